Background: an optimization exercise with open tools, aiming at small area, a short achievable clock period and few clock cycles. Do not read the settings as production practice.
Where RTL was checked, it was by simulation tests only, not by an equivalence proof against the original.
Runs are listed by start time; runs that overlapped did not see each other's results, and the first one shown may already differ from the original design.
The series may have gaps, and a smaller design here may also do less where the tests do not look.
No functional check of the RTL was part of runs 5 to 9, 12 and 15.

==> design/flow/design.v <==
module B2BCD_IP #(parameter WIDTH = 4, parameter DIGIT = 2) (
    Binary_code,
    BCD_code
);
input  [WIDTH-1:0]   Binary_code;
output [DIGIT*4-1:0] BCD_code;
parameter W = WIDTH - 3;
parameter D = DIGIT * 4;
genvar i, j;
integer m;
wire [D-1:0] Binary_code_temp;
assign Binary_code_temp = {{(D - WIDTH){1'b0}}, Binary_code};
assign BCD_code = loop_i[W - 1].BCD_temp;
reg [D-1:0] result;
generate
for(i = 0; i < W; i = i + 1) begin: loop_i
    reg [3:0] result [0:5];
    reg [D-1:0] BCD_temp;
    case(i)
    0: begin
        for(j = 0; j <= i / 3; j = j + 1) begin
            always@ (*) begin
                case(Binary_code_temp[WIDTH - i + j * 4 -: 4])
                0: result[j] = 0;
                1: result[j] = 1;
                2: result[j] = 2;
                3: result[j] = 3;
                4: result[j] = 4;
                5: result[j] = 8;
                6: result[j] = 9;
                7: result[j] = 10;
                8: result[j] = 11;
                9: result[j] = 12;
                default: result[j] = 0;
                endcase
            end
        end
    end
    default: begin  
        for(j = 0; j <= i / 3; j = j + 1) begin
            always@ (*) begin
                case(loop_i[i - 1].BCD_temp[WIDTH - i + j * 4 -: 4])
                0: result[j] = 0;
                1: result[j] = 1;
                2: result[j] = 2;
                3: result[j] = 3;
                4: result[j] = 4;
                5: result[j] = 8;
                6: result[j] = 9;
                7: result[j] = 10;
                8: result[j] = 11;
                9: result[j] = 12;
                default: result[j] = 0;
                endcase
            end
        end
    end
    endcase
    case(i)
    0: begin
        always@ (*) begin
            BCD_temp = Binary_code_temp;
            for(m = 0; m <= i / 3; m = m + 1) begin
                BCD_temp[WIDTH - i + m * 4 -: 4] = result[m];
            end
        end
    end
    default: begin
        always@ (*) begin
            BCD_temp = loop_i[i - 1].BCD_temp;
            for(m = 0; m <= i / 3; m = m + 1) begin
                BCD_temp[WIDTH - i + m * 4 -: 4] = result[m];
            end
        end
    end
    endcase
end
endgenerate
endmodule
module handle_binary(Binary_temp, BCD);
parameter WIDTH = 4;
parameter DIGIT = 2;
input [DIGIT * 4-1:0] Binary_temp;
output [DIGIT * 4-1:0] BCD;
reg [DIGIT * 4-1:0] BCD;
integer k;
always@ (*) begin
    BCD = 0;
    for (k = 0; k < WIDTH; k = k + 1) begin
        case(WIDTH)
        0, 1, 2, 3, 4: begin
            if (BCD[3:0] >= 5) BCD[3:0] = BCD[3:0] + 3;
            if (BCD[7:4] >= 5) BCD[7:4] = BCD[7:4] + 3;
            BCD = {BCD[DIGIT*4-2:0], Binary_temp[WIDTH - 1 - k]};	 
        end
        5, 6, 7, 8: begin
            if (BCD[3:0] >= 5) BCD[3:0] = BCD[3:0] + 3;
            if (BCD[7:4] >= 5) BCD[7:4] = BCD[7:4] + 3;
            BCD = {BCD[DIGIT*4-2:0], Binary_temp[WIDTH - 1 - k]};	 
        end
        9, 10, 11, 12: begin
            if (BCD[3:0] >= 5) BCD[3:0] = BCD[3:0] + 3;
            if (BCD[7:4] >= 5) BCD[7:4] = BCD[7:4] + 3;
            BCD = {BCD[DIGIT*4-2:0], Binary_temp[WIDTH - 1 - k]};	 
        end
        13, 14, 15, 16: begin
            if (BCD[3:0] >= 5) BCD[3:0] = BCD[3:0] + 3;
            if (BCD[7:4] >= 5) BCD[7:4] = BCD[7:4] + 3;
            BCD = {BCD[DIGIT*4-2:0], Binary_temp[WIDTH - 1 - k]};	 
        end
        17, 18, 19, 20: begin
            if (BCD[3:0] >= 5) BCD[3:0] = BCD[3:0] + 3;
            if (BCD[7:4] >= 5) BCD[7:4] = BCD[7:4] + 3;
            BCD = {BCD[DIGIT*4-2:0], Binary_temp[WIDTH - 1 - k]};	 
        end
        endcase
    end
end
endmodule
module UT_TOP (
    clk, rst_n, in_valid, in_time,
    out_valid, out_display, out_day
);
input clk, rst_n, in_valid;
input [30:0] in_time;
output reg out_valid;
output reg [3:0] out_display;
output reg [2:0] out_day;
parameter IDLE = 0;
parameter INPUT = 1;
parameter CAL = 2;
parameter OUTPUT = 3;
reg [1:0] next_state, current_state;
reg [4:0] count;
reg [4:0] four_year_span;
reg [1:0] leap_count;  
reg [30:0] in_time_reg;
reg [26:0] four_year;
reg [24:0] one_year;
reg [21:0] month;
reg [17:0] date;
reg [17:0] hour;
reg [5:0] minute;
reg [5:0] second;
reg [10:0] year_ip_in;
reg [3:0] month_ip_in;
reg [4:0] date_ip_in;
reg [4:0] hour_ip_in;
reg [5:0] minute_ip_in;
reg [5:0] second_ip_in;
reg [11:0] bin;
wire [15:0] bout;
reg [2:0] out_day_reg;  
reg [15:0] year_ip_out;
reg [7:0] month_ip_out, date_ip_out, hour_ip_out, minute_ip_out, second_ip_out;
always@ (posedge clk or negedge rst_n) begin
  if(!rst_n)
    current_state <= IDLE;
  else
    current_state <= next_state;
end
always@ (*) begin
    case(current_state)
    IDLE: begin
        if(in_valid)
            next_state = CAL;
        else
            next_state = IDLE;
    end
    CAL: begin
        if(count == 17)
            next_state = IDLE;
        else
            next_state = CAL;
    end
    default: next_state = current_state;
    endcase
end
B2BCD_IP #(.WIDTH(12), .DIGIT(4)) B0(.Binary_code(bin), .BCD_code(bout));
always@ (*) begin
    if(current_state == CAL) begin
        case(count - 1)
        2: bin = {1'b0, year_ip_in};
        3: bin = {8'b0, month_ip_in};
        4: bin = {7'b0, date_ip_in};
        5: bin = {7'b0, hour_ip_in};
        6: bin = {6'b0, minute_ip_in};
        7: bin = {6'b0, second_ip_in};
        default: bin = 0;
        endcase
    end
    else begin
        bin = 0;
    end
end
always@ (posedge clk or negedge rst_n) begin
    if(!rst_n) begin
        year_ip_out <= 0;
        month_ip_out <= 0;
        date_ip_out <= 0;
        hour_ip_out <= 0;
        minute_ip_out <= 0;
        second_ip_out <= 0;
    end
    else begin
        if(current_state == IDLE) begin
            year_ip_out <= 0;
            month_ip_out <= 0;
            date_ip_out <= 0;
            hour_ip_out <= 0;
            minute_ip_out <= 0;
            second_ip_out <= 0;
        end
        else if(current_state == CAL) begin
            case(count - 1)
            2: year_ip_out <= bout;
            3: month_ip_out <= bout[7:0];
            4: date_ip_out <= bout[7:0];
            5: hour_ip_out <= bout[7:0];
            6: minute_ip_out <= bout[7:0];
            7: second_ip_out <= bout[7:0];
            endcase
        end
    end
end
always@ (posedge clk or negedge rst_n) begin
    if(!rst_n) begin
        in_time_reg <= 0;
    end
    else begin
        if(in_valid) begin
            in_time_reg <= in_time;
        end
        else if(current_state == CAL) begin
            in_time_reg <= in_time_reg;
        end
    end
end
always@ (posedge clk or negedge rst_n) begin
    if(!rst_n) begin
        count <= 0;
    end
    else begin
        if(current_state == IDLE) begin
            count <= 0;
        end
        else if(current_state == CAL) begin
            count <= count + 1;
        end
        else begin
            count <= count;
        end
    end
end
always@ (posedge clk or negedge rst_n) begin
    if(!rst_n) begin
        four_year_span <= 0;
    end
    else begin
        if(current_state == IDLE)
            four_year_span <= 0;
        else if(current_state == CAL) begin
            if(count == 0) begin
                if(in_time_reg >= 0 && in_time_reg < 126230400) four_year_span <= 0;
                else if(in_time_reg < 252460800)  four_year_span <= 1;
                else if(in_time_reg < 378691200)  four_year_span <= 2;
                else if(in_time_reg < 504921600)  four_year_span <= 3;
                else if(in_time_reg < 631152000)  four_year_span <= 4;
                else if(in_time_reg < 757382400)  four_year_span <= 5;
                else if(in_time_reg < 883612800)  four_year_span <= 6;
                else if(in_time_reg < 1009843200) four_year_span <= 7;
                else if(in_time_reg < 1136073600) four_year_span <= 8;
                else if(in_time_reg < 1262304000) four_year_span <= 9;
                else if(in_time_reg < 1388534400) four_year_span <= 10;
                else if(in_time_reg < 1514764800) four_year_span <= 11;
                else if(in_time_reg < 1640995200) four_year_span <= 12;
                else if(in_time_reg < 1767225600) four_year_span <= 13;
                else if(in_time_reg < 1893456000) four_year_span <= 14;
                else if(in_time_reg < 2019686400) four_year_span <= 15;
                else if(in_time_reg < 2145916800) four_year_span <= 16;
                else                              four_year_span <= 17;
            end
            else begin
                four_year_span <= four_year_span;
            end
        end
    end
end
always@ (posedge clk or negedge rst_n) begin
    if(!rst_n) begin
        four_year <= 0;
    end
    else begin
        if(current_state == IDLE)
            four_year <= 0;
        else if(current_state == CAL) begin
            if(in_time_reg >= 0 && in_time_reg < 126230400) four_year <= in_time_reg;
            else if(in_time_reg < 252460800)  four_year <= in_time_reg - 126230400;
            else if(in_time_reg < 378691200)  four_year <= in_time_reg - 252460800;
            else if(in_time_reg < 504921600)  four_year <= in_time_reg - 378691200;
            else if(in_time_reg < 631152000)  four_year <= in_time_reg - 504921600;
            else if(in_time_reg < 757382400)  four_year <= in_time_reg - 631152000;
            else if(in_time_reg < 883612800)  four_year <= in_time_reg - 757382400;
            else if(in_time_reg < 1009843200) four_year <= in_time_reg - 883612800;
            else if(in_time_reg < 1136073600) four_year <= in_time_reg - 1009843200;
            else if(in_time_reg < 1262304000) four_year <= in_time_reg - 1136073600;
            else if(in_time_reg < 1388534400) four_year <= in_time_reg - 1262304000;
            else if(in_time_reg < 1514764800) four_year <= in_time_reg - 1388534400;
            else if(in_time_reg < 1640995200) four_year <= in_time_reg - 1514764800;
            else if(in_time_reg < 1767225600) four_year <= in_time_reg - 1640995200;
            else if(in_time_reg < 1893456000) four_year <= in_time_reg - 1767225600;
            else if(in_time_reg < 2019686400) four_year <= in_time_reg - 1893456000;
            else if(in_time_reg < 2145916800) four_year <= in_time_reg - 2019686400;
            else                              four_year <= in_time_reg - 2145916800;
        end
    end
end
always@ (posedge clk or negedge rst_n) begin
    if(!rst_n) begin
        one_year <= 0;
    end
    else begin
        if(current_state == IDLE)
            one_year <= 0;
        else if(current_state == CAL) begin
            if(four_year >= 0 && four_year < 31536000)
                one_year <= four_year;
            else if(four_year < 63072000)
                one_year <= four_year - 31536000;
            else if(four_year < 94694400)
                one_year <= four_year - 63072000;
            else
                one_year <= four_year - 94694400;
        end
    end
end
always@ (posedge clk or negedge rst_n) begin
    if(!rst_n) begin
        leap_count <= 0;
    end
    else begin
        if(current_state == IDLE) begin
            leap_count <= 0;
        end
        else if (current_state == CAL) begin
            if(four_year >= 0 && four_year < 31536000)
                leap_count <= 0;
            else if(four_year < 63072000)
                leap_count <= 1;
            else if(four_year < 94694400)
                leap_count <= 2;
            else
                leap_count <= 3;
        end
    end
end
always@ (posedge clk) begin
    if(current_state == IDLE) begin
        year_ip_in <= 0;
    end
    else if(current_state == CAL) begin
        if(count == 2)
            year_ip_in <= 1970 + four_year_span * 4 + leap_count;
    end
end
always@ (posedge clk or negedge rst_n) begin
    if(!rst_n) begin
        month <= 0;
        month_ip_in <= 0;
    end
    else begin
        if(current_state == IDLE) begin
            month <= 0;
            month_ip_in <= 0;
        end
        else if(current_state == CAL) begin
            if(count == 2) begin
                if(leap_count == 2) begin  
                    if(one_year >= 0 && one_year < 2678400) begin 
                        month <= one_year;
                        month_ip_in <= 1;
                    end
                    else if(one_year < 5184000) begin 
                        month <= one_year - 2678400;
                        month_ip_in <= 2;
                    end
                    else if(one_year < 7862400) begin 
                        month <= one_year - 5184000;
                        month_ip_in <= 3;
                    end
                    else if(one_year < 10454400) begin 
                        month <= one_year - 7862400;
                        month_ip_in <= 4;
                    end
                    else if(one_year < 13132800) begin 
                        month <= one_year - 10454400;
                        month_ip_in <= 5;
                    end
                    else if(one_year < 15724800) begin 
                        month <= one_year - 13132800;
                        month_ip_in <= 6;
                    end
                    else if(one_year < 18403200) begin 
                        month <= one_year - 15724800;
                        month_ip_in <= 7;
                    end
                    else if(one_year < 21081600) begin 
                        month <= one_year - 18403200;
                        month_ip_in <= 8;
                    end
                    else if(one_year < 23673600) begin 
                        month <= one_year - 21081600;
                        month_ip_in <= 9;
                    end
                    else if(one_year < 26352000) begin 
                        month <= one_year - 23673600;
                        month_ip_in <= 10;
                    end
                    else if(one_year < 28944000) begin 
                        month <= one_year - 26352000;
                        month_ip_in <= 11;
                    end
                    else  begin 
                        month <= one_year - 28944000;
                        month_ip_in <= 12;
                    end
                end
                else begin  
                    if(one_year >= 0 && one_year < 2678400) begin 
                        month <= one_year;
                        month_ip_in <= 1;
                    end
                    else if(one_year < 5097600) begin 
                        month <= one_year - 2678400;
                        month_ip_in <= 2;
                    end
                    else if(one_year < 7776000) begin 
                        month <= one_year - 5097600;
                        month_ip_in <= 3;
                    end
                    else if(one_year < 10368000) begin 
                        month <= one_year - 7776000;
                        month_ip_in <= 4;
                    end
                    else if(one_year < 13046400) begin 
                        month <= one_year - 10368000;
                        month_ip_in <= 5;
                    end
                    else if(one_year < 15638400) begin 
                        month <= one_year - 13046400;
                        month_ip_in <= 6;
                    end
                    else if(one_year < 18316800) begin 
                        month <= one_year - 15638400;
                        month_ip_in <= 7;
                    end
                    else if(one_year < 20995200) begin 
                        month <= one_year - 18316800;
                        month_ip_in <= 8;
                    end
                    else if(one_year < 23587200) begin 
                        month <= one_year - 20995200;
                        month_ip_in <= 9;
                    end
                    else if(one_year < 26265600) begin 
                        month <= one_year - 23587200;
                        month_ip_in <= 10;
                    end
                    else if(one_year < 28857600) begin 
                        month <= one_year - 26265600;
                        month_ip_in <= 11;
                    end
                    else begin 
                        month <= one_year - 28857600;
                        month_ip_in <= 12;
                    end
                end
            end
        end
    end
end
always@ (posedge clk or negedge rst_n) begin
    if(!rst_n) begin
        date <= 0;
        date_ip_in <= 0;
    end
    else begin
        if(current_state == IDLE) begin
            date <= 0;
            date_ip_in <= 0;
        end
        else if(current_state == CAL) begin
            if(count == 3) begin
                if(month >= 0 && month < 86400) begin
                    date <= month;
                    date_ip_in <= 1;
                end
                else if(month < 172800) begin
                    date <= month - 86400;
                    date_ip_in <= 2;
                end
                else if(month < 259200) begin
                    date <= month - 172800;
                    date_ip_in <= 3;
                end
                else if(month < 345600) begin
                    date <= month - 259200;
                    date_ip_in <= 4;
                end
                else if(month < 432000) begin
                    date <= month - 345600;
                    date_ip_in <= 5;
                end
                else if(month < 518400) begin
                    date <= month - 432000;
                    date_ip_in <= 6;
                end
                else if(month < 604800) begin
                    date <= month - 518400;
                    date_ip_in <= 7;
                end
                else if(month < 691200) begin
                    date <= month - 604800;
                    date_ip_in <= 8;
                end
                else if(month < 777600) begin
                    date <= month - 691200;
                    date_ip_in <= 9;
                end
                else if(month < 864000) begin
                    date <= month - 777600;
                    date_ip_in <= 10;
                end
                else if(month < 950400) begin
                    date <= month - 864000;
                    date_ip_in <= 11;
                end
                else if(month < 1036800) begin
                    date <= month - 950400;
                    date_ip_in <= 12;
                end
                else if(month < 1123200) begin
                    date <= month - 1036800;
                    date_ip_in <= 13;
                end
                else if(month < 1209600) begin
                    date <= month - 1123200;
                    date_ip_in <= 14;
                end
                else if(month < 1296000) begin
                    date <= month - 1209600;
                    date_ip_in <= 15;
                end
                else if(month < 1382400) begin
                    date <= month - 1296000;
                    date_ip_in <= 16;
                end
                else if(month < 1468800) begin
                    date <= month - 1382400;
                    date_ip_in <= 17;
                end
                else if(month < 1555200) begin
                    date <= month - 1468800;
                    date_ip_in <= 18;
                end
                else if(month < 1641600) begin
                    date <= month - 1555200;
                    date_ip_in <= 19;
                end
                else if(month < 1728000) begin
                    date <= month - 1641600;
                    date_ip_in <= 20;
                end
                else if(month < 1814400) begin
                    date <= month - 1728000;
                    date_ip_in <= 21;
                end
                else if(month < 1900800) begin
                    date <= month - 1814400;
                    date_ip_in <= 22;
                end
                else if(month < 1987200) begin
                    date <= month - 1900800;
                    date_ip_in <= 23;
                end
                else if(month < 2073600) begin
                    date <= month - 1987200;
                    date_ip_in <= 24;
                end
                else if(month < 2160000) begin
                    date <= month - 2073600;
                    date_ip_in <= 25;
                end
                else if(month < 2246400) begin
                    date <= month - 2160000;
                    date_ip_in <= 26;
                end
                else if(month < 2332800) begin
                    date <= month - 2246400;
                    date_ip_in <= 27;
                end
                else if(month < 2419200) begin
                    date <= month - 2332800;
                    date_ip_in <= 28;
                end
                else if(month < 2505600) begin
                    date <= month - 2419200;
                    date_ip_in <= 29;
                end
                else if(month < 2592000) begin
                    date <= month - 2505600;
                    date_ip_in <= 30;
                end
                else begin
                    date <= month - 2592000;
                    date_ip_in <= 31;
                end
            end
        end
    end
end
always@ (posedge clk or negedge rst_n) begin
    if(!rst_n) begin
        hour <= 0;
        hour_ip_in <= 0;
    end
    else begin
        if(current_state == IDLE) begin
            hour <= 0;
            hour_ip_in <= 0;
        end
        else if(current_state == CAL) begin
            if(date >= 0 && date < 3600) begin
                hour <= date;
                hour_ip_in <= 0;
            end
            else if(date < 7200) begin
                hour <= date - 3600;
                hour_ip_in <= 1;
            end
            else if(date < 10800) begin
                hour <= date - 7200;
                hour_ip_in <= 2;
            end
            else if(date < 14400) begin
                hour <= date - 10800;
                hour_ip_in <= 3;
            end
            else if(date < 18000) begin
                hour <= date - 14400;
                hour_ip_in <= 4;
            end
            else if(date < 21600) begin
                hour <= date - 18000;
                hour_ip_in <= 5;
            end
            else if(date < 25200) begin
                hour <= date - 21600;
                hour_ip_in <= 6;
            end
            else if(date < 28800) begin
                hour <= date - 25200;
                hour_ip_in <= 7;
            end
            else if(date < 32400) begin
                hour <= date - 28800;
                hour_ip_in <= 8;
            end
            else if(date < 36000) begin
                hour <= date - 32400;
                hour_ip_in <= 9;
            end
            else if(date < 39600) begin
                hour <= date - 36000;
                hour_ip_in <= 10;
            end
            else if(date < 43200) begin
                hour <= date - 39600;
                hour_ip_in <= 11;
            end
            else if(date < 46800) begin
                hour <= date - 43200;
                hour_ip_in <= 12;
            end
            else if(date < 50400) begin
                hour <= date - 46800;
                hour_ip_in <= 13;
            end
            else if(date < 54000) begin
                hour <= date - 50400;
                hour_ip_in <= 14;
            end
            else if(date < 57600) begin
                hour <= date - 54000;
                hour_ip_in <= 15;
            end
            else if(date < 61200) begin
                hour <= date - 57600;
                hour_ip_in <= 16;
            end
            else if(date < 64800) begin
                hour <= date - 61200;
                hour_ip_in <= 17;
            end
            else if(date < 68400) begin
                hour <= date - 64800;
                hour_ip_in <= 18;
            end
            else if(date < 72000) begin
                hour <= date - 68400;
                hour_ip_in <= 19;
            end
            else if(date < 75600) begin
                hour <= date - 72000;
                hour_ip_in <= 20;
            end
            else if(date < 79200) begin
                hour <= date - 75600;
                hour_ip_in <= 21;
            end
            else if(date < 82800) begin
                hour <= date - 79200;
                hour_ip_in <= 22;
            end
            else begin
                hour <= date - 82800;
                hour_ip_in <= 23;
            end
        end
    end
end
always@ (posedge clk or negedge rst_n) begin
    if(!rst_n) begin
        minute_ip_in <= 0;
        second_ip_in <= 0;
    end
    else begin
        if(current_state == IDLE) begin
            minute_ip_in <= 0;
            second_ip_in <= 0;
        end
        else if(current_state == CAL) begin
            minute_ip_in <= hour / 'd60;
            second_ip_in <= hour % 'd60;
        end
    end
end
always@ (*) begin
    if(current_state == CAL) begin
        if(count == 4) begin
            if(month_ip_in == 1 || month_ip_in == 2) begin
                out_day_reg = (date_ip_in + (month_ip_in + 12) * 2 + 3 * (month_ip_in + 13) / 5 + (year_ip_in - 1) + (year_ip_in - 1) / 4) % 7;
            end
            else begin
                out_day_reg = (date_ip_in + month_ip_in * 2 + 3 * (month_ip_in + 1) / 5 + year_ip_in + year_ip_in / 4 ) % 7;
            end
        end
        else begin
            out_day_reg = 0;
        end
    end
    else begin
        out_day_reg = 0;
    end
end
always@ (posedge clk or negedge rst_n) begin
    if(!rst_n) begin
        out_valid <= 0;
    end
    else begin
        if(current_state == CAL) begin
            if(count >= 4 && count <= 17)
                out_valid <= 1;
            else
                out_valid <= 0;
        end
        else begin
            out_valid <= 0;
        end
    end
end
always@ (posedge clk or negedge rst_n) begin
    if(!rst_n) begin
        out_day <= 0;
    end
    else begin
        if(current_state == CAL) begin
            if(count == 4) begin
                out_day <= out_day_reg;
            end
            else begin
                out_day <= out_day;
            end
        end
        else begin
            out_day <= 0;
        end
    end
end
always@ (posedge clk or negedge rst_n) begin
    if(!rst_n) begin
        out_display <= 0;
    end
    else begin
        if(current_state == CAL) begin
            case(count)
            4: out_display <= year_ip_out[15:12];
            5: out_display <= year_ip_out[11:8];
            6: out_display <= year_ip_out[7:4];
            7: out_display <= year_ip_out[3:0];
            8: out_display <= month_ip_out[7:4];
            9: out_display <= month_ip_out[3:0];
            10: out_display <= date_ip_out[7:4];
            11: out_display <= date_ip_out[3:0];
            12: out_display <= hour_ip_out[7:4];
            13: out_display <= hour_ip_out[3:0];
            14: out_display <= minute_ip_out[7:4];
            15: out_display <= minute_ip_out[3:0];
            16: out_display <= second_ip_out[7:4];
            17: out_display <= second_ip_out[3:0];
            default: out_display <= 0;
            endcase
        end
        else begin
            out_display <= 0;
        end
    end
end
endmodule
==> design/flow/run.sh <==
#!/bin/bash
# synth_recipe.tcl (not shown) runs the flow's synth.tcl, then flattens the netlist and writes it again
# the make line also repeats each setting of config.mk as NAME=value (left out here)
make -C /OpenROAD-flow-scripts/flow DESIGN_CONFIG=/design/flow/config.mk WORK_HOME=/design/flow/orfs CLKGATE_MAP_FILE= SYNTH_SCRIPT=/design/flow/synth_recipe.tcl finish
==> design/flow/config.mk <==
export PLATFORM = sky130hd
export DESIGN_NAME = UT_TOP
export DESIGN_NICKNAME = UT_TOP
export VERILOG_FILES = /design/flow/design.v
export SDC_FILE = /design/flow/constraint.sdc
export NUM_CORES = 4
export LEC_CHECK = 0
export CAP_MARGIN = 20
export CORE_MARGIN = 2
export CORE_UTILIZATION = 40
export SLEW_MARGIN = 20
==> design/flow/constraint.sdc <==
create_clock -name core_clock -period 20.0 [get_ports {clk}]
set_input_delay 4.0000 -clock core_clock [delete_from_list [all_inputs] [get_ports {clk}]]
set_output_delay 4.0000 -clock core_clock [all_outputs]
set_load 0.01 [all_outputs]
==> results of run 1 <==
==> per-layer routing <==
| metal | GRT usage [%] | routed length (microns) | share of wire [%] | vias to the layer above |
|---|---|---|---|---|
| li1 | - | - | - | 22010 |
| met1 | 41.87 | 68360 | 42 | 22340 |
| met2 | 45.57 | 68920 | 43 | 2979 |
| met3 | 5.289 | 17600 | 11 | 517 |
| met4 | 10.97 | 6542 | 4.1 | 0 |
| met5 | 0 | 0 | 0 | - |
==> worst max-delay path by stage <==
stage | slack [ps] | from | end | cells past startpoint
after floorplan | 5270 | month_ip_in[0] | out_day[1] | 68
after global placement | 3710 | month_ip_in[0] | out_day[1] | 66
after detailed placement | 3470 | month_ip_in[0] | out_day[1] | 66
after CTS | 3400 | month_ip_in[0] | out_day[1] | 66
after global routing | 1840 | month_ip_in[0] | out_day[1] | 66
final | 3330 | month_ip_in[0] | out_day[1] | 66
==> layout make-up <==
type / instances / area [sq um] / area share (%)
Sequential cell: 253 / 6280 / 14.85
Antenna cell: 1 / 2.502 / 0.005918
Inverter: 160 / 603.1 / 1.426
Tap cell: 1298 / 1624 / 3.841
Clock buffer: 48 / 857.1 / 2.027
Timing Repair Buffer: 182 / 1469 / 3.474
Multi-Input combinational cell: 5136 / 31400 / 74.25
Clock inverter: 6 / 52.55 / 0.1243
==> per-stage QoR <==
step           cell area, sq um  cells  setup WS [ps]  hold slack, ps
6_report                  42280   7084           3326           449.8
5_1_grt                   42280   7084           1840           488.4
4_1_cts                   42270   7083           3399           452.1
3_5_place_dp              41360   7029           3465           444.0
3_3_place_gp              41360   7029           3711           441.7
2_1_floorplan             40190   6071           5266           433.7
==> cells by family (layout without fill, tap and decap cells) <==
| logic type | count (synthesis) | in the layout |
|---|---|---|
| compound gates | 2489 | 2489 |
| xor+xnor | 176 | 176 |
| buf+inv | 682 | 396 |
| other cells | 0 | 1 |
| mux | 74 | 74 |
| fa+ha+maj | 219 | 219 |
| simple gates | 2178 | 2178 |
| flops | 253 | 253 |
==> cells in the mapped netlist (all sizes together), types with 20 or more instances <==
cell	n
a31o	20
o31ai	47
a21o	66
or2	41
o311ai	36
xnor2	137
a221oi	73
o21ai	602
nor2	625
or3	44
nor3	160
nor2b	40
a21boi	29
nand4	35
a31oi	149
o21a	59
nor4	32
xor2	39
mux2i	39
a22oi	39
o21bai	23
a2111oi	22
o22ai	74
a21oi	656
a311oi	43
a211oi	116
a211o	23
and2	85
fa	31
buf	43
ha	182
and3	57
nand3	213
o221ai	71
dfrtp	242
inv	148
o211ai	135
nand2	740
nand2b	55
clkbuf	479
mux2	35
o2111ai	29
==> critical path, delay by kind of cell, from the launching register on <==
kind	cells	cell delay (ps)
compound gates	29	7370
fa+ha+maj	12	3830
simple gates	13	2660
buf+inv	9	1060
mux	2	670
flops	1	640
xor+xnor	1	260
==> out/qor.txt, run 1 <==
total number of vias = 47850
r2r setup slk = 3330 ps
top cell type's share of synthesized area = 15.07%
syn avg cell area = 6.620 sq um
final design utilization = 42.34%
H-tree levels = 1
slowest CP cell = dfrtp_1
area grow syn2layout = 5.209%
Die Width = 321.0 microns
TritonCTS clock tree = built
adder-cell area share of the yosys netlist = 7.369%
GRT Residual Overflow = 0
Seq cells post-synth = 253
final cycle utilization of the critical path = 83.37%
CTS clk-pin slew, worst paths = 60 ps
final routed DRC violation total = 0
crit path kind = register to register
Synth Cell Area = 40190 sq um
final net count = 6009
Data required, critical path = 20480 ps
Hold/Removal Path Class = register to register
Die Y-Extent = 321.0 microns
R2R depth = 66
Slew Limit Fails = 0
first-pass GRT wire length = 251.9 mm
simple-gate area share of the yosys netlist = 24.61%
WHS Endpoint = second_ip_in[1]
Final ANT Viol Nets = 0
crit-path most repeated cell = inv_1
synth unique cells = 111
CTS root buf = clkbuf_16
Die ar. = 103000 sq um
Final min period = 16670 ps
endpoints failing setup = 0
number of synthesized flops with an enable pin = 0
max incr delay on CP = 640 ps
drt wl/cell = 22.79 microns
CP Capture Type = register
outcome = timing/DRC/antenna clean
clk_skew = 15.88 ps
DPL Wire Length = 116.1 mm
Slew Limit Headroom = 27.83%
Row Count = 116
Seq/Total Area, Yosys = 15.62%
Reg-to-Reg Start = month_ip_in[0]
clock insertion delay at the later pin of the skew report = 600 ps
total track usage = 29.85%
leading cell types in the layout, fill and taps excluded = nand2_1 (739), a21oi_1 (651), nor2_1 (623)
post-DR vias/cell = 6.755
Ys Warns = 11
Iteration-0 DRC Markers = 6972
post-synthesis mux area share = 1.952%
# Post-CTS Setup Buffers = 0
Worst Path Arrival = 17160 ps
initial antenna violation count = 1
vias in the first global route = 43700
Sink Count = 253
largest area contributor in the netlist = dfrtp_1
XOR/XNOR Fraction of Synth Area = 3.835%
total wire length = 161.4 mm
top cells by area, synth = dfrtp_1 (15%), a21oi_1 (8.1%), o21ai_0 (7.1%)
Inserted Clock Buffers = 29
worst-case clock buffer depth = 3
CP Launch Type = register
share of layout cells above drive strength 1 = 5.704%
I/O Buffers = 41
Hold Fails Final Rpt = 0
# fillers = 10520
fmax = 0.05997 GHz
compound-gate portion of the synthesized area = 40.18%
sum of negative setup slack = 0 ps
hold_buf cts = 0
most common cell after layout, fill and taps aside = nand2_1
ys flop type = dfrtp_1
Cells after Synth = 6071
Initial Util = 40.25%
asr flop ratio synth = 95.65%
IO Pins = 42
placer's final routability congestion estimate = 1.033
largest net degree at the start of global routing = 109
post-synthesis net count = 6318
core box area = 99860 sq um
worst r2r dst = out_day[1]
min-delay src = hour[1]
RSZ-0062 raised after global routing = no
maxcap violations = 0
dominant combinational cell family by area after synthesis = compound AO/OA/AOI/OAI gates
cell depth of the worst hold path = 1
crit path max fanout = 12
Resized Gates After CTS = 0
Least-Margin Pin Slew = 1083 ps
max reg flops = 31
Initial DRT Pass Iterations = 9
Testbench counts, summed over its fixed seeds: cycles 6,392.
Power of run 1 is left out: the tool's default activity adds up to more than one toggle a clock period on the data nets, which glitch-free logic cannot reach.
==> run 2: changes to the inputs <==
==> design/flow/design.v (replaced) <==
module B2BCD_IP #(parameter WIDTH = 4, parameter DIGIT = 2) (
    Binary_code,
    BCD_code
);
input  [WIDTH-1:0]   Binary_code;
output reg [DIGIT*4-1:0] BCD_code;
integer i, j;
always @(*) begin
    BCD_code = 0;
    for (i = WIDTH - 1; i >= 0; i = i - 1) begin
        for (j = 0; j < DIGIT; j = j + 1)
            if (BCD_code[j*4 +: 4] >= 5) BCD_code[j*4 +: 4] = BCD_code[j*4 +: 4] + 4'd3;
        BCD_code = {BCD_code[DIGIT*4-2:0], Binary_code[i]};
    end
end
endmodule
module UT_TOP (
    clk, rst_n, in_valid, in_time,
    out_valid, out_display, out_day
);
input clk, rst_n, in_valid;
input [30:0] in_time;
output reg out_valid;
output reg [3:0] out_display;
output reg [2:0] out_day;
reg [4:0] cnt;
reg [10:0] R;       
reg [15:0] S;       
reg [13:0] HS;      
reg [1:0] h1; reg [3:0] h0;
reg [2:0] m1; reg [3:0] m0;
reg [2:0] s1; reg [3:0] s0;
reg y2k;
wire ph_b = cnt[2] & cnt[0] | cnt[2] & cnt[1];    
wire [11:0] C = ph_b ? 12'd1461 : 12'd675;
reg [10:0] r_t; reg [15:0] s_t; reg [11:0] x; reg q;
integer k;
always @(*) begin
    r_t = R; s_t = S;
    for (k = 0; k < 4; k = k + 1) begin
        x = {r_t, s_t[15]};
        q = (x >= C);
        r_t = q ? (x - C) : x[10:0];
        s_t = {s_t[14:0], q};
    end
end
function [19:0] dd;    
    input [19:0] v; input b;
    reg [1:0] a1; reg [3:0] a0; reg [2:0] b1; reg [3:0] b0; reg [2:0] c1; reg [3:0] c0;
    reg k0, k1, k2, k3, k4;
    begin
        {a1, a0, b1, b0, c1, c0} = v;
        k0 = c0 >= 5; k1 = c1 >= 3; k2 = b0 >= 5; k3 = b1 >= 3; k4 = a0 >= 5;
        c0 = {(k0 ? c0 - 4'd5 : c0), b} ;
        c1 = {(k1 ? c1 - 3'd3 : c1), k0};
        b0 = {(k2 ? b0 - 4'd5 : b0), k1};
        b1 = {(k3 ? b1 - 3'd3 : b1), k2};
        a0 = {(k4 ? a0 - 4'd5 : a0), k3};
        a1 = {a1[0], k4};
        dd = {a1, a0, b1, b0, c1, c0};
    end
endfunction
wire [19:0] dd1 = dd({h1,h0,m1,m0,s1,s0}, HS[13]);
wire [19:0] dd2 = dd(dd1, HS[12]);
wire [15:0] Dd = {R[9:0], S[15:10]};        
wire [2:0] wd = (Dd + 16'd4) % 7;
wire y2k_n = Dd >= 16'd10957;
wire [6:0] yo = S[6:0];                      
wire [8:0] doy = R[10:2];
wire leap = (yo[1:0] == 2'b10);
reg [6:0] yv; reg [3:0] yt, yn;
always @(*) begin
    yv = (yo < 30) ? yo + 7'd70 : yo - 7'd30;
    yt = yv / 10; yn = yv % 10;
end
reg [3:0] mon; reg [8:0] dm; reg [8:0] d2;
always @(*) begin
    d2 = doy - leap;
    if (doy < 31) begin mon = 1; dm = doy; end
    else if (doy < 59 + leap) begin mon = 2; dm = doy - 31; end
    else if (d2 < 90)  begin mon = 3;  dm = d2 - 59;  end
    else if (d2 < 120) begin mon = 4;  dm = d2 - 90;  end
    else if (d2 < 151) begin mon = 5;  dm = d2 - 120; end
    else if (d2 < 181) begin mon = 6;  dm = d2 - 151; end
    else if (d2 < 212) begin mon = 7;  dm = d2 - 181; end
    else if (d2 < 243) begin mon = 8;  dm = d2 - 212; end
    else if (d2 < 273) begin mon = 9;  dm = d2 - 243; end
    else if (d2 < 304) begin mon = 10; dm = d2 - 273; end
    else if (d2 < 334) begin mon = 11; dm = d2 - 304; end
    else               begin mon = 12; dm = d2 - 334; end
end
wire [4:0] dom = dm[4:0] + 5'd1;
wire [3:0] dt = dom / 10;
wire [3:0] dn = dom % 10;
always @(posedge clk or negedge rst_n) begin
    if (!rst_n) cnt <= 0;
    else if (in_valid) cnt <= 1;
    else if (cnt == 18) cnt <= 0;
    else if (cnt != 0) cnt <= cnt + 1;
end
always @(posedge clk) begin
    if (in_valid) begin
        R <= {3'b0, in_time[30:23]};
        S <= in_time[22:7];
    end else if (cnt == 4) begin
        R <= {1'b0, s_t[15:6]};
        S <= {s_t[5:0], 2'b10, 8'b0};
    end else if (cnt >= 1 && cnt <= 6) begin
        R <= r_t;
        S <= s_t;
    end
end
always @(posedge clk) begin
    if (in_valid) HS[6:0] <= in_time[6:0];
    else if (cnt == 4) begin
        HS[13:7] <= r_t[6:0];
        {h1, h0, m1, m0, s1} <= 0;
        s0 <= {1'b0, r_t[9:7]};
    end else if (cnt >= 5 && cnt <= 11) begin
        HS <= {HS[11:0], 2'b00};
        {h1, h0, m1, m0, s1, s0} <= dd2;
    end
end
always @(posedge clk) if (cnt == 5) y2k <= y2k_n;
always @(posedge clk or negedge rst_n) begin
    if (!rst_n) begin
        out_valid <= 0; out_display <= 0; out_day <= 0;
    end else begin
        out_valid <= (cnt >= 5 && cnt <= 18);
        if (cnt == 5) out_day <= wd;
        else if (!(cnt >= 6 && cnt <= 18)) out_day <= 0;
        case (cnt)
        5:  out_display <= y2k_n ? 4'd2 : 4'd1;
        6:  out_display <= y2k ? 4'd0 : 4'd9;
        7:  out_display <= yt;
        8:  out_display <= yn;
        9:  out_display <= {3'b0, mon >= 10};
        10: out_display <= (mon >= 10) ? mon - 4'd10 : mon;
        11: out_display <= dt;
        12: out_display <= dn;
        13: out_display <= {2'b0, h1};
        14: out_display <= h0;
        15: out_display <= {1'b0, m1};
        16: out_display <= m0;
        17: out_display <= {1'b0, s1};
        18: out_display <= s0;
        default: out_display <= 0;
        endcase
    end
end
endmodule
==> out/qor.txt, run 2 <==
outcome = timing/DRC/antenna clean
Hold/Removal Path Class = register to register
GRT Residual Overflow = 0
total number of vias = 10240
Row Count = 59
I/O Buffers = 41
clock insertion delay at the later pin of the skew report = 350 ps
Die Width = 166.0 microns
final routed DRC violation total = 0
core box area = 25910 sq um
IO Pins = 42
post-DR vias/cell = 6.116
Placed Instance Area = 11170 sq um
Initial DRT Pass Iterations = 6
top cell type's share of synthesized area = 16.88%
# Post-CTS Setup Buffers = 0
TritonCTS clock tree = built
total track usage = 21.86%
drt wl/cell = 18.43 microns
most common cell after layout, fill and taps aside = nand2_1
CP Launch Type = register
top cells by area, synth = edfxtp_1 (17%), ha_1 (10%), xnor2_1 (5.0%)
final cycle utilization of the critical path = 55.05%
crit-path most repeated cell = o21a_1
max reg flops = 16
total wire length = 30.86 mm
post-synthesis net count = 1446
cell depth of the worst hold path = 2
H-tree levels = 3
Resized Gates After CTS = 0
asr flop ratio synth = 17.33%
first-pass GRT wire length = 50.16 mm
CTS clk-pin slew, worst paths = 70 ps
cell with the most instances after synthesis = nand2_1
Seq cells post-synth = 75
Initial Util = 40.52%
Sink Count = 75
maxcap violations = 0
DPL Wire Length = 23.43 mm
Inserted Clock Buffers = 9
WHS Endpoint = HS[9]
vias in the first global route = 9589
ys flop type = edfxtp_1
Iteration-0 DRC Markers = 919
Hold Fails Final Rpt = 0
CP Capture Type = register
Ys Warns = 1
Final min period = 11010 ps
placer's final routability congestion estimate = 0.9002
leading cell types in the layout, fill and taps excluded = nand2_1 (127), a21oi_1 (102), nor2_1 (100)
Slew Limit Fails = 0
Data required, critical path = 20060 ps
number of synthesized flops with an enable pin = 59
antenna diode count = 0
min-delay src = HS[7]
hold_buf cts = 0
largest net degree at the start of global routing = 62
RSZ-0062 raised after global routing = no
syn avg cell area = 7.936 sq um
fmax = 0.09083 GHz
Cells after Synth = 1323
fin area = 11520 sq um
largest area contributor in the netlist = edfxtp_1
synth cell count leaders = nand2_1 (128), a21oi_1 (103), nor2_1 (100)
endpoints failing setup = 0
sum of negative setup slack = 0 ps
Synth Cell Area = 10500 sq um
worst r2r dst = R[7]
r2r setup slk = 8990 ps
Final ANT Viol Nets = 0
max incr delay on CP = 690 ps
crit path max fanout = 17
final net count = 1457
Die Y-Extent = 166.0 microns
slowest CP cell = o31ai_4
Slew Limit Headroom = 30.00%
CTS root buf = clkbuf_16
Die ar. = 27560 sq um
Least-Margin Pin Slew = 1050 ps
# fillers = 2563
crit path kind = register to register
synth unique cells = 104
Reg-to-Reg Start = cnt[2]
R2R depth = 39
area grow syn2layout = 9.761%
share of layout cells above drive strength 1 = 6.497%
clk_skew = 9.956 ps
Worst Path Arrival = 11070 ps
worst-case clock buffer depth = 2
Seq/Total Area, Yosys = 20.55%
initial antenna violation count = 0
==> run 2: changes by cell type in the layout (fill, tap and decap cells not counted), moves of 124 or more <==
| cell | before | now |
|---|---|---|
| nand3_1 | 212 | 44 |
| buf_4 | 141 | 15 |
| o21ai_0 | 571 | 95 |
| nand2_1 | 739 | 127 |
| dfrtp_1 | 241 | 13 |
| nor2_1 | 623 | 100 |
| a31oi_1 | 147 | 23 |
| a21oi_1 | 651 | 102 |
==> run 2: layer usage <==
metal | up-vias | global-route usage, % | share of wire (%)
met2 | 342 | 36.71 | 47
met1 | 4873 | 29.82 | 46
met5 | - | 0 | 0
met3 | 38 | 2.502 | 5.7
met4 | 0 | 5.936 | 1.7
li1 | 4985 | - | -
==> run 2: per-stage QoR <==
step           cells  hold WS, ps  util, %  setup slack (ps)
2_1_floorplan   1323        490.7        -             10720
3_3_place_gp    1658        495.1    43.12              9345
3_5_place_dp    1658        507.6    43.12              9125
4_1_cts         1674        522.2    44.46              9090
5_1_grt         1674        576.1    44.47              8146
6_report        1674        521.6    44.47              8991
==> run 2: cell type report <==
| class | instances | area [sq um] | share of cell area (%) |
|---|---|---|---|
| tap | 335 | 419.2 | 3.637 |
| timing repair buffer | 56 | 518.0 | 4.495 |
| multi-input combinational | 1127 | 7836 | 68.00 |
| clock inverter | 7 | 123.9 | 1.075 |
| inverter | 65 | 244.0 | 2.117 |
| clock buffer | 9 | 225.2 | 1.954 |
| sequential | 75 | 2157 | 18.72 |
==> run 2: worst max path at each step <==
stage,start,endpoint,slack (ps),depth (start not counted)
after floorplan,cnt[2],HS[12],10720,41
after global placement,cnt[2],R[7],9340,39
after detailed placement,cnt[2],R[7],9120,39
after CTS,cnt[2],R[7],9090,39
after global routing,cnt[2],R[7],8150,39
final,cnt[2],R[7],8990,39
==> run 2: kinds of logic (layout without fill, tap and decap cells) <==
| kind of cell | Yosys count | count (layout) | synth area share, % |
|---|---|---|---|
| AND/OR/NAND/NOR | 454 | 454 | 21.51 |
| AO/OA/AOI/OAI | 449 | 449 | 29.83 |
| buffers and inverters | 121 | 137 | 4.874 |
| adder cells (fa/ha/maj) | 91 | 91 | 11.10 |
| XOR/XNOR | 87 | 87 | 7.532 |
| flip-flops | 75 | 75 | 20.55 |
| multiplexers | 46 | 46 | 4.612 |
==> run 2: critical path, delay by kind of cell (launching register included) <==
family	cells	cell delay, ps
AOI/OAI and AO/OA	20	5340
DFF	1	610
buffers and inverters	4	910
and+or+nand+nor	7	1320
muxes	2	510
xor gates and xnor gates	2	400
adders and majority gates	4	1650
Testbench counts for the RTL of run 2, summed over its fixed seeds: cycles 6,392.
Power of run 2 is left out for the same reason.
==> run 3: changes to the inputs <==
==> design/flow/design.v (replaced) <==
module B2BCD_IP #(parameter WIDTH = 4, parameter DIGIT = 2) (
    Binary_code,
    BCD_code
);
input  [WIDTH-1:0]   Binary_code;
output reg [DIGIT*4-1:0] BCD_code;
integer i, j;
always @(*) begin
    BCD_code = 0;
    for (i = WIDTH - 1; i >= 0; i = i - 1) begin
        for (j = 0; j < DIGIT; j = j + 1)
            if (BCD_code[j*4 +: 4] >= 5) BCD_code[j*4 +: 4] = BCD_code[j*4 +: 4] + 4'd3;
        BCD_code = {BCD_code[DIGIT*4-2:0], Binary_code[i]};
    end
end
endmodule
module UT_TOP (
    clk, rst_n, in_valid, in_time,
    out_valid, out_display, out_day
);
input clk, rst_n, in_valid;
input [30:0] in_time;
output reg out_valid;
output reg [3:0] out_display;
output reg [2:0] out_day;
reg [4:0] cnt;
reg [27:0] S;                  
reg [4:0] hh;                  
reg [2:0] m1; reg [3:0] m0;    
reg [2:0] s1; reg [3:0] s0;    
reg [2:0] w;                   
reg [10:0] RB;                 
reg [6:0] Y;                   
function [3:0] dec10; input [3:0] d;
    case (d)
    4'd5: dec10 = 4'b1000; 4'd6: dec10 = 4'b1001; 4'd7: dec10 = 4'b1010;
    4'd8: dec10 = 4'b1011; 4'd9: dec10 = 4'b1100;
    default: dec10 = {1'b0, d[2:0]};
    endcase
endfunction
function [2:0] dec6; input [2:0] d;
    case (d)
    3'd3: dec6 = 3'b100; 3'd4: dec6 = 3'b101; 3'd5: dec6 = 3'b110;
    default: dec6 = {1'b0, d[1:0]};
    endcase
endfunction
reg [4:0] th; reg [2:0] tm1; reg [3:0] tm0; reg [2:0] ts1; reg [3:0] ts0;
reg [27:0] tS; reg [6:0] qd;
reg [3:0] e0, e2; reg [2:0] e1, e3; reg c4;
integer k;
always @(*) begin
    th = hh; tm1 = m1; tm0 = m0; ts1 = s1; ts0 = s0; tS = S;
    for (k = 6; k >= 0; k = k - 1) begin
        e0 = dec10(ts0); e1 = dec6(ts1); e2 = dec10(tm0); e3 = dec6(tm1);
        c4 = th[4] | (th[3] & th[2]);
        ts0 = {e0[2:0], tS[27]};
        ts1 = {e1[1:0], e0[3]};
        tm0 = {e2[2:0], e1[2]};
        tm1 = {e3[1:0], e2[3]};
        th  = {c4 ? {th[4] & th[2], th[4] & ~th[2]} : th[3:2], th[1:0], e3[2]};
        tS  = {tS[26:0], c4};
        qd[k] = c4;
    end
end
wire [2:0] w_n = ({w, 1'b0} + qd[6] + qd[5:3] + qd[2:0]) % 7;   
reg [1:0] bb;
always @(*) begin
    case (cnt[1:0])
    2'd1: bb = S[5:4];
    2'd2: bb = S[3:2];
    2'd3: bb = S[1:0];
    default: bb = 2'b10;
    endcase
end
wire [11:0] x1 = {RB, bb[1]};
wire q1 = x1 >= 12'd1461;
wire [10:0] r1 = q1 ? x1 - 12'd1461 : x1[10:0];
wire [11:0] x2 = {r1, bb[0]};
wire q2 = x2 >= 12'd1461;
wire [10:0] r2 = q2 ? x2 - 12'd1461 : x2[10:0];
wire [14:0] D = S[14:0];
wire y2k = D >= 15'd10957;
wire [6:0] yv = (Y < 30) ? Y + 7'd70 : Y - 7'd30;
wire [3:0] yt = yv / 10;
wire [3:0] yn = yv % 10;
wire [8:0] doy = RB[10:2];
wire leap = (Y[1:0] == 2'b10);
wire late = doy >= (leap ? 9'd60 : 9'd59);
wire [8:0] d2 = doy + (late ? (leap ? 9'd1 : 9'd2) : 9'd0);
wire hi = d2 >= 214;
wire [7:0] r = hi ? d2 - 9'd214 : d2;
wire [1:0] pair = r >= 183 ? 2'd3 : r >= 122 ? 2'd2 : r >= 61 ? 2'd1 : 2'd0;
wire [5:0] rr = r - pair * 6'd61;
wire sec = rr >= 31;
wire [4:0] d0 = sec ? rr - 6'd31 : rr;       
wire [3:0] mon = (hi ? 4'd8 : 4'd1) + {pair, sec};
wire [4:0] dom = d0 + 5'd1;
always @(posedge clk or negedge rst_n) begin
    if (!rst_n) cnt <= 0;
    else if (in_valid) cnt <= 1;
    else if (cnt == 20) cnt <= 0;
    else if (cnt != 0) cnt <= cnt + 1;
end
always @(posedge clk) begin
    if (in_valid) begin
        S <= in_time[27:0];
        hh <= 0; m1 <= 0; m0 <= 0; s1 <= 0; s0 <= {1'b0, in_time[30:28]};
        w <= 0;
    end else if (cnt >= 1 && cnt <= 4) begin
        S <= tS; hh <= th; m1 <= tm1; m0 <= tm0; s1 <= ts1; s0 <= ts0;
        w <= w_n;
    end
end
always @(posedge clk) begin
    if (cnt == 4) RB <= {2'b0, tS[14:6]};
    else if (cnt >= 5 && cnt <= 8) begin
        RB <= r2;
        Y <= {Y[4:0], q1, q2};
    end
end
always @(posedge clk or negedge rst_n) begin
    if (!rst_n) begin
        out_valid <= 0; out_display <= 0; out_day <= 0;
    end else begin
        out_valid <= (cnt >= 7 && cnt <= 20);
        out_day <= (cnt >= 7 && cnt <= 20) ? ((w + 3'd4) % 7) : 3'd0;
        case (cnt)
        7:  out_display <= y2k ? 4'd2 : 4'd1;
        8:  out_display <= y2k ? 4'd0 : 4'd9;
        9:  out_display <= yt;
        10: out_display <= yn;
        11: out_display <= {3'b0, mon >= 10};
        12: out_display <= (mon >= 10) ? mon - 4'd10 : mon;
        13: out_display <= dom / 10;
        14: out_display <= dom % 10;
        15: out_display <= hh / 10;
        16: out_display <= hh % 10;
        17: out_display <= {1'b0, m1};
        18: out_display <= m0;
        19: out_display <= {1'b0, s1};
        20: out_display <= s0;
        default: out_display <= 0;
        endcase
    end
end
endmodule
--- a/design/flow/config.mk
+++ b/design/flow/config.mk
@@ -5,6 +5,7 @@
 export SDC_FILE = /design/flow/constraint.sdc
 export NUM_CORES = 4
 export LEC_CHECK = 0
+export ABC_AREA = 1
 export CAP_MARGIN = 20
 export CORE_MARGIN = 2
 export CORE_UTILIZATION = 40
==> out/qor.txt, run 3 <==
endpoints failing setup = 0
leading cell types in the layout, fill and taps excluded = nand2_1 (379), inv_1 (215), nor2_1 (120)
crit path max fanout = 11
IO Pins = 42
drt wl/cell = 12.86 microns
Initial DRT Pass Iterations = 5
CP startpoint = Y[1]
Hold Fails Final Rpt = 0
clock insertion delay at the later pin of the skew report = 350 ps
Reg-to-Reg Start = Y[1]
largest area contributor in the netlist = nand2_1
Sink Count = 81
final routed DRC violation total = 0
outcome = timing/DRC/antenna clean
Die ar. = 22980 sq um
syn avg cell area = 6.380 sq um
crit-path most repeated cell = nand2_1
Worst Path Arrival = 9660 ps
total track usage = 19.32%
top cells by area, synth = nand2_1 (16%), edfxtp_1 (16%), inv_1 (9.3%)
max reg flops = 28
R2R depth = 63
core box area = 21620 sq um
H-tree levels = 3
CTS clk-pin slew, worst paths = 60 ps
Row Count = 54
post-DR vias/cell = 5.008
final design utilization = 44.68%
clk_skew = 5.730 ps
maxcap violations = 0
Least-Margin Pin Slew = 838.1 ps
Die Y-Extent = 151.6 microns
worst r2r dst = out_display[3]
Slew Limit Fails = 0
vias in the first global route = 7559
final net count = 1482
crit path kind = register to register
DPL Wire Length = 17.67 mm
area grow syn2layout = 10.84%
CP Capture Type = register
number of synthesized flops with an enable pin = 47
# Post-CTS Setup Buffers = 0
# fillers = 2279
top cell type's share of synthesized area = 16.32%
Inserted Clock Buffers = 9
Iteration-0 DRC Markers = 567
sum of negative setup slack = 0 ps
total number of vias = 8433
Synth Cell Area = 8715 sq um
antenna diode count = 0
Final ANT Viol Nets = 0
TritonCTS clock tree = built
Cells after Synth = 1366
largest net degree at the start of global routing = 53
I/O Buffers = 41
share of layout cells above drive strength 1 = 9.687%
asr flop ratio synth = 16.05%
post-synthesis net count = 1448
total wire length = 21.65 mm
Data required, critical path = 20280 ps
CTS root buf = clkbuf_16
area of the multi-input gates = 5519 sq um
Slew Limit Headroom = 44.07%
CP Launch Type = register
synth unique cells = 61
cell with the most instances after synthesis = nand2_1
Die Width = 151.6 microns
r2r setup slk = 10620 ps
RSZ-0062 raised after global routing = no
GRT Residual Overflow = 0
hold_buf cts = 0
Ys Warns = 1
fmax = 0.1066 GHz
Final min period = 9380 ps
Initial Util = 40.31%
register area = 2157 sq um
ys flop type = edfxtp_1
slowest CP cell = o21ai_0
initial antenna violation count = 0
placer's final routability congestion estimate = 0.8864
Seq cells post-synth = 81
Hold/Removal Path Class = register to register
Critical Path Sink = out_display[3]
synth cell count leaders = nand2_1 (379), inv_1 (215), nor2_1 (120)
first-pass GRT wire length = 35.67 mm
cell depth of the worst hold path = 0
Resized Gates After CTS = 0
Seq/Total Area, Yosys = 24.75%
max incr delay on CP = 560 ps
most common cell after layout, fill and taps aside = nand2_1
worst-case clock buffer depth = 2
final cycle utilization of the critical path = 46.90%
-- run 3: changes by cell type in the layout (fill, tap and decap cells not counted), moves of 27 or more --
cell / before / now
nand2_1: 127 / 379
inv_1: 63 / 215
xnor2_1: 60 / 4
a21oi_1: 102 / 47
ha_1: 85 / 40
nand3_1: 44 / 82
nor3_1: 44 / 11
inv_2: 0 / 32
mux2i_1: 32 / 0
nand2_2: 1 / 33
nand2b_1: 27 / 0
-- run 3: through the flow --
| stage | hold slack [ps] | setup slack (ps) | cell area (sq um) | instances |
|---|---|---|---|---|
| 4_1_cts | 486.2 | 10580 | 9659 | 1684 |
| 3_5_place_dp | 471.5 | 10590 | 9390 | 1669 |
| 3_3_place_gp | 461.0 | 11000 | 9390 | 1669 |
| 5_1_grt | 495.2 | 9456 | 9659 | 1684 |
| 6_report | 483.9 | 10620 | 9659 | 1684 |
| 2_1_floorplan | 451.1 | 11570 | 8715 | 1366 |
-- run 3: cell families after synthesis --
family | synth area share [%]
buffers and inverters | 11.92
AOI/OAI and AO/OA | 16.67
xor gates and xnor gates | 4.135
and+or+nand+nor | 34.95
adders and majority gates | 7.581
DFF | 24.75
-- run 3: cell type report --
cell class	count	share of cell area, %
Clock buffer	9	2.332
Multi-Input combinational cell	1015	57.14
Clock inverter	6	0.4534
Sequential cell	81	22.33
Tap cell	280	3.627
Inverter	250	9.715
Timing Repair Buffer	43	4.404
-- run 3: metal layers --
| metal | wire length (microns) | vias up | track usage, % |
|---|---|---|---|
| li1 | - | 4470 | - |
| met1 | 10710 | 3786 | 26.78 |
| met2 | 9813 | 158 | 31.99 |
| met3 | 828 | 19 | 3.114 |
| met4 | 295 | 0 | 3.750 |
| met5 | 0 | - | 0 |
-- run 3: worst min-delay path by stage --
| stage | slack (ps) | startpoint | endpoint |
|---|---|---|---|
| after CTS | 490 | Y[1] | Y[3] |
| after global placement | 460 | Y[1] | Y[3] |
| after detailed placement | 470 | Y[1] | Y[3] |
| final | 480 | Y[1] | Y[3] |
| after global routing | 500 | Y[1] | Y[3] |
| after floorplan | 450 | Y[0] | Y[2] |
-- run 3: worst max-delay path, delay by kind of cell, from the launching register on --
kind	cells	cell delay, ps
and+or+nand+nor	34	3460
adders and majority gates	9	2510
AOI/OAI and AO/OA	9	1630
buffers and inverters	9	910
xor gates and xnor gates	2	420
DFF	1	360
Testbench counts for the RTL of run 3, summed over its fixed seeds: cycles 7,032.
Power of run 3 is left out for the same reason.
==> run 4: changes to the inputs <==
==> design/flow/design.v (replaced) <==
module B2BCD_IP #(parameter WIDTH = 4, parameter DIGIT = 2) (
    Binary_code,
    BCD_code
);
input  [WIDTH-1:0]   Binary_code;
output reg [DIGIT*4-1:0] BCD_code;
integer i, j;
always @(*) begin
    BCD_code = 0;
    for (i = WIDTH - 1; i >= 0; i = i - 1) begin
        for (j = 0; j < DIGIT; j = j + 1)
            if (BCD_code[j*4 +: 4] >= 5) BCD_code[j*4 +: 4] = BCD_code[j*4 +: 4] + 4'd3;
        BCD_code = {BCD_code[DIGIT*4-2:0], Binary_code[i]};
    end
end
endmodule
module UT_TOP (
    clk, rst_n, in_valid, in_time,
    out_valid, out_display, out_day
);
input clk, rst_n, in_valid;
input [30:0] in_time;
output reg out_valid;
output reg [3:0] out_display;
output reg [2:0] out_day;
reg [4:0] cnt;                 
reg [27:0] S;                  
reg [4:0] hh;                  
reg [2:0] m1; reg [3:0] m0;    
reg [2:0] s1; reg [3:0] s0;    
reg [2:0] w;                   
reg [10:0] RB;                 
reg [2:0] yt; reg [3:0] yn;    
wire idle = (cnt == 5'd0);
wire ph_a = (cnt >= 5'd1) && (cnt <= 5'd4);
wire ph_b = (cnt >= 5'd5) && (cnt <= 5'd8);
function [3:0] dec10; input [3:0] d;
    reg c;
    begin
        c = d[3] | d[2] & (d[1] | d[0]);
        dec10 = {c, d[3] & d[0] | ~c & d[2], d[1] & (~d[2] | d[0]) | d[3] & ~d[0], d[0] ^ c};
    end
endfunction
function [2:0] dec6; input [2:0] d;
    reg c;
    begin
        c = d[2] | d[1] & d[0];
        dec6 = {c, d[2] & d[0] | ~d[2] & d[1] & ~d[0], d[0] ^ c};
    end
endfunction
reg [4:0] th; reg [2:0] tm1; reg [3:0] tm0; reg [2:0] ts1; reg [3:0] ts0;
reg [27:0] tS; reg [6:0] qd;
reg [3:0] e0, e2; reg [2:0] e1, e3; reg c4;
integer k;
always @(*) begin
    th = hh; tm1 = m1; tm0 = m0; ts1 = s1; ts0 = s0; tS = S;
    for (k = 6; k >= 0; k = k - 1) begin
        e0 = dec10(ts0); e1 = dec6(ts1); e2 = dec10(tm0); e3 = dec6(tm1);
        c4 = th[4] | (th[3] & th[2]);
        ts0 = {e0[2:0], tS[27]};
        ts1 = {e1[1:0], e0[3]};
        tm0 = {e2[2:0], e1[2]};
        tm1 = {e3[1:0], e2[3]};
        th  = {th[4] & th[2] | ~c4 & th[3], c4 ? th[4] & ~th[2] : th[2], th[1:0], e3[2]};
        tS  = {tS[26:0], c4};
        qd[k] = c4;
    end
end
wire [2:0] w_n = ({w, 1'b0} + S[6] + S[5:3] + S[2:0]) % 7;   
reg [1:0] bb;
always @(*) begin
    case (cnt[1:0])
    2'd1: bb = S[5:4];
    2'd2: bb = S[3:2];
    2'd3: bb = S[1:0];
    default: bb = 2'b10;
    endcase
end
wire [11:0] x1 = {RB, bb[1]};
wire q1 = x1 >= 12'd1461;
wire [10:0] r1 = q1 ? x1 - 12'd1461 : x1[10:0];
wire [11:0] x2 = {r1, bb[0]};
wire q2 = x2 >= 12'd1461;
wire [10:0] r2 = q2 ? x2 - 12'd1461 : x2[10:0];
wire [3:0] ya = dec10({1'b0, yt});
wire [3:0] yb = dec10(yn);
wire [3:0] yc = dec10({ya[2:0], yb[3]});
wire [3:0] yd = dec10({yb[2:0], q1});
wire [2:0] yt_n = {yc[1:0], yd[3]};
wire [3:0] yn_n = {yd[2:0], q2};
wire y2k = S[14:0] >= 15'd10957;
wire leap = ~yn[0] & (yn[1] ^ yt[0]);         
wire [8:0] doy = RB[10:2];
wire late = doy >= (leap ? 9'd60 : 9'd59);
wire [8:0] d2 = doy + (late ? (leap ? 9'd1 : 9'd2) : 9'd0);
wire hi = d2 >= 9'd214;
wire [7:0] r = hi ? d2 - 9'd214 : d2;
wire [7:0] rs = RB[7:0];
wire [1:0] pair = rs >= 8'd183 ? 2'd3 : rs >= 8'd122 ? 2'd2 : rs >= 8'd61 ? 2'd1 : 2'd0;
wire [5:0] rr = rs - pair * 6'd61;
wire sec = rr >= 6'd31;
wire [4:0] d0 = sec ? rr - 6'd31 : rr;       
wire [3:0] mon = (RB[10] ? 4'd8 : 4'd1) + RB[9:7];
reg [3:0] dt, dn;
always @(*) begin
    if (RB[4:0] >= 5'd29)      begin dt = 3; dn = RB[4:0] - 5'd29; end
    else if (RB[4:0] >= 5'd19) begin dt = 2; dn = RB[4:0] - 5'd19; end
    else if (RB[4:0] >= 5'd9)  begin dt = 1; dn = RB[4:0] - 5'd9;  end
    else                       begin dt = 0; dn = RB[4:0] + 5'd1;  end
end
always @(posedge clk or negedge rst_n) begin
    if (!rst_n) cnt <= 0;
    else if (idle) cnt <= in_valid ? 5'd1 : 5'd0;
    else if (cnt == 5'd20) cnt <= 0;
    else cnt <= cnt + 1;
end
always @(posedge clk) begin
    if (idle) begin
        S <= in_time[27:0];
        hh <= 0; m1 <= 0; m0 <= 0; s1 <= 0; s0 <= {1'b0, in_time[30:28]};
    end else if (ph_a) begin
        S <= tS; hh <= th; m1 <= tm1; m0 <= tm0; s1 <= ts1; s0 <= ts0;
    end
end
always @(posedge clk) begin
    if (idle) w <= 3'd2;
    else if (cnt >= 5'd2 && cnt <= 5'd5) w <= w_n;
end
always @(posedge clk) begin
    if (cnt == 5'd4) begin
        RB <= {2'b0, tS[14:6]};
        yt <= 0; yn <= 0;
    end else if (ph_b) begin
        RB <= r2;
        yt <= yt_n; yn <= yn_n;
    end else if (cnt == 5'd9)  RB <= {3'b0, r[7:0]} | {hi, 10'b0};
    else if (cnt == 5'd10) RB <= {RB[10], pair, sec, 2'b0, d0};
end
always @(posedge clk or negedge rst_n) begin
    if (!rst_n) begin
        out_valid <= 0; out_display <= 0; out_day <= 0;
    end else begin
        out_valid <= (cnt >= 5'd7);
        out_day <= (cnt >= 5'd7) ? w : 3'd0;
        case (cnt)
        7:  out_display <= y2k ? 4'd2 : 4'd1;
        8:  out_display <= y2k ? 4'd0 : 4'd9;
        9:  out_display <= (yt >= 3'd3) ? {1'b0, yt} - 4'd3 : {1'b0, yt} + 4'd7;
        10: out_display <= yn;
        11: out_display <= {3'b0, RB[10] & (RB[9:8] != 2'b00)};
        12: out_display <= (mon >= 4'd10) ? mon - 4'd10 : mon;
        13: out_display <= dt;
        14: out_display <= dn;
        15: out_display <= (hh >= 5'd20) ? 4'd2 : (hh >= 5'd10) ? 4'd1 : 4'd0;
        16: out_display <= (hh >= 5'd20) ? hh - 5'd20 : (hh >= 5'd10) ? hh - 5'd10 : hh;
        17: out_display <= {1'b0, m1};
        18: out_display <= m0;
        19: out_display <= {1'b0, s1};
        20: out_display <= s0;
        default: out_display <= 0;
        endcase
    end
end
endmodule
==> out/qor.txt, run 4 <==
RSZ-0062 raised after global routing = no
I/O Buffers = 41
worst r2r dst = RB[6]
core box area = 19330 sq um
IO Pins = 42
min-delay src = w[2]
worst path cell trace = clkdlybuf4s50_1
Worst Path Arrival = 1220 ps
post-synthesis net count = 1228
Hold Fails Final Rpt = 0
Final ANT Viol Nets = 0
r2r setup slk = 15130 ps
TritonCTS clock tree = built
leading cell types in the layout, fill and taps excluded = nand2_1 (267), inv_1 (175), o21ai_0 (91)
Seq cells post-synth = 81
synth unique cells = 67
R2R depth = 25
cell depth of the worst hold path = 2
share of layout cells above drive strength 1 = 9.628%
Critical path buffers and inverters = 1
cell with the most instances after synthesis = nand2_1
max incr delay on CP = 530 ps
CP Capture Type = output port
slowest CP cell = clkdlybuf4s50_1
final cycle utilization of the critical path = 26.12%
endpoints failing setup = 0
CP startpoint = out_day[0]
ys flop type = edfxtp_1
Die Width = 144.1 microns
Final min period = 5225 ps
worst hold slack = 454.6 ps
most common cell after layout, fill and taps aside = nand2_1
outcome = timing/DRC/antenna clean
Data required, critical path = 16000 ps
final net count = 1264
DPL Wire Length = 17.00 mm
area grow syn2layout = 12.70%
# fillers = 2015
Reg-to-Reg Start = yt[0]
final routed DRC violation total = 0
sum of negative setup slack = 0 ps
WHS Endpoint = out_day[2]
initial antenna violation count = 0
GRT Residual Overflow = 0
top cells by area, synth = edfxtp_1 (15%), nand2_1 (13%), inv_1 (8.4%)
# Post-CTS Setup Buffers = 0
total number of vias = 7442
clk_skew = 10.08 ps
largest net degree at the start of global routing = 47
vias in the first global route = 6889
Synth Cell Area = 7854 sq um
post-DR vias/cell = 5.136
Sink Count = 81
H-tree levels = 3
drt wl/cell = 14.86 microns
crit path kind = register to output port
Initial DRT Pass Iterations = 6
CP Launch Type = register
first-pass GRT wire length = 34.87 mm
asr flop ratio synth = 16.05%
CP top delay family = buffers and inverters
CTS clk-pin slew, worst paths = 70 ps
crit path max fanout = 1
Seq/Total Area, Yosys = 26.57%
Slew Limit Fails = 0
Row Count = 51
antenna diode count = 0
max reg flops = 28
Resized Gates After CTS = 0
maxcap violations = 0
worst-case clock buffer depth = 2
hold_buf cts = 0
Least-Margin Pin Slew = 733.8 ps
Slew Limit Headroom = 50.92%
Die Y-Extent = 144.1 microns
total wire length = 21.53 mm
largest area contributor in the netlist = edfxtp_1
CTS root buf = clkbuf_16
Iteration-0 DRC Markers = 592
Ys Warns = 1
top cell type's share of synthesized area = 15.29%
Hold/Removal Path Class = register to register
placer's final routability congestion estimate = 0.9160
clock insertion delay at the later pin of the skew report = 350 ps
total track usage = 21.45%
synth cell count leaders = nand2_1 (267), inv_1 (175), o21ai_0 (91)
Cells after Synth = 1143
Inserted Clock Buffers = 9
Die ar. = 20770 sq um
syn avg cell area = 6.871 sq um
Initial Util = 40.62%
number of synthesized flops with an enable pin = 40
fmax = 0.1914 GHz
==> run 4: changes by cell type in the layout (fill, tap and decap cells not counted), moves of 7 or more <==
cell / delta
nand3_1: -25
nand2_1: -112
nand2_2: -11
inv_1: -40
nor2_1: -35
edfxtp_1: -7
nand4_1: -7
a21oi_1: +10
dfxtp_1: +7
nor2_2: -7
inv_2: -9
==> run 4: per-layer routing <==
layer / routed length, microns / track usage [%] / vias up
met4: 318 / 6.037 / 0
met3: 906 / 2.285 / 20
met5: 0 / 0 / -
li1: - / - / 3850
met2: 10280 / 37.19 / 159
met1: 10020 / 28.32 / 3413
==> run 4: area by class of cell <==
cell class / count / area [sq um] / share of cell area [%]
tap: 265 / 331.6 / 3.746
sequential: 81 / 2087 / 23.58
multi-input combinational: 841 / 4912 / 55.50
timing repair buffer: 44 / 432.9 / 4.891
clock buffer: 9 / 225.2 / 2.545
clock inverter: 7 / 98.84 / 1.117
inverter: 202 / 763.2 / 8.623
==> run 4: how the worst max path moves through the flow <==
| stage | end | slack, ps | depth (start not counted) |
|---|---|---|---|
| 6_report | out_day[0] | 14780 | 1 |
| 5_1_grt | RB[6] | 14660 | 25 |
| 4_1_cts | out_day[0] | 14750 | 1 |
| 3_5_place_dp | out_display[1] | 15030 | 1 |
| 3_3_place_gp | out_display[1] | 15050 | 1 |
| 2_1_floorplan | s0[2] | 15570 | 1 |
==> run 4: cells by family after synthesis <==
family / count (synthesis) / share of synthesized area, %
buffers and inverters: 221 / 10.98
xor gates and xnor gates: 42 / 4.779
AOI/OAI and AO/OA: 277 / 22.40
and+or+nand+nor: 469 / 26.02
DFF: 81 / 26.57
adders and majority gates: 51 / 8.985
muxes: 2 / 0.2708
==> run 4: metrics by stage <==
stage          area [sq um]  setup slack, ps  instances  util (%)
2_1_floorplan          7854            15570       1143         -
3_3_place_gp           8527            15050       1433     44.10
3_5_place_dp           8527            15030       1433     44.10
4_1_cts                8851            14750       1449     45.78
5_1_grt                8851            14660       1449     45.78
6_report               8851            14780       1449     45.78
Testbench counts for the RTL of run 4, summed over its fixed seeds: cycles 7,032.
Power of run 4 is left out for the same reason.
==> run 5: changes to the inputs <==
--- a/design/flow/design.v
+++ b/design/flow/design.v
@@ -66,7 +66,19 @@
         qd[k] = c4;
     end
 end
-wire [2:0] w_n = ({w, 1'b0} + S[6] + S[5:3] + S[2:0]) % 7;   
+function [2:0] wstep; input [2:0] v; input b;
+    reg [2:0] t;
+    begin
+        t = {v[1:0], v[2]};
+        wstep = b ? ((t == 3'd7) ? 3'd1 : t + 3'd1) : t;
+    end
+endfunction
+reg [2:0] w_n;
+integer j;
+always @(*) begin
+    w_n = w;
+    for (j = 6; j >= 0; j = j - 1) w_n = wstep(w_n, S[j]);
+end
 reg [1:0] bb;
 always @(*) begin
     case (cnt[1:0])
@@ -141,7 +153,7 @@
         out_valid <= 0; out_display <= 0; out_day <= 0;
     end else begin
         out_valid <= (cnt >= 5'd7);
-        out_day <= (cnt >= 5'd7) ? w : 3'd0;
+        out_day <= (cnt >= 5'd7 && w != 3'd7) ? w : 3'd0;
         case (cnt)
         7:  out_display <= y2k ? 4'd2 : 4'd1;
         8:  out_display <= y2k ? 4'd0 : 4'd9;
==> design/flow/flow/run.sh (new file) <==
#!/bin/bash
# Standard ORFS flow (standard.sh), with the port buffers the standard flow's flow
# inserts on every input and output made from buf_2 cells instead of the
# default delay-buffer cell.
set -e
export BUFFER_PORTS_ARGS="-buffer_cell sky130_fd_sc_hd__buf_2"
ls -la > listing.log 2>&1
bash standard.sh > standard.log 2>&1
==> design/flow/standard.sh (new file) <==
#!/bin/bash
# synth_recipe.tcl (not shown) runs the flow's synth.tcl, then flattens the netlist and writes it again
# the make line also repeats each setting of config.mk as NAME=value (left out here)
make -C /OpenROAD-flow-scripts/flow DESIGN_CONFIG=/design/flow/config.mk WORK_HOME=/design/flow/orfs CLKGATE_MAP_FILE= SYNTH_SCRIPT=/design/flow/synth_recipe.tcl "${@:-finish}"
removed: design/flow/run.sh
==> out/qor.txt, run 5 <==
leading cell types in the layout, fill and taps excluded = nand2_1 (293), inv_1 (166), o21ai_0 (102)
TritonCTS clock tree = built
crit path max fanout = 5
first-pass GRT wire length = 35.46 mm
Ys Warns = 1
dpl cells = 1459
adder-cell area share of the yosys netlist = 9.326%
worst hold slack = 489.2 ps
Row Count = 51
fin area = 8558 sq um
synth unique cells = 57
syn avg cell area = 6.656 sq um
r2r setup slk = 14350 ps
final non-filler cell total = 1475
outcome = timing/DRC/antenna clean
IO Pins = 42
# fillers = 2055
Die ar. = 20590 sq um
simple-gate area share of the yosys netlist = 27.26%
crit path kind = register to register
Data required, critical path = 20210 ps
Final min period = 5650 ps
hold_buf cts = 0
most common cell after layout, fill and taps aside = nand2_1
area grow syn2layout = 9.986%
worst-case clock buffer depth = 2
post-DR vias/cell = 5.191
synth cell count leaders = nand2_1 (293), inv_1 (166), o21ai_0 (102)
RSZ-0062 raised after global routing = no
cell with the most instances after synthesis = nand2_1
post-synthesis mux area share = 0%
max incr delay on CP = 350 ps
final cycle utilization of the critical path = 28.25%
CTS clk-pin slew, worst paths = 60 ps
Slew Limit Headroom = 30.36%
initial antenna violation count = 0
Slew Limit Fails = 0
Synth Cell Area = 7781 sq um
slowest CP cell = dfxtp_1
Resized Gates After CTS = 0
share of layout cells above drive strength 1 = 10.83%
largest net degree at the start of global routing = 55
vias in the first global route = 7004
XOR/XNOR Fraction of Synth Area = 3.940%
largest area contributor in the netlist = edfxtp_1
Inserted Clock Buffers = 9
Die Width = 143.5 microns
H-tree levels = 3
total number of vias = 7656
Worst Path Arrival = 5860 ps
ys flop type = edfxtp_1
fmax = 0.1770 GHz
maxcap violations = 0
Seq/Total Area, Yosys = 26.82%
placer's final routability congestion estimate = 0.9253
CP startpoint = w[2]
compound-gate portion of the synthesized area = 22.45%
Iteration-0 DRC Markers = 581
asr flop ratio synth = 16.05%
sum of negative setup slack = 0 ps
clock insertion delay at the later pin of the skew report = 360 ps
number of synthesized flops with an enable pin = 40
Die Y-Extent = 143.5 microns
CP Capture Type = register
Critical Path Sink = w[2]
total track usage = 21.92%
final net count = 1294
endpoints failing setup = 0
Least-Margin Pin Slew = 1043 ps
drt wl/cell = 14.69 microns
dominant combinational cell family by area after synthesis = simple AND/OR/NAND/NOR gates
Sink Count = 81
core box area = 19270 sq um
GRT Residual Overflow = 0
CP Launch Type = register
Cells after Synth = 1169
crit-path most repeated cell = ha_1
Initial DRT Pass Iterations = 5
Final ANT Viol Nets = 0
Placed Instance Area = 8270 sq um
clk_skew = 14.22 ps
worst r2r dst = w[2]
Seq cells post-synth = 81
antenna diode count = 0
CTS root buf = clkbuf_16
Initial Util = 40.38%
Hold/Removal Path Class = register to register
top cells by area, synth = edfxtp_1 (15%), nand2_1 (14%), ha_1 (8.0%)
total wire length = 21.67 mm
I/O Buffers = 41
# Post-CTS Setup Buffers = 0
post-synthesis net count = 1258
max reg flops = 28
R2R depth = 31
top cell type's share of synthesized area = 15.44%
final routed DRC violation total = 0
Hold Fails Final Rpt = 0
Reg-to-Reg Start = w[2]
DPL Wire Length = 17.10 mm
run 5: worst min path at each step:
stage               slack (ps)  start  cells after the start    end
floorplan                  460  s0[3]                      2  s0[3]
global placement           480   w[0]                      2   w[0]
detailed placement         480   w[0]                      2   w[0]
CTS                        490   w[0]                      2   w[0]
global route               530   w[0]                      2   w[0]
finish                     490   w[0]                      2   w[0]
run 5: layer usage:
layer,wire [microns],global-route usage (%)
met1,10500,30.72
met5,0,0
met4,413,6.811
met3,1093,2.699
met2,9658,35.24
run 5: area by class of cell:
type | instances | area [sq um] | share of cell area, %
timing repair buffer | 45 | 235.2 | 2.749
inverter | 188 | 709.4 | 8.289
clock buffer | 11 | 232.7 | 2.719
sequential | 81 | 2087 | 24.39
tap | 265 | 331.6 | 3.874
multi-input combinational | 880 | 4907 | 57.34
clock inverter | 5 | 55.05 | 0.6433
run 5: through the flow:
step | worst slack (ps) | util, %
final | 14350 | 44.41
after global routing | 13830 | 44.41
after CTS | 14350 | 44.41
after global placement | 14620 | 42.92
after detailed placement | 14410 | 42.92
after floorplan | 14930 | -
run 5: critical path, delay by kind of cell, from the launching register on:
| family | cells | cell delay [ps] |
|---|---|---|
| flip-flops | 1 | 350 |
| AND/OR/NAND/NOR | 7 | 750 |
| AO/OA/AOI/OAI | 10 | 1260 |
| adder cells (fa/ha/maj) | 14 | 3140 |
run 5: cells by family (layout without fill, tap and decap cells):
kind of cell	Yosys count	after routing
AO/OA/AOI/OAI	285	285
XOR/XNOR	35	35
adder cells (fa/ha/maj)	55	55
buffers and inverters	208	249
flip-flops	81	81
AND/OR/NAND/NOR	505	505
Power of run 5 is left out for the same reason.
==> run 6: changes to the inputs <==
==> design/flow/run.sh (new file) <==
#!/bin/bash
# synth_recipe.tcl (not shown) runs the flow's synth.tcl, then flattens the netlist and writes it again
# the make line also repeats each setting of config.mk as NAME=value (left out here)
make -C /OpenROAD-flow-scripts/flow DESIGN_CONFIG=/design/flow/config.mk WORK_HOME=/design/flow/orfs CLKGATE_MAP_FILE= SYNTH_SCRIPT=/design/flow/synth_recipe.tcl finish
--- a/design/flow/config.mk
+++ b/design/flow/config.mk
@@ -8,5 +8,5 @@
 export ABC_AREA = 1
 export CAP_MARGIN = 20
 export CORE_MARGIN = 2
-export CORE_UTILIZATION = 40
+export CORE_UTILIZATION = 70
 export SLEW_MARGIN = 20
removed: design/flow/flow/run.sh
removed: design/flow/standard.sh
==> out/qor.txt, run 6 <==
outcome = timing/DRC/antenna clean
Critical path buffers and inverters = 0
Final ANT Viol Nets = 0
Initial DRT Pass Iterations = 5
Slew Limit Headroom = 37.78%
Hold Fails Final Rpt = 0
Hold/Removal Path Class = register to register
Sink Count = 81
number of synthesized flops with an enable pin = 40
cell with the most instances after synthesis = nand2_1
Initial Util = 71.78%
max incr delay on CP = 360 ps
crit path kind = register to register
initial antenna violation count = 0
ys flop type = edfxtp_1
Inserted Clock Buffers = 9
CP Launch Type = register
r2r setup slk = 14150 ps
fmax = 0.1709 GHz
adder-cell area share of the yosys netlist = 9.326%
CTS root buf = clkbuf_8
IO Pins = 42
endpoints failing setup = 0
Ys Warns = 1
Row Count = 38
clk_skew = 15.86 ps
DPL Wire Length = 16.41 mm
Setup WS pre-CTS = 14300 ps
GRT Residual Overflow = 0
slowest CP cell = dfxtp_1
H-tree levels = 3
CP Capture Type = register
Die Width = 109.4 microns
I/O Buffers = 41
first-pass GRT wire length = 34.04 mm
crit path max fanout = 5
Slew Limit Fails = 0
largest area contributor in the netlist = edfxtp_1
maxcap violations = 0
total wire length = 21.23 mm
simple-gate area share of the yosys netlist = 27.26%
largest net degree at the start of global routing = 55
met1 WL = 8.898 mm
Worst Path Arrival = 6110 ps
TritonCTS clock tree = built
post-DR vias/cell = 5.910
leading cell types in the layout, fill and taps excluded = nand2_1 (293), inv_1 (166), o21ai_0 (102)
vias in the first global route = 7202
antenna diode count = 0
total track usage = 36.57%
cell depth of the worst hold path = 2
Top Metal Used = met4
clock insertion delay at the later pin of the skew report = 390 ps
post-route setup slack = 14150 ps
compound-gate portion of the synthesized area = 22.45%
hold_buf cts = 0
synth unique cells = 57
met3 routed WL = 1.908 mm
most common cell after layout, fill and taps aside = nand2_1
CTS clk-pin slew, worst paths = 90 ps
core box area = 10840 sq um
asr flop ratio synth = 16.05%
R2R depth = 31
final cycle utilization of the critical path = 29.25%
final net count = 1294
Least-Margin Pin Slew = 929.9 ps
post-synthesis mux area share = 0%
Die ar. = 11970 sq um
syn avg cell area = 6.656 sq um
post-synthesis net count = 1258
# Post-CTS Setup Buffers = 0
XOR/XNOR Fraction of Synth Area = 3.940%
synth cell count leaders = nand2_1 (293), inv_1 (166), o21ai_0 (102)
final routed DRC violation total = 0
WP depth = 31
Synth Cell Area = 7781 sq um
Resized Gates After CTS = 0
Seq/Total Area, Yosys = 26.82%
crit-path most repeated cell = ha_1
Cells after Synth = 1169
sum of negative setup slack = 0 ps
drt wl/cell = 15.72 microns
total number of vias = 7979
placer's final routability congestion estimate = 0.9860
CP top delay family = adder cells
max reg flops = 28
Data required, critical path = 20260 ps
share of layout cells above drive strength 1 = 7.521%
Die Y-Extent = 109.4 microns
RSZ-0062 raised after global routing = no
top cell type's share of synthesized area = 15.44%
top cells by area, synth = edfxtp_1 (15%), nand2_1 (14%), ha_1 (8.0%)
Iteration-0 DRC Markers = 818
worst-case clock buffer depth = 2
Seq cells post-synth = 81
Final min period = 5850 ps
dominant combinational cell family by area after synthesis = simple AND/OR/NAND/NOR gates
area grow syn2layout = 9.407%
met2 wire len = 9.619 mm
-- run 6: cell type report --
type | count | area (sq um)
flip-flops and latches | 81 | 2087
inverters | 188 | 709.4
fillers | 858 | 2327
well taps | 140 | 175.2
multi-input cells | 880 | 4907
clock inverters | 6 | 66.31
repair buffers | 45 | 440.4
clock buffers | 10 | 127.6
-- run 6: through the flow --
stage	hold slack [ps]	util [%]	instance area, sq um	std cells
global route	543.6	78.53	8513	1350
finish	501.0	78.53	8513	1350
floorplan	458.2	-	7781	1169
detailed placement	490.6	76.74	8319	1334
CTS	503.8	78.53	8513	1350
global placement	478.1	76.74	8319	1334
-- run 6: final timing paths --
check                            from  endpoint
worst max-delay path             w[2]      w[2]
min in group asynchronous       rst_n    cnt[0]
max in group asynchronous       rst_n    cnt[4]
worst max register to register   w[2]      w[2]
worst min-delay path             w[0]      w[0]
worst min register to register   w[0]      w[0]
-- run 6: cells by family (layout without fill, tap and decap cells) --
kind of cell / count (synthesis) / count (layout)
compound gates: 285 / 285
simple gates: 505 / 505
buf+inv: 208 / 249
xor+xnor: 35 / 35
flops: 81 / 81
fa+ha+maj: 55 / 55
-- run 6: worst register-to-register path, delay by kind of cell, from the launching register on --
family	cells	cell delay (ps)
flops	1	360
fa+ha+maj	14	3190
compound gates	10	1350
simple gates	7	810
-- run 6: routing by layer --
layer / GRT usage (%) / vias up
met5: 0 / -
met4: 17.45 / 0
met3: 8.180 / 72
met2: 58.82 / 378
met1: 46.58 / 3565
li1: - / 3964
Power of run 6 is left out for the same reason.
==> run 7: changes to the inputs <==
--- a/design/flow/design.v
+++ b/design/flow/design.v
@@ -33,7 +33,7 @@
 reg [2:0] yt; reg [3:0] yn;    
 wire idle = (cnt == 5'd0);
 wire ph_a = (cnt >= 5'd1) && (cnt <= 5'd4);
-wire ph_b = (cnt >= 5'd5) && (cnt <= 5'd8);
+wire ph_b = (cnt >= 5'd5) && (cnt <= 5'd8);    
 function [3:0] dec10; input [3:0] d;
     reg c;
     begin
@@ -66,34 +66,33 @@
         qd[k] = c4;
     end
 end
-function [2:0] wstep; input [2:0] v; input b;
-    reg [2:0] t;
+function [2:0] add7; input [2:0] a; input [2:0] b;
+    reg [3:0] t;
     begin
-        t = {v[1:0], v[2]};
-        wstep = b ? ((t == 3'd7) ? 3'd1 : t + 3'd1) : t;
+        t = a + b;
+        add7 = t[2:0] + t[3];
     end
 endfunction
-reg [2:0] w_n;
-integer j;
-always @(*) begin
-    w_n = w;
-    for (j = 6; j >= 0; j = j - 1) w_n = wstep(w_n, S[j]);
-end
+wire [2:0] w_n = add7(add7({w[1:0], w[2]}, S[5:3]), add7(S[2:0], {2'b0, S[6]}));
 reg [1:0] bb;
 always @(*) begin
     case (cnt[1:0])
-    2'd1: bb = S[5:4];
-    2'd2: bb = S[3:2];
-    2'd3: bb = S[1:0];
-    default: bb = 2'b10;
+    2'd1: bb = S[4:3];
+    2'd2: bb = S[2:1];
+    2'd3: bb = {S[0], 1'b1};
+    default: bb = 2'b00;
     endcase
 end
 wire [11:0] x1 = {RB, bb[1]};
 wire q1 = x1 >= 12'd1461;
-wire [10:0] r1 = q1 ? x1 - 12'd1461 : x1[10:0];
-wire [11:0] x2 = {r1, bb[0]};
+wire [10:0] r1a = q1 ? x1 - 12'd1461 : x1[10:0];
+wire [11:0] x2 = {r1a, bb[0]};
 wire q2 = x2 >= 12'd1461;
 wire [10:0] r2 = q2 ? x2 - 12'd1461 : x2[10:0];
+wire [12:0] z = {RB, 1'b0};
+wire [13:0] za1 = {1'b0, z} - 14'd1461;
+wire q1s = ~za1[13];
+wire [10:0] r1 = q1s ? za1[10:0] : z[10:0];
 wire [3:0] ya = dec10({1'b0, yt});
 wire [3:0] yb = dec10(yn);
 wire [3:0] yc = dec10({ya[2:0], yb[3]});
@@ -101,6 +100,7 @@
 wire [2:0] yt_n = {yc[1:0], yd[3]};
 wire [3:0] yn_n = {yd[2:0], q2};
 wire y2k = S[14:0] >= 15'd10957;
+wire [3:0] ytf = {yt, yn >= 4'd5};
 wire leap = ~yn[0] & (yn[1] ^ yt[0]);         
 wire [8:0] doy = RB[10:2];
 wire late = doy >= (leap ? 9'd60 : 9'd59);
@@ -123,7 +123,7 @@
 always @(posedge clk or negedge rst_n) begin
     if (!rst_n) cnt <= 0;
     else if (idle) cnt <= in_valid ? 5'd1 : 5'd0;
-    else if (cnt == 5'd20) cnt <= 0;
+    else if (cnt == 5'd19) cnt <= 0;
     else cnt <= cnt + 1;
 end
 always @(posedge clk) begin
@@ -140,11 +140,14 @@
 end
 always @(posedge clk) begin
     if (cnt == 5'd4) begin
-        RB <= {2'b0, tS[14:6]};
+        RB <= {1'b0, tS[14:5]};
         yt <= 0; yn <= 0;
-    end else if (ph_b) begin
+    end else if (ph_b && cnt != 5'd8) begin
         RB <= r2;
         yt <= yt_n; yn <= yn_n;
+    end else if (ph_b) begin
+        RB <= r1;
+        yt <= {ya[1:0], yb[3]}; yn <= {yb[2:0], q1s};
     end else if (cnt == 5'd9)  RB <= {3'b0, r[7:0]} | {hi, 10'b0};
     else if (cnt == 5'd10) RB <= {RB[10], pair, sec, 2'b0, d0};
 end
@@ -152,23 +155,23 @@
     if (!rst_n) begin
         out_valid <= 0; out_display <= 0; out_day <= 0;
     end else begin
-        out_valid <= (cnt >= 5'd7);
-        out_day <= (cnt >= 5'd7 && w != 3'd7) ? w : 3'd0;
+        out_valid <= (cnt >= 5'd6);
+        out_day <= (cnt >= 5'd6 && w != 3'd7) ? w : 3'd0;
         case (cnt)
-        7:  out_display <= y2k ? 4'd2 : 4'd1;
-        8:  out_display <= y2k ? 4'd0 : 4'd9;
-        9:  out_display <= (yt >= 3'd3) ? {1'b0, yt} - 4'd3 : {1'b0, yt} + 4'd7;
-        10: out_display <= yn;
-        11: out_display <= {3'b0, RB[10] & (RB[9:8] != 2'b00)};
-        12: out_display <= (mon >= 4'd10) ? mon - 4'd10 : mon;
-        13: out_display <= dt;
-        14: out_display <= dn;
-        15: out_display <= (hh >= 5'd20) ? 4'd2 : (hh >= 5'd10) ? 4'd1 : 4'd0;
-        16: out_display <= (hh >= 5'd20) ? hh - 5'd20 : (hh >= 5'd10) ? hh - 5'd10 : hh;
-        17: out_display <= {1'b0, m1};
-        18: out_display <= m0;
-        19: out_display <= {1'b0, s1};
-        20: out_display <= s0;
+        6:  out_display <= y2k ? 4'd2 : 4'd1;
+        7:  out_display <= y2k ? 4'd0 : 4'd9;
+        8:  out_display <= (ytf >= 4'd3) ? ytf - 4'd3 : ytf + 4'd7;
+        9:  out_display <= yn;
+        10: out_display <= {3'b0, RB[10] & (RB[7:0] >= 8'd61)};
+        11: out_display <= (mon >= 4'd10) ? mon - 4'd10 : mon;
+        12: out_display <= dt;
+        13: out_display <= dn;
+        14: out_display <= (hh >= 5'd20) ? 4'd2 : (hh >= 5'd10) ? 4'd1 : 4'd0;
+        15: out_display <= (hh >= 5'd20) ? hh - 5'd20 : (hh >= 5'd10) ? hh - 5'd10 : hh;
+        16: out_display <= {1'b0, m1};
+        17: out_display <= m0;
+        18: out_display <= {1'b0, s1};
+        19: out_display <= s0;
         default: out_display <= 0;
         endcase
     end
==> design/flow/flow/run.sh (new file) <==
#!/bin/bash
# Standard ORFS flow (standard.sh), with the port buffers the standard flow's flow
# inserts on every input and output made from buf_2 cells instead of the
# default delay-buffer cell.
set -e
export BUFFER_PORTS_ARGS="-buffer_cell sky130_fd_sc_hd__buf_2"
bash standard.sh > standard.log 2>&1
==> design/flow/standard.sh (new file) <==
#!/bin/bash
# synth_recipe.tcl (not shown) runs the flow's synth.tcl, then flattens the netlist and writes it again
# the make line also repeats each setting of config.mk as NAME=value (left out here)
make -C /OpenROAD-flow-scripts/flow DESIGN_CONFIG=/design/flow/config.mk WORK_HOME=/design/flow/orfs CLKGATE_MAP_FILE= SYNTH_SCRIPT=/design/flow/synth_recipe.tcl "${@:-finish}"
removed: design/flow/run.sh
==> out/qor.txt, run 7 <==
placer's final routability congestion estimate = 1.045
total number of vias = 8653
post-synthesis net count = 1345
initial antenna violation count = 0
crit-path most repeated cell = nand2_1
IO Pins = 42
H-tree levels = 3
Worst Path Arrival = 5210 ps
cell with the most instances after synthesis = nand2_1
Data required, critical path = 20180 ps
final net count = 1377
# fillers = 890
worst r2r dst = RB[4]
slowest CP cell = a311oi_1
share of layout cells above drive strength 1 = 10.79%
DPL Wire Length = 18.16 mm
Row Count = 39
WHS Endpoint = out_day[1]
clock insertion delay at the later pin of the skew report = 360 ps
adder-cell area share of the yosys netlist = 9.739%
synth unique cells = 71
simple-gate area share of the yosys netlist = 28.00%
Iteration-0 DRC Markers = 985
max reg flops = 28
post-DR vias/cell = 6.047
ys flop type = edfxtp_1
top cell type's share of synthesized area = 14.93%
CP top delay family = compound AO/OA/AOI/OAI gates
min-delay src = w[1]
core box area = 11470 sq um
cell depth of the worst hold path = 2
Resized Gates After CTS = 0
# Post-CTS Setup Buffers = 0
hold_buf cts = 0
Hold/Removal Path Class = register to register
Seq cells post-synth = 81
Ys Warns = 1
fmax = 0.1989 GHz
area grow syn2layout = 7.327%
Initial DRT Pass Iterations = 7
largest net degree at the start of global routing = 41
max incr delay on CP = 460 ps
Sink Count = 81
Seq/Total Area, Yosys = 25.42%
Inserted Clock Buffers = 9
endpoints failing setup = 0
final routed DRC violation total = 0
Die Width = 112.6 microns
Die ar. = 12670 sq um
I/O Buffers = 41
syn avg cell area = 6.593 sq um
Least-Margin Pin Slew = 1003 ps
antenna diode count = 0
Final ANT Viol Nets = 0
Cells after Synth = 1251
CP Capture Type = register
Reg-to-Reg Start = yt[0]
largest area contributor in the netlist = edfxtp_1
total track usage = 37.64%
CP Launch Type = register
compound-gate portion of the synthesized area = 21.09%
CTS clk-pin slew, worst paths = 70 ps
dominant combinational cell family by area after synthesis = simple AND/OR/NAND/NOR gates
Final min period = 5028 ps
most common cell after layout, fill and taps aside = nand2_1
asr flop ratio synth = 16.05%
Initial Util = 71.93%
r2r setup slk = 14970 ps
Die Y-Extent = 112.6 microns
total wire length = 23.73 mm
TritonCTS clock tree = built
post-synthesis mux area share = 0.2427%
XOR/XNOR Fraction of Synth Area = 4.232%
vias in the first global route = 8039
Slew Limit Headroom = 32.87%
R2R depth = 28
drt wl/cell = 16.58 microns
worst-case clock buffer depth = 2
final cycle utilization of the critical path = 25.14%
synth cell count leaders = nand2_1 (317), inv_1 (185), nor2_1 (105)
RSZ-0062 raised after global routing = no
clk_skew = 8.978 ps
sum of negative setup slack = 0 ps
leading cell types in the layout, fill and taps excluded = nand2_1 (317), inv_1 (185), nor2_1 (105)
crit path max fanout = 9
crit path kind = register to register
maxcap violations = 0
number of synthesized flops with an enable pin = 41
Synth Cell Area = 8248 sq um
first-pass GRT wire length = 38.23 mm
Slew Limit Fails = 0
Hold Fails Final Rpt = 0
Critical path buffers and inverters = 4
outcome = timing/DRC/antenna clean
GRT Residual Overflow = 0
CTS root buf = clkbuf_16
top cells by area, synth = edfxtp_1 (15%), nand2_1 (14%), inv_1 (8.4%)
[run 7: cell type report]
| cell class | instances | area (sq um) | area share (%) |
|---|---|---|---|
| Multi-Input combinational cell | 930 | 5221 | 58.98 |
| Inverter | 214 | 803.3 | 9.074 |
| Sequential cell | 81 | 2097 | 23.69 |
| Clock buffer | 10 | 229.0 | 2.587 |
| Clock inverter | 6 | 72.57 | 0.8198 |
| Timing Repair Buffer | 47 | 250.2 | 2.827 |
| Tap cell | 143 | 178.9 | 2.021 |
[run 7: cells by family after synthesis]
group / count (synthesis)
compound gates: 282
xor+xnor: 39
fa+ha+maj: 60
buf+inv: 240
flops: 81
mux: 2
simple gates: 547
[run 7: routing by layer]
metal | GRT usage, % | wire length, microns | up-vias
li1 | - | - | 4201
met1 | 52.21 | 9941 | 3868
met2 | 57.41 | 10280 | 513
met3 | 11.34 | 2965 | 71
met4 | 10.24 | 543 | 0
met5 | 0 | 0 | -
[run 7: through the flow]
| step | utilization, % | instance area, sq um | hold slack (ps) | instances | setup slack, ps |
|---|---|---|---|---|---|
| 2_1_floorplan | - | 8248 | 443.2 | 1251 | 15570 |
| 3_3_place_gp | 74.57 | 8551 | 479.2 | 1415 | 15230 |
| 3_5_place_dp | 74.57 | 8551 | 495.1 | 1415 | 15140 |
| 4_1_cts | 77.20 | 8852 | 503.7 | 1431 | 15120 |
| 5_1_grt | 77.20 | 8852 | 514.5 | 1431 | 14440 |
| 6_report | 77.20 | 8852 | 502.5 | 1431 | 14970 |
[run 7: worst max path at each step]
stage                 from    end  slack [ps]  cells past startpoint
2_1_floorplan  in_time[30]  s0[2]       15570                      1
3_3_place_gp         yt[0]  RB[4]       15230                     28
3_5_place_dp         yt[0]  RB[4]       15140                     28
4_1_cts              yt[0]  RB[4]       15120                     28
5_1_grt              yt[0]  RB[4]       14440                     28
6_report             yt[0]  RB[4]       14970                     28
[run 7: tightest hold or removal path, cell delays in order, from the launching register on]
cell and delay (ps):
dfxtp_1 340, inv_1 80, nor2_1 50
Power of run 7 is left out for the same reason.
==> run 8: changes to the inputs <==
--- a/design/flow/design.v
+++ b/design/flow/design.v
@@ -83,12 +83,13 @@
     default: bb = 2'b00;
     endcase
 end
-wire [11:0] x1 = {RB, bb[1]};
-wire q1 = x1 >= 12'd1461;
-wire [10:0] r1a = q1 ? x1 - 12'd1461 : x1[10:0];
-wire [11:0] x2 = {r1a, bb[0]};
-wire q2 = x2 >= 12'd1461;
-wire [10:0] r2 = q2 ? x2 - 12'd1461 : x2[10:0];
+wire [12:0] y = {RB, bb};
+wire [13:0] ya1 = {1'b0, y} - 14'd1461;
+wire [13:0] ya2 = {1'b0, y} - 14'd2922;
+wire [13:0] ya3 = {1'b0, y} - 14'd4383;
+wire q1 = ~ya2[13];
+wire q2 = q1 ? ~ya3[13] : ~ya1[13];
+wire [10:0] r2 = q1 ? (q2 ? ya3[10:0] : ya2[10:0]) : (q2 ? ya1[10:0] : y[10:0]);
 wire [12:0] z = {RB, 1'b0};
 wire [13:0] za1 = {1'b0, z} - 14'd1461;
 wire q1s = ~za1[13];
==> out/qor.txt, run 8 <==
Data required, critical path = 20080 ps
CP Capture Type = register
Least-Margin Pin Slew = 897.7 ps
Seq/Total Area, Yosys = 25.55%
R2R depth = 27
largest net degree at the start of global routing = 49
register area = 2097 sq um
area grow syn2layout = 7.241%
drt wl/cell = 17.26 microns
Ys Warns = 1
Slew Limit Headroom = 39.75%
WHS Endpoint = out_day[2]
leading cell types in the layout, fill and taps excluded = nand2_1 (273), inv_1 (182), nor2_1 (99), o21ai_0 (99), a21oi_1 (72)
crit path max fanout = 11
Slew Limit Fails = 0
top cell type's share of synthesized area = 15.00%
most common cell after layout, fill and taps aside = nand2_1
Iteration-0 DRC Markers = 1321
Die Width = 112.3 microns
outcome = timing/DRC/antenna clean
share of layout cells above drive strength 1 = 11.07%
CTS root buf = clkbuf_16
Initial DRT Pass Iterations = 6
top cells by area, synth = edfxtp_1 (15%), nand2_1 (12%), inv_1 (8.3%)
H-tree levels = 3
IO Pins = 42
core box area = 11420 sq um
placer's final routability congestion estimate = 1.020
final routed DRC violation total = 0
CTS clk-pin slew, worst paths = 60 ps
Initial Util = 71.88%
initial antenna violation count = 1
total track usage = 39.48%
ys flop type = edfxtp_1
worst-case clock buffer depth = 2
# Post-CTS Setup Buffers = 0
Seq cells post-synth = 81
Synth Cell Area = 8208 sq um
asr flop ratio synth = 16.05%
vias in the first global route = 8084
r2r setup slk = 14770 ps
GRT Residual Overflow = 0
crit path kind = register to register
Die ar. = 12610 sq um
Row Count = 39
total wire length = 24.32 mm
Resized Gates After CTS = 0
post-DR vias/cell = 6.168
max reg flops = 28
post-synthesis net count = 1325
CP startpoint = RB[2]
Reg-to-Reg Start = RB[2]
Final min period = 5229 ps
sum of negative setup slack = 0 ps
first-pass GRT wire length = 39.92 mm
I/O Buffers = 41
RSZ-0062 raised after global routing = no
number of synthesized flops with an enable pin = 41
cell depth of the worst hold path = 2
Sink Count = 81
# fillers = 890
worst r2r dst = RB[6]
synth cell count leaders = nand2_1 (273), inv_1 (182), nor2_1 (99), o21ai_0 (99), a21oi_1 (72)
min-delay src = w[2]
cell with the most instances after synthesis = nand2_1
hold_buf cts = 0
syn avg cell area = 6.673 sq um
DPL Wire Length = 18.71 mm
area of the multi-input gates = 5220 sq um
fmax = 0.1912 GHz
Hold Fails Final Rpt = 0
final cycle utilization of the critical path = 26.15%
Final ANT Viol Nets = 0
clk_skew = 9.343 ps
Worst Path Arrival = 5310 ps
Cells after Synth = 1230
final net count = 1355
synth unique cells = 59
largest area contributor in the netlist = edfxtp_1
clock insertion delay at the later pin of the skew report = 350 ps
maxcap violations = 0
Inserted Clock Buffers = 9
TritonCTS clock tree = built
endpoints failing setup = 0
total number of vias = 8691
Hold/Removal Path Class = register to register
Die Y-Extent = 112.3 microns
CP Launch Type = register
## run 8: cell types whose count changed after synthesis, moves of 5 or more
cell / before / now
a21oi_1: 57 / 72
clkbuf_1: 19 / 25
inv_2: 25 / 15
nand2_1: 317 / 273
nand2_2: 19 / 26
nand3_1: 69 / 63
nor2_1: 105 / 99
nor3_1: 12 / 17
o21ai_1: 23 / 30
## run 8: cell type report
| type | count | share of cell area (%) |
|---|---|---|
| inverter | 204 | 8.827 |
| tap | 143 | 2.033 |
| multi-input combinational | 916 | 59.30 |
| sequential | 81 | 23.82 |
| timing repair buffer | 48 | 2.928 |
| clock buffer | 13 | 2.843 |
| clock inverter | 3 | 0.2132 |
| antenna | 1 | 0.02843 |
## run 8: cells by family (layout without fill, tap and decap cells)
family	count (synthesis)	count (layout)	share of synthesized area, %
compound gates	310	310	22.85
xor+xnor	37	37	3.948
fa+ha+maj	61	61	9.939
buf+inv	233	268	10.85
flops	81	81	25.55
mux	3	3	0.3659
other cells	0	1	0
simple gates	505	505	26.49
## run 8: per-layer routing
layer | vias up | GRT usage, % | wire length (microns)
met5 | - | 0 | 0
met4 | 0 | 12.76 | 687
met3 | 66 | 7.505 | 2914
met2 | 541 | 62.13 | 10790
met1 | 3904 | 55.31 | 9928
li1 | 4180 | - | -
## run 8: worst max-delay path by stage
stage / cells past startpoint / to / slack (ps)
5_1_grt: 21 / RB[3] / 14420
3_5_place_dp: 27 / RB[6] / 15000
2_1_floorplan: 1 / s0[2] / 15570
3_3_place_gp: 27 / RB[6] / 15190
6_report: 27 / RB[6] / 14770
4_1_cts: 27 / RB[6] / 14980
## run 8: critical path, cell delays in order, from the launching register on
cell      delay [ps]
edfxtp_1         620
clkinv_1         470
ha_1             420
o21ai_0          160
nand2_1           70
a21oi_1          130
o211ai_1         110
nand2_1           80
inv_1             40
ha_1             190
fa_1             410
xor2_1           250
ha_1             230
inv_1             50
a21oi_1          180
inv_1             60
nand2_1           70
o21ai_0          100
inv_1             60
nor2_1            70
inv_1            180
nand2_1          100
or2_2            290
o21ai_0          100
xor2_1           180
o22ai_1           90
a21oi_1          150
a22oi_1           80
## run 8: metrics by stage
stage	utilization [%]	area, sq um	cells	hold slack (ps)	worst slack, ps
2_1_floorplan	-	8208	1230	437.6	15570
3_3_place_gp	74.71	8531	1392	466.6	15190
3_5_place_dp	74.71	8531	1392	479.1	15000
4_1_cts	77.07	8800	1408	487.0	14980
5_1_grt	77.07	8800	1408	516.1	14420
6_report	77.09	8802	1409	485.4	14770
Power of run 8 is left out for the same reason.
==> run 9: changes to the inputs <==
--- a/design/flow/design.v
+++ b/design/flow/design.v
@@ -77,9 +77,9 @@
 reg [1:0] bb;
 always @(*) begin
     case (cnt[1:0])
-    2'd1: bb = S[4:3];
-    2'd2: bb = S[2:1];
-    2'd3: bb = {S[0], 1'b1};
+    2'd1: bb = S[4:3];            
+    2'd2: bb = S[9:8];            
+    2'd3: bb = {S[14], 1'b1};     
     default: bb = 2'b00;
     endcase
 end
@@ -100,14 +100,14 @@
 wire [3:0] yd = dec10({yb[2:0], q1});
 wire [2:0] yt_n = {yc[1:0], yd[3]};
 wire [3:0] yn_n = {yd[2:0], q2};
-wire y2k = S[14:0] >= 15'd10957;
 wire [3:0] ytf = {yt, yn >= 4'd5};
 wire leap = ~yn[0] & (yn[1] ^ yt[0]);         
 wire [8:0] doy = RB[10:2];
-wire late = doy >= (leap ? 9'd60 : 9'd59);
-wire [8:0] d2 = doy + (late ? (leap ? 9'd1 : 9'd2) : 9'd0);
-wire hi = d2 >= 9'd214;
-wire [7:0] r = hi ? d2 - 9'd214 : d2;
+wire late = {doy, ~leap} >= 10'd119;           
+wire hi   = {doy, ~leap} >= 10'd425;           
+wire [8:0] kadd = hi ? (leap ? -9'd213 : -9'd212) : late ? (leap ? 9'd1 : 9'd2) : 9'd0;
+wire [8:0] rsum = doy + kadd;
+wire [7:0] r = rsum[7:0];
 wire [7:0] rs = RB[7:0];
 wire [1:0] pair = rs >= 8'd183 ? 2'd3 : rs >= 8'd122 ? 2'd2 : rs >= 8'd61 ? 2'd1 : 2'd0;
 wire [5:0] rr = rs - pair * 6'd61;
@@ -128,13 +128,18 @@
     else cnt <= cnt + 1;
 end
 always @(posedge clk) begin
+    if (idle) S <= in_time[27:0];
+    else S <= tS;
+end
+always @(posedge clk) begin
     if (idle) begin
-        S <= in_time[27:0];
         hh <= 0; m1 <= 0; m0 <= 0; s1 <= 0; s0 <= {1'b0, in_time[30:28]};
     end else if (ph_a) begin
-        S <= tS; hh <= th; m1 <= tm1; m0 <= tm0; s1 <= ts1; s0 <= ts0;
+        hh <= th; m1 <= tm1; m0 <= tm0; s1 <= ts1; s0 <= ts0;
     end
 end
+reg y2k;
+always @(posedge clk) if (cnt == 5'd5) y2k <= S[14:0] >= 15'd10957;
 always @(posedge clk) begin
     if (idle) w <= 3'd2;
     else if (cnt >= 5'd2 && cnt <= 5'd5) w <= w_n;
==> out/qor.txt, run 9 <==
outcome = timing/DRC/antenna clean
Setup WS pre-CTS = 15210 ps
Hold Fails Final Rpt = 0
Hold/Removal Path Class = register to register
share of layout cells above drive strength 1 = 12.44%
vias in the first global route = 7889
placer's final routability congestion estimate = 1.036
adder-cell area share of the yosys netlist = 10.06%
XOR/XNOR Fraction of Synth Area = 2.945%
slowest CP cell = edfxtp_1
final routed DRC violation total = 0
worst path cell trace = inv_1, ha_1, inv_1, nand3_1, a31oi_1, a21boi_0, inv_1, fa_1, inv_1, ha_1, a21oi_1, xor2_1, nor4_1, nor2_1, o211ai_1, nand3_1, o21ai_0, nand2_1, o211ai_1, o21ai_0
sum of negative setup slack = 0 ps
post-DR vias/cell = 6.091
clock insertion delay at the later pin of the skew report = 350 ps
antenna diode count = 0
synth unique cells = 65
RSZ-0062 raised after global routing = no
CTS clk-pin slew, worst paths = 70 ps
core box area = 11270 sq um
simple-gate area share of the yosys netlist = 29.17%
DPL Wire Length = 17.81 mm
drt wl/cell = 16.32 microns
post-synthesis mux area share = 0.1253%
Final min period = 4927 ps
I/O Buffers = 41
CP Capture Type = register
total wire length = 23.06 mm
Slew Limit Headroom = 36.90%
final net count = 1359
Seq/Total Area, Yosys = 23.12%
Row Count = 39
Initial Util = 70.85%
worst-case clock buffer depth = 2
top cell type's share of synthesized area = 13.82%
initial antenna violation count = 1
largest net degree at the start of global routing = 48
min-delay src = S[16]
max incr delay on CP = 700 ps
Initial DRT Pass Iterations = 6
largest area contributor in the netlist = nand2_1
fin area = 8612 sq um
Placed Instance Area = 8302 sq um
fmax = 0.2030 GHz
Slew Limit Fails = 0
hold_buf cts = 0
crit path max fanout = 14
top cells by area, synth = nand2_1 (14%), dfxtp_1 (14%), ha_1 (8.3%)
Die Y-Extent = 110.8 microns
final cycle utilization of the critical path = 24.63%
number of synthesized flops with an enable pin = 14
# Post-CTS Setup Buffers = 0
post-route setup slack = 15070 ps
Ys Warns = 1
Inserted Clock Buffers = 9
endpoints failing setup = 0
r2r setup slk = 15070 ps
Cells after Synth = 1236
clk_skew = 12.76 ps
post-synthesis net count = 1330
Resized Gates After CTS = 0
ys flop type = dfxtp_1
Iteration-0 DRC Markers = 1121
# fillers = 886
TritonCTS clock tree = built
Die ar. = 12280 sq um
asr flop ratio synth = 15.85%
dominant combinational cell family by area after synthesis = simple AND/OR/NAND/NOR gates
Data required, critical path = 20090 ps
Synth Cell Area = 7986 sq um
first-pass GRT wire length = 38.01 mm
max reg flops = 28
Final ANT Viol Nets = 0
Die Width = 110.8 microns
H-tree levels = 3
area grow syn2layout = 7.833%
cell depth of the worst hold path = 2
Worst Path Arrival = 5010 ps
Seq cells post-synth = 82
crit-path most repeated cell = inv_1
compound-gate portion of the synthesized area = 23.81%
IO Pins = 42
leading cell types in the layout, fill and taps excluded = nand2_1 (294), inv_1 (166), nor2_1 (109)
total track usage = 37.90%
CTS root buf = clkbuf_16
cell with the most instances after synthesis = nand2_1
WHS Endpoint = S[23]
Least-Margin Pin Slew = 940.2 ps
worst r2r dst = RB[1]
Sink Count = 82
R2R depth = 20
total number of vias = 8606
syn avg cell area = 6.461 sq um
synth cell count leaders = nand2_1 (294), inv_1 (166), nor2_1 (109)
CP Launch Type = register
crit path kind = register to register
most common cell after layout, fill and taps aside = nand2_1
GRT Residual Overflow = 0
maxcap violations = 0
Reg-to-Reg Start = RB[0]
run 9: changes by cell type after synthesis, sizes merged, moves of 4 or more:
cell	delta
edfxtp	-27
o21ai	-10
nand2	+28
nor3	-4
xor2	-10
inv	-8
dfxtp	+28
nor2	+11
run 9: kinds of logic after synthesis:
group	Yosys count
AO/OA/AOI/OAI	304
AND/OR/NAND/NOR	540
XOR/XNOR	26
multiplexers	1
flip-flops	82
adder cells (fa/ha/maj)	60
buffers and inverters	223
run 9: cell type report:
| type | instances | area (sq um) | area share (%) |
|---|---|---|---|
| clock buffers | 10 | 229.0 | 2.659 |
| clock inverters | 6 | 81.33 | 0.9444 |
| repair buffers | 47 | 250.2 | 2.906 |
| well taps | 143 | 178.9 | 2.078 |
| multi-input cells | 931 | 5280 | 61.31 |
| flip-flops and latches | 82 | 1847 | 21.44 |
| inverters | 194 | 745.7 | 8.659 |
run 9: worst max-delay path: cells and delay by family, from the launching register on:
family | cells | cell delay (ps)
flip-flops | 1 | 700
AO/OA/AOI/OAI | 7 | 1550
XOR/XNOR | 1 | 100
adder cells (fa/ha/maj) | 3 | 970
buffers and inverters | 4 | 630
AND/OR/NAND/NOR | 5 | 730
run 9: worst max path at each step:
stage | cells past startpoint | startpoint | endpoint
2_1_floorplan | 0 | out_day[0] | out_day[0]
3_3_place_gp | 20 | RB[0] | RB[1]
3_5_place_dp | 20 | RB[0] | RB[1]
4_1_cts | 1 | out_display[2] | out_display[2]
5_1_grt | 20 | RB[0] | RB[2]
6_report | 20 | RB[0] | RB[1]
run 9: through the flow:
stage	hold slack, ps	utilization (%)	cells
2_1_floorplan	403.0	-	1236
3_3_place_gp	420.3	73.65	1397
3_5_place_dp	424.4	73.65	1397
4_1_cts	444.5	76.40	1413
5_1_grt	463.7	76.40	1413
6_report	447.4	76.40	1413
run 9: per-layer routing:
layer | vias up | global-route usage, % | share of wire [%]
met5 | - | 0 | 0
met3 | 62 | 6.561 | 12
li1 | 4171 | - | -
met1 | 3877 | 54.62 | 43
met2 | 496 | 56.69 | 42
met4 | 0 | 14.75 | 3.0
Power of run 9 is left out for the same reason.
==> run 10: changes to the inputs <==
--- a/design/flow/design.v
+++ b/design/flow/design.v
@@ -83,13 +83,12 @@
     default: bb = 2'b00;
     endcase
 end
-wire [12:0] y = {RB, bb};
-wire [13:0] ya1 = {1'b0, y} - 14'd1461;
-wire [13:0] ya2 = {1'b0, y} - 14'd2922;
-wire [13:0] ya3 = {1'b0, y} - 14'd4383;
-wire q1 = ~ya2[13];
-wire q2 = q1 ? ~ya3[13] : ~ya1[13];
-wire [10:0] r2 = q1 ? (q2 ? ya3[10:0] : ya2[10:0]) : (q2 ? ya1[10:0] : y[10:0]);
+wire [11:0] x1 = {RB, bb[1]};
+wire q1 = x1 >= 12'd1461;
+wire [10:0] r1a = q1 ? x1 - 12'd1461 : x1[10:0];
+wire [11:0] x2 = {r1a, bb[0]};
+wire q2 = x2 >= 12'd1461;
+wire [10:0] r2 = q2 ? x2 - 12'd1461 : x2[10:0];
 wire [12:0] z = {RB, 1'b0};
 wire [13:0] za1 = {1'b0, z} - 14'd1461;
 wire q1s = ~za1[13];
==> out/qor.txt, run 10 <==
maxcap violations = 0
antenna diode count = 0
CTS root buf = clkbuf_8
vias in the first global route = 7203
max reg flops = 28
Die Width = 109.1 microns
synth unique cells = 66
top cell type's share of synthesized area = 14.24%
share of layout cells above drive strength 1 = 9.782%
Critical path buffers and inverters = 5
Final ANT Viol Nets = 0
synth cell count leaders = nand2_1 (293), inv_1 (175), nor2_1 (94)
endpoints failing setup = 0
I/O Buffers = 41
Iteration-0 DRC Markers = 913
asr flop ratio synth = 15.85%
Cells after Synth = 1199
RSZ-0062 raised after global routing = no
CTS clk-pin slew, worst paths = 90 ps
GRT Residual Overflow = 0
Worst Path Arrival = 4990 ps
Final min period = 4902 ps
cell with the most instances after synthesis = nand2_1
Inserted Clock Buffers = 9
clk_skew = 16.86 ps
Seq/Total Area, Yosys = 23.88%
TritonCTS clock tree = built
Sink Count = 82
outcome = timing/DRC/antenna clean
fmax = 0.2040 GHz
Die ar. = 11910 sq um
Slew Limit Fails = 0
final routed DRC violation total = 0
CP top delay family = simple AND/OR/NAND/NOR gates
Row Count = 38
total number of vias = 8132
leading cell types in the layout, fill and taps excluded = nand2_1 (293), inv_1 (175), nor2_1 (94)
first-pass GRT wire length = 34.17 mm
IO Pins = 42
Synth Cell Area = 7734 sq um
number of synthesized flops with an enable pin = 14
Hold Fails Final Rpt = 0
clock insertion delay at the later pin of the skew report = 380 ps
Seq cells post-synth = 82
post-DR vias/cell = 5.906
Initial DRT Pass Iterations = 8
largest net degree at the start of global routing = 50
slowest CP cell = edfxtp_1
worst path cell trace = inv_1, ha_1, or2_2, a31oi_1, inv_1, nor2_1, nor2_1, inv_1, fa_1, inv_1, ha_1, a21oi_1, xor2_1, nor4_1, nor2_1, inv_1, nand2_1, a21oi_1, o21ai_0, nand3_1, o211ai_1, a31oi_1
final cycle utilization of the critical path = 24.51%
post-synthesis net count = 1292
drt wl/cell = 15.71 microns
Resized Gates After CTS = 0
sum of negative setup slack = 0 ps
CP Launch Type = register
crit-path most repeated cell = inv_1
area grow syn2layout = 6.018%
# Post-CTS Setup Buffers = 0
final net count = 1325
most common cell after layout, fill and taps aside = nand2_1
placer's final routability congestion estimate = 1.107
initial antenna violation count = 0
CP Capture Type = register
crit path kind = register to register
crit path max fanout = 8
Initial Util = 71.66%
DPL Wire Length = 16.92 mm
ys flop type = dfxtp_1
largest area contributor in the netlist = dfxtp_1
hold_buf cts = 0
Die Y-Extent = 109.1 microns
Least-Margin Pin Slew = 813.6 ps
H-tree levels = 3
Data required, critical path = 20090 ps
total wire length = 21.63 mm
Ys Warns = 1
Slew Limit Headroom = 45.56%
core box area = 10790 sq um
total track usage = 36.96%
top cells by area, synth = dfxtp_1 (14%), nand2_1 (14%), inv_1 (8.5%)
syn avg cell area = 6.450 sq um
worst-case clock buffer depth = 2
max incr delay on CP = 520 ps
Hold/Removal Path Class = register to register
[run 10: changes by cell type in the layout (fill, tap and decap cells not counted), moves of 5 or more]
cell	previous run	this run
clkbuf_16	9	1
clkbuf_8	0	9
inv_1	166	175
inv_4	5	0
nand2_2	30	15
nand2_4	9	1
nand3_1	63	70
nor2_1	109	94
o211ai_1	16	8
o21ai_0	102	91
o21ai_1	17	27
xor2_1	16	25
[run 10: kinds of logic (layout without fill, tap and decap cells)]
logic type / after synthesis / in the layout / share of synthesized area, %
flops: 82 / 82 / 23.88
xor+xnor: 33 / 33 / 3.737
fa+ha+maj: 59 / 59 / 10.22
simple gates: 512 / 512 / 27.84
buf+inv: 220 / 258 / 11.39
compound gates: 292 / 292 / 22.80
mux: 1 / 1 / 0.1294
[run 10: final cells by class]
cell class                      instances  area, sq um
Multi-Input combinational cell        897         5006
Fill cell                             882         2594
Sequential cell                        82         1847
Inverter                              197        740.7
Timing Repair Buffer                   45        235.2
Tap cell                              140        175.2
Clock buffer                           11        152.6
Clock inverter                          5        42.54
[run 10: worst paths after layout]
path	from	endpoint	slack [ps]	depth (start not counted)
hold reg to reg	S[16]	S[23]	430	2
setup / recovery	RB[0]	RB[3]	15100	22
min in group asynchronous	rst_n	cnt[3]	3520	1
hold / removal	S[16]	S[23]	430	2
setup reg to reg	RB[0]	RB[3]	15100	22
max in group asynchronous	rst_n	out_display[1]	16210	1
[run 10: metal layers]
| layer | GRT usage, % | vias up | part of all wire (%) |
|---|---|---|---|
| met5 | 0 | - | 0 |
| met4 | 11.63 | 0 | 1.8 |
| met1 | 50.85 | 3608 | 43 |
| met3 | 9.504 | 45 | 12 |
| li1 | - | 4028 | - |
| met2 | 56.70 | 451 | 43 |
[run 10: through the flow]
stage / cells / utilization [%] / cell area [sq um] / worst slack, ps / hold slack [ps]
finish: 1377 / 75.97 / 8199 / 15100 / 431.4
floorplan: 1199 / - / 7734 / 15570 / 403.0
global placement: 1361 / 74.16 / 8004 / 15450 / 405.9
CTS: 1377 / 75.97 / 8199 / 15110 / 432.5
global route: 1377 / 75.97 / 8199 / 14810 / 450.6
detailed placement: 1361 / 74.16 / 8004 / 15280 / 410.5
[run 10: tightest hold or removal path: stages, from the launching register on]
cell	delay, ps
dfxtp_1	310
nand2_1	40
nand2_1	50
Testbench counts for the RTL of run 10, summed over its fixed seeds: cycles 6,712.
Power of run 10 is left out for the same reason.
==> run 11: changes to the inputs <==
--- a/design/flow/config.mk
+++ b/design/flow/config.mk
@@ -8,5 +8,5 @@
 export ABC_AREA = 1
 export CAP_MARGIN = 20
 export CORE_MARGIN = 2
-export CORE_UTILIZATION = 70
+export CORE_UTILIZATION = 85
 export SLEW_MARGIN = 20
==> out/qor.txt, run 11 <==
Seq cells post-synth = 82
post-synthesis net count = 1292
Seq/Total Area, Yosys = 23.88%
synth unique cells = 66
Fail Step = 3_1_place_gp_skip_io
largest area contributor in the netlist = dfxtp_1
Ys Warns = 1
Die Y-Extent = 99.39 microns
asr flop ratio synth = 15.85%
number of synthesized flops with an enable pin = 14
Synth Cell Area = 7734 sq um
Die Width = 99.39 microns
Row Count = 34
Initial Util = 88.25%
synth cell count leaders = nand2_1 (293), inv_1 (175), nor2_1 (94)
syn avg cell area = 6.450 sq um
cell with the most instances after synthesis = nand2_1
Cells after Synth = 1199
top cell type's share of synthesized area = 14.24%
top cells by area, synth = dfxtp_1 (14%), nand2_1 (14%), inv_1 (8.5%)
First Err = [ERROR GPL-0301] Utilization 102.854 % exceeds 100%.
outcome = did not finish
ys flop type = dfxtp_1
## run 11: cells by family after synthesis
kind of cell,synth area share [%]
and+or+nand+nor,27.84
adders and majority gates,10.22
xor gates and xnor gates,3.737
buffers and inverters,11.39
DFF,23.88
muxes,0.1294
AOI/OAI and AO/OA,22.80
==> run 12: changes to the inputs <==
--- a/design/flow/design.v
+++ b/design/flow/design.v
@@ -89,10 +89,6 @@
 wire [11:0] x2 = {r1a, bb[0]};
 wire q2 = x2 >= 12'd1461;
 wire [10:0] r2 = q2 ? x2 - 12'd1461 : x2[10:0];
-wire [12:0] z = {RB, 1'b0};
-wire [13:0] za1 = {1'b0, z} - 14'd1461;
-wire q1s = ~za1[13];
-wire [10:0] r1 = q1s ? za1[10:0] : z[10:0];
 wire [3:0] ya = dec10({1'b0, yt});
 wire [3:0] yb = dec10(yn);
 wire [3:0] yc = dec10({ya[2:0], yb[3]});
@@ -151,8 +147,8 @@
         RB <= r2;
         yt <= yt_n; yn <= yn_n;
     end else if (ph_b) begin
-        RB <= r1;
-        yt <= {ya[1:0], yb[3]}; yn <= {yb[2:0], q1s};
+        RB <= r1a;
+        yt <= {ya[1:0], yb[3]}; yn <= {yb[2:0], q1};
     end else if (cnt == 5'd9)  RB <= {3'b0, r[7:0]} | {hi, 10'b0};
     else if (cnt == 5'd10) RB <= {RB[10], pair, sec, 2'b0, d0};
 end
--- a/design/flow/config.mk
+++ b/design/flow/config.mk
@@ -8,5 +8,5 @@
 export ABC_AREA = 1
 export CAP_MARGIN = 20
 export CORE_MARGIN = 2
-export CORE_UTILIZATION = 85
+export CORE_UTILIZATION = 70
 export SLEW_MARGIN = 20
==> out/qor.txt, run 12 <==
outcome = timing/DRC/antenna clean
asr flop ratio synth = 15.85%
placer's final routability congestion estimate = 1.014
final design utilization = 77.37%
TritonCTS clock tree = built
Slew Limit Headroom = 37.97%
CP Capture Type = output port
synth cell count leaders = nand2_1 (275), inv_1 (177), nor2_1 (98)
CP Launch Type = register
Inserted Clock Buffers = 9
antenna diode count = 0
CP top delay family = flip-flops
leading cell types in the layout, fill and taps excluded = nand2_1 (275), inv_1 (177), nor2_1 (97)
hold_buf cts = 0
total track usage = 37.43%
Die Width = 107.9 microns
Critical path buffers and inverters = 1
# fillers = 839
total number of vias = 7888
area of the multi-input gates = 4862 sq um
post-DR vias/cell = 5.904
initial antenna violation count = 0
max reg flops = 28
clk_skew = 12.55 ps
clock insertion delay at the later pin of the skew report = 370 ps
largest net degree at the start of global routing = 49
CTS root buf = clkbuf_8
top cells by area, synth = dfxtp_1 (15%), nand2_1 (14%), inv_1 (8.8%)
max incr delay on CP = 380 ps
endpoints failing setup = 0
Cells after Synth = 1162
sum of negative setup slack = 0 ps
Resized Gates After CTS = 0
share of layout cells above drive strength 1 = 11.08%
crit path kind = register to output port
I/O Buffers = 41
Final ANT Viol Nets = 0
synth unique cells = 59
Sink Count = 82
maxcap violations = 0
total wire length = 20.83 mm
final net count = 1284
Slew Limit Fails = 0
Iteration-0 DRC Markers = 1031
Final min period = 4880 ps
Ys Warns = 1
cell with the most instances after synthesis = nand2_1
crit path max fanout = 1
fmax = 0.2049 GHz
slowest CP cell = dfrtp_1
Synth Cell Area = 7561 sq um
Seq/Total Area, Yosys = 24.42%
Least-Margin Pin Slew = 924.2 ps
ys flop type = dfxtp_1
syn avg cell area = 6.507 sq um
largest area contributor in the netlist = dfxtp_1
IO Pins = 42
Hold Fails Final Rpt = 0
post-synthesis net count = 1251
final cycle utilization of the critical path = 24.40%
worst path cell trace = buf_2
Initial Util = 72.59%
worst-case clock buffer depth = 2
Initial DRT Pass Iterations = 6
RSZ-0062 raised after global routing = no
DPL Wire Length = 16.35 mm
first-pass GRT wire length = 34.47 mm
most common cell after layout, fill and taps aside = nand2_1
Row Count = 37
Die Y-Extent = 107.9 microns
number of synthesized flops with an enable pin = 14
core box area = 10420 sq um
top cell type's share of synthesized area = 14.56%
drt wl/cell = 15.59 microns
Hold/Removal Path Class = register to register
vias in the first global route = 7095
Seq cells post-synth = 82
# Post-CTS Setup Buffers = 0
GRT Residual Overflow = 0
CTS clk-pin slew, worst paths = 90 ps
area grow syn2layout = 6.586%
final routed DRC violation total = 0
Die ar. = 11650 sq um
H-tree levels = 3
register area = 1847 sq um
Worst Path Arrival = 880 ps
Data required, critical path = 16000 ps
-- run 12: changes by cell type after synthesis, sizes merged, moves of 4 or more --
cell / before / now
a21oi: 82 / 77
a221oi: 7 / 12
buf: 10 / 3
clkbuf: 12 / 19
ha: 52 / 48
inv: 192 / 197
nand2: 309 / 301
nand3: 71 / 63
nor3: 9 / 13
o211ai: 8 / 15
o21ai: 127 / 109
o221ai: 5 / 9
or2: 7 / 3
-- run 12: cell families (layout without fill, tap and decap cells) --
family | Yosys count | after routing | share of synthesized area [%]
AOI/OAI and AO/OA | 274 | 274 | 22.62
xor gates and xnor gates | 34 | 34 | 3.938
adders and majority gates | 55 | 55 | 9.796
DFF | 82 | 82 | 24.42
and+or+nand+nor | 494 | 494 | 27.78
muxes | 1 | 1 | 0.1324
buffers and inverters | 222 | 260 | 11.30
-- run 12: worst paths after layout --
| check | startpoint | end | slack [ps] | cells after the start |
|---|---|---|---|---|
| worst min register to register | S[17] | S[24] | 450 | 2 |
| worst min-delay path | S[17] | S[24] | 450 | 2 |
| worst max-delay path | out_valid | out_valid | 15120 | 1 |
| min in group asynchronous | rst_n | out_day[0] | 3530 | 1 |
| max in group asynchronous | rst_n | cnt[1] | 16200 | 1 |
| worst max register to register | RB[3] | RB[0] | 15140 | 20 |
-- run 12: stage by stage --
stage | cells | hold slack [ps] | setup slack [ps] | cell area (sq um)
detailed placement | 1320 | 426.0 | 15190 | 7860
global route | 1336 | 467.1 | 14710 | 8059
global placement | 1320 | 405.8 | 15430 | 7860
finish | 1336 | 449.2 | 15120 | 8059
CTS | 1336 | 446.8 | 15110 | 8056
floorplan | 1162 | 403.0 | 15570 | 7561
-- run 12: layout make-up --
type	instances	share of cell area [%]
Clock inverter	5	0.5434
Clock buffer	11	1.894
Tap cell	136	2.111
Timing Repair Buffer	44	2.826
Inverter	200	9.377
Sequential cell	82	22.92
Multi-Input combinational cell	858	60.33
-- run 12: layer usage --
metal / part of all wire, % / track usage, %
met3: 11 / 5.425
met5: 0 / 0
met1: 44 / 54.25
met2: 43 / 57.95
met4: 2.4 / 11.17
Power of run 12 is left out for the same reason.
==> run 13: changes to the inputs <==
--- a/design/flow/design.v
+++ b/design/flow/design.v
@@ -140,12 +140,12 @@
     else if (cnt >= 5'd2 && cnt <= 5'd5) w <= w_n;
 end
 always @(posedge clk) begin
-    if (cnt == 5'd4) begin
+    if (ph_b && cnt != 5'd8) begin
+        RB <= r2;
+        yt <= yt_n; yn <= yn_n;
+    end else if (cnt == 5'd4) begin
         RB <= {1'b0, tS[14:5]};
         yt <= 0; yn <= 0;
-    end else if (ph_b && cnt != 5'd8) begin
-        RB <= r2;
-        yt <= yt_n; yn <= yn_n;
     end else if (ph_b) begin
         RB <= r1a;
         yt <= {ya[1:0], yb[3]}; yn <= {yb[2:0], q1};
==> design/flow/flow/run.sh (replaced) <==
#!/bin/bash
# Standard ORFS flow (standard.sh), with the port buffers the standard flow's flow
# inserts on every input and output made from buf_1 cells instead of the
# default delay-buffer cell.
set -e
export BUFFER_PORTS_ARGS="-buffer_cell sky130_fd_sc_hd__buf_1"
bash standard.sh > standard.log 2>&1
==> out/qor.txt, run 13 <==
fmax = 0.2054 GHz
Hold Fails Final Rpt = 0
cell with the most instances after synthesis = nand2_1
placer's final routability congestion estimate = 1.029
# fillers = 849
final cycle utilization of the critical path = 24.34%
post-DR vias/cell = 5.854
final net count = 1296
drt wl/cell = 15.42 microns
Slew Limit Headroom = 26.05%
leading cell types in the layout, fill and taps excluded = nand2_1 (302), inv_1 (178), nor2_1 (97), o21ai_0 (97), a21oi_1 (62)
worst path cell trace = buf_1
synth cell count leaders = nand2_1 (303), inv_1 (178), nor2_1 (97), o21ai_0 (97), a21oi_1 (62)
antenna diode count = 0
CTS clk-pin slew, worst paths = 110 ps
worst-case clock buffer depth = 2
Row Count = 37
initial antenna violation count = 0
Initial Util = 72.56%
Die Y-Extent = 107.7 microns
DPL Wire Length = 16.35 mm
maxcap violations = 0
slowest CP cell = dfrtp_1
Synth Cell Area = 7525 sq um
Data required, critical path = 16000 ps
I/O Buffers = 41
Sink Count = 82
top cells by area, synth = nand2_1 (15%), dfxtp_1 (13%), inv_1 (8.9%)
register area = 1927 sq um
area of the multi-input gates = 4778 sq um
largest net degree at the start of global routing = 47
Initial DRT Pass Iterations = 6
share of layout cells above drive strength 1 = 7.585%
most common cell after layout, fill and taps aside = nand2_1
area grow syn2layout = 6.435%
# Post-CTS Setup Buffers = 0
max incr delay on CP = 380 ps
Final ANT Viol Nets = 0
CP top delay family = flip-flops
syn avg cell area = 6.442 sq um
largest area contributor in the netlist = nand2_1
first-pass GRT wire length = 33.35 mm
final routed DRC violation total = 0
Seq/Total Area, Yosys = 25.61%
hold_buf cts = 0
synth unique cells = 55
TritonCTS clock tree = built
Cells after Synth = 1168
Die ar. = 11600 sq um
CTS root buf = clkbuf_8
crit path max fanout = 1
outcome = timing/DRC/antenna clean
number of synthesized flops with an enable pin = 22
RSZ-0062 raised after global routing = no
endpoints failing setup = 0
CP Launch Type = register
vias in the first global route = 6983
total number of vias = 7897
max reg flops = 28
top cell type's share of synthesized area = 15.11%
IO Pins = 42
Seq cells post-synth = 82
clock insertion delay at the later pin of the skew report = 380 ps
Iteration-0 DRC Markers = 857
Critical path buffers and inverters = 1
worst hold slack = 444.4 ps
Resized Gates After CTS = 0
Inserted Clock Buffers = 9
GRT Residual Overflow = 0
Worst Path Arrival = 870 ps
sum of negative setup slack = 0 ps
total wire length = 20.80 mm
crit path kind = register to output port
H-tree levels = 3
Least-Margin Pin Slew = 1102 ps
post-synthesis net count = 1256
asr flop ratio synth = 15.85%
Hold/Removal Path Class = register to register
Final min period = 4868 ps
CP Capture Type = output port
Ys Warns = 1
clk_skew = 14.96 ps
core box area = 10370 sq um
Die Width = 107.7 microns
total track usage = 36.66%
ys flop type = dfxtp_1
Slew Limit Fails = 0
## run 13: changes by cell type after synthesis, sizes merged, moves of 5 or more
cell,delta
o211ai,-5
dfxtp,-8
edfxtp,+8
a221oi,-9
clkbuf,-9
o21ai,+20
nand2,+28
o221ai,-5
a21oi,-7
## run 13: final timing paths
check                            from          to  slack, ps  depth (start not counted)
max                        out_day[1]  out_day[1]      15130                          1
max in group asynchronous       rst_n  out_day[1]      15810                          1
min reg2reg                     S[19]       S[26]        440                          2
max reg2reg                    cnt[0]       RB[2]      15200                         23
min                             S[19]       S[26]        440                          2
min in group asynchronous       rst_n      cnt[3]       3680                          1
## run 13: through the flow
stage | std cells | area [sq um] | setup WS, ps | util (%)
4_1_cts | 1349 | 8006 | 15130 | 77.21
5_1_grt | 1349 | 8009 | 14880 | 77.23
3_5_place_dp | 1333 | 7806 | 15400 | 75.28
3_3_place_gp | 1333 | 7806 | 15420 | 75.28
6_report | 1349 | 8009 | 15130 | 77.23
2_1_floorplan | 1168 | 7525 | 15620 | -
## run 13: final cells by class
type	count	area share, %
inverter	201	9.452
timing repair buffer	44	2.203
tap	136	2.125
sequential	82	24.06
clock inverter	7	0.9530
multi-input combinational	870	59.66
clock buffer	9	1.547
## run 13: kinds of logic (layout without fill, tap and decap cells)
kind of cell             count (synthesis)  in the layout  synth area share, %
XOR/XNOR                                32             32                3.725
buffers and inverters                  216            261                10.92
adder cells (fa/ha/maj)                 54             54                9.677
multiplexers                             3              3               0.4157
flip-flops                              82             82                25.61
AND/OR/NAND/NOR                        519            519                28.97
AO/OA/AOI/OAI                          262            262                20.69
## run 13: worst register-to-register path: cells and delay by family (launching register included)
family / cells / cell delay (ps)
simple gates: 13 / 1780
buf+inv: 4 / 620
xor+xnor: 1 / 270
compound gates: 2 / 780
fa+ha+maj: 3 / 700
flops: 1 / 420
## run 13: per-layer routing
layer,global-route usage [%],wire length [microns],share of wire (%),vias up
li1,-,-,-,3900
met1,51.90,9085,44,3490
met2,56.83,8913,43,450
met3,6.538,2249,11,57
met4,11.36,547,2.6,0
met5,0,0,0,-
Testbench counts for the RTL of run 13, summed over its fixed seeds: cycles 6,712.
Power of run 13 is left out for the same reason.
==> run 14: changes to the inputs <==
--- a/design/flow/design.v
+++ b/design/flow/design.v
@@ -31,9 +31,15 @@
 reg [2:0] w;                   
 reg [10:0] RB;                 
 reg [2:0] yt; reg [3:0] yn;    
-wire idle = (cnt == 5'd0);
-wire ph_a = (cnt >= 5'd1) && (cnt <= 5'd4);
-wire ph_b = (cnt >= 5'd5) && (cnt <= 5'd8);    
+wire lo = ~cnt[4] & ~cnt[3];
+wire idle = lo & (cnt[2:0] == 3'd0);
+wire ph_a = lo & (cnt[2:0] != 3'd0) & ~(cnt[2] & (cnt[1] | cnt[0]));      
+wire ph_b2 = lo & cnt[2] & (cnt[1] | cnt[0]);                           
+wire ph_b1 = ~cnt[4] & cnt[3] & (cnt[2:0] == 3'd0);                       
+wire cn4 = lo & cnt[2] & ~cnt[1] & ~cnt[0];
+wire c9 = ~cnt[4] & cnt[3] & (cnt[2:0] == 3'd1);
+wire c10 = ~cnt[4] & cnt[3] & (cnt[2:0] == 3'd2);
+wire busy_out = cnt[4] | cnt[3] | (cnt[2] & cnt[1]);                    
 function [3:0] dec10; input [3:0] d;
     reg c;
     begin
@@ -134,30 +140,30 @@
     end
 end
 reg y2k;
-always @(posedge clk) if (cnt == 5'd5) y2k <= S[14:0] >= 15'd10957;
+always @(posedge clk) if (lo & (cnt[2:0] == 3'd5)) y2k <= S[14:0] >= 15'd10957;
 always @(posedge clk) begin
     if (idle) w <= 3'd2;
-    else if (cnt >= 5'd2 && cnt <= 5'd5) w <= w_n;
+    else if (lo & (cnt[2] ^ cnt[1])) w <= w_n;                     
 end
 always @(posedge clk) begin
-    if (ph_b && cnt != 5'd8) begin
+    if (ph_b2) begin
         RB <= r2;
         yt <= yt_n; yn <= yn_n;
-    end else if (cnt == 5'd4) begin
+    end else if (cn4) begin
         RB <= {1'b0, tS[14:5]};
         yt <= 0; yn <= 0;
-    end else if (ph_b) begin
+    end else if (ph_b1) begin
         RB <= r1a;
         yt <= {ya[1:0], yb[3]}; yn <= {yb[2:0], q1};
-    end else if (cnt == 5'd9)  RB <= {3'b0, r[7:0]} | {hi, 10'b0};
-    else if (cnt == 5'd10) RB <= {RB[10], pair, sec, 2'b0, d0};
+    end else if (c9)  RB <= {3'b0, r[7:0]} | {hi, 10'b0};
+    else if (c10) RB <= {RB[10], pair, sec, 2'b0, d0};
 end
 always @(posedge clk or negedge rst_n) begin
     if (!rst_n) begin
         out_valid <= 0; out_display <= 0; out_day <= 0;
     end else begin
-        out_valid <= (cnt >= 5'd6);
-        out_day <= (cnt >= 5'd6 && w != 3'd7) ? w : 3'd0;
+        out_valid <= busy_out;
+        out_day <= (busy_out && w != 3'd7) ? w : 3'd0;
         case (cnt)
         6:  out_display <= y2k ? 4'd2 : 4'd1;
         7:  out_display <= y2k ? 4'd0 : 4'd9;
==> out/qor.txt, run 14 <==
area grow syn2layout = 5.753%
maxcap violations = 0
Die Width = 107.4 microns
Final ANT Viol Nets = 0
clk_skew = 17.77 ps
max incr delay on CP = 370 ps
Slew Limit Fails = 0
top cells by area, synth = nand2_1 (14%), dfxtp_1 (13%), edfxtp_1 (8.8%)
Critical path buffers and inverters = 1
register area = 1927 sq um
Final min period = 4879 ps
vias in the first global route = 6875
# fillers = 892
worst path cell trace = buf_1
Reg-to-Reg Start = cnt[0]
drt wl/cell = 15.48 microns
CP Launch Type = register
first-pass GRT wire length = 32.71 mm
worst-case clock buffer depth = 2
core box area = 10370 sq um
crit path kind = register to output port
Least-Margin Pin Slew = 1048 ps
min-delay src = S[15]
Iteration-0 DRC Markers = 913
initial antenna violation count = 0
Die Y-Extent = 107.4 microns
final routed DRC violation total = 0
Die ar. = 11530 sq um
slowest CP cell = dfrtp_1
outcome = timing/DRC/antenna clean
CP Capture Type = output port
largest area contributor in the netlist = nand2_1
top cell type's share of synthesized area = 14.40%
IO Pins = 42
Hold Fails Final Rpt = 0
CTS clk-pin slew, worst paths = 100 ps
synth cell count leaders = nand2_1 (287), inv_1 (169), nor2_1 (94), o21ai_0 (94), a21oi_1 (62)
post-DR vias/cell = 5.823
Placed Instance Area = 7731 sq um
share of layout cells above drive strength 1 = 7.815%
number of synthesized flops with an enable pin = 22
GRT Residual Overflow = 0
DPL Wire Length = 16.20 mm
Sink Count = 82
final cycle utilization of the critical path = 24.40%
total track usage = 36.03%
antenna diode count = 0
CP startpoint = out_day[0]
Ys Warns = 1
Slew Limit Headroom = 30.06%
area of the multi-input gates = 4716 sq um
# Post-CTS Setup Buffers = 0
Seq/Total Area, Yosys = 25.75%
sum of negative setup slack = 0 ps
RSZ-0062 raised after global routing = no
CTS root buf = clkbuf_8
fin area = 7913 sq um
Cells after Synth = 1151
hold_buf cts = 0
Worst Path Arrival = 880 ps
max reg flops = 28
Data required, critical path = 16000 ps
Inserted Clock Buffers = 9
endpoints failing setup = 0
total wire length = 20.52 mm
Initial DRT Pass Iterations = 8
leading cell types in the layout, fill and taps excluded = nand2_1 (287), inv_1 (169), o21ai_0 (94)
CP top delay family = flip-flops
total number of vias = 7721
fmax = 0.2050 GHz
I/O Buffers = 41
synth unique cells = 52
Resized Gates After CTS = 0
TritonCTS clock tree = built
crit path max fanout = 1
Seq cells post-synth = 82
most common cell after layout, fill and taps aside = nand2_1
Initial Util = 72.15%
Row Count = 37
Hold/Removal Path Class = register to register
final net count = 1273
clock insertion delay at the later pin of the skew report = 390 ps
placer's final routability congestion estimate = 0.9826
largest net degree at the start of global routing = 48
asr flop ratio synth = 15.85%
ys flop type = dfxtp_1
H-tree levels = 3
syn avg cell area = 6.501 sq um
Synth Cell Area = 7482 sq um
cell with the most instances after synthesis = nand2_1
post-synthesis net count = 1239
run 14: cells by family (layout without fill, tap and decap cells):
group	Yosys count	in the layout	share of synthesized area (%)
AO/OA/AOI/OAI	268	268	21.17
XOR/XNOR	29	29	3.395
adder cells (fa/ha/maj)	54	54	9.732
buffers and inverters	215	254	11.32
flip-flops	82	82	25.75
AND/OR/NAND/NOR	503	503	28.63
run 14: area by class of cell:
class | instances | area share (%)
sequential | 82 | 24.35
timing repair buffer | 45 | 2.324
inverter | 193 | 9.282
clock inverter | 7 | 0.7274
tap | 136 | 2.151
multi-input combinational | 854 | 59.60
clock buffer | 9 | 1.565
run 14: path summary, 6_finish.rpt:
check                            endpoint  slack, ps  depth (start not counted)
setup / recovery               out_day[0]      15120                          1
setup reg to reg                    RB[7]      15380                         23
hold reg to reg                     S[22]        440                          2
max in group asynchronous  out_display[0]      15660                          1
hold / removal                      S[22]        440                          2
min in group asynchronous      out_day[2]       3730                          1
run 14: per-layer routing:
| layer | vias to the layer above | track usage [%] | wire length, microns |
|---|---|---|---|
| met4 | 0 | 12.64 | 537 |
| li1 | 3866 | - | - |
| met1 | 3445 | 48.04 | 8843 |
| met5 | - | 0 | 0 |
| met2 | 354 | 58.50 | 9313 |
| met3 | 56 | 6.961 | 1824 |
run 14: through the flow:
step                      hold slack [ps]  worst slack, ps  util [%]  instances
after global placement              407.0            15320     74.55       1310
after global routing                470.8            14890     76.30       1326
final                               437.1            15120     76.30       1326
after detailed placement            415.8            15290     74.55       1310
after floorplan                     396.0            15620         -       1151
after CTS                           439.7            15110     76.30       1326
Testbench counts for the RTL of run 14, summed over its fixed seeds: cycles 6,712.
Power of run 14 is left out for the same reason.
==> run 15: changes to the inputs <==
--- a/design/flow/design.v
+++ b/design/flow/design.v
@@ -31,15 +31,16 @@
 reg [2:0] w;                   
 reg [10:0] RB;                 
 reg [2:0] yt; reg [3:0] yn;    
+reg y2k;
 wire lo = ~cnt[4] & ~cnt[3];
 wire idle = lo & (cnt[2:0] == 3'd0);
 wire ph_a = lo & (cnt[2:0] != 3'd0) & ~(cnt[2] & (cnt[1] | cnt[0]));      
 wire ph_b2 = lo & cnt[2] & (cnt[1] | cnt[0]);                           
-wire ph_b1 = ~cnt[4] & cnt[3] & (cnt[2:0] == 3'd0);                       
 wire cn4 = lo & cnt[2] & ~cnt[1] & ~cnt[0];
+wire cn5 = lo & cnt[2] & ~cnt[1] & cnt[0];
+wire c8 = ~cnt[4] & cnt[3] & (cnt[2:0] == 3'd0);
 wire c9 = ~cnt[4] & cnt[3] & (cnt[2:0] == 3'd1);
-wire c10 = ~cnt[4] & cnt[3] & (cnt[2:0] == 3'd2);
-wire busy_out = cnt[4] | cnt[3] | (cnt[2] & cnt[1]);                    
+wire busy_out = cnt[4] | cnt[3] | cnt[2] & (cnt[1] | cnt[0]);           
 function [3:0] dec10; input [3:0] d;
     reg c;
     begin
@@ -80,13 +81,15 @@
     end
 endfunction
 wire [2:0] w_n = add7(add7({w[1:0], w[2]}, S[5:3]), add7(S[2:0], {2'b0, S[6]}));
+wire [10:0] x4 = tS[14:4];
+wire q4 = x4 >= 11'd1461;
+wire [10:0] r4 = q4 ? x4 - 11'd1461 : x4;
 reg [1:0] bb;
 always @(*) begin
     case (cnt[1:0])
-    2'd1: bb = S[4:3];            
-    2'd2: bb = S[9:8];            
-    2'd3: bb = {S[14], 1'b1};     
-    default: bb = 2'b00;
+    2'd1: bb = S[3:2];            
+    2'd2: bb = S[8:7];            
+    default: bb = 2'b10;
     endcase
 end
 wire [11:0] x1 = {RB, bb[1]};
@@ -101,7 +104,8 @@
 wire [3:0] yd = dec10({yb[2:0], q1});
 wire [2:0] yt_n = {yc[1:0], yd[3]};
 wire [3:0] yn_n = {yd[2:0], q2};
-wire [3:0] ytf = {yt, yn >= 4'd5};
+wire yb1 = RB >= 11'd730;
+wire [3:0] ytf = {yt, yb[3], {yb[2:0], yb1} >= 4'd5};
 wire leap = ~yn[0] & (yn[1] ^ yt[0]);         
 wire [8:0] doy = RB[10:2];
 wire late = {doy, ~leap} >= 10'd119;           
@@ -122,10 +126,11 @@
     else if (RB[4:0] >= 5'd9)  begin dt = 1; dn = RB[4:0] - 5'd9;  end
     else                       begin dt = 0; dn = RB[4:0] + 5'd1;  end
 end
+wire y2k_n = S[14:0] >= 15'd10957;            
 always @(posedge clk or negedge rst_n) begin
     if (!rst_n) cnt <= 0;
     else if (idle) cnt <= in_valid ? 5'd1 : 5'd0;
-    else if (cnt == 5'd19) cnt <= 0;
+    else if (cnt == 5'd18) cnt <= 0;
     else cnt <= cnt + 1;
 end
 always @(posedge clk) begin
@@ -139,8 +144,7 @@
         hh <= th; m1 <= tm1; m0 <= tm0; s1 <= ts1; s0 <= ts0;
     end
 end
-reg y2k;
-always @(posedge clk) if (lo & (cnt[2:0] == 3'd5)) y2k <= S[14:0] >= 15'd10957;
+always @(posedge clk) if (cn5) y2k <= y2k_n;
 always @(posedge clk) begin
     if (idle) w <= 3'd2;
     else if (lo & (cnt[2] ^ cnt[1])) w <= w_n;                     
@@ -150,35 +154,33 @@
         RB <= r2;
         yt <= yt_n; yn <= yn_n;
     end else if (cn4) begin
-        RB <= {1'b0, tS[14:5]};
-        yt <= 0; yn <= 0;
-    end else if (ph_b1) begin
-        RB <= r1a;
-        yt <= {ya[1:0], yb[3]}; yn <= {yb[2:0], q1};
-    end else if (c9)  RB <= {3'b0, r[7:0]} | {hi, 10'b0};
-    else if (c10) RB <= {RB[10], pair, sec, 2'b0, d0};
+        RB <= r4;
+        yt <= 0; yn <= {3'b0, q4};
+    end else if (c8)  RB <= {3'b0, r[7:0]} | {hi, 10'b0};
+    else if (c9) RB <= {RB[10], pair, sec, 2'b0, d0};
 end
 always @(posedge clk or negedge rst_n) begin
     if (!rst_n) begin
         out_valid <= 0; out_display <= 0; out_day <= 0;
     end else begin
         out_valid <= busy_out;
-        out_day <= (busy_out && w != 3'd7) ? w : 3'd0;
+        if (cn5) out_day <= (w_n != 3'd7) ? w_n : 3'd0;
+        else if (!busy_out) out_day <= 3'd0;
         case (cnt)
-        6:  out_display <= y2k ? 4'd2 : 4'd1;
-        7:  out_display <= y2k ? 4'd0 : 4'd9;
-        8:  out_display <= (ytf >= 4'd3) ? ytf - 4'd3 : ytf + 4'd7;
-        9:  out_display <= yn;
-        10: out_display <= {3'b0, RB[10] & (RB[7:0] >= 8'd61)};
-        11: out_display <= (mon >= 4'd10) ? mon - 4'd10 : mon;
-        12: out_display <= dt;
-        13: out_display <= dn;
-        14: out_display <= (hh >= 5'd20) ? 4'd2 : (hh >= 5'd10) ? 4'd1 : 4'd0;
-        15: out_display <= (hh >= 5'd20) ? hh - 5'd20 : (hh >= 5'd10) ? hh - 5'd10 : hh;
-        16: out_display <= {1'b0, m1};
-        17: out_display <= m0;
-        18: out_display <= {1'b0, s1};
-        19: out_display <= s0;
+        5:  out_display <= y2k_n ? 4'd2 : 4'd1;
+        6:  out_display <= y2k ? 4'd0 : 4'd9;
+        7:  out_display <= (ytf >= 4'd3) ? ytf - 4'd3 : ytf + 4'd7;
+        8:  out_display <= yn;
+        9:  out_display <= {3'b0, RB[10] & (RB[7:0] >= 8'd61)};
+        10: out_display <= (mon >= 4'd10) ? mon - 4'd10 : mon;
+        11: out_display <= dt;
+        12: out_display <= dn;
+        13: out_display <= (hh >= 5'd20) ? 4'd2 : (hh >= 5'd10) ? 4'd1 : 4'd0;
+        14: out_display <= (hh >= 5'd20) ? hh - 5'd20 : (hh >= 5'd10) ? hh - 5'd10 : hh;
+        15: out_display <= {1'b0, m1};
+        16: out_display <= m0;
+        17: out_display <= {1'b0, s1};
+        18: out_display <= s0;
         default: out_display <= 0;
         endcase
     end
==> out/qor.txt, run 15 <==
clk_skew = 18.46 ps
crit path kind = register to output port
Inserted Clock Buffers = 9
# Post-CTS Setup Buffers = 0
post-synthesis net count = 1252
endpoints failing setup = 0
max reg flops = 28
H-tree levels = 3
antenna diode count = 0
synth cell count leaders = nand2_1 (298), inv_1 (154), nor2_1 (82), o21ai_0 (82), a21oi_1 (62)
Final min period = 4926 ps
Seq cells post-synth = 82
largest area contributor in the netlist = nand2_1
area grow syn2layout = 5.819%
total track usage = 34.56%
final net count = 1286
Worst Path Arrival = 930 ps
DPL Wire Length = 15.65 mm
Cells after Synth = 1162
CP Launch Type = register
Row Count = 38
Hold Fails Final Rpt = 0
sum of negative setup slack = 0 ps
maxcap violations = 0
Least-Margin Pin Slew = 945.8 ps
hold_buf cts = 0
I/O Buffers = 41
Initial DRT Pass Iterations = 7
slowest CP cell = dfrtp_1
Data required, critical path = 16000 ps
most common cell after layout, fill and taps aside = nand2_1
Sink Count = 82
Iteration-0 DRC Markers = 570
ys flop type = dfxtp_1
Ys Warns = 1
RSZ-0062 raised after global routing = no
vias in the first global route = 6922
initial antenna violation count = 0
CTS clk-pin slew, worst paths = 100 ps
worst path cell trace = buf_1
Initial Util = 71.52%
Resized Gates After CTS = 0
synth unique cells = 63
Synth Cell Area = 7719 sq um
final cycle utilization of the critical path = 24.63%
TritonCTS clock tree = built
worst-case clock buffer depth = 2
Seq/Total Area, Yosys = 24.96%
IO Pins = 42
final routed DRC violation total = 0
total number of vias = 7708
crit path max fanout = 2
CP top delay family = flip-flops
max incr delay on CP = 410 ps
share of layout cells above drive strength 1 = 9.575%
top cells by area, synth = nand2_1 (14%), dfxtp_1 (12%), edfxtp_1 (8.6%)
leading cell types in the layout, fill and taps excluded = nand2_1 (298), inv_1 (154), o21ai_0 (82)
largest net degree at the start of global routing = 59
asr flop ratio synth = 15.85%
core box area = 10790 sq um
cell with the most instances after synthesis = nand2_1
total wire length = 19.86 mm
placer's final routability congestion estimate = 1.001
Die Y-Extent = 109.0 microns
Hold/Removal Path Class = register to register
Die Width = 109.0 microns
Slew Limit Headroom = 36.46%
Slew Limit Fails = 0
CP Capture Type = output port
drt wl/cell = 14.81 microns
GRT Residual Overflow = 0
clock insertion delay at the later pin of the skew report = 390 ps
post-DR vias/cell = 5.748
CTS root buf = clkbuf_8
Final ANT Viol Nets = 0
outcome = timing/DRC/antenna clean
first-pass GRT wire length = 32.19 mm
fmax = 0.2030 GHz
number of synthesized flops with an enable pin = 22
syn avg cell area = 6.643 sq um
top cell type's share of synthesized area = 14.49%
Die ar. = 11880 sq um
Critical path buffers and inverters = 1
## run 15: cell count changes in the layout (fill, tap and decap cells not counted), moves of 4 or more
cell / previous run / this run
nand2_1: 287 / 298
o21ai_1: 22 / 32
xnor2_1: 6 / 12
xor2_1: 23 / 27
o21ai_0: 94 / 82
nor2_1: 93 / 81
o22ai_1: 16 / 3
inv_2: 18 / 28
inv_1: 169 / 154
## run 15: cell families after synthesis
family | count (synthesis) | synth area share, %
and+or+nand+nor | 508 | 28.48
buffers and inverters | 206 | 10.49
AOI/OAI and AO/OA | 269 | 21.46
adders and majority gates | 56 | 9.758
xor gates and xnor gates | 41 | 4.847
DFF | 82 | 24.96
## run 15: per-layer routing
layer | GRT usage [%] | wire length [microns]
met1 | 47.94 | 9073
met2 | 54.21 | 8794
met3 | 7.053 | 1511
met4 | 10.44 | 476
met5 | 0 | 0
## run 15: cell type report
cell class                      count  area, sq um
Clock buffer                        9        123.9
Tap cell                          140        175.2
Timing Repair Buffer               44        176.4
Sequential cell                    82         1927
Fill cell                         909         2625
Multi-Input combinational cell    874         4990
Clock inverter                      7        76.32
Inverter                          185        699.4
## run 15: worst paths after layout
check | from | end | slack (ps) | cells after the start
max | out_day[2] | out_day[2] | 15070 | 1
min | S[16] | S[23] | 430 | 2
max reg2reg | RB[3] | RB[3] | 15150 | 18
min reg2reg | S[16] | S[23] | 430 | 2
max in group asynchronous | rst_n | out_display[0] | 15730 | 1
min in group asynchronous | rst_n | cnt[1] | 3700 | 1
## run 15: through the flow
stage / area, sq um / util [%] / setup WS [ps] / cells / hold slack, ps
finish: 8168 / 75.68 / 15070 / 1341 / 427.8
floorplan: 7719 / - / 15620 / 1162 / 396.0
global placement: 7968 / 73.82 / 15320 / 1325 / 402.2
CTS: 8168 / 75.68 / 15070 / 1341 / 429.3
global route: 8168 / 75.68 / 14740 / 1341 / 452.1
detailed placement: 7968 / 73.82 / 15290 / 1325 / 406.1
Power of run 15 is left out for the same reason.
==> run 16: changes to the inputs <==
==> design/flow/design.v: back to that of run 14 <==
--- a/design/flow/config.mk
+++ b/design/flow/config.mk
@@ -9,4 +9,6 @@
 export CAP_MARGIN = 20
 export CORE_MARGIN = 2
 export CORE_UTILIZATION = 70
+export CTS_CLUSTER_DIAMETER = 200
+export CTS_CLUSTER_SIZE = 50
 export SLEW_MARGIN = 20
==> out/qor.txt, run 16 <==
slowest CP cell = dfrtp_1
Slew Limit Headroom = 30.06%
Least-Margin Pin Slew = 1048 ps
Sink Count = 82
hold_buf cts = 0
Die Y-Extent = 107.4 microns
outcome = timing/DRC/antenna clean
largest area contributor in the netlist = nand2_1
WP depth = 1
CTS clk-pin slew, worst paths = 100 ps
Ys Warns = 1
R2R depth = 23
synth cell count leaders = nand2_1 (287), inv_1 (169), nor2_1 (94), o21ai_0 (94), a21oi_1 (62)
area grow syn2layout = 5.753%
Reg-to-Reg Start = cnt[0]
DPL Wire Length = 16.20 mm
Final min period = 4879 ps
syn avg cell area = 6.501 sq um
crit path kind = register to output port
total number of vias = 7721
CTS root buf = clkbuf_8
top cell type's share of synthesized area = 14.40%
CP top delay family = flip-flops
vias in the first global route = 6875
Hold/Removal Path Class = register to register
core box area = 10370 sq um
worst path cell trace = buf_1
total wire length = 20.52 mm
Seq cells post-synth = 82
TritonCTS clock tree = built
final net count = 1273
Synth Cell Area = 7482 sq um
GRT Residual Overflow = 0
drt wl/cell = 15.48 microns
fmax = 0.2050 GHz
Resized Gates After CTS = 0
maxcap violations = 0
min-delay src = S[15]
Seq/Total Area, Yosys = 25.75%
IO Pins = 42
r2r setup slk = 15380 ps
Die Width = 107.4 microns
Cells after Synth = 1151
RSZ-0062 raised after global routing = no
sum of negative setup slack = 0 ps
I/O Buffers = 41
Initial Util = 72.15%
CP Launch Type = register
Data required, critical path = 16000 ps
post-synthesis net count = 1239
CP Capture Type = output port
endpoints failing setup = 0
Iteration-0 DRC Markers = 913
WHS Endpoint = S[22]
final routed DRC violation total = 0
Worst Path Arrival = 880 ps
clk_skew = 17.77 ps
first-pass GRT wire length = 32.71 mm
Slew Limit Fails = 0
number of synthesized flops with an enable pin = 22
Final ANT Viol Nets = 0
max reg flops = 28
final cycle utilization of the critical path = 24.40%
initial antenna violation count = 0
max incr delay on CP = 370 ps
crit path max fanout = 1
Hold Fails Final Rpt = 0
leading cell types in the layout, fill and taps excluded = nand2_1 (287), inv_1 (169), o21ai_0 (94)
share of layout cells above drive strength 1 = 7.815%
H-tree levels = 3
Initial DRT Pass Iterations = 8
worst r2r dst = RB[7]
asr flop ratio synth = 15.85%
Critical path buffers and inverters = 1
ys flop type = dfxtp_1
placer's final routability congestion estimate = 0.9826
Row Count = 37
antenna diode count = 0
worst-case clock buffer depth = 2
Die ar. = 11530 sq um
most common cell after layout, fill and taps aside = nand2_1
post-DR vias/cell = 5.823
total track usage = 36.03%
Inserted Clock Buffers = 9
clock insertion delay at the later pin of the skew report = 390 ps
# Post-CTS Setup Buffers = 0
top cells by area, synth = nand2_1 (14%), dfxtp_1 (13%), edfxtp_1 (8.8%)
cell depth of the worst hold path = 2
cell with the most instances after synthesis = nand2_1
synth unique cells = 52
largest net degree at the start of global routing = 48
## run 16: changes by cell type after synthesis, sizes merged, moves of 4 or more
| cell | previous run | this run |
|---|---|---|
| clkbuf | 11 | 15 |
| xor2 | 29 | 23 |
| a21boi | 6 | 1 |
| o22ai | 4 | 16 |
| nor2 | 83 | 94 |
| nand2 | 325 | 309 |
| inv | 184 | 191 |
| xnor2 | 12 | 6 |
## run 16: area by class of cell
class / instances / area, sq um
multi-input cells: 854 / 4716
fillers: 892 / 2457
flip-flops and latches: 82 / 1927
inverters: 193 / 734.5
repair buffers: 45 / 183.9
well taps: 136 / 170.2
clock buffers: 9 / 123.9
clock inverters: 7 / 57.56
## run 16: metrics by stage
stage / utilization [%] / hold slack [ps] / worst slack (ps) / cells / cell area (sq um)
global route: 76.30 / 470.8 / 14890 / 1326 / 7913
global placement: 74.55 / 407.0 / 15320 / 1310 / 7731
CTS: 76.30 / 439.7 / 15110 / 1326 / 7913
finish: 76.30 / 437.1 / 15120 / 1326 / 7913
detailed placement: 74.55 / 415.8 / 15290 / 1310 / 7731
floorplan: - / 396.0 / 15620 / 1151 / 7482
## run 16: cell families after synthesis
| kind of cell | share of synthesized area, % |
|---|---|
| simple gates | 28.63 |
| compound gates | 21.17 |
| buf+inv | 11.32 |
| flops | 25.75 |
| fa+ha+maj | 9.732 |
| xor+xnor | 3.395 |
## run 16: worst max path at each step
stage                    start              to  slack [ps]
CTS                 out_day[0]      out_day[0]       15110
floorplan           out_day[0]      out_day[0]       15620
global route            cnt[0]           RB[7]       14890
finish              out_day[0]      out_day[0]       15120
global placement         rst_n  out_display[2]       15320
detailed placement       rst_n  out_display[2]       15290
## run 16: metal layers
layer,wire [microns],global-route usage [%],vias up
li1,-,-,3866
met1,8843,48.04,3445
met2,9313,58.50,354
met3,1824,6.961,56
met4,537,12.64,0
met5,0,0,-
Testbench counts for the RTL of run 16, summed over its fixed seeds: cycles 6,712.
Power of run 16 is left out for the same reason.
==> run 17: changes to the inputs <==
--- a/design/flow/config.mk
+++ b/design/flow/config.mk
@@ -9,6 +9,6 @@
 export CAP_MARGIN = 20
 export CORE_MARGIN = 2
 export CORE_UTILIZATION = 70
-export CTS_CLUSTER_DIAMETER = 200
-export CTS_CLUSTER_SIZE = 50
+export CTS_CLUSTER_DIAMETER = 100
+export CTS_CLUSTER_SIZE = 30
 export SLEW_MARGIN = 20
==> out/qor.txt, run 17 <==
WHS Endpoint = S[22]
fmax = 0.2050 GHz
area grow syn2layout = 5.753%
worst path cell trace = buf_1
worst-case clock buffer depth = 2
DPL Wire Length = 16.20 mm
post-synthesis net count = 1239
CP Capture Type = output port
first-pass GRT wire length = 32.71 mm
dpl cells = 1310
min-delay src = S[15]
I/O Buffers = 41
R2R depth = 23
antenna diode count = 0
Die Y-Extent = 107.4 microns
IO Pins = 42
H-tree levels = 3
CP top delay family = flip-flops
Reg-to-Reg Start = cnt[0]
final routed DRC violation total = 0
Seq/Total Area, Yosys = 25.75%
Final ANT Viol Nets = 0
Worst Path Arrival = 880 ps
outcome = timing/DRC/antenna clean
total number of vias = 7721
Sink Count = 82
Row Count = 37
Hold Fails Final Rpt = 0
post-DR vias/cell = 5.823
most common cell after layout, fill and taps aside = nand2_1
CTS root buf = clkbuf_8
number of synthesized flops with an enable pin = 22
XOR/XNOR Fraction of Synth Area = 3.395%
core box area = 10370 sq um
Cells after Synth = 1151
syn avg cell area = 6.501 sq um
Die Width = 107.4 microns
Critical path buffers and inverters = 1
hold_buf cts = 0
leading cell types in the layout, fill and taps excluded = nand2_1 (287), inv_1 (169), o21ai_0 (94)
cell depth of the worst hold path = 2
largest net degree at the start of global routing = 48
Slew Limit Headroom = 30.06%
Seq cells post-synth = 82
crit path kind = register to output port
synth unique cells = 52
r2r setup slk = 15380 ps
Inserted Clock Buffers = 9
max incr delay on CP = 370 ps
Data required, critical path = 16000 ps
TritonCTS clock tree = built
# fillers = 892
dominant combinational cell family by area after synthesis = simple AND/OR/NAND/NOR gates
maxcap violations = 0
synth cell count leaders = nand2_1 (287), inv_1 (169), nor2_1 (94), o21ai_0 (94), a21oi_1 (62)
Synth Cell Area = 7482 sq um
Slew Limit Fails = 0
CP startpoint = out_day[0]
final non-filler cell total = 1326
# Post-CTS Setup Buffers = 0
slowest CP cell = dfrtp_1
placer's final routability congestion estimate = 0.9826
max reg flops = 28
worst r2r dst = RB[7]
final net count = 1273
total track usage = 36.03%
Least-Margin Pin Slew = 1048 ps
post-synthesis mux area share = 0%
final design utilization = 76.30%
Hold/Removal Path Class = register to register
simple-gate area share of the yosys netlist = 28.63%
Final min period = 4879 ps
worst hold slack = 437.1 ps
initial antenna violation count = 0
vias in the first global route = 6875
Resized Gates After CTS = 0
largest area contributor in the netlist = nand2_1
total wire length = 20.52 mm
adder-cell area share of the yosys netlist = 9.732%
endpoints failing setup = 0
Initial DRT Pass Iterations = 8
RSZ-0062 raised after global routing = no
Die ar. = 11530 sq um
CTS clk-pin slew, worst paths = 100 ps
final cycle utilization of the critical path = 24.40%
sum of negative setup slack = 0 ps
clock insertion delay at the later pin of the skew report = 390 ps
asr flop ratio synth = 15.85%
crit path max fanout = 1
CP Launch Type = register
Ys Warns = 1
Initial Util = 72.15%
clk_skew = 17.77 ps
GRT Residual Overflow = 0
Iteration-0 DRC Markers = 913
top cells by area, synth = nand2_1 (14%), dfxtp_1 (13%), edfxtp_1 (8.8%)
cell with the most instances after synthesis = nand2_1
share of layout cells above drive strength 1 = 7.815%
compound-gate portion of the synthesized area = 21.17%
ys flop type = dfxtp_1
top cell type's share of synthesized area = 14.40%
drt wl/cell = 15.48 microns
run 17: cell counts after synthesis:
Identical to the previous run, type by type.
run 17: cells by family (layout without fill, tap and decap cells):
| group | count (synthesis) | after routing |
|---|---|---|
| buffers and inverters | 215 | 254 |
| AO/OA/AOI/OAI | 268 | 268 |
| XOR/XNOR | 29 | 29 |
| adder cells (fa/ha/maj) | 54 | 54 |
| AND/OR/NAND/NOR | 503 | 503 |
| flip-flops | 82 | 82 |
run 17: area by class of cell:
cell class / instances / area, sq um / share of cell area [%]
well taps: 136 / 170.2 / 2.151
clock inverters: 7 / 57.56 / 0.7274
multi-input cells: 854 / 4716 / 59.60
inverters: 193 / 734.5 / 9.282
flip-flops and latches: 82 / 1927 / 24.35
clock buffers: 9 / 123.9 / 1.565
repair buffers: 45 / 183.9 / 2.324
run 17: layer usage:
metal / GRT usage, % / vias to the layer above / part of all wire, % / wire, microns
li1: - / 3866 / - / -
met1: 48.04 / 3445 / 43 / 8843
met2: 58.50 / 354 / 45 / 9313
met3: 6.961 / 56 / 8.9 / 1824
met4: 12.64 / 0 / 2.6 / 537
met5: 0 / - / 0 / 0
run 17: stage by stage:
stage | cell area, sq um | worst slack, ps
after floorplan | 7482 | 15620
after global placement | 7731 | 15320
after detailed placement | 7731 | 15290
after CTS | 7913 | 15110
after global routing | 7913 | 14890
final | 7913 | 15120
run 17: worst max path at each step:
stage | end | slack [ps] | cells past startpoint
6_report | out_day[0] | 15120 | 1
5_1_grt | RB[7] | 14890 | 23
2_1_floorplan | out_day[0] | 15620 | 0
3_5_place_dp | out_display[2] | 15290 | 1
4_1_cts | out_day[0] | 15110 | 1
3_3_place_gp | out_display[2] | 15320 | 1
Power of run 17 is left out for the same reason.
==> run 18: changes to the inputs <==
--- a/design/flow/config.mk
+++ b/design/flow/config.mk
@@ -8,7 +8,5 @@
 export ABC_AREA = 1
 export CAP_MARGIN = 20
 export CORE_MARGIN = 2
-export CORE_UTILIZATION = 70
-export CTS_CLUSTER_DIAMETER = 100
-export CTS_CLUSTER_SIZE = 30
+export CORE_UTILIZATION = 82
 export SLEW_MARGIN = 20
==> out/qor.txt, run 18 <==
largest area contributor in the netlist = nand2_1
Slew Limit Fails = 0
worst r2r dst = RB[3]
Row Count = 34
post-synthesis net count = 1239
total track usage = 43.78%
Top Metal Used = met4
number of synthesized flops with an enable pin = 22
max reg flops = 28
Die ar. = 9904 sq um
RSZ-0062 raised after global routing = no
Final ANT Viol Nets = 0
Hold Fails Final Rpt = 0
drt wl/cell = 16.49 microns
CTS root buf = clkbuf_8
Final min period = 4909 ps
Ys Warns = 1
synth cell count leaders = nand2_1 (287), inv_1 (169), nor2_1 (94), o21ai_0 (94), a21oi_1 (62)
share of layout cells above drive strength 1 = 7.647%
crit path max fanout = 7
Hold/Removal Path Class = register to register
Initial DRT Pass Iterations = 10
initial antenna violation count = 0
ys flop type = dfxtp_1
sum of negative setup slack = 0 ps
H-tree levels = 3
most common cell after layout, fill and taps aside = nand2_1
Worst Path Arrival = 5100 ps
CP Capture Type = register
hold_buf cts = 0
TritonCTS clock tree = built
worst-case clock buffer depth = 2
GRT Residual Overflow = 0
final net count = 1273
DPL Wire Length = 16.62 mm
crit-path most repeated cell = inv_1
first-pass GRT wire length = 34.93 mm
I/O Buffers = 41
cell depth of the worst hold path = 2
core box area = 8806 sq um
min-delay src = S[15]
vias in the first global route = 7624
final routed DRC violation total = 0
top cell type's share of synthesized area = 14.40%
post-DR vias/cell = 6.429
WHS Endpoint = S[22]
top cells by area, synth = nand2_1 (14%), dfxtp_1 (13%), edfxtp_1 (8.8%)
total number of vias = 8345
largest net degree at the start of global routing = 50
met1 WL = 8.114 mm
Sink Count = 82
clk_skew = 17.26 ps
Die Y-Extent = 99.52 microns
max incr delay on CP = 530 ps
Reg-to-Reg Start = RB[5]
Data required, critical path = 20190 ps
IO Pins = 42
met2 wire len = 9.421 mm
cell with the most instances after synthesis = nand2_1
clock insertion delay at the later pin of the skew report = 370 ps
slowest CP cell = edfxtp_1
total wire length = 21.41 mm
antenna diode count = 0
placer's final routability congestion estimate = 1.043
syn avg cell area = 6.501 sq um
outcome = timing/DRC/antenna clean
Cells after Synth = 1151
# Post-CTS Setup Buffers = 0
endpoints failing setup = 0
CTS clk-pin slew, worst paths = 100 ps
Synth Cell Area = 7482 sq um
maxcap violations = 0
fmax = 0.2037 GHz
Critical path buffers and inverters = 5
synth unique cells = 52
Resized Gates After CTS = 0
met3 routed WL = 2.579 mm
Iteration-0 DRC Markers = 1054
Least-Margin Pin Slew = 997.0 ps
asr flop ratio synth = 15.85%
Seq cells post-synth = 82
Inserted Clock Buffers = 9
worst hold slack = 440.0 ps
Die Width = 99.52 microns
crit path kind = register to register
CP top delay family = simple AND/OR/NAND/NOR gates
worst path cell trace = nand2_1, nor2_1, inv_1, o21ai_0, a21oi_1, nor3_1, inv_1, ha_1, fa_1, inv_1, ha_1, inv_1, nor4_1, nor2_1, inv_1, nand2_1, a21oi_1, o21ai_0, o211ai_1, o21ai_0, o221ai_1
R2R depth = 21
Seq/Total Area, Yosys = 25.75%
CP Launch Type = register
final cycle utilization of the critical path = 24.55%
area grow syn2layout = 5.284%
leading cell types in the layout, fill and taps excluded = nand2_1 (287), inv_1 (169), o21ai_0 (94)
r2r setup slk = 15090 ps
Initial Util = 84.97%
Slew Limit Headroom = 33.46%
run 18: cell counts after synthesis:
No cell type changed its count.
run 18: final cells by class:
cell class,count,area [sq um]
tap,108,135.1
clock buffer,13,158.9
inverter,193,734.5
sequential,82,1927
fill,462,928.4
timing repair buffer,45,183.9
multi-input combinational,854,4716
clock inverter,3,22.52
run 18: routing by layer:
metal	track usage, %	vias to the layer above
met4	25.29	0
met2	68.81	673
li1	-	3872
met3	8.011	164
met1	56.71	3636
met5	0	-
run 18: worst max-delay path by stage:
stage,from,slack (ps),cells past startpoint,end
final,RB[5],15090,21,RB[3]
after global placement,rst_n,15420,1,out_display[0]
after CTS,out_display[1],15130,1,out_display[1]
after detailed placement,RB[5],15270,21,RB[3]
after global routing,RB[5],14740,21,RB[3]
after floorplan,out_day[0],15620,0,out_day[0]
run 18: cell families (layout without fill, tap and decap cells):
| family | count (synthesis) | after routing | synth area share, % |
|---|---|---|---|
| AO/OA/AOI/OAI | 268 | 268 | 21.17 |
| XOR/XNOR | 29 | 29 | 3.395 |
| adder cells (fa/ha/maj) | 54 | 54 | 9.732 |
| buffers and inverters | 215 | 254 | 11.32 |
| flip-flops | 82 | 82 | 25.75 |
| AND/OR/NAND/NOR | 503 | 503 | 28.63 |
run 18: tightest hold or removal path: cells and delay by family (launching register included):
kind,cells,cell delay (ps)
flops,1,310
simple gates,2,110
run 18: stage by stage:
step | instances | utilization [%] | instance area, sq um | setup slack (ps)
floorplan | 1151 | - | 7482 | 15620
global placement | 1282 | 87.40 | 7696 | 15420
detailed placement | 1282 | 87.40 | 7696 | 15270
CTS | 1298 | 89.46 | 7878 | 15130
global route | 1298 | 89.46 | 7878 | 14740
finish | 1298 | 89.46 | 7878 | 15090
Power of run 18 is left out for the same reason.
==> run 19: changes to the inputs <==
--- a/design/flow/config.mk
+++ b/design/flow/config.mk
@@ -8,5 +8,5 @@
 export ABC_AREA = 1
 export CAP_MARGIN = 20
 export CORE_MARGIN = 2
-export CORE_UTILIZATION = 82
+export CORE_UTILIZATION = 76
 export SLEW_MARGIN = 20
==> out/qor.txt, run 19 <==
post-synthesis net count = 1239
fin area = 7926 sq um
maxcap violations = 0
Final min period = 4924 ps
Die ar. = 10650 sq um
crit path max fanout = 1
met3 routed WL = 1.973 mm
area grow syn2layout = 5.936%
Resized Gates After CTS = 0
CP top delay family = flip-flops
Data required, critical path = 16000 ps
cell with the most instances after synthesis = nand2_1
antenna diode count = 0
core box area = 9684 sq um
Critical path buffers and inverters = 1
H-tree levels = 3
dpl cells = 1306
Synth Cell Area = 7482 sq um
Die Y-Extent = 103.2 microns
TritonCTS clock tree = built
# Post-CTS Setup Buffers = 0
slowest CP cell = dfrtp_1
total number of vias = 7866
Inserted Clock Buffers = 9
Initial DRT Pass Iterations = 9
Slew Limit Headroom = 35.98%
r2r setup slk = 15380 ps
CTS clk-pin slew, worst paths = 90 ps
final cycle utilization of the critical path = 24.62%
first-pass GRT wire length = 32.36 mm
IO Pins = 42
total track usage = 38.78%
vias in the first global route = 7020
fmax = 0.2031 GHz
number of synthesized flops with an enable pin = 22
Final ANT Viol Nets = 0
Hold/Removal Path Class = register to register
Seq cells post-synth = 82
Least-Margin Pin Slew = 959.3 ps
worst-case clock buffer depth = 2
Row Count = 36
RSZ-0062 raised after global routing = no
hold_buf cts = 0
largest net degree at the start of global routing = 50
share of layout cells above drive strength 1 = 7.738%
initial antenna violation count = 0
Sink Count = 82
Top Metal Used = met4
GRT Residual Overflow = 0
synth cell count leaders = nand2_1 (287), inv_1 (169), nor2_1 (94), o21ai_0 (94), a21oi_1 (62)
final net count = 1272
syn avg cell area = 6.501 sq um
Seq/Total Area, Yosys = 25.75%
Die Width = 103.2 microns
endpoints failing setup = 0
Ys Warns = 1
crit path kind = register to output port
CTS root buf = clkbuf_8
worst hold slack = 456.6 ps
Placed Instance Area = 7720 sq um
largest area contributor in the netlist = nand2_1
worst path cell trace = buf_1
ys flop type = dfxtp_1
max incr delay on CP = 390 ps
DPL Wire Length = 15.90 mm
outcome = timing/DRC/antenna clean
asr flop ratio synth = 15.85%
final non-filler cell total = 1322
I/O Buffers = 41
Slew Limit Fails = 0
Cells after Synth = 1151
top cells by area, synth = nand2_1 (14%), dfxtp_1 (13%), edfxtp_1 (8.8%)
placer's final routability congestion estimate = 1.055
clock insertion delay at the later pin of the skew report = 370 ps
leading cell types in the layout, fill and taps excluded = nand2_1 (287), inv_1 (169), o21ai_0 (94)
Initial Util = 77.26%
final routed DRC violation total = 0
met2 wire len = 9.147 mm
clk_skew = 8.903 ps
most common cell after layout, fill and taps aside = nand2_1
max reg flops = 28
CP Launch Type = register
top cell type's share of synthesized area = 14.40%
met1 WL = 8.506 mm
Iteration-0 DRC Markers = 819
total wire length = 20.36 mm
Hold Fails Final Rpt = 0
CP Capture Type = output port
synth unique cells = 52
post-DR vias/cell = 5.950
Worst Path Arrival = 920 ps
sum of negative setup slack = 0 ps
drt wl/cell = 15.40 microns
[run 19: kinds of logic after synthesis]
logic type | Yosys count | synth area share, %
and+or+nand+nor | 503 | 28.63
AOI/OAI and AO/OA | 268 | 21.17
buffers and inverters | 215 | 11.32
DFF | 82 | 25.75
adders and majority gates | 54 | 9.732
xor gates and xnor gates | 29 | 3.395
[run 19: tightest hold or removal path: stages (launching register included)]
cell and delay [ps]:
dfxtp_1 320, nand2_1 60, nand2_1 60
[run 19: final cells by class]
cell class | count | area (sq um)
Fill cell | 712 | 1758
Clock buffer | 11 | 162.7
Clock inverter | 5 | 43.79
Tap cell | 133 | 166.4
Timing Repair Buffer | 44 | 176.4
Multi-Input combinational cell | 854 | 4716
Sequential cell | 82 | 1927
Inverter | 193 | 734.5
[run 19: through the flow]
stage / utilization (%) / setup WS (ps)
finish: 81.85 / 15080
floorplan: - / 15620
detailed placement: 79.72 / 15390
CTS: 81.85 / 15110
global placement: 79.72 / 15410
global route: 81.85 / 14950
[run 19: per-layer routing]
layer	track usage, %	vias up
li1	-	3864
met1	51.55	3522
met2	62.59	402
met3	8.401	78
met4	14.07	0
met5	0	-
[run 19: final timing paths]
kind,startpoint,cells after the start,end
min,S[16],2,S[23]
max in group asynchronous,rst_n,1,out_display[2]
min in group asynchronous,rst_n,1,cnt[0]
max,out_display[2],1,out_display[2]
max reg2reg,RB[5],21,RB[3]
min reg2reg,S[16],2,S[23]
Power of run 19 is left out for the same reason.

==> static timing again, ports no longer ideal <==
Ports are ideal in the flow. The routed layouts listed here were re-timed in OpenROAD. Step 1: set_driving_cell puts a clkbuf_16 on clk and a buf_2 on each other input, an assumption about the parent block. Step 2 adds t to the input delays and takes it off the output delays; t is the mean of the earliest and latest rising clock arrival at the registers after step 1. Input paths then give back, and output paths get back, about the clock's delay inside the block. Slacks: ideal ports / drivers / drivers and shift; pairs: ideal ports / drivers.
run | t (ns) | setup slack, ns | hold slack, ns | clock arrival spread, ns
run 1 | 0.659 | 3.326 / 3.326 / 3.326 | 0.450 / 0.450 / 0.450 | 0.017 / 0.017
run 2 | 0.388 | 8.991 / 8.991 / 8.991 | 0.522 / 0.522 / 0.522 | 0.010 / 0.010
run 3 | 0.385 | 10.620 / 10.620 / 10.620 | 0.484 / 0.484 / 0.484 | 0.006 / 0.006
run 4 | 0.389 | 14.775 / 14.731 / 15.079 | 0.455 / 0.455 / 0.455 | 0.011 / 0.012
run 5 | 0.392 | 14.350 / 14.350 / 14.350 | 0.489 / 0.489 / 0.489 | 0.016 / 0.015
run 6 | 0.420 | 14.150 / 14.150 / 14.150 | 0.501 / 0.501 / 0.501 | 0.016 / 0.016
run 7 | 0.391 | 14.972 / 14.972 / 14.972 | 0.503 / 0.503 / 0.503 | 0.009 / 0.009
run 8 | 0.384 | 14.771 / 14.771 / 14.771 | 0.485 / 0.485 / 0.485 | 0.009 / 0.010
run 9 | 0.386 | 15.073 / 15.073 / 15.073 | 0.447 / 0.447 / 0.447 | 0.012 / 0.013
run 10 | 0.402 | 15.099 / 15.079 / 15.099 | 0.431 / 0.431 / 0.431 | 0.017 / 0.017
run 12 | 0.406 | 15.120 / 15.080 / 15.140 | 0.449 / 0.449 / 0.449 | 0.013 / 0.013
run 13 | 0.406 | 15.132 / 15.095 / 15.200 | 0.444 / 0.444 / 0.444 | 0.015 / 0.015
run 14 | 0.412 | 15.121 / 15.085 / 15.255 | 0.437 / 0.437 / 0.437 | 0.017 / 0.017
run 15 | 0.415 | 15.074 / 15.038 / 15.154 | 0.428 / 0.428 / 0.428 | 0.018 / 0.019
run 16 | 0.412 | 15.121 / 15.085 / 15.255 | 0.437 / 0.437 / 0.437 | 0.017 / 0.017
run 17 | 0.412 | 15.121 / 15.085 / 15.255 | 0.437 / 0.437 / 0.437 | 0.017 / 0.017
run 18 | 0.400 | 15.091 / 15.087 / 15.091 | 0.440 / 0.440 / 0.440 | 0.018 / 0.018
run 19 | 0.403 | 15.076 / 15.040 / 15.378 | 0.457 / 0.457 / 0.457 | 0.009 / 0.010
After both steps every run listed still meets setup and hold. The worst setup slack also covers recovery checks on asynchronous resets.
